Source: an optimization exercise on an open RTL-to-GDS flow (aim: small area). Production flows keep margins and buffers that such runs may drop. At most, simulation tests tie the RTL to the original design; equivalence was not proved. Order is by start time. A run may have started before the one above it ended, and the first run may already hold edits. The series may have gaps, and a smaller design here may also do less where the tests do not look. For runs 1 and 13, only the layout was checked, not whether the RTL still works. Power and IR drop assume default switching activity.

==> flow/design.v <==
module ly_2257_7_1(clk_in,rst,clk_div);   
parameter NUM_DIV = 2;      
input       clk_in;         
input       rst;
output reg  clk_div;        
reg [19:0]  count;          
always@(posedge clk_in or negedge rst)
begin
	if(!rst)
		begin
			count   <= 0;
			clk_div <= 0;
		end
	else
		begin
			if(count == NUM_DIV)
			begin
				clk_div <= !clk_div;
				count   <= 0;
			end
			else
				count   <= count + 1;
		end
end
endmodule
module ly_2257_7_2(clk_in,Key,codeout);   
input clk_in;         
input [13:0] Key;     
output reg [7:0] codeout;
always@ (*)
	begin
		if(Key[0] == 1)
			codeout = 8'b0000_0110;     
		else if(Key[1] == 1)
			codeout = 8'b0101_1011;     
		else if(Key[2] == 1)
			codeout = 8'b0100_1111;     
		else if(Key[3] == 1)
			codeout = 8'b0110_0110;     
		else if(Key[4] == 1)
			codeout = 8'b0110_1101;     
		else if(Key[5] == 1)
			codeout = 8'b0111_1100;     
		else if(Key[6] == 1)
			codeout = 8'b0000_0111;     
		else if(Key[7] == 1)
			codeout = 8'b1000_0110;     
		else if(Key[8] == 1)
			codeout = 8'b1101_1011;     
		else if(Key[9] == 1)
			codeout = 8'b1100_1111;     
		else if(Key[10] == 1)
			codeout = 8'b1110_0110;     
		else if(Key[11] == 1)
			codeout = 8'b1110_1101;     
		else if(Key[12] == 1)
			codeout = 8'b1111_1100;     
		else if(Key[13] == 1) 
			codeout = 8'b1000_0111;     
		else    
			codeout = 8'b0011_1111;	    
	end
endmodule
module ly_2257_7_3(clk_in,rst,auto,Key,clk_out,clk_out2,codeout,low,middle);
input clk_in;    
input rst;       
input auto;      
input [13:0]  Key;      
output reg   clk_out;    
output reg   clk_out2;	 
output [7:0] codeout;    
output wire  [6:0] low;   	  
output wire  [6:0] middle;   
reg [13:0] tone;             
ly_2257_7_1 #(6*3882/2) l1(clk_in,rst,low[0]);
ly_2257_7_1 #(6*3405/2) l2(clk_in,rst,low[1]);
ly_2257_7_1 #(6*3033/2) l3(clk_in,rst,low[2]);
ly_2257_7_1 #(6*2863/2) l4(clk_in,rst,low[3]);
ly_2257_7_1 #(6*2551/2) l5(clk_in,rst,low[4]);
ly_2257_7_1 #(6*2272/2) l6(clk_in,rst,low[5]);
ly_2257_7_1 #(6*2025/2) l7(clk_in,rst,low[6]);
ly_2257_7_1 #(6*1991/2) m1(clk_in,rst,middle[0]);
ly_2257_7_1 #(6*1702/2) m2(clk_in,rst,middle[1]);
ly_2257_7_1 #(6*1516/2) m3(clk_in,rst,middle[2]);
ly_2257_7_1 #(6*1431/2) m4(clk_in,rst,middle[3]);
ly_2257_7_1 #(6*1275/2) m5(clk_in,rst,middle[4]);
ly_2257_7_1 #(6*1136/2) m6(clk_in,rst,middle[5]);
ly_2257_7_1 #(6*1012/2) m7(clk_in,rst,middle[6]);
parameter NUM_DIV_4HZ = 6*2500/2;
reg [19:0] count_4HZ;
reg        clk_4HZ;
wire       step_4HZ = (count_4HZ == NUM_DIV_4HZ) && !clk_4HZ;  
always @(posedge clk_in or negedge rst)
begin
	if(!rst)
	begin
		count_4HZ <= 0;
		clk_4HZ   <= 0;
	end
	else
	begin
		if(count_4HZ == NUM_DIV_4HZ)
		begin
			clk_4HZ   <= !clk_4HZ;
			count_4HZ <= 0;
		end
		else
			count_4HZ <= count_4HZ + 1;
	end
end
reg [7:0] count;
always @(posedge clk_in or negedge rst)   
begin
	if(!rst)
		count   <= 0;
	else
	begin
		if(auto && step_4HZ)
		begin
			if(count == 61)	
				count <= 0;
			else
				count <= count + 1'b1;
		end
	end
end
always @(posedge clk_in or negedge rst)
begin
	if(!rst)
		tone <= 0;
	else
	begin
		if(!auto)	tone <= Key;
		else
		begin
			case(count)              
					 1: tone <= 14'b000_0000_000_0000; 
					 2: tone <= 14'b000_0100_000_0000; 
					 3: tone <= 14'b001_0000_000_0000; 
					 4: tone <= 14'b000_0100_000_0000; 
					 5: tone <= 14'b000_0010_000_0000; 
					 6: tone <= 14'b000_0100_000_0000; 
					 7: tone <= 14'b001_0000_000_0000; 
					 8: tone <= 14'b000_0100_000_0000; 
					 9: tone <= 14'b000_0010_000_0000; 
					10: tone <= 14'b000_0010_000_0000; 
					11: tone <= 14'b001_0000_000_0000; 
					12: tone <= 14'b000_0100_000_0000; 
					13: tone <= 14'b000_0010_000_0000; 
					14: tone <= 14'b000_0100_000_0000; 
					15: tone <= 14'b001_0000_000_0000; 
					16: tone <= 14'b000_0010_000_0000; 
					17: tone <= 14'b000_0001_000_0000; 
					18: tone <= 14'b000_0001_000_0000; 
					19: tone <= 14'b000_0001_000_0000; 
					20: tone <= 14'b000_0010_000_0000; 
					21: tone <= 14'b000_0100_000_0000; 
					22: tone <= 14'b010_0000_000_0000; 
					23: tone <= 14'b010_0000_000_0000; 
					24: tone <= 14'b000_0100_000_0000; 
					25: tone <= 14'b000_0010_000_0000; 
					26: tone <= 14'b000_0010_000_0000; 
					27: tone <= 14'b000_0010_000_0000; 
					28: tone <= 14'b000_0001_000_0000; 
					29: tone <= 14'b000_0010_000_0000; 
					30: tone <= 14'b000_0100_000_0000; 
					31: tone <= 14'b000_0100_000_0000; 
					32: tone <= 14'b001_0000_000_0000; 
					33: tone <= 14'b000_0100_000_0000; 
					34: tone <= 14'b001_0000_000_0000; 
					35: tone <= 14'b001_0000_000_0000; 
					36: tone <= 14'b000_0100_000_0000; 
					37: tone <= 14'b000_0010_000_0000; 
					38: tone <= 14'b000_0100_000_0000; 
					39: tone <= 14'b001_0000_000_0000; 
					40: tone <= 14'b000_0100_000_0000; 
					41: tone <= 14'b000_0010_000_0000; 
					42: tone <= 14'b000_0100_000_0000; 
					43: tone <= 14'b001_0000_000_0000; 
					44: tone <= 14'b000_0100_000_0000; 
					45: tone <= 14'b000_0000_001_0000; 
					46: tone <= 14'b010_0000_000_0000; 
					47: tone <= 14'b010_0000_000_0000; 
					48: tone <= 14'b000_0100_000_0000; 
					49: tone <= 14'b000_0100_000_0000; 
					50: tone <= 14'b000_0100_000_0000; 
					51: tone <= 14'b000_0010_000_0000; 
					52: tone <= 14'b000_0001_000_0000; 
					53: tone <= 14'b000_0010_000_0000; 
					54: tone <= 14'b000_0100_000_0000; 
					55: tone <= 14'b000_0010_000_0000; 
					56: tone <= 14'b000_0001_000_0000; 
					57: tone <= 14'b000_0010_000_0000; 
					58: tone <= 14'b000_0100_000_0000; 
					59: tone <= 14'b000_0010_000_0000; 
					60: tone <= 14'b010_0000_000_0000; 
					61: tone <= 14'b010_0000_000_0000; 
			endcase	
	   end
	end
end
always@(*)       
begin
	case(tone)
		default: clk_out = 0;    
		14'b000_0000_000_0000: clk_out = 0;
		14'b000_0000_000_0001: clk_out = low[0];
		14'b000_0000_000_0010: clk_out = low[1];
		14'b000_0000_000_0100: clk_out = low[2];
		14'b000_0000_000_1000: clk_out = low[3];
		14'b000_0000_001_0000: clk_out = low[4];
		14'b000_0000_010_0000: clk_out = low[5];
		14'b000_0000_100_0000: clk_out = low[6];
		14'b000_0001_000_0000: clk_out = middle[0];
		14'b000_0010_000_0000: clk_out = middle[1];
		14'b000_0100_000_0000: clk_out = middle[2];
		14'b000_1000_000_0000: clk_out = middle[3];
		14'b001_0000_000_0000: clk_out = middle[4];
		14'b010_0000_000_0000: clk_out = middle[5];
		14'b100_0000_000_0000: clk_out = middle[6];
	endcase
end
always @(*)	clk_out2 = clk_out;
ly_2257_7_2 show(
	.clk_in(clk_in),
	.Key(tone),
	.codeout(codeout)
);
endmodule
module ly_2257_7(clk_in,rst,auto,Key,clk_out,clk_out2,codeout,low,middle);
input 		clk_in; 
input 		rst; 
input			auto; 
input [13:0]Key;
output wire [7:0]	codeout;  
output wire	clk_out;		 
output wire clk_out2;	 
output wire [6:0]low;
output wire [6:0]middle;
ly_2257_7_3 play(
	.clk_in(clk_in),
	.rst(rst),
	.auto(auto),
	.Key(Key) ,
	.clk_out(clk_out),
	.codeout(codeout),
	.low(low),
	.clk_out2(clk_out2),
	.middle(middle)
);
endmodule
==> flow/run.sh <==
#!/bin/bash
# synth_recipe.tcl (not shown) runs the flow's synth.tcl, then flattens the netlist and writes it again
# the make line also repeats each setting of config.mk as NAME=value (left out here)
make -C /OpenROAD-flow-scripts/flow DESIGN_CONFIG=/design/flow/config.mk WORK_HOME=/design/flow/orfs CLKGATE_MAP_FILE= SYNTH_SCRIPT=/design/flow/synth_recipe.tcl finish
==> flow/config.mk <==
export PLATFORM = sky130hd
export DESIGN_NAME = ly_2257_7
export DESIGN_NICKNAME = ly_2257_7
export VERILOG_FILES = /design/flow/design.v
export SDC_FILE = /design/flow/constraint.sdc
export NUM_CORES = 4
export LEC_CHECK = 0
export CAP_MARGIN = 20
export CORE_MARGIN = 2
export CORE_UTILIZATION = 40
export SLEW_MARGIN = 20
==> flow/constraint.sdc <==
create_clock -name core_clock -period 10.0 [get_ports {clk_in}]
set_input_delay 2.0000 -clock core_clock [delete_from_list [all_inputs] [get_ports {clk_in}]]
set_output_delay 2.0000 -clock core_clock [all_outputs]
set_load 0.01 [all_outputs]
==> results of run 1 <==
-- routing by layer --
metal | up-vias | GRT usage | wire length [um]
met5 | - | 0 | 23
met1 | 5362 | 0.210 | 14900
met4 | 4 | 0.0577 | 940
li1 | 5489 | - | -
met2 | 145 | 0.247 | 14400
met3 | 67 | 0.0318 | 1250
-- synth_stat cells, types with 3 or more instances --
cell type / instances / area (um^2)
dfrtp_1: 337 / 8430
nor2_1: 241 / 905
xnor2_1: 148 / 1300
nand3_1: 134 / 671
xor2_1: 127 / 1110
nand2_1: 117 / 439
nand4_1: 61 / 382
and3_1: 45 / 282
inv_1: 40 / 150
o21ai_0: 34 / 170
ha_1: 31 / 388
nor3_1: 30 / 150
nor4_1: 27 / 169
clkbuf_1: 21 / 78.8
buf_4: 20 / 150
a21oi_1: 19 / 95.1
nor4b_1: 16 / 140
nor2b_1: 14 / 87.6
and4_1: 13 / 114
and2_1: 12 / 75.1
a22o_1: 10 / 87.6
or3_1: 8 / 50.1
nand3b_1: 6 / 45.0
or2_2: 6 / 37.5
a31oi_1: 4 / 25.0
mux2_2: 4 / 45.0
a21bo_2: 3 / 30.0
a221o_1: 3 / 30.0
buf_2: 3 / 15.0
nand2b_1: 3 / 18.8
nand4bb_1: 3 / 33.8
nor3b_1: 3 / 22.5
or4_1: 3 / 22.5
-- through the flow --
stage	utilization	worst slack (ps)	instances	cell area (um^2)
5_1_grt	0.463	4940	2179	18400
3_3_place_gp	0.427	5690	2110	17000
2_1_floorplan	-	6310	1587	16100
3_5_place_dp	0.428	5640	2110	17000
6_report	0.463	5030	2179	18400
4_1_cts	0.463	5060	2178	18400
-- placed cells by master (no fill, tap or decap), types with 4 or more instances in the layout --
cell	count
clkbuf_1	6
nor2_1	241
ha_1	31
nor2b_1	14
nand2_1	117
nand3b_1	6
clkdlybuf4s50_1	39
nand4_1	61
and2_1	12
xor2_1	127
and3_1	45
clkbuf_8	9
a22o_1	10
or3_1	8
inv_1	40
and4_1	13
nor3_1	29
mux2_2	4
xnor2_1	148
dfrtp_1	337
a31oi_1	4
clkbuf_16	41
or2_2	6
a21oi_1	19
nor4_1	24
buf_4	5
nor4b_1	16
o21ai_0	34
bufinv_16	7
nand3_1	134
-- critical path, cell delays in order, from the launching register on --
cell and delay, ps:
dfrtp_1 490, nor4_1 510, nand2_1 140, o32ai_1 630, clkdlybuf4s50_1 670
-- final cells by class --
type | instances | area, um^2
multi-input combinational | 1163 | 7290
clock buffer | 56 | 1170
inverter | 40 | 150
tap | 525 | 657
clock inverter | 12 | 241
timing repair buffer | 46 | 463
sequential | 337 | 8430
fill | 3685 | 21300
-- cells by family after synthesis --
kind of cell,Yosys count
AOI/OAI and AO/OA,98
xor gates and xnor gates,275
adders and majority gates,31
buffers and inverters,87
DFF,337
muxes,5
and+or+nand+nor,754
-- sequential cells by signal (all words and copies together), names as in the netlist, 8 cells and up --
register,cells
play.l7.count,20
play.l2.count,20
play.m4.count,20
play.m2.count,20
play.m5.count,20
play.l4.count,20
play.l3.count,20
play.m1.count,20
play.count_4HZ,20
play.tone,14
play.m6.count,20
play.m7.count,20
play.m3.count,20
play.l6.count,20
play.l5.count,20
play.count,8
play.l1.count,20
-- worst max path at each step --
stage | end | from | cells after the start | slack (ps)
global placement | clk_out2 | play.tone[2] | 4 | 5690
finish | clk_out | play.tone[3] | 4 | 5030
CTS | clk_out | play.tone[2] | 4 | 5060
global route | clk_out | play.tone[3] | 6 | 4940
detailed placement | clk_out | play.tone[2] | 4 | 5640
floorplan | clk_out2 | play.tone[2] | 5 | 6310
-- report_power, final --
part | switching (mW) | leakage (nW) | total (mW) | internal [mW]
Combinational | 0.0466 | 2.91 | 0.0695 | 0.0229
Sequential | 0.0110 | 4.46 | 1.38 | 1.37
Clock | 0.557 | 0.692 | 1.55 | 0.993
==> notes.md, run 1 <==
status=complete, no violations; gr usage total=0.156; global route total overflow=0; Area Growth Syn to Fin=14.2%; post-CTS resize count=0; die width=205 um; crit share post-route=0.497; # diodes=0; leakage=8.07 nW; Ports=41; H-tree Lvls=2; Routed WL per cell=14.4 um; first-pass iteration count of the detailed router=7; Max-Cap Viols=0; worst hold start=play.l7.count[0]; synth warn=16; r2r setup slk=7370 ps; reg-to-reg endpoint=play.tone[8]; routability congestion estimate from global placement=0.830; row count=73; layout cell share with drive strength beyond 1=0.0544; DPL Wire Length=21.1 mm; Clk pin slew, worst setup/hold paths=60 ps; distinct cell type count after synthesis=64; Nets=1675; Worst Skew=13.6 ps; Seq/Total Area, Yosys=0.523; initial antenna violation count=2; CP Launch Type=flop; total chip power=3.00 mW; drt via density=5.08; syn_area_per_cell=10.2 um^2; crit path time final=4970 ps; Clk Latency, worst-skew pair=530 ps; first-pass GRT wire length=53.7 mm; drt drc=0; Compound-Gate Fraction of Synth Area=0.0398; Post-Synth XOR/XNOR Area=0.149; hold_buf cts=0; Synth Area in Adders=0.0241; post-route ant nets=0; Iteration-0 DRC Markers=748; Post CTS Setup Buffer Count=0; top_reg_cell synth=dfrtp_1; post-synthesis mux area share=0.00342; Die ar.=41900 um^2; number of flops mapped to enable cells by yosys=0; Buffers on Ports=40; final number of setup-violating endpoints=0; Synth Area in Simple Gates=0.233; synthesized area=16100 um^2; crit-path max FO=11; Worst Max-Slew Pin Slew=980 ps; Power Dens Cells=163 nW/um^2; largest family of logic cells by synthesized area=simple AND/OR/NAND/NOR gates; Fmax=0.201 GHz; Max Slew Vio Count=0; WHS Path Cells=1; Slew HR=0.346; clock root buffer master=clkbuf_16; CP required=8000 ps; async set or reset register ratio after synthesis=1.00; via count=11100; CTS Buf Count=39; Syn Nets=1635; Hold Violations, Final=0; Worst R2R Start=play.count[1]; Worst Hold End=play.l7.count[0]; largest net degree at the start of global routing=170; Starting Density=0.406; worst vdd ir=0.144 mV; Synth Register Bits=337; worst hold slack=463 ps; RSZ-0062 raised after global routing=no; Crit Path Category=reg2out; R2R depth=8; Sum Neg Setup Slack=0 ps; Clock Path Buffers=3; type of destination of the critical path=primary output; WL final=31.5 mm; cell count after synthesis=1587; critical path data arrival time=2970 ps; CTS Sinks=337; die span in y=205 um; CTS tree=done; number of global-route vias before repair=10900; HP Class=reg2reg; core area=39700 um^2
==> inputs of run 2 (changes only) <==
==> flow/design.v (replaced) <==
module ly_2257_7_lfsr(clk_in, rst, det);
parameter K    = 14;
parameter FT   = 0;
parameter NN   = 0;
parameter A    = 0;
parameter B    = 0;
parameter J    = 0;
parameter [K-1:0] X    = 0;
parameter [K-1:0] MASK = 0;
parameter [K-1:0] RSTV = 0;
parameter [K-1:0] INV  = 0;
input  clk_in;
input  rst;
output det;
reg  [K-1:0] t;                  
wire [K-1:0] s = t ^ INV;        
assign det = ((s ^ X) & MASK) == 0;
wire x = s[A];
wire y = s[B];
wire g = (FT == 0) ? x :
         (FT == 1) ? (x & y) :
         (FT == 2) ? (x | y) :
         (FT == 3) ? (x ^ y) : (x & ~y);
wire fb = s[K-1] ^ g ^ NN;
wire [K-1:0] flip = {{(K-1){1'b0}}, det} << J;
wire [K-1:0] n = {s[K-2:0], fb} ^ flip;
always @(posedge clk_in or negedge rst)
begin
	if(!rst)
		t <= RSTV ^ INV;
	else
		t <= n ^ INV;
end
endmodule
module ly_2257_7_1(clk_in,rst,clk_div);
parameter K    = 14;
parameter FT   = 0;
parameter NN   = 0;
parameter A    = 0;
parameter B    = 0;
parameter J    = 0;
parameter [K-1:0] X    = 0;
parameter [K-1:0] MASK = 0;
parameter [K-1:0] RSTV = 0;
parameter [K-1:0] INV  = 0;
input       clk_in;
input       rst;
output reg  clk_div;
wire det;
ly_2257_7_lfsr #(.K(K), .FT(FT), .NN(NN), .A(A), .B(B), .J(J),
                 .X(X), .MASK(MASK), .RSTV(RSTV), .INV(INV)) cnt(clk_in, rst, det);
always@(posedge clk_in or negedge rst)
begin
	if(!rst)
		clk_div <= 0;
	else if(det)
		clk_div <= !clk_div;
end
endmodule
module ly_2257_7_2(code,codeout);
input [3:0] code;
output reg [7:0] codeout;
always@ (*)
	begin
		case(code)
			4'd1:  codeout = 8'b0000_0110;     
			4'd2:  codeout = 8'b0101_1011;     
			4'd3:  codeout = 8'b0100_1111;     
			4'd4:  codeout = 8'b0110_0110;     
			4'd5:  codeout = 8'b0110_1101;     
			4'd6:  codeout = 8'b0111_1100;     
			4'd7:  codeout = 8'b0000_0111;     
			4'd8:  codeout = 8'b1000_0110;     
			4'd9:  codeout = 8'b1101_1011;     
			4'd10: codeout = 8'b1100_1111;     
			4'd11: codeout = 8'b1110_0110;     
			4'd12: codeout = 8'b1110_1101;     
			4'd13: codeout = 8'b1111_1100;     
			4'd14: codeout = 8'b1000_0111;     
			default: codeout = 8'b0011_1111;  
		endcase
	end
endmodule
module ly_2257_7_3(clk_in,rst,auto,Key,clk_out,clk_out2,codeout,low,middle);
input clk_in;
input rst;
input auto;
input [13:0]  Key;
output reg   clk_out;
output reg   clk_out2;
output [7:0] codeout;
output wire  [6:0] low;
output wire  [6:0] middle;
ly_2257_7_1 #(.K(14), .FT(2), .NN(0), .A(3), .B(4), .J(7), .X(14'd8095), .MASK(14'd16315), .RSTV(14'd16319), .INV(14'd16383)) l1(clk_in,rst,low[0]);
ly_2257_7_1 #(.K(14), .FT(0), .NN(0), .A(0), .B(0), .J(11), .X(14'd9865), .MASK(14'd11775), .RSTV(14'd1298), .INV(14'd0)) l2(clk_in,rst,low[1]);
ly_2257_7_1 #(.K(14), .FT(4), .NN(1), .A(8), .B(3), .J(0), .X(14'd1026), .MASK(14'd7159), .RSTV(14'd2052), .INV(14'd0)) l3(clk_in,rst,low[2]);
ly_2257_7_1 #(.K(14), .FT(2), .NN(0), .A(4), .B(7), .J(1), .X(14'd8158), .MASK(14'd7166), .RSTV(14'd16319), .INV(14'd16383)) l4(clk_in,rst,low[3]);
ly_2257_7_1 #(.K(13), .FT(0), .NN(0), .A(2), .B(0), .J(9), .X(13'd4359), .MASK(13'd7935), .RSTV(13'd14), .INV(13'd0)) l5(clk_in,rst,low[4]);
ly_2257_7_1 #(.K(13), .FT(0), .NN(0), .A(3), .B(0), .J(4), .X(13'd4085), .MASK(13'd8063), .RSTV(13'd8186), .INV(13'd8191)) l6(clk_in,rst,low[5]);
ly_2257_7_1 #(.K(13), .FT(0), .NN(0), .A(9), .B(0), .J(3), .X(13'd5924), .MASK(13'd2047), .RSTV(13'd3648), .INV(13'd0)) l7(clk_in,rst,low[6]);
ly_2257_7_1 #(.K(13), .FT(0), .NN(0), .A(11), .B(0), .J(5), .X(13'd3686), .MASK(13'd6655), .RSTV(13'd7405), .INV(13'd8191)) m1(clk_in,rst,middle[0]);
ly_2257_7_1 #(.K(13), .FT(0), .NN(0), .A(7), .B(0), .J(11), .X(13'd2559), .MASK(13'd3071), .RSTV(13'd7167), .INV(13'd8191)) m2(clk_in,rst,middle[1]);
ly_2257_7_1 #(.K(13), .FT(0), .NN(0), .A(3), .B(0), .J(8), .X(13'd3869), .MASK(13'd5119), .RSTV(13'd7995), .INV(13'd8191)) m3(clk_in,rst,middle[2]);
ly_2257_7_1 #(.K(13), .FT(2), .NN(0), .A(7), .B(10), .J(1), .X(13'd4094), .MASK(13'd6109), .RSTV(13'd8191), .INV(13'd8191)) m4(clk_in,rst,middle[3]);
ly_2257_7_1 #(.K(12), .FT(4), .NN(1), .A(2), .B(1), .J(9), .X(12'd3741), .MASK(12'd3839), .RSTV(12'd3899), .INV(12'd4095)) m5(clk_in,rst,middle[4]);
ly_2257_7_1 #(.K(12), .FT(2), .NN(0), .A(4), .B(7), .J(5), .X(12'd3090), .MASK(12'd4083), .RSTV(12'd2052), .INV(12'd0)) m6(clk_in,rst,middle[5]);
ly_2257_7_1 #(.K(12), .FT(2), .NN(0), .A(2), .B(10), .J(0), .X(12'd4087), .MASK(12'd2045), .RSTV(12'd4079), .INV(12'd4095)) m7(clk_in,rst,middle[6]);
wire step_4HZ;
ly_2257_7_lfsr #(.K(14), .FT(2), .NN(0), .A(5), .B(8), .J(7), .X(14'd9324), .MASK(14'd16255), .RSTV(14'd13437), .INV(14'd16383)) tempo(clk_in,rst,step_4HZ);
reg [5:0] count;
always @(posedge clk_in or negedge rst)
begin
	if(!rst)
		count   <= 0;
	else
	begin
		if(auto && step_4HZ)
		begin
			if(count == 61)
				count <= 0;
			else
				count <= count + 1'b1;
		end
	end
end
reg [3:0] tcode;
reg       tmulti;
reg [3:0] kcode;
integer   i;
always @(*)
begin
	kcode = 4'd0;
	for(i = 13; i >= 0; i = i - 1)
		if(Key[i]) kcode = i + 1;
end
wire kmulti = |(Key & (Key - 14'd1));
always @(posedge clk_in or negedge rst)
begin
	if(!rst)
	begin
		tcode  <= 4'd0;
		tmulti <= 1'b0;
	end
	else
	begin
		if(!auto)
		begin
			tcode  <= kcode;
			tmulti <= kmulti;
		end
		else
		begin
			case(count)
				 1: tcode <= 4'd0;
				 2: tcode <= 4'd10;
				 3: tcode <= 4'd12;
				 4: tcode <= 4'd10;
				 5: tcode <= 4'd9;
				 6: tcode <= 4'd10;
				 7: tcode <= 4'd12;
				 8: tcode <= 4'd10;
				 9: tcode <= 4'd9;
				10: tcode <= 4'd9;
				11: tcode <= 4'd12;
				12: tcode <= 4'd10;
				13: tcode <= 4'd9;
				14: tcode <= 4'd10;
				15: tcode <= 4'd12;
				16: tcode <= 4'd9;
				17: tcode <= 4'd8;
				18: tcode <= 4'd8;
				19: tcode <= 4'd8;
				20: tcode <= 4'd9;
				21: tcode <= 4'd10;
				22: tcode <= 4'd13;
				23: tcode <= 4'd13;
				24: tcode <= 4'd10;
				25: tcode <= 4'd9;
				26: tcode <= 4'd9;
				27: tcode <= 4'd9;
				28: tcode <= 4'd8;
				29: tcode <= 4'd9;
				30: tcode <= 4'd10;
				31: tcode <= 4'd10;
				32: tcode <= 4'd12;
				33: tcode <= 4'd10;
				34: tcode <= 4'd12;
				35: tcode <= 4'd12;
				36: tcode <= 4'd10;
				37: tcode <= 4'd9;
				38: tcode <= 4'd10;
				39: tcode <= 4'd12;
				40: tcode <= 4'd10;
				41: tcode <= 4'd9;
				42: tcode <= 4'd10;
				43: tcode <= 4'd12;
				44: tcode <= 4'd10;
				45: tcode <= 4'd5;
				46: tcode <= 4'd13;
				47: tcode <= 4'd13;
				48: tcode <= 4'd10;
				49: tcode <= 4'd10;
				50: tcode <= 4'd10;
				51: tcode <= 4'd9;
				52: tcode <= 4'd8;
				53: tcode <= 4'd9;
				54: tcode <= 4'd10;
				55: tcode <= 4'd9;
				56: tcode <= 4'd8;
				57: tcode <= 4'd9;
				58: tcode <= 4'd10;
				59: tcode <= 4'd9;
				60: tcode <= 4'd13;
				61: tcode <= 4'd13;
			endcase
			if(count != 0)
				tmulti <= 1'b0;
		end
	end
end
wire [15:0] wave = {1'b0, middle, low, 1'b0};
always@(*)
	clk_out = wave[tcode] & !tmulti;
always @(*)	clk_out2 = clk_out;
ly_2257_7_2 show(
	.code(tcode),
	.codeout(codeout)
);
endmodule
module ly_2257_7(clk_in,rst,auto,Key,clk_out,clk_out2,codeout,low,middle);
input 		clk_in; 
input 		rst; 
input			auto; 
input [13:0]Key;
output wire [7:0]	codeout;  
output wire	clk_out;		 
output wire clk_out2;	 
output wire [6:0]low;
output wire [6:0]middle;
ly_2257_7_3 play(
	.clk_in(clk_in),
	.rst(rst),
	.auto(auto),
	.Key(Key) ,
	.clk_out(clk_out),
	.codeout(codeout),
	.low(low),
	.clk_out2(clk_out2),
	.middle(middle)
);
endmodule
==> run 2 against run 1 <==
Effect of this change:
- largest cell class unchanged
- via count decreased by 62%
- power shrank 41%
- still clean on timing, DRC and antenna
- sequential share of layout area rose by 15 points
- area after synthesis fell by 51%
- die area down 50%
==> notes.md, run 2 <==
cell taking the most area after synthesis=dfrtp_1; largest family of logic cells by synthesized area=simple AND/OR/NAND/NOR gates; Clk Latency, worst-skew pair=500 ps (-30 ps); syn_area_per_cell=14.4 um^2 (+42%); critical path data arrival time=2790 ps (-180 ps); worst vdd ir=0.109 mV (-24%); H-tree Lvls=1 (-1); core area=19400 um^2 (-51%); Sum Neg Setup Slack=0 ps (unchanged); # diodes=0 (unchanged); crit path time final=4790 ps (-174 ps); drt drc=0 (unchanged); crit-path cells=mux4_2 > mux4_2 > nor2b_1 > clkdlybuf4s50_1; total chip power=1.77 mW (-41%); gr usage total=0.136 (-0.0192); fin util=0.474 (+0.0104); distinct cell type count after synthesis=63 (-1.6%); Placed Cells=822 (-61%); Fmax=0.209 GHz (+3.6%); post-route ant nets=0 (unchanged); cell count after synthesis=548 (-65%); leakage=3.92 nW (-51%); post-synthesis mux area share=0.0136 (+0.0102); Worst Skew=9.05 ps (-4.56 ps); HP Class=reg2reg; layout cell share with drive strength beyond 1=0.162 (+0.108); Syn Nets=576 (-65%); die span in y=145 um (-29%); first-pass GRT wire length=22.6 mm (-58%); Synth top cells by count=dfrtp_1 (186), dfstp_2 (36), xnor2_1 (27); largest net degree at the start of global routing=82 (-52%); Seq/Total Area, Yosys=0.709 (+0.185); CTS Buf Count=23 (-41%); Post CTS Setup Buffer Count=0 (unchanged); final number of setup-violating endpoints=0 (unchanged); count leader, synth=dfrtp_1; Die ar.=20900 um^2 (-50%); type of destination of the critical path=primary output; Worst Max-Slew Pin Slew=950 ps (-30.4 ps); Synth Area in Simple Gates=0.122 (-0.111); Clock Path Buffers=3 (unchanged); Max Slew Vio Count=0 (unchanged); clock root buffer master=clkbuf_16; Synth Area in Adders=0.0237 (-0.000323); critical path's most frequent cell=mux4_2; Crit Path Category=reg2out; worst hold slack=342 ps (-121 ps); initial antenna violation count=0 (-2); CP Launch Type=flop; first-pass iteration count of the detailed router=6 (-1); number of flops mapped to enable cells by yosys=0 (unchanged); via count=4201 (-62%); Ports=41 (unchanged); Layout Cells excl Fill=864 (-60%); CP required=8000 ps (about the same); CTS Sinks=222 (-34%); synthesized area=7900 um^2 (-51%); commonest non-fill, non-tap cell in the layout=dfrtp_1; WL final=13.7 mm (-57%); CTS tree=done; Post-Synth XOR/XNOR Area=0.0421 (-0.107); Clock Power Share=0.453 (-0.064); routability congestion estimate from global placement=0.838 (+0.90%); commonest non-fill, non-tap cells in the layout=dfrtp_1 (186), clkdlybuf4s50_1 (39), dfstp_2 (36); largest cells by area after synthesis=dfrtp_1 (59%), dfstp_2 (12%), xnor2_1 (3.0%), ha_1 (1.7%), buf_4 (1.4%); Clk pin slew, worst setup/hold paths=60 ps (about the same); Buffers on Ports=40 (unchanged); number of global-route vias before repair=4337 (-60%); Crit. Startpoint=play.tcode[0]; DPL Wire Length=8.85 mm (-58%); async set or reset register ratio after synthesis=1.00 (unchanged); status=complete, no violations; post-CTS resize count=0 (unchanged); Nets=610 (-64%); crit share post-route=0.479 (-0.0174); Iteration-0 DRC Markers=271 (-64%); Routed WL per cell=15.8 um (+9.7%); synth warn=31 (+15); Slowest-stage cell, CP=dfrtp_1; Power Dens Cells=193 nW/um^2 (+19%); Starting Density=0.407 (+0.00184); P_int=1.40 mW (-41%); sequential share of power=0.511 (+0.051); combinational group share of total power=0.036 (+0.013); switching share of power=0.211 (+0.00613); worst hold start=play.m4.cnt.t[5]; RSZ-0062 raised after global routing=no; Compound-Gate Fraction of Synth Area=0.0606 (+0.0208); Synth Register Bits=222 (-34%); net switching power=374 uW (-39%); drt via density=4.86 (-4.3%); global route total overflow=0 (unchanged); Max-Cap Viols=0 (unchanged); row count=51 (-30%); Synth top area share=0.589 (+0.0656); hold_buf cts=0 (unchanged); crit-path max FO=11 (unchanged); Slew HR=0.367 (+0.0203); Worst R2R Start=play.count[0]; Area Growth Syn to Fin=16.3%; CP max stage delay=590 ps (-80 ps); die width=145 um (-29%); top_reg_cell synth=dfrtp_1; Hold Violations, Final=0 (unchanged)
[run 2: path summary, 6_finish.rpt]
kind                       slack, ps  cells past startpoint          endpoint
hold reg to reg                  340                      0  play.m4.cnt.t[6]
min in group asynchronous       1500                      1  play.m5.cnt.t[4]
setup / recovery                5210                      4          clk_out2
hold / removal                   340                      0  play.m4.cnt.t[6]
max in group asynchronous       7120                      2  play.m7.cnt.t[3]
setup reg to reg                7820                      7     play.tcode[0]
[run 2: power groups by stage]
stage / Clock, mW / Combinational (mW) / Sequential (mW)
6_report: 0.803 / 0.0642 / 0.907
3_3_place_gp: 0 / 0.0644 / 0.922
2_1_floorplan: 0 / 0.0271 / 0.918
3_5_place_dp: 0 / 0.0658 / 0.922
4_1_cts: 0.832 / 0.0661 / 0.906
5_1_grt: 0.875 / 0.0719 / 0.907
[run 2: cell type report]
| class | instances | area (um^2) |
|---|---|---|
| clock buffers | 30 | 632 |
| fillers | 1691 | 10200 |
| multi-input cells | 282 | 2070 |
| repair buffers | 42 | 419 |
| clock inverters | 12 | 95.1 |
| well taps | 265 | 332 |
| flip-flops and latches | 222 | 5600 |
| inverters | 11 | 41.3 |
[run 2: critical path: cells and delay by family, from the launching register on]
family / cells / cell delay (ps)
muxes: 2 / 1060
buffers and inverters: 1 / 470
and+or+nand+nor: 1 / 170
DFF: 1 / 590
[run 2: routing by layer]
layer	share of wire	global-route usage	wire length [um]
met1	0.47	0.196	6470
met2	0.45	0.208	6210
met3	0.055	0.0325	755
met4	0.018	0.0404	246
met5	0	0	0
[run 2: cells by family after synthesis]
group | Yosys count
AO/OA/AOI/OAI | 66
flip-flops | 222
adder cells (fa/ha/maj) | 16
buffers and inverters | 44
AND/OR/NAND/NOR | 155
XOR/XNOR | 38
multiplexers | 7
[run 2: per-stage QoR]
stage / setup slack [ps] / instance area, um^2
floorplan: 6070 / 7900
global placement: 5760 / 8460
detailed placement: 5710 / 8460
CTS: 5170 / 9190
global route: 5070 / 9190
finish: 5210 / 9190
==> inputs of run 3 (changes only) <==
--- a/flow/config.mk
+++ b/flow/config.mk
@@ -9,3 +9,4 @@
 export CORE_MARGIN = 2
 export CORE_UTILIZATION = 40
+export CTS_BUF_LIST = sky130_fd_sc_hd__clkbuf_4
 export SLEW_MARGIN = 20
==> run 3 against run 2 <==
Effect of this change:
- first-iteration DRC count fell by 25%
- sequential power about the same
- power shrank 0.43%
- die area did not move
- wire length grew 3.1%
- largest cell class unchanged
- highest routed layer unchanged
==> notes.md, run 3 <==
critical path data arrival time=2940 ps (+150 ps); Slew HR=0.360 (-0.00649); status=complete, no violations; synth warn=31 (unchanged); Max-Cap Viols=0 (unchanged); CP max stage delay=600 ps (about the same); CTS Buf Count=56 (+140%); Slowest-stage cell, CP=dfrtp_1; clock root buffer master=clkbuf_4; async set or reset register ratio after synthesis=1.00 (unchanged); cell taking the most area after synthesis=dfrtp_1; top_reg_cell synth=dfrtp_1; HP Class=reg2reg; WL final=14.1 mm (+3.1%); Largest delay share family, worst path=multiplexers; sequential share of power=0.513 (+0.002); Clock Path Buffers=3 (unchanged); Clock Power Share=0.451 (-0.002); Routed WL per cell=15.2 um (-4.0%); die span in y=145 um (unchanged); CP Launch Type=flop; post-route ant nets=0 (unchanged); count leader, synth=dfrtp_1; core area=19400 um^2 (unchanged); Starting Density=0.407 (unchanged); global route total overflow=0 (unchanged); type of destination of the critical path=primary output; die width=145 um (unchanged); Fmax=0.202 GHz (-3.0%); cell count after synthesis=548 (unchanged); leakage=4.00 nW (+2.3%); distinct cell type count after synthesis=63 (unchanged); Die ar.=20900 um^2 (unchanged); post-CTS resize count=0 (unchanged); Worst Path Buf+Inv=1 (unchanged); fin util=0.476 (+0.00245); Worst Max-Slew Pin Slew=960 ps (+9.74 ps); Clk Latency, worst-skew pair=640 ps (+140 ps); Area Growth Syn to Fin=16.9%; commonest non-fill, non-tap cells in the layout=dfrtp_1 (186), clkbuf_4 (85), clkdlybuf4s50_1 (39); net switching power=399 uW (+6.5%); first-pass iteration count of the detailed router=4 (-2); Post CTS Setup Buffer Count=0 (unchanged); Sum Neg Setup Slack=0 ps (unchanged); crit path time final=4940 ps (+150 ps); initial antenna violation count=1 (+1); Power Dens Cells=191 nW/um^2 (-0.94%); Synth Register Bits=222 (unchanged); routability congestion estimate from global placement=0.838 (unchanged); layout cell share with drive strength beyond 1=0.227 (+0.0646); drt drc=0 (unchanged); Syn Nets=576 (unchanged); final number of setup-violating endpoints=0 (unchanged); Nets=643 (+5.4%); RSZ-0062 raised after global routing=no; CP required=8000 ps (about the same); DPL Wire Length=8.85 mm (unchanged); crit share post-route=0.494 (+0.0150); combinational group share of total power=0.036 (about the same); number of global-route vias before repair=4608 (+6.2%); Worst Skew=49.1 ps (+40.0 ps); row count=51 (unchanged); hold_buf cts=0 (unchanged); drt via density=4.75 (-2.4%); Ports=41 (unchanged); Synth top cells by count=dfrtp_1 (186), dfstp_2 (36), xnor2_1 (27); Hold Violations, Final=0 (unchanged); largest cells by area after synthesis=dfrtp_1 (59%), dfstp_2 (12%), xnor2_1 (3.0%), ha_1 (1.7%), buf_4 (1.4%); Iteration-0 DRC Markers=203 (-25%); gr usage total=0.143 (+0.00624); first-pass GRT wire length=23.4 mm (+3.6%); syn_area_per_cell=14.4 um^2 (unchanged); Clk pin slew, worst setup/hold paths=70 ps (about the same); number of flops mapped to enable cells by yosys=0 (unchanged); via count=4405 (+4.9%); critical path's most frequent cell=mux4_2; commonest non-fill, non-tap cell in the layout=dfrtp_1; Max Slew Vio Count=0 (unchanged); CTS Sinks=222 (unchanged); CTS tree=done; Buffers on Ports=40 (unchanged); synthesized area=7900 um^2 (unchanged); switching share of power=0.226 (+0.0147); Crit Path Category=reg2out; Seq/Total Area, Yosys=0.709 (unchanged); worst vdd ir=0.0831 mV (-24%); largest net degree at the start of global routing=82 (unchanged); H-tree Lvls=2 (+1); Synth top area share=0.589 (unchanged); crit-path cells=mux4_2 > mux4_2 > nor2b_1 > clkdlybuf4s50_1; P_int=1.37 mW (-2.3%); crit-path max FO=11 (unchanged)
run 3: cell types whose count changed in the layout (fill, tap and decap cells not counted), moves of 3 or more:
cell,previous run,this run
clkbuf_4,0,85
clkbuf_16,23,0
clkinv_1,0,14
clkinv_2,8,2
clkbuf_1,4,0
clkbuf_8,4,1
run 3: cell families (layout without fill, tap and decap cells):
kind of cell	after synthesis	count (layout)	share of synthesized area
xor gates and xnor gates	38	38	0.0421
adders and majority gates	16	16	0.0237
muxes	7	7	0.0136
DFF	222	222	0.709
AOI/OAI and AO/OA	66	66	0.0606
other	0	1	0
and+or+nand+nor	155	155	0.122
buffers and inverters	44	158	0.0296
run 3: path summary, 6_finish.rpt:
kind / start / to / slack, ps / depth (start not counted)
min in group asynchronous: rst / play.m5.cnt.t[3] / 1350 / 1
setup reg to reg: play.count[0] / play.tcode[0] / 7820 / 7
setup / recovery: play.tcode[0] / clk_out2 / 5060 / 4
hold reg to reg: play.m1.cnt.t[10] / play.m1.cnt.t[11] / 310 / 0
max in group asynchronous: rst / play.m6.cnt.t[9] / 7250 / 2
hold / removal: play.m1.cnt.t[10] / play.m1.cnt.t[11] / 310 / 0
run 3: stage by stage:
step | std cells | power, mW | cell area [um^2] | hold slack [ps] | setup WS (ps)
2_1_floorplan | 548 | 0.945 | 7900 | 331 | 6070
3_3_place_gp | 822 | 0.986 | 8460 | 336 | 5760
3_5_place_dp | 822 | 0.988 | 8460 | 336 | 5710
4_1_cts | 927 | 1.80 | 9230 | 303 | 4970
5_1_grt | 928 | 1.86 | 9240 | 329 | 4870
6_report | 928 | 1.77 | 9240 | 308 | 5060
run 3: final cells by class:
type,count,area [um^2]
sequential,222,5600
tap,265,332
multi-input combinational,282,2070
fill,1717,10200
timing repair buffer,42,419
inverter,11,41.3
clock buffer,85,638
clock inverter,20,134
antenna,1,2.50
run 3: layer usage:
| layer | global-route usage | part of all wire | vias up |
|---|---|---|---|
| li1 | - | - | 2088 |
| met1 | 0.198 | 0.47 | 2215 |
| met2 | 0.208 | 0.46 | 89 |
| met3 | 0.0493 | 0.055 | 13 |
| met4 | 0.0531 | 0.013 | 0 |
| met5 | 0 | 0 | - |
run 3: power by group through the flow:
stage          clock [mW]  combinational [mW]  sequential [mW]
6_report            0.796              0.0643            0.906
5_1_grt             0.886              0.0720            0.906
2_1_floorplan           0              0.0271            0.918
4_1_cts             0.830              0.0661            0.906
3_5_place_dp            0              0.0658            0.922
3_3_place_gp            0              0.0644            0.922
==> inputs of run 4 (changes only) <==
==> flow/flow/run.sh (new file) <==
#!/bin/bash
# Standard ORFS layout, with smaller port buffers and a clock tree without dummy loads.
set -euo pipefail
export CTS_ARGS="-sink_clustering_enable -repair_clock_nets -dont_use_dummy_load -buf_list sky130_fd_sc_hd__clkbuf_4"
export BUFFER_PORTS_ARGS="-buffer_cell sky130_fd_sc_hd__buf_1"
bash standard.sh > standard_flow.log 2>&1
==> flow/standard.sh (new file) <==
#!/bin/bash
# synth_recipe.tcl (not shown) runs the flow's synth.tcl, then flattens the netlist and writes it again
# the make line also repeats each setting of config.mk as NAME=value (left out here)
make -C /OpenROAD-flow-scripts/flow DESIGN_CONFIG=/design/flow/config.mk WORK_HOME=/design/flow/orfs CLKGATE_MAP_FILE= SYNTH_SCRIPT=/design/flow/synth_recipe.tcl "${@:-finish}"
--- a/flow/config.mk
+++ b/flow/config.mk
@@ -9,4 +9,3 @@
 export CORE_MARGIN = 2
 export CORE_UTILIZATION = 40
-export CTS_BUF_LIST = sky130_fd_sc_hd__clkbuf_4
 export SLEW_MARGIN = 20
removed: flow/run.sh
==> run 4 against run 3 <==
Effect of this change:
- still clean
- sequential power barely moved
- area after synthesis did not move
- die area did not move
- power is 15% lower
- worst hold slack improved by 21 ps
- maximum frequency grew 9.2%
- flip-flop and latch count did not move
- wire length fell by 1.7%
- clock skew increased by 5.0 ps
- critical path type unchanged
==> notes.md, run 4 <==
pre-CTS WS=6080 ps (+362 ps); Crit. Startpoint=play.tcode[0]; Worst Skew=54.1 ps (+5.03 ps); gr usage total=0.141 (-0.00117); Sum Neg Setup Slack=0 ps (unchanged); Clock Path Buffers=3 (unchanged); Buffers on Ports=40 (unchanged); Seq/Total Area, Yosys=0.709 (unchanged); largest family of logic cells by synthesized area=simple AND/OR/NAND/NOR gates; crit-path cells=mux4_2 > mux4_2 > nor2b_1 > buf_1; top_reg_cell synth=dfrtp_1; largest cells by area after synthesis=dfrtp_1 (59%), dfstp_2 (12%), xnor2_1 (3.0%), ha_1 (1.7%), buf_4 (1.4%); commonest non-fill, non-tap cells in the layout=dfrtp_1 (186), clkbuf_4 (55), buf_1 (39); critical path data arrival time=2530 ps (-410 ps); Clk Latency, worst-skew pair=640 ps (about the same); Synth Register Bits=222 (unchanged); routability congestion estimate from global placement=0.883 (+5.4%); CP max stage delay=590 ps (about the same); count leader, synth=dfrtp_1; cell taking the most area after synthesis=dfrtp_1; Area Growth Syn to Fin=9.45%; Slowest-stage cell, CP=dfrtp_1; die span in y=145 um (unchanged); critical path's most frequent cell=mux4_2; Compound-Gate Fraction of Synth Area=0.0606 (unchanged); CTS Sinks=222 (unchanged); crit path time final=4530 ps (-417 ps); die width=145 um (unchanged); largest net degree at the start of global routing=86 (+4.9%); synth warn=31 (unchanged); Routed WL per cell=15.8 um (+3.9%); Clk pin slew, worst setup/hold paths=60 ps (about the same); clock root buffer master=clkbuf_4; number of flops mapped to enable cells by yosys=0 (unchanged); drt drc=0 (unchanged); leakage=3.71 nW (-7.3%); WL final=13.9 mm (-1.7%); CTS Buf Count=54 (-3.6%); Worst Max-Slew Pin Slew=727 ps (-233 ps); DPL Wire Length=8.95 mm (+1.1%); hold_buf cts=0 (unchanged); Hold Violations, Final=0 (unchanged); Die ar.=20900 um^2 (unchanged); Post CTS Setup Buffer Count=0 (unchanged); CTS tree=done; Synth top area share=0.589 (unchanged); worst hold start=play.m3.cnt.t[10]; Ports=41 (unchanged); Starting Density=0.407 (unchanged); H-tree Lvls=2 (unchanged); RSZ-0062 raised after global routing=no; fin util=0.446 (-0.0302); Final WS setup=5470 ps (+417 ps); cell count after synthesis=548 (unchanged); post-synthesis mux area share=0.0136 (unchanged); Slew HR=0.515 (+0.155); Power Dens Cells=173 nW/um^2 (-9.4%); row count=51 (unchanged); crit share post-route=0.453 (-0.0417); Post-Synth XOR/XNOR Area=0.0421 (unchanged); Syn Nets=576 (unchanged); final number of setup-violating endpoints=0 (unchanged); first-pass iteration count of the detailed router=4 (unchanged); Synth Area in Simple Gates=0.122 (unchanged); HP Class=reg2reg; Synth Area in Adders=0.0237 (unchanged); core area=19400 um^2 (unchanged); Max Slew Vio Count=0 (unchanged); Iteration-0 DRC Markers=250 (+23%); drt via density=5.00 (+5.4%); via count=4392 (-0.30%); Fmax=0.221 GHz (+9.2%); Synth top cells by count=dfrtp_1 (186), dfstp_2 (36), xnor2_1 (27); type of destination of the critical path=primary output; layout cell share with drive strength beyond 1=0.186 (-0.0403); global route total overflow=0 (unchanged); crit-path max FO=11 (unchanged); number of global-route vias before repair=4585 (-0.50%); post-CTS resize count=0 (unchanged); Max-Cap Viols=0 (unchanged); Worst R2R Start=play.count[0]; async set or reset register ratio after synthesis=1.00 (unchanged); CP Launch Type=flop; Crit Path Category=reg2out; post-route ant nets=0 (unchanged); Nets=642 (-0.16%); distinct cell type count after synthesis=63 (unchanged); worst vdd ir=0.0770 mV (-7.3%); syn_area_per_cell=14.4 um^2 (unchanged); CP required=8000 ps (about the same); initial antenna violation count=1 (unchanged); synthesized area=7900 um^2 (unchanged); first-pass GRT wire length=23.1 mm (-1.4%); commonest non-fill, non-tap cell in the layout=dfrtp_1; status=complete, no violations
-- run 4: cell counts after synthesis --
Identical to the previous run, type by type.
-- run 4: cell families after synthesis --
| kind of cell | count (synthesis) |
|---|---|
| flip-flops | 222 |
| adder cells (fa/ha/maj) | 16 |
| AO/OA/AOI/OAI | 66 |
| multiplexers | 7 |
| XOR/XNOR | 38 |
| AND/OR/NAND/NOR | 155 |
| buffers and inverters | 44 |
-- run 4: per-layer routing --
| layer | GRT usage | routed length [um] | up-vias |
|---|---|---|---|
| met2 | 0.204 | 6230 | 103 |
| met4 | 0.0516 | 247 | 0 |
| met1 | 0.199 | 6450 | 2221 |
| met5 | 0 | 0 | - |
| li1 | - | - | 2045 |
| met3 | 0.0497 | 941 | 23 |
-- run 4: final cells by class --
type | count | area [um^2]
Antenna cell | 1 | 2.50
Tap cell | 265 | 332
Fill cell | 1791 | 10700
Inverter | 11 | 41.3
Multi-Input combinational cell | 282 | 2070
Sequential cell | 222 | 5600
Timing Repair Buffer | 43 | 200
Clock buffer | 54 | 405
-- run 4: worst max-delay path, delay by kind of cell, from the launching register on --
kind	cells	cell delay [ps]
multiplexers	2	1050
AND/OR/NAND/NOR	1	170
buffers and inverters	1	120
flip-flops	1	590
-- run 4: power breakdown --
part / internal [mW] / total [mW] / switching [mW]
logic: 0.0172 / 0.0553 / 0.0381
registers: 0.901 / 0.907 / 0.00584
clock network: 0.244 / 0.538 / 0.293
-- run 4: path summary, 6_finish.rpt --
| check | to | slack (ps) | cells after the start |
|---|---|---|---|
| worst max-delay path | clk_out | 5470 | 4 |
| worst min-delay path | play.m3.cnt.t[11] | 330 | 0 |
| worst max register to register | play.tcode[0] | 7800 | 7 |
| worst min register to register | play.m3.cnt.t[11] | 330 | 0 |
| max in group asynchronous | play.m1.cnt.t[6] | 7330 | 2 |
| min in group asynchronous | play.l6.cnt.t[8] | 1430 | 1 |
-- run 4: per-stage QoR --
| step | std cells | power [mW] | hold slack, ps | area (um^2) |
|---|---|---|---|---|
| 6_report | 878 | 1.50 | 329 | 8650 |
| 5_1_grt | 878 | 1.59 | 341 | 8650 |
| 4_1_cts | 876 | 1.53 | 329 | 8620 |
| 3_5_place_dp | 822 | 0.977 | 335 | 8210 |
| 3_3_place_gp | 822 | 0.976 | 332 | 8210 |
| 2_1_floorplan | 548 | 0.945 | 331 | 7900 |
==> inputs of run 5 (changes only) <==
--- a/flow/design.v
+++ b/flow/design.v
@@ -23,6 +23,17 @@
          (FT == 3) ? (x ^ y) : (x & ~y);
 wire fb = s[K-1] ^ g ^ NN;
-wire [K-1:0] flip = {{(K-1){1'b0}}, det} << J;
-wire [K-1:0] n = {s[K-2:0], fb} ^ flip;
+localparam XG  = (FT == 0) ? X[A] :
+                 (FT == 1) ? (X[A] & X[B]) :
+                 (FT == 2) ? (X[A] | X[B]) :
+                 (FT == 3) ? (X[A] ^ X[B]) : (X[A] & ~X[B]);
+localparam XJ  = (J == 0) ? !(X[K-1] ^ XG ^ NN) : !X[(J == 0) ? 0 : J-1];
+wire [K-1:0] nat = {s[K-2:0], fb};
+reg  [K-1:0] n;
+always @(*)
+begin
+	n = nat;
+	if(det)
+		n[J] = XJ;
+end
 always @(posedge clk_in or negedge rst)
 begin
@@ -58,25 +69,20 @@
 end
 endmodule
-module ly_2257_7_2(code,codeout);
-input [3:0] code;
+module ly_2257_7_2(oct,dig,codeout);
+input oct;
+input [2:0] dig;
 output reg [7:0] codeout;
 always@ (*)
 	begin
-		case(code)
-			4'd1:  codeout = 8'b0000_0110;     
-			4'd2:  codeout = 8'b0101_1011;     
-			4'd3:  codeout = 8'b0100_1111;     
-			4'd4:  codeout = 8'b0110_0110;     
-			4'd5:  codeout = 8'b0110_1101;     
-			4'd6:  codeout = 8'b0111_1100;     
-			4'd7:  codeout = 8'b0000_0111;     
-			4'd8:  codeout = 8'b1000_0110;     
-			4'd9:  codeout = 8'b1101_1011;     
-			4'd10: codeout = 8'b1100_1111;     
-			4'd11: codeout = 8'b1110_0110;     
-			4'd12: codeout = 8'b1110_1101;     
-			4'd13: codeout = 8'b1111_1100;     
-			4'd14: codeout = 8'b1000_0111;     
-			default: codeout = 8'b0011_1111;  
+		codeout[7] = oct;
+		case(dig)
+			3'd1:    codeout[6:0] = 7'b000_0110;     
+			3'd2:    codeout[6:0] = 7'b101_1011;     
+			3'd3:    codeout[6:0] = 7'b100_1111;     
+			3'd4:    codeout[6:0] = 7'b110_0110;     
+			3'd5:    codeout[6:0] = 7'b110_1101;     
+			3'd6:    codeout[6:0] = 7'b111_1100;     
+			3'd7:    codeout[6:0] = 7'b000_0111;     
+			default: codeout[6:0] = 7'b011_1111;     
 		endcase
 	end
@@ -124,20 +130,28 @@
 	end
 end
-reg [3:0] tcode;
+reg       toct;
+reg [2:0] tdig;
 reg       tmulti;
-reg [3:0] kcode;
+reg [2:0] ldig, mdig;
 integer   i;
 always @(*)
 begin
-	kcode = 4'd0;
-	for(i = 13; i >= 0; i = i - 1)
-		if(Key[i]) kcode = i + 1;
-end
-wire kmulti = |(Key & (Key - 14'd1));
+	ldig = 3'd0;
+	mdig = 3'd0;
+	for(i = 6; i >= 0; i = i - 1)
+	begin
+		if(Key[i])   ldig = i + 1;
+		if(Key[i+7]) mdig = i + 1;
+	end
+end
+wire       koct   = (ldig == 3'd0) && (mdig != 3'd0);
+wire [2:0] kdig   = koct ? mdig : ldig;
+wire       kmulti = |(Key & (Key - 14'd1));
 always @(posedge clk_in or negedge rst)
 begin
 	if(!rst)
 	begin
-		tcode  <= 4'd0;
+		toct   <= 1'b0;
+		tdig   <= 3'd0;
 		tmulti <= 1'b0;
 	end
@@ -146,5 +160,6 @@
 		if(!auto)
 		begin
-			tcode  <= kcode;
+			toct   <= koct;
+			tdig   <= kdig;
 			tmulti <= kmulti;
 		end
@@ -152,65 +167,65 @@
 		begin
 			case(count)
-				 1: tcode <= 4'd0;
-				 2: tcode <= 4'd10;
-				 3: tcode <= 4'd12;
-				 4: tcode <= 4'd10;
-				 5: tcode <= 4'd9;
-				 6: tcode <= 4'd10;
-				 7: tcode <= 4'd12;
-				 8: tcode <= 4'd10;
-				 9: tcode <= 4'd9;
-				10: tcode <= 4'd9;
-				11: tcode <= 4'd12;
-				12: tcode <= 4'd10;
-				13: tcode <= 4'd9;
-				14: tcode <= 4'd10;
-				15: tcode <= 4'd12;
-				16: tcode <= 4'd9;
-				17: tcode <= 4'd8;
-				18: tcode <= 4'd8;
-				19: tcode <= 4'd8;
-				20: tcode <= 4'd9;
-				21: tcode <= 4'd10;
-				22: tcode <= 4'd13;
-				23: tcode <= 4'd13;
-				24: tcode <= 4'd10;
-				25: tcode <= 4'd9;
-				26: tcode <= 4'd9;
-				27: tcode <= 4'd9;
-				28: tcode <= 4'd8;
-				29: tcode <= 4'd9;
-				30: tcode <= 4'd10;
-				31: tcode <= 4'd10;
-				32: tcode <= 4'd12;
-				33: tcode <= 4'd10;
-				34: tcode <= 4'd12;
-				35: tcode <= 4'd12;
-				36: tcode <= 4'd10;
-				37: tcode <= 4'd9;
-				38: tcode <= 4'd10;
-				39: tcode <= 4'd12;
-				40: tcode <= 4'd10;
-				41: tcode <= 4'd9;
-				42: tcode <= 4'd10;
-				43: tcode <= 4'd12;
-				44: tcode <= 4'd10;
-				45: tcode <= 4'd5;
-				46: tcode <= 4'd13;
-				47: tcode <= 4'd13;
-				48: tcode <= 4'd10;
-				49: tcode <= 4'd10;
-				50: tcode <= 4'd10;
-				51: tcode <= 4'd9;
-				52: tcode <= 4'd8;
-				53: tcode <= 4'd9;
-				54: tcode <= 4'd10;
-				55: tcode <= 4'd9;
-				56: tcode <= 4'd8;
-				57: tcode <= 4'd9;
-				58: tcode <= 4'd10;
-				59: tcode <= 4'd9;
-				60: tcode <= 4'd13;
-				61: tcode <= 4'd13;
+				 1: begin toct <= 1'b0; tdig <= 3'd0; end
+				 2: begin toct <= 1'b1; tdig <= 3'd3; end
+				 3: begin toct <= 1'b1; tdig <= 3'd5; end
+				 4: begin toct <= 1'b1; tdig <= 3'd3; end
+				 5: begin toct <= 1'b1; tdig <= 3'd2; end
+				 6: begin toct <= 1'b1; tdig <= 3'd3; end
+				 7: begin toct <= 1'b1; tdig <= 3'd5; end
+				 8: begin toct <= 1'b1; tdig <= 3'd3; end
+				 9: begin toct <= 1'b1; tdig <= 3'd2; end
+				10: begin toct <= 1'b1; tdig <= 3'd2; end
+				11: begin toct <= 1'b1; tdig <= 3'd5; end
+				12: begin toct <= 1'b1; tdig <= 3'd3; end
+				13: begin toct <= 1'b1; tdig <= 3'd2; end
+				14: begin toct <= 1'b1; tdig <= 3'd3; end
+				15: begin toct <= 1'b1; tdig <= 3'd5; end
+				16: begin toct <= 1'b1; tdig <= 3'd2; end
+				17: begin toct <= 1'b1; tdig <= 3'd1; end
+				18: begin toct <= 1'b1; tdig <= 3'd1; end
+				19: begin toct <= 1'b1; tdig <= 3'd1; end
+				20: begin toct <= 1'b1; tdig <= 3'd2; end
+				21: begin toct <= 1'b1; tdig <= 3'd3; end
+				22: begin toct <= 1'b1; tdig <= 3'd6; end
+				23: begin toct <= 1'b1; tdig <= 3'd6; end
+				24: begin toct <= 1'b1; tdig <= 3'd3; end
+				25: begin toct <= 1'b1; tdig <= 3'd2; end
+				26: begin toct <= 1'b1; tdig <= 3'd2; end
+				27: begin toct <= 1'b1; tdig <= 3'd2; end
+				28: begin toct <= 1'b1; tdig <= 3'd1; end
+				29: begin toct <= 1'b1; tdig <= 3'd2; end
+				30: begin toct <= 1'b1; tdig <= 3'd3; end
+				31: begin toct <= 1'b1; tdig <= 3'd3; end
+				32: begin toct <= 1'b1; tdig <= 3'd5; end
+				33: begin toct <= 1'b1; tdig <= 3'd3; end
+				34: begin toct <= 1'b1; tdig <= 3'd5; end
+				35: begin toct <= 1'b1; tdig <= 3'd5; end
+				36: begin toct <= 1'b1; tdig <= 3'd3; end
+				37: begin toct <= 1'b1; tdig <= 3'd2; end
+				38: begin toct <= 1'b1; tdig <= 3'd3; end
+				39: begin toct <= 1'b1; tdig <= 3'd5; end
+				40: begin toct <= 1'b1; tdig <= 3'd3; end
+				41: begin toct <= 1'b1; tdig <= 3'd2; end
+				42: begin toct <= 1'b1; tdig <= 3'd3; end
+				43: begin toct <= 1'b1; tdig <= 3'd5; end
+				44: begin toct <= 1'b1; tdig <= 3'd3; end
+				45: begin toct <= 1'b0; tdig <= 3'd5; end
+				46: begin toct <= 1'b1; tdig <= 3'd6; end
+				47: begin toct <= 1'b1; tdig <= 3'd6; end
+				48: begin toct <= 1'b1; tdig <= 3'd3; end
+				49: begin toct <= 1'b1; tdig <= 3'd3; end
+				50: begin toct <= 1'b1; tdig <= 3'd3; end
+				51: begin toct <= 1'b1; tdig <= 3'd2; end
+				52: begin toct <= 1'b1; tdig <= 3'd1; end
+				53: begin toct <= 1'b1; tdig <= 3'd2; end
+				54: begin toct <= 1'b1; tdig <= 3'd3; end
+				55: begin toct <= 1'b1; tdig <= 3'd2; end
+				56: begin toct <= 1'b1; tdig <= 3'd1; end
+				57: begin toct <= 1'b1; tdig <= 3'd2; end
+				58: begin toct <= 1'b1; tdig <= 3'd3; end
+				59: begin toct <= 1'b1; tdig <= 3'd2; end
+				60: begin toct <= 1'b1; tdig <= 3'd6; end
+				61: begin toct <= 1'b1; tdig <= 3'd6; end
 			endcase
 			if(count != 0)
@@ -219,10 +234,12 @@
 	end
 end
-wire [15:0] wave = {1'b0, middle, low, 1'b0};
+wire [7:0] lwave = {low, 1'b0};
+wire [7:0] mwave = {middle, 1'b0};
 always@(*)
-	clk_out = wave[tcode] & !tmulti;
+	clk_out = (toct ? mwave[tdig] : lwave[tdig]) & !tmulti;
 always @(*)	clk_out2 = clk_out;
 ly_2257_7_2 show(
-	.code(tcode),
+	.oct(toct),
+	.dig(tdig),
 	.codeout(codeout)
 );
==> flow/flow/run.sh (replaced) <==
#!/bin/bash
# The standard ORFS layout (standard.sh) with three changes:
#  - ABC maps the logic with an area-oriented script (flow/abc_area.script),
#    otherwise the synthesis is synth_recipe.tcl unchanged;
#  - the ports get buf_1 buffers;
#  - the clock tree uses clkbuf_8 over sink clusters of up to 20 flip-flops,
#    without dummy loads.
set -euo pipefail
here=$(pwd)
export BUFFER_PORTS_ARGS="-buffer_cell sky130_fd_sc_hd__buf_1"
export CTS_ARGS="-sink_clustering_enable -repair_clock_nets -dont_use_dummy_load -sink_clustering_size 20 -sink_clustering_max_diameter 50 -buf_list sky130_fd_sc_hd__clkbuf_8"
if [[ -f flow/abc_area.script ]]; then
  { head -n 1 synth_recipe.tcl
    echo "proc abc {args} { set i [lsearch -exact \$args -script]; if {\$i >= 0} { lset args [expr {\$i+1}] $here/flow/abc_area.script }; yosys abc {*}\$args }"
    tail -n +2 synth_recipe.tcl; } > own_synth.tcl
  sed "s#SYNTH_SCRIPT=[^ ]*#SYNTH_SCRIPT=$here/own_synth.tcl#" standard.sh > own_standard.sh
else
  cp standard.sh own_standard.sh
fi
bash own_standard.sh > standard_flow.log 2>&1
==> run 5 against run 4 <==
Effect of this change:
- via count fell by 5.1%
- synthesized cell count shrank 1.8%
- flip-flop and latch count did not move
- register-to-register slack lost 530 ps
- utilization fell by 0.64 points
- still clean
- wire length is 2.9% lower
- worst setup slack better by 160 ps
- power down 5.1%
- clock skew up 2.5 ps
- die area shrank 2.7%
==> notes.md, run 5 <==
status=complete, no violations; WHS Path Cells=0 (unchanged); clock root buffer master=clkbuf_8; Iteration-0 DRC Markers=252 (+0.80%); largest cells by area after synthesis=dfrtp_1 (61%), dfstp_2 (12%), xnor2_1 (2.2%), buf_4 (1.8%), nor2_1 (1.5%); row count=50 (-2.0%); crit-path cells=mux4_2 > mux2_2 > a21oi_1 > nor2_1 > buf_1; commonest non-fill, non-tap cell in the layout=dfrtp_1; initial antenna violation count=0 (-1); Synth Register Bits=222 (unchanged); Worst Skew=56.6 ps (+2.47 ps); number of global-route vias before repair=4308 (-6.0%); die width=143 um (-1.4%); Clk pin slew, worst setup/hold paths=100 ps (+40 ps); worst hold start=play.m4.cnt.t[1]; Fmax=0.229 GHz (+3.7%); via count=4167 (-5.1%); die span in y=143 um (-1.4%); Fill cells=1679 (-6.3%); worst hold slack=326 ps (-3.32 ps); Area Growth Syn to Fin=7.34%; Ports=41 (unchanged); hold_buf cts=0 (unchanged); Synth top area share=0.606 (+0.0168); H-tree Lvls=1 (-1); cell count after synthesis=538 (-1.8%); Clk Latency, worst-skew pair=520 ps (-120 ps); Power Dens Cells=172 nW/um^2 (-0.53%); # diodes=0 (-1); Routed WL per cell=16.7 um (+5.7%); core area=18800 um^2 (-3.3%); RSZ-0062 raised after global routing=no; number of flops mapped to enable cells by yosys=0 (unchanged); post-route cell area=8250 um^2 (-4.6%); drt drc=0 (unchanged); Buffers on Ports=40 (unchanged); Crit Path Category=reg2out; syn_area_per_cell=14.3 um^2 (-0.96%); HP Class=reg2reg; Max Slew Vio Count=0 (unchanged); Worst Path Buf+Inv=1 (unchanged); type of destination of the critical path=primary output; Post CTS Setup Buffer Count=0 (unchanged); global route total overflow=0 (unchanged); total chip power=1.42 mW (-5.1%); Hold Violations, Final=0 (unchanged); Worst Hold End=play.m4.cnt.t[2]; gr usage total=0.138 (-0.00336); r2r setup slk=7270 ps (-530 ps); Nets=597 (-7.0%); layout cell share with drive strength beyond 1=0.120 (-0.0659); critical path data arrival time=2360 ps (-170 ps); Syn Nets=560 (-2.8%); DPL Wire Length=9.13 mm (+2.0%); synth warn=31 (unchanged); commonest non-fill, non-tap cells in the layout=dfrtp_1 (186), buf_1 (39), dfstp_2 (36); Slew HR=0.381 (-0.134); routability congestion estimate from global placement=0.848 (-4.0%); post-CTS resize count=0 (unchanged); top_reg_cell synth=dfrtp_1; Placed Area=7960 um^2 (-3.1%); async set or reset register ratio after synthesis=1.00 (unchanged); crit-path max FO=9 (-2); Worst Max-Slew Pin Slew=929 ps (+201 ps); Starting Density=0.409 (+0.00202); first-pass iteration count of the detailed router=4 (unchanged); count leader, synth=dfrtp_1; fin util=0.440 (-0.00642); crit path time final=4360 ps (-161 ps); CTS Buf Count=21 (-61%); R2R depth=8 (+1); leakage=3.52 nW (-5.1%); Die ar.=20300 um^2 (-2.7%); CP max stage delay=550 ps (-40 ps); Worst R2R Start=play.count[1]; crit share post-route=0.436 (-0.0161); worst vdd ir=0.0688 mV (-11%); Sum Neg Setup Slack=0 ps (unchanged); reg-to-reg endpoint=play.tdig[2]; final number of setup-violating endpoints=0 (unchanged); Slowest-stage cell, CP=dfrtp_1; post-route ant nets=0 (unchanged); distinct cell type count after synthesis=59 (-6.3%); CP Launch Type=flop; CTS tree=done; synthesized area=7680 um^2 (-2.8%); Seq/Total Area, Yosys=0.729 (+0.0202); Largest delay share family, worst path=multiplexers; drt via density=5.16 (+3.2%); WL final=13.5 mm (-2.9%); Clock Path Buffers=3 (unchanged); first-pass GRT wire length=22.3 mm (-3.3%); Synth top cells by count=dfrtp_1 (186), dfstp_2 (36), nor2_1 (31); Max-Cap Viols=0 (unchanged); CP required=8000 ps (about the same); cell taking the most area after synthesis=dfrtp_1; CTS Sinks=222 (unchanged); largest net degree at the start of global routing=88 (+2.3%)
run 5: cell count changes after synthesis, moves of 4 or more:
| cell | change |
|---|---|
| nor2_1 | +12 |
| and2_1 | +4 |
| ha_1 | -6 |
| or3_1 | +5 |
| a21oi_1 | +8 |
| maj3_1 | -4 |
| buf_2 | -7 |
| xnor2_1 | -8 |
| a31oi_1 | +6 |
| nor2b_1 | -7 |
run 5: how the worst max path moves through the flow:
stage                            start           to  slack, ps  cells past startpoint
after floorplan           play.tdig[0]     clk_out2       6250                      6
after global placement    play.tdig[0]      clk_out       6160                      5
after detailed placement           rst  play.tmulti       6080                      2
after CTS                 play.tdig[0]      clk_out       5560                      5
after global routing      play.tdig[0]     clk_out2       5470                      5
final                     play.tdig[0]      clk_out       5640                      5
run 5: layout make-up:
class	instances	area [um^2]	share of cell area
sequential	222	5600	0.679
multi-input combinational	275	1850	0.224
tap	234	293	0.0355
clock buffer	21	289	0.0350
timing repair buffer	42	173	0.0209
inverter	13	48.8	0.00592
run 5: power breakdown:
group / internal (mW) / switching [mW] / leakage (nW)
logic: 0.0185 / 0.0455 / 0.722
registers: 0.901 / 0.00888 / 2.65
clock network: 0.188 / 0.261 / 0.151
run 5: cells by family (layout without fill, tap and decap cells):
family                   count (synthesis)  after routing  synth area share
flip-flops                             222            222             0.729
AND/OR/NAND/NOR                        154            154             0.115
AO/OA/AOI/OAI                           76             76            0.0664
buffers and inverters                   41             76            0.0311
XOR/XNOR                                32             32            0.0365
multiplexers                             7              7            0.0127
adder cells (fa/ha/maj)                  6              6           0.00944
run 5: layer usage:
| metal | track usage | routed length [um] | vias to the layer above |
|---|---|---|---|
| met1 | 0.204 | 6540 | 2123 |
| met4 | 0.0464 | 340 | 0 |
| met3 | 0.0286 | 549 | 23 |
| met2 | 0.205 | 6050 | 87 |
| met5 | 0 | 0 | - |
| li1 | - | - | 1934 |
run 5: through the flow:
stage	setup slack, ps	std cells
2_1_floorplan	6250	538
3_3_place_gp	6160	786
3_5_place_dp	6080	786
4_1_cts	5560	807
5_1_grt	5470	807
6_report	5640	807
==> inputs of run 6 (changes only) <==
==> flow/flow/abc_area.script (new file) <==
strash
&get -n
&dch -f
&nf -R 1000 -a
&put
topo
==> run 6 against run 5 <==
Effect of this change:
- cell count up 1.4%
- non-clock buffer count unchanged
- maximum frequency up 4.2%
- via count up 1.7%
- flip-flop and latch count unchanged
- first-iteration DRC count up 36%
- sequential share of layout area up 0.64 points
- die area down 1.1%
- worst hold slack better by 1.1 ps
- synthesized cell count up 0.56%
- critical endpoint unchanged
- largest cell class unchanged
==> notes.md, run 6 <==
CTS Sinks=222 (unchanged); Fill cells=1688 (+0.54%); crit share post-route=0.419 (-0.0174); commonest non-fill, non-tap cell in the layout=dfrtp_1; die width=142 um (-0.56%); Clk Latency, worst-skew pair=500 ps (-20 ps); Starting Density=0.407 (-0.00202); drt drc=0 (unchanged); Synth top cells by count=dfrtp_1 (186), nand2_1 (39), dfstp_2 (36); async set or reset register ratio after synthesis=1.00 (unchanged); Ports=41 (unchanged); Max-Cap Viols=0 (unchanged); cell taking the most area after synthesis=dfrtp_1; row count=50 (unchanged); critical path's most frequent cell=a21oi_1; number of flops mapped to enable cells by yosys=0 (unchanged); register area=5600 um^2 (unchanged); distinct cell type count after synthesis=50 (-15%); Synth top area share=0.613 (+0.00708); worst vdd ir=0.0602 mV (-13%); CTS tree=done; largest cells by area after synthesis=dfrtp_1 (61%), dfstp_2 (12%), xnor2_1 (2.4%), nand2_1 (1.9%), nor2_1 (1.7%); worst hold start=play.l4.cnt.t[10]; Synth Register Bits=222 (unchanged); CP max stage delay=570 ps (+20 ps); leakage=3.40 nW (-3.4%); top_reg_cell synth=dfrtp_1; Crit Path Category=reg2out; Fmax=0.239 GHz (+4.2%); Largest delay share family, worst path=simple AND/OR/NAND/NOR gates; CTS Buf Count=17 (-19%); pre-CTS WS=6180 ps (+97.7 ps); via count=4236 (+1.7%); Routed WL per cell=16.2 um (-3.2%); cell count after synthesis=541 (+0.56%); HP Class=reg2reg; Slowest-stage cell, CP=dfrtp_1; layout cell share with drive strength beyond 1=0.101 (-0.0194); Die ar.=20100 um^2 (-1.1%); Seq/Total Area, Yosys=0.737 (+0.00852); first-pass GRT wire length=22.4 mm (+0.43%); Final WS setup=5810 ps (+174 ps); hold_buf cts=0 (unchanged); WL final=13.2 mm (-1.9%); clock root buffer master=clkbuf_8; Worst Max-Slew Pin Slew=964 ps (+35.9 ps); Power Dens Cells=164 nW/um^2 (-5.0%); Crit. Startpoint=play.tdig[0]; CP required=8000 ps (about the same); crit-path max FO=11 (+2); Worst Skew=91.5 ps (+34.9 ps); first-pass iteration count of the detailed router=4 (unchanged); Nets=608 (+1.8%); syn_area_per_cell=14.0 um^2 (-1.7%); Hold Violations, Final=0 (unchanged); Iteration-0 DRC Markers=342 (+36%); die span in y=142 um (-0.56%); Sum Neg Setup Slack=0 ps (unchanged); post-CTS resize count=0 (unchanged); Syn Nets=563 (+0.54%); status=complete, no violations; number of global-route vias before repair=4421 (+2.6%); global route total overflow=0 (unchanged); count leader, synth=dfrtp_1; Buffers on Ports=40 (unchanged); crit-path cells=nor2b_1 > o21ai_0 > a21oi_1 > a21oi_1 > nor2_1 > a21oi_1 > nor2_1 > buf_1; crit path time final=4190 ps (-174 ps); commonest non-fill, non-tap cells in the layout=dfrtp_1 (186), nand2_1 (39), buf_1 (39); fin util=0.438 (-0.00121); Clock Path Buffers=3 (unchanged); H-tree Lvls=1 (unchanged); DPL Wire Length=9.10 mm (-0.26%); critical path data arrival time=2190 ps (-170 ps); synthesized area=7600 um^2 (-1.2%); Worst Path Buf+Inv=1 (unchanged); post-route ant nets=0 (unchanged); Max Slew Vio Count=0 (unchanged); Area Growth Syn to Fin=7.58%; Post CTS Setup Buffer Count=0 (unchanged); type of destination of the critical path=primary output; largest net degree at the start of global routing=80 (-9.1%); Worst R2R Start=play.count[0]; routability congestion estimate from global placement=0.923 (+8.7%); RSZ-0062 raised after global routing=no; # diodes=0 (unchanged); area occupied by multi-input gates=1850 um^2 (unchanged); drt via density=5.18 (+0.29%); core area=18600 um^2 (-0.67%); synth warn=31 (unchanged); initial antenna violation count=0 (unchanged); Clk pin slew, worst setup/hold paths=100 ps (about the same); gr usage total=0.138 (-0.000370); Slew HR=0.357 (-0.0239); CP Launch Type=flop; final number of setup-violating endpoints=0 (unchanged)
[run 6: final timing paths]
kind | to | slack [ps] | depth (start not counted)
worst max-delay path | clk_out | 5810 | 8
worst min-delay path | play.l4.cnt.t[11] | 330 | 0
worst max register to register | play.tdig[0] | 7520 | 9
worst min register to register | play.l4.cnt.t[11] | 330 | 0
max in group asynchronous | play.count[5] | 6750 | 2
min in group asynchronous | play.l5.cnt.t[11] | 1670 | 1
[run 6: where the power goes]
group / switching (mW) / internal, mW / total, mW
logic: 0.0295 / 0.00851 / 0.0380
registers: 0.00289 / 0.899 / 0.902
clock network: 0.246 / 0.153 / 0.399
total: 0.278 / 1.06 / 1.34
[run 6: final cells by class]
| cell class | instances | share of cell area |
|---|---|---|
| Sequential cell | 222 | 0.685 |
| Multi-Input combinational cell | 295 | 0.226 |
| Tap cell | 234 | 0.0358 |
| Clock buffer | 17 | 0.0286 |
| Timing Repair Buffer | 42 | 0.0207 |
| Inverter | 8 | 0.00367 |
[run 6: layer usage]
layer / global-route usage / wire (um) / vias to the layer above
met2: 0.206 / 5780 / 97
met4: 0.0447 / 289 / 0
met3: 0.0273 / 635 / 26
li1: - / - / 1958
met5: 0 / 0 / -
met1: 0.204 / 6520 / 2155
[run 6: metrics by stage]
step	instance area [um^2]	power (mW)	hold slack (ps)	instances
final	8170	1.34	327	818
after global routing	8170	1.40	336	818
after detailed placement	7940	0.958	336	801
after global placement	7940	0.956	332	801
after floorplan	7600	0.930	331	541
after CTS	8170	1.36	329	818
[run 6: worst register-to-register path, delay by kind of cell, from the launching register on]
family / cells / cell delay (ps)
buf+inv: 1 / 150
flops: 1 / 470
fa+ha+maj: 1 / 300
simple gates: 4 / 700
compound gates: 3 / 790
[run 6: kinds of logic after synthesis]
family,count (synthesis),synth area share
flops,222,0.737
simple gates,187,0.132
compound gates,66,0.0545
xor+xnor,32,0.0369
buf+inv,24,0.0198
fa+ha+maj,6,0.00955
mux,4,0.0102
==> inputs of run 7 (changes only) <==
--- a/flow/design.v
+++ b/flow/design.v
@@ -98,20 +98,20 @@
 output wire  [6:0] low;
 output wire  [6:0] middle;
-ly_2257_7_1 #(.K(14), .FT(2), .NN(0), .A(3), .B(4), .J(7), .X(14'd8095), .MASK(14'd16315), .RSTV(14'd16319), .INV(14'd16383)) l1(clk_in,rst,low[0]);
-ly_2257_7_1 #(.K(14), .FT(0), .NN(0), .A(0), .B(0), .J(11), .X(14'd9865), .MASK(14'd11775), .RSTV(14'd1298), .INV(14'd0)) l2(clk_in,rst,low[1]);
-ly_2257_7_1 #(.K(14), .FT(4), .NN(1), .A(8), .B(3), .J(0), .X(14'd1026), .MASK(14'd7159), .RSTV(14'd2052), .INV(14'd0)) l3(clk_in,rst,low[2]);
-ly_2257_7_1 #(.K(14), .FT(2), .NN(0), .A(4), .B(7), .J(1), .X(14'd8158), .MASK(14'd7166), .RSTV(14'd16319), .INV(14'd16383)) l4(clk_in,rst,low[3]);
-ly_2257_7_1 #(.K(13), .FT(0), .NN(0), .A(2), .B(0), .J(9), .X(13'd4359), .MASK(13'd7935), .RSTV(13'd14), .INV(13'd0)) l5(clk_in,rst,low[4]);
-ly_2257_7_1 #(.K(13), .FT(0), .NN(0), .A(3), .B(0), .J(4), .X(13'd4085), .MASK(13'd8063), .RSTV(13'd8186), .INV(13'd8191)) l6(clk_in,rst,low[5]);
-ly_2257_7_1 #(.K(13), .FT(0), .NN(0), .A(9), .B(0), .J(3), .X(13'd5924), .MASK(13'd2047), .RSTV(13'd3648), .INV(13'd0)) l7(clk_in,rst,low[6]);
-ly_2257_7_1 #(.K(13), .FT(0), .NN(0), .A(11), .B(0), .J(5), .X(13'd3686), .MASK(13'd6655), .RSTV(13'd7405), .INV(13'd8191)) m1(clk_in,rst,middle[0]);
-ly_2257_7_1 #(.K(13), .FT(0), .NN(0), .A(7), .B(0), .J(11), .X(13'd2559), .MASK(13'd3071), .RSTV(13'd7167), .INV(13'd8191)) m2(clk_in,rst,middle[1]);
-ly_2257_7_1 #(.K(13), .FT(0), .NN(0), .A(3), .B(0), .J(8), .X(13'd3869), .MASK(13'd5119), .RSTV(13'd7995), .INV(13'd8191)) m3(clk_in,rst,middle[2]);
-ly_2257_7_1 #(.K(13), .FT(2), .NN(0), .A(7), .B(10), .J(1), .X(13'd4094), .MASK(13'd6109), .RSTV(13'd8191), .INV(13'd8191)) m4(clk_in,rst,middle[3]);
-ly_2257_7_1 #(.K(12), .FT(4), .NN(1), .A(2), .B(1), .J(9), .X(12'd3741), .MASK(12'd3839), .RSTV(12'd3899), .INV(12'd4095)) m5(clk_in,rst,middle[4]);
-ly_2257_7_1 #(.K(12), .FT(2), .NN(0), .A(4), .B(7), .J(5), .X(12'd3090), .MASK(12'd4083), .RSTV(12'd2052), .INV(12'd0)) m6(clk_in,rst,middle[5]);
-ly_2257_7_1 #(.K(12), .FT(2), .NN(0), .A(2), .B(10), .J(0), .X(12'd4087), .MASK(12'd2045), .RSTV(12'd4079), .INV(12'd4095)) m7(clk_in,rst,middle[6]);
+ly_2257_7_1 #(.K(14), .FT(1), .NN(1), .A(2), .B(9), .J(3), .X(14'd68), .MASK(14'd16251), .RSTV(14'd129), .INV(14'd0)) l1(clk_in,rst,low[0]);
+ly_2257_7_1 #(.K(14), .FT(4), .NN(1), .A(4), .B(11), .J(8), .X(14'd8799), .MASK(14'd16376), .RSTV(14'd1471), .INV(14'd255)) l2(clk_in,rst,low[1]);
+ly_2257_7_1 #(.K(14), .FT(4), .NN(1), .A(3), .B(8), .J(11), .X(14'd1919), .MASK(14'd11262), .RSTV(14'd1791), .INV(14'd2047)) l3(clk_in,rst,low[2]);
+ly_2257_7_1 #(.K(14), .FT(2), .NN(0), .A(11), .B(12), .J(1), .X(14'd4389), .MASK(14'd11991), .RSTV(14'd8777), .INV(14'd1)) l4(clk_in,rst,low[3]);
+ly_2257_7_1 #(.K(13), .FT(0), .NN(0), .A(2), .B(0), .J(8), .X(13'd6275), .MASK(13'd8183), .RSTV(13'd4103), .INV(13'd0)) l5(clk_in,rst,low[4]);
+ly_2257_7_1 #(.K(13), .FT(0), .NN(0), .A(3), .B(0), .J(4), .X(13'd4085), .MASK(13'd8189), .RSTV(13'd8186), .INV(13'd8176)) l6(clk_in,rst,low[5]);
+ly_2257_7_1 #(.K(13), .FT(1), .NN(1), .A(10), .B(11), .J(7), .X(13'd4040), .MASK(13'd7162), .RSTV(13'd7952), .INV(13'd8064)) l7(clk_in,rst,low[6]);
+ly_2257_7_1 #(.K(13), .FT(0), .NN(0), .A(2), .B(0), .J(10), .X(13'd3688), .MASK(13'd6907), .RSTV(13'd6352), .INV(13'd7168)) m1(clk_in,rst,middle[0]);
+ly_2257_7_1 #(.K(13), .FT(0), .NN(0), .A(7), .B(0), .J(12), .X(13'd5119), .MASK(13'd6142), .RSTV(13'd6142), .INV(13'd8191)) m2(clk_in,rst,middle[1]);
+ly_2257_7_1 #(.K(13), .FT(0), .NN(0), .A(7), .B(0), .J(3), .X(13'd7352), .MASK(13'd7407), .RSTV(13'd6520), .INV(13'd8184)) m3(clk_in,rst,middle[2]);
+ly_2257_7_1 #(.K(13), .FT(1), .NN(1), .A(1), .B(4), .J(1), .X(13'd3), .MASK(13'd7930), .RSTV(13'd5), .INV(13'd1)) m4(clk_in,rst,middle[3]);
+ly_2257_7_1 #(.K(12), .FT(4), .NN(1), .A(1), .B(2), .J(9), .X(12'd354), .MASK(12'd4079), .RSTV(12'd196), .INV(12'd0)) m5(clk_in,rst,middle[4]);
+ly_2257_7_1 #(.K(12), .FT(1), .NN(1), .A(1), .B(2), .J(2), .X(12'd4031), .MASK(12'd4030), .RSTV(12'd3963), .INV(12'd4095)) m6(clk_in,rst,middle[5]);
+ly_2257_7_1 #(.K(12), .FT(0), .NN(0), .A(0), .B(0), .J(6), .X(12'd1224), .MASK(12'd4055), .RSTV(12'd2512), .INV(12'd4032)) m7(clk_in,rst,middle[6]);
 wire step_4HZ;
-ly_2257_7_lfsr #(.K(14), .FT(2), .NN(0), .A(5), .B(8), .J(7), .X(14'd9324), .MASK(14'd16255), .RSTV(14'd13437), .INV(14'd16383)) tempo(clk_in,rst,step_4HZ);
+ly_2257_7_lfsr #(.K(14), .FT(1), .NN(1), .A(4), .B(7), .J(1), .X(14'd3557), .MASK(14'd15343), .RSTV(14'd5763), .INV(14'd1)) tempo(clk_in,rst,step_4HZ);
 reg [5:0] count;
 always @(posedge clk_in or negedge rst)
==> run 7 against run 6 <==
Effect of this change:
- largest cell class unchanged
- synthesized cell count grew 1.3%
- worst setup slack worse by 46 ps
- largest power group unchanged
- maximum frequency shrank 1.1%
- final area is essentially flat
- still clean
- highest routed layer unchanged
- combinational power is 21% higher
==> notes.md, run 7 <==
status=complete, no violations; final number of setup-violating endpoints=0 (unchanged); CP Launch Type=flop; CP required=8000 ps (about the same); crit path time final=4240 ps (+45.6 ps); commonest non-fill, non-tap cells in the layout=dfrtp_1 (181), nand2_1 (51), nor2_1 (46); HP Class=reg2reg; Power Dens Cells=169 nW/um^2 (+3.1%); Synth Register Bits=222 (unchanged); first-pass GRT wire length=22.3 mm (-0.83%); initial antenna violation count=0 (unchanged); combinational group share of total power=0.033 (+0.005); Fill cells=1694 (+0.36%); Ports=41 (unchanged); crit-path max FO=7 (-4); gr usage total=0.136 (-0.00150); count leader, synth=dfrtp_1; largest cells by area after synthesis=dfrtp_1 (60%), dfstp_2 (14%), nand2_1 (2.5%), nor2_1 (2.3%), xnor2_1 (2.2%); # diodes=0 (unchanged); Clock Power Share=0.311 (+0.013); row count=50 (unchanged); hold_buf cts=0 (unchanged); clock root buffer master=clkbuf_8; Buffers on Ports=40 (unchanged); DPL Wire Length=8.78 mm (-3.6%); Clock Path Buffers=3 (unchanged); Post CTS Setup Buffer Count=0 (unchanged); async set or reset register ratio after synthesis=1.00 (unchanged); Seq/Total Area, Yosys=0.742 (+0.00424); Sum Neg Setup Slack=0 ps (unchanged); worst vdd ir=0.0605 mV (+0.53%); Starting Density=0.406 (-0.00188); largest net degree at the start of global routing=82 (+2.5%); Clk Latency, worst-skew pair=510 ps (about the same); die span in y=141 um (-0.23%); Worst Skew=58.6 ps (-32.9 ps); H-tree Lvls=1 (unchanged); net switching power=296 uW (+6.6%); Nets=616 (+1.3%); type of destination of the critical path=primary output; CTS Buf Count=19 (+2); top_reg_cell synth=dfrtp_1; Placed Area=7900 um^2 (-0.44%); fin util=0.438 (about the same); synth warn=31 (unchanged); routability congestion estimate from global placement=0.881 (-4.6%); Syn Nets=569 (+1.1%); commonest non-fill, non-tap cell in the layout=dfrtp_1; synthesized area=7560 um^2 (-0.46%); WL final=13.2 mm (-0.55%); leakage=3.32 nW (-2.4%); post-route ant nets=0 (unchanged); cell taking the most area after synthesis=dfrtp_1; Slew HR=0.316 (-0.0410); Synth top area share=0.599 (-0.0137); Iteration-0 DRC Markers=371 (+8.5%); layout cell share with drive strength beyond 1=0.111 (+0.0103); area occupied by multi-input gates=1810 um^2 (-1.8%); P_int=1.08 mW (+2.0%); register area=5610 um^2 (+0.11%); Max-Cap Viols=0 (unchanged); Worst Max-Slew Pin Slew=1020 ps (+52.2 ps); sequential share of power=0.656 (-0.018); Routed WL per cell=15.9 um (-1.6%); Die ar.=20000 um^2 (-0.45%); switching share of power=0.215 (+0.00737); via count=4294 (+1.4%); Area Growth Syn to Fin=7.98%; drt drc=0 (unchanged); Synth top cells by count=dfrtp_1 (181), nand2_1 (51), nor2_1 (46); distinct cell type count after synthesis=42 (-16%); CTS tree=done; post-CTS resize count=0 (unchanged); first-pass iteration count of the detailed router=5 (+1); crit share post-route=0.424 (+0.00456); Hold Violations, Final=0 (unchanged); number of global-route vias before repair=4388 (-0.75%); worst hold slack=340 ps (+13.4 ps); post-route cell area=8160 um^2 (about the same); drt via density=5.19 (+0.27%); syn_area_per_cell=13.8 um^2 (-1.7%); cell count after synthesis=548 (+1.3%); Crit Path Category=reg2out; Clk pin slew, worst setup/hold paths=110 ps (about the same); CTS Sinks=222 (unchanged); Fmax=0.236 GHz (-1.1%); critical path data arrival time=2240 ps (+50 ps); RSZ-0062 raised after global routing=no; global route total overflow=0 (unchanged); number of flops mapped to enable cells by yosys=0 (unchanged); Max Slew Vio Count=0 (unchanged); core area=18600 um^2 (unchanged); die width=141 um (-0.23%)
## run 7: cell types whose count changed after synthesis, sizes merged, moves of 4 or more
cell | before | now
and2 | 15 | 5
and3 | 4 | 0
dfrtp | 186 | 181
dfstp | 36 | 41
nand2 | 39 | 51
nand4 | 12 | 7
nor2 | 35 | 46
nor4 | 13 | 17
nor4b | 15 | 10
o21ai | 16 | 20
## run 7: per-stage QoR
stage | power (mW) | worst slack [ps] | cells
2_1_floorplan | 0.938 | 6460 | 548
3_5_place_dp | 0.968 | 6020 | 808
6_report | 1.38 | 5760 | 827
5_1_grt | 1.44 | 5620 | 827
3_3_place_gp | 0.966 | 6130 | 808
4_1_cts | 1.40 | 5700 | 827
## run 7: cell families (layout without fill, tap and decap cells)
kind of cell	Yosys count	after routing	synth area share
adder cells (fa/ha/maj)	4	4	0.00662
multiplexers	3	3	0.00894
XOR/XNOR	29	29	0.0336
buffers and inverters	22	67	0.0189
AO/OA/AOI/OAI	71	71	0.0569
flip-flops	222	222	0.742
AND/OR/NAND/NOR	197	197	0.134
## run 7: layout make-up
class / count / share of cell area
Clock buffer: 19 / 0.0320
Inverter: 6 / 0.00276
Multi-Input combinational cell: 304 / 0.222
Sequential cell: 222 / 0.687
Tap cell: 234 / 0.0359
Timing Repair Buffer: 42 / 0.0207
## run 7: path summary, 6_finish.rpt
check / slack, ps / to / cells after the start / startpoint
worst max register to register: 7080 / play.tdig[0] / 8 / play.count[0]
worst max-delay path: 5760 / clk_out2 / 6 / play.toct
max in group asynchronous: 6840 / play.tempo.t[8] / 2 / rst
min in group asynchronous: 1620 / play.m1.cnt.t[0] / 1 / rst
worst min register to register: 340 / play.m4.cnt.t[8] / 0 / play.m4.cnt.t[7]
worst min-delay path: 340 / play.m4.cnt.t[8] / 0 / play.m4.cnt.t[7]
## run 7: worst max-delay path, cell delays in order, from the launching register on
cell	delay, ps
dfrtp_1	530
mux4_2	550
nand2_1	80
a21oi_1	60
a21oi_1	220
nor2_1	130
buf_1	150
## run 7: power by group through the flow
stage	clock network (mW)	registers (mW)	logic (mW)
6_report	0.429	0.904	0.0460
3_3_place_gp	0	0.921	0.0455
3_5_place_dp	0	0.921	0.0471
5_1_grt	0.485	0.905	0.0534
4_1_cts	0.451	0.904	0.0472
2_1_floorplan	0	0.920	0.0180
## run 7: per-layer routing
layer | global-route usage | vias up | share of wire | wire length, um
met4 | 0.0532 | 0 | 0.030 | 393
met3 | 0.0226 | 38 | 0.047 | 617
met5 | 0 | - | 0 | 0
met1 | 0.209 | 2139 | 0.50 | 6550
met2 | 0.194 | 119 | 0.43 | 5590
li1 | - | 1998 | - | -
==> inputs of run 8 (changes only) <==
--- a/flow/flow/run.sh
+++ b/flow/flow/run.sh
@@ -4,10 +4,10 @@
 #    otherwise the synthesis is synth_recipe.tcl unchanged;
 #  - the ports get buf_1 buffers;
-#  - the clock tree uses clkbuf_8 over sink clusters of up to 20 flip-flops,
+#  - the clock tree uses clkbuf_8 over sink clusters of up to 20 flip-flops (80 um across),
 #    without dummy loads.
 set -euo pipefail
 here=$(pwd)
 export BUFFER_PORTS_ARGS="-buffer_cell sky130_fd_sc_hd__buf_1"
-export CTS_ARGS="-sink_clustering_enable -repair_clock_nets -dont_use_dummy_load -sink_clustering_size 20 -sink_clustering_max_diameter 50 -buf_list sky130_fd_sc_hd__clkbuf_8"
+export CTS_ARGS="-sink_clustering_enable -repair_clock_nets -dont_use_dummy_load -sink_clustering_size 20 -sink_clustering_max_diameter 80 -buf_list sky130_fd_sc_hd__clkbuf_8"
 if [[ -f flow/abc_area.script ]]; then
   { head -n 1 synth_recipe.tcl
--- a/flow/config.mk
+++ b/flow/config.mk
@@ -8,4 +8,5 @@
 export CAP_MARGIN = 20
 export CORE_MARGIN = 2
-export CORE_UTILIZATION = 40
+export CORE_UTILIZATION = 60
+export PLACE_DENSITY = 0.75
 export SLEW_MARGIN = 20
==> run 8 against run 7 <==
Effect of this change:
- first-iteration DRC count is 22% lower
- highest routed layer unchanged
- critical path type unchanged
- power is 3.7% lower
- still clean
- non-clock buffer count unchanged
- maximum frequency grew 1.8%
- sequential share of layout area up 1.1 points
- cell count fell by 8.0%
- wire length down 3.1%
==> notes.md, run 8 <==
worst hold start=play.l7.cnt.t[2]; Slew HR=0.285 (-0.0307); CTS Buf Count=15 (-4); Placed Cells=746 (-7.7%); Clock Path Buffers=3 (unchanged); HP Class=reg2reg; P_int=1.05 mW (-3.2%); Synth Area in Simple Gates=0.134 (unchanged); async set or reset register ratio after synthesis=1.00 (unchanged); Ports=41 (unchanged); switching share of power=0.211 (-0.00406); WL final=12.8 mm (-3.1%); core area=12500 um^2 (-33%); initial antenna violation count=0 (unchanged); Final WS setup=5840 ps (+75.5 ps); Post CTS Setup Buffer Count=0 (unchanged); drt via density=5.61 (+8.0%); CTS Sinks=222 (unchanged); distinct cell type count after synthesis=42 (unchanged); cell taking the most area after synthesis=dfrtp_1; status=complete, no violations; Power Dens Cells=165 nW/um^2 (-2.1%); type of destination of the critical path=primary output; commonest non-fill, non-tap cell in the layout=dfrtp_1; clock root buffer master=clkbuf_8; DPL Wire Length=8.69 mm (-1.0%); Worst Skew=55.9 ps (-2.71 ps); crit-path max FO=7 (unchanged); via count=4266 (-0.65%); Area Growth Syn to Fin=6.27%; worst hold slack=305 ps (-35.3 ps); Seq/Total Area, Yosys=0.742 (unchanged); R2R depth=7 (-1); layout cell share with drive strength beyond 1=0.105 (-0.00604); gr usage total=0.195 (+0.0588); post-route cell area=8040 um^2 (-1.6%); number of global-route vias before repair=4297 (-2.1%); Compound-Gate Fraction of Synth Area=0.0569 (unchanged); pre-CTS WS=6000 ps (-21.8 ps); die span in y=116 um (-18%); Worst R2R Start=play.count[0]; Iteration-0 DRC Markers=291 (-22%); Routed WL per cell=16.8 um (+5.4%); Synth top area share=0.599 (unchanged); CTS tree=done; top_reg_cell synth=dfrtp_1; synthesized area=7560 um^2 (unchanged); die width=116 um (-18%); drt drc=0 (unchanged); net switching power=280 uW (-5.5%); Clk Latency, worst-skew pair=490 ps (-20 ps); crit share post-route=0.416 (-0.00755); largest family of logic cells by synthesized area=simple AND/OR/NAND/NOR gates; Nets=612 (-0.65%); leakage=3.30 nW (-0.83%); Clock Power Share=0.285 (-0.026); Crit Path Category=reg2out; Syn Nets=569 (unchanged); Synth top cells by count=dfrtp_1 (181), nand2_1 (51), nor2_1 (46); Worst Max-Slew Pin Slew=1060 ps (+45.7 ps); worst vdd ir=0.128 mV (+110%); CP required=8000 ps (about the same); r2r setup slk=6980 ps (-100 ps); count leader, synth=dfrtp_1; syn_area_per_cell=13.8 um^2 (unchanged); cell count after synthesis=548 (unchanged); WHS Path Cells=0 (unchanged); Sum Neg Setup Slack=0 ps (unchanged); number of flops mapped to enable cells by yosys=0 (unchanged); Clk pin slew, worst setup/hold paths=110 ps (about the same); Synth Area in Adders=0.00662 (unchanged); Die ar.=13500 um^2 (-32%); CP Launch Type=flop; crit path time final=4160 ps (-75.5 ps); largest net degree at the start of global routing=89 (+8.5%); fin util=0.645 (+0.207); Post-Synth XOR/XNOR Area=0.0336 (unchanged); first-pass iteration count of the detailed router=4 (-1); reg-to-reg endpoint=play.tdig[0]; critical path data arrival time=2160 ps (-80 ps); post-synthesis mux area share=0.00894 (unchanged); row count=41 (-18%); routability congestion estimate from global placement=0.909 (+3.2%); Placed Area=7830 um^2 (-0.98%); total chip power=1.33 mW (-3.7%); Layout Cells excl Fill=761 (-8.0%); hold_buf cts=0 (unchanged); sequential share of power=0.681 (+0.025); RSZ-0062 raised after global routing=no; largest cells by area after synthesis=dfrtp_1 (60%), dfstp_2 (14%), nand2_1 (2.5%), nor2_1 (2.3%), xnor2_1 (2.2%); post-CTS resize count=0 (unchanged); Hold Violations, Final=0 (unchanged); synth warn=31 (unchanged); first-pass GRT wire length=21.0 mm (-5.9%); Max-Cap Viols=0 (unchanged); Buffers on Ports=40 (unchanged); Fmax=0.240 GHz (+1.8%); Synth Register Bits=222 (unchanged); H-tree Lvls=1 (unchanged); global route total overflow=0 (unchanged); combinational group share of total power=0.034 (about the same); # diodes=0 (unchanged); post-route ant nets=0 (unchanged); final number of setup-violating endpoints=0 (unchanged); Starting Density=0.607 (+0.201); Max Slew Vio Count=0 (unchanged); commonest non-fill, non-tap cells in the layout=dfrtp_1 (181), nand2_1 (51), nor2_1 (46); Worst Hold End=play.l7.cnt.t[3]
## run 8: cell counts after synthesis
Identical to the previous run, type by type.
## run 8: cell type report
class / count / area, um^2
Clock buffer: 15 / 206
Fill cell: 945 / 4430
Inverter: 6 / 22.5
Multi-Input combinational cell: 304 / 1810
Sequential cell: 222 / 5610
Tap cell: 172 / 215
Timing Repair Buffer: 42 / 173
## run 8: power groups by stage
stage / Combinational (mW) / Sequential (mW) / Clock (mW)
finish: 0.0456 / 0.905 / 0.378
global route: 0.0527 / 0.905 / 0.434
CTS: 0.0464 / 0.905 / 0.396
detailed placement: 0.0462 / 0.921 / 0
global placement: 0.0441 / 0.921 / 0
floorplan: 0.0180 / 0.920 / 0
## run 8: worst max path at each step
stage / startpoint / to / slack (ps) / cells past startpoint
5_1_grt: play.toct / clk_out2 / 5710 / 6
4_1_cts: play.toct / clk_out / 5780 / 6
3_3_place_gp: Key[0] / play.tmulti / 6190 / 9
2_1_floorplan: Key[0] / play.tmulti / 6460 / 8
3_5_place_dp: Key[0] / play.tmulti / 6000 / 9
6_report: play.toct / clk_out / 5840 / 6
## run 8: cell families after synthesis
kind of cell / Yosys count
and+or+nand+nor: 197
adders and majority gates: 4
AOI/OAI and AO/OA: 71
xor gates and xnor gates: 29
muxes: 3
buffers and inverters: 22
DFF: 222
## run 8: metal layers
| metal | global-route usage | part of all wire | up-vias |
|---|---|---|---|
| met1 | 0.295 | 0.48 | 2146 |
| met2 | 0.300 | 0.45 | 120 |
| met3 | 0.0332 | 0.053 | 25 |
| met5 | 0 | 0 | - |
| met4 | 0.0516 | 0.019 | 0 |
| li1 | - | - | 1975 |
## run 8: worst max-delay path, stage by stage (launching register included)
cell and delay (ps):
dfrtp_1 550, mux4_2 570, nand2_1 90, a21oi_1 60, a21oi_1 210, nor2_1 100
buf_1 140
==> inputs of run 9 (changes only) <==
--- a/flow/design.v
+++ b/flow/design.v
@@ -114,19 +114,21 @@
 wire step_4HZ;
 ly_2257_7_lfsr #(.K(14), .FT(1), .NN(1), .A(4), .B(7), .J(1), .X(14'd3557), .MASK(14'd15343), .RSTV(14'd5763), .INV(14'd1)) tempo(clk_in,rst,step_4HZ);
-reg [5:0] count;
+reg  [5:0] count_n;
+wire [5:0] count = ~count_n;
+wire       cdet  = ((count ^ 6'd62) & 6'd62) == 0;
+wire       cfb   = !(count[5] ^ (count[0] & count[1]));
+reg  [5:0] cnext;
+always @(*)
+begin
+	cnext = {count[4:0], cfb};
+	if(cdet)
+		cnext[2] = 1'b0;
+end
 always @(posedge clk_in or negedge rst)
 begin
 	if(!rst)
-		count   <= 0;
-	else
-	begin
-		if(auto && step_4HZ)
-		begin
-			if(count == 61)
-				count <= 0;
-			else
-				count <= count + 1'b1;
-		end
-	end
+		count_n <= ~6'd31;
+	else if(auto && step_4HZ)
+		count_n <= ~cnext;
 end
 reg       toct;
@@ -167,67 +169,67 @@
 		begin
 			case(count)
-				 1: begin toct <= 1'b0; tdig <= 3'd0; end
-				 2: begin toct <= 1'b1; tdig <= 3'd3; end
-				 3: begin toct <= 1'b1; tdig <= 3'd5; end
-				 4: begin toct <= 1'b1; tdig <= 3'd3; end
-				 5: begin toct <= 1'b1; tdig <= 3'd2; end
-				 6: begin toct <= 1'b1; tdig <= 3'd3; end
-				 7: begin toct <= 1'b1; tdig <= 3'd5; end
-				 8: begin toct <= 1'b1; tdig <= 3'd3; end
-				 9: begin toct <= 1'b1; tdig <= 3'd2; end
-				10: begin toct <= 1'b1; tdig <= 3'd2; end
-				11: begin toct <= 1'b1; tdig <= 3'd5; end
-				12: begin toct <= 1'b1; tdig <= 3'd3; end
-				13: begin toct <= 1'b1; tdig <= 3'd2; end
-				14: begin toct <= 1'b1; tdig <= 3'd3; end
-				15: begin toct <= 1'b1; tdig <= 3'd5; end
-				16: begin toct <= 1'b1; tdig <= 3'd2; end
-				17: begin toct <= 1'b1; tdig <= 3'd1; end
-				18: begin toct <= 1'b1; tdig <= 3'd1; end
-				19: begin toct <= 1'b1; tdig <= 3'd1; end
-				20: begin toct <= 1'b1; tdig <= 3'd2; end
-				21: begin toct <= 1'b1; tdig <= 3'd3; end
-				22: begin toct <= 1'b1; tdig <= 3'd6; end
-				23: begin toct <= 1'b1; tdig <= 3'd6; end
-				24: begin toct <= 1'b1; tdig <= 3'd3; end
-				25: begin toct <= 1'b1; tdig <= 3'd2; end
-				26: begin toct <= 1'b1; tdig <= 3'd2; end
-				27: begin toct <= 1'b1; tdig <= 3'd2; end
-				28: begin toct <= 1'b1; tdig <= 3'd1; end
-				29: begin toct <= 1'b1; tdig <= 3'd2; end
-				30: begin toct <= 1'b1; tdig <= 3'd3; end
-				31: begin toct <= 1'b1; tdig <= 3'd3; end
-				32: begin toct <= 1'b1; tdig <= 3'd5; end
-				33: begin toct <= 1'b1; tdig <= 3'd3; end
-				34: begin toct <= 1'b1; tdig <= 3'd5; end
-				35: begin toct <= 1'b1; tdig <= 3'd5; end
-				36: begin toct <= 1'b1; tdig <= 3'd3; end
-				37: begin toct <= 1'b1; tdig <= 3'd2; end
-				38: begin toct <= 1'b1; tdig <= 3'd3; end
-				39: begin toct <= 1'b1; tdig <= 3'd5; end
-				40: begin toct <= 1'b1; tdig <= 3'd3; end
-				41: begin toct <= 1'b1; tdig <= 3'd2; end
-				42: begin toct <= 1'b1; tdig <= 3'd3; end
-				43: begin toct <= 1'b1; tdig <= 3'd5; end
-				44: begin toct <= 1'b1; tdig <= 3'd3; end
-				45: begin toct <= 1'b0; tdig <= 3'd5; end
-				46: begin toct <= 1'b1; tdig <= 3'd6; end
-				47: begin toct <= 1'b1; tdig <= 3'd6; end
-				48: begin toct <= 1'b1; tdig <= 3'd3; end
-				49: begin toct <= 1'b1; tdig <= 3'd3; end
-				50: begin toct <= 1'b1; tdig <= 3'd3; end
-				51: begin toct <= 1'b1; tdig <= 3'd2; end
-				52: begin toct <= 1'b1; tdig <= 3'd1; end
-				53: begin toct <= 1'b1; tdig <= 3'd2; end
-				54: begin toct <= 1'b1; tdig <= 3'd3; end
-				55: begin toct <= 1'b1; tdig <= 3'd2; end
-				56: begin toct <= 1'b1; tdig <= 3'd1; end
-				57: begin toct <= 1'b1; tdig <= 3'd2; end
-				58: begin toct <= 1'b1; tdig <= 3'd3; end
-				59: begin toct <= 1'b1; tdig <= 3'd2; end
-				60: begin toct <= 1'b1; tdig <= 3'd6; end
-				61: begin toct <= 1'b1; tdig <= 3'd6; end
+				6'd62: begin toct <= 1'b0; tdig <= 3'd0; end
+				6'd56: begin toct <= 1'b1; tdig <= 3'd3; end
+				6'd48: begin toct <= 1'b1; tdig <= 3'd5; end
+				6'd32: begin toct <= 1'b1; tdig <= 3'd3; end
+				6'd0 : begin toct <= 1'b1; tdig <= 3'd2; end
+				6'd1 : begin toct <= 1'b1; tdig <= 3'd3; end
+				6'd3 : begin toct <= 1'b1; tdig <= 3'd5; end
+				6'd6 : begin toct <= 1'b1; tdig <= 3'd3; end
+				6'd13: begin toct <= 1'b1; tdig <= 3'd2; end
+				6'd27: begin toct <= 1'b1; tdig <= 3'd2; end
+				6'd54: begin toct <= 1'b1; tdig <= 3'd5; end
+				6'd44: begin toct <= 1'b1; tdig <= 3'd3; end
+				6'd24: begin toct <= 1'b1; tdig <= 3'd2; end
+				6'd49: begin toct <= 1'b1; tdig <= 3'd3; end
+				6'd34: begin toct <= 1'b1; tdig <= 3'd5; end
+				6'd4 : begin toct <= 1'b1; tdig <= 3'd2; end
+				6'd9 : begin toct <= 1'b1; tdig <= 3'd1; end
+				6'd19: begin toct <= 1'b1; tdig <= 3'd1; end
+				6'd38: begin toct <= 1'b1; tdig <= 3'd1; end
+				6'd12: begin toct <= 1'b1; tdig <= 3'd2; end
+				6'd25: begin toct <= 1'b1; tdig <= 3'd3; end
+				6'd51: begin toct <= 1'b1; tdig <= 3'd6; end
+				6'd39: begin toct <= 1'b1; tdig <= 3'd6; end
+				6'd15: begin toct <= 1'b1; tdig <= 3'd3; end
+				6'd30: begin toct <= 1'b1; tdig <= 3'd2; end
+				6'd61: begin toct <= 1'b1; tdig <= 3'd2; end
+				6'd58: begin toct <= 1'b1; tdig <= 3'd2; end
+				6'd52: begin toct <= 1'b1; tdig <= 3'd1; end
+				6'd40: begin toct <= 1'b1; tdig <= 3'd2; end
+				6'd16: begin toct <= 1'b1; tdig <= 3'd3; end
+				6'd33: begin toct <= 1'b1; tdig <= 3'd3; end
+				6'd2 : begin toct <= 1'b1; tdig <= 3'd5; end
+				6'd5 : begin toct <= 1'b1; tdig <= 3'd3; end
+				6'd11: begin toct <= 1'b1; tdig <= 3'd5; end
+				6'd22: begin toct <= 1'b1; tdig <= 3'd5; end
+				6'd45: begin toct <= 1'b1; tdig <= 3'd3; end
+				6'd26: begin toct <= 1'b1; tdig <= 3'd2; end
+				6'd53: begin toct <= 1'b1; tdig <= 3'd3; end
+				6'd42: begin toct <= 1'b1; tdig <= 3'd5; end
+				6'd20: begin toct <= 1'b1; tdig <= 3'd3; end
+				6'd41: begin toct <= 1'b1; tdig <= 3'd2; end
+				6'd18: begin toct <= 1'b1; tdig <= 3'd3; end
+				6'd37: begin toct <= 1'b1; tdig <= 3'd5; end
+				6'd10: begin toct <= 1'b1; tdig <= 3'd3; end
+				6'd21: begin toct <= 1'b0; tdig <= 3'd5; end
+				6'd43: begin toct <= 1'b1; tdig <= 3'd6; end
+				6'd23: begin toct <= 1'b1; tdig <= 3'd6; end
+				6'd46: begin toct <= 1'b1; tdig <= 3'd3; end
+				6'd28: begin toct <= 1'b1; tdig <= 3'd3; end
+				6'd57: begin toct <= 1'b1; tdig <= 3'd3; end
+				6'd50: begin toct <= 1'b1; tdig <= 3'd2; end
+				6'd36: begin toct <= 1'b1; tdig <= 3'd1; end
+				6'd8 : begin toct <= 1'b1; tdig <= 3'd2; end
+				6'd17: begin toct <= 1'b1; tdig <= 3'd3; end
+				6'd35: begin toct <= 1'b1; tdig <= 3'd2; end
+				6'd7 : begin toct <= 1'b1; tdig <= 3'd1; end
+				6'd14: begin toct <= 1'b1; tdig <= 3'd2; end
+				6'd29: begin toct <= 1'b1; tdig <= 3'd3; end
+				6'd59: begin toct <= 1'b1; tdig <= 3'd2; end
+				6'd55: begin toct <= 1'b1; tdig <= 3'd6; end
+				6'd47: begin toct <= 1'b1; tdig <= 3'd6; end
 			endcase
-			if(count != 0)
+			if(count != 6'd31 && count != 6'd60 && count != 6'd63)
 				tmulti <= 1'b0;
 		end
==> run 9 against run 8 <==
Effect of this change:
- still clean
- register-to-register slack gained 160 ps
- maximum frequency rose by 3.0%
- worst setup slack better by 120 ps
- utilization up 1.5 points
- non-clock buffer count unchanged
- synthesized cell count is 2.2% lower
- critical path depth unchanged
- area after synthesis is 0.46% lower
- wire length increased by 0.65%
- clock power decreased by 1%
- cell count decreased by 2.1%
- first-iteration DRC count rose by 37%
- highest routed layer unchanged
==> notes.md, run 9 <==
drt drc=0 (unchanged); Layout Cells excl Fill=745 (-2.1%); Max-Cap Viols=0 (unchanged); cell count after synthesis=536 (-2.2%); Seq/Total Area, Yosys=0.745 (+0.00362); hold_buf cts=0 (unchanged); distinct cell type count after synthesis=44 (+4.8%); type of destination of the critical path=primary output; Routed WL per cell=17.2 um (+2.8%); count leader, synth=dfrtp_1; crit share post-route=0.404 (-0.0122); Ports=41 (unchanged); die span in y=116 um (-0.22%); number of flops mapped to enable cells by yosys=0 (unchanged); crit-path max FO=7 (unchanged); reg-to-reg endpoint=play.toct; Max Slew Vio Count=0 (unchanged); Hold Violations, Final=0 (unchanged); final number of setup-violating endpoints=0 (unchanged); synth warn=31 (unchanged); drt via density=5.66 (+0.97%); Starting Density=0.621 (+0.0148); Clock Path Buffers=3 (unchanged); commonest non-fill, non-tap cell in the layout=dfrtp_1; Die ar.=13500 um^2 (-0.45%); Slew HR=0.371 (+0.0856); status=complete, no violations; synthesized area=7530 um^2 (-0.46%); cell taking the most area after synthesis=dfrtp_1; Synth top area share=0.599 (about the same); gr usage total=0.202 (+0.00676); largest net degree at the start of global routing=83 (-6.7%); WHS Path Cells=0 (unchanged); Clk Latency, worst-skew pair=470 ps (-20 ps); first-pass GRT wire length=21.4 mm (+2.1%); initial antenna violation count=0 (unchanged); Crit Path Category=reg2out; WL final=12.8 mm (+0.65%); CTS Sinks=222 (unchanged); Synth top cells by count=dfrtp_1 (180), nand2_1 (45), nor2_1 (43); CTS tree=done; Iteration-0 DRC Markers=398 (+37%); Placed Area=7780 um^2 (-0.51%); number of global-route vias before repair=4223 (-1.7%); Sum Neg Setup Slack=0 ps (unchanged); Fmax=0.248 GHz (+3.0%); Synth Register Bits=222 (unchanged); post-CTS resize count=0 (unchanged); worst hold start=play.m1.cnt.t[11]; Area Growth Syn to Fin=6.18% (about the same); top_reg_cell synth=dfrtp_1; CTS Buf Count=15 (unchanged); crit path time final=4040 ps (-122 ps); post-route ant nets=0 (unchanged); total chip power=1.32 mW (-0.55%); Placed Cells=730 (-2.1%); Post CTS Setup Buffer Count=0 (unchanged); Power Dens Cells=165 nW/um^2 (about the same); DPL Wire Length=8.83 mm (+1.7%); R2R depth=9 (+2); die width=116 um (-0.22%); worst vdd ir=0.121 mV (-5.0%); # diodes=0 (unchanged); layout cell share with drive strength beyond 1=0.109 (+0.00392); syn_area_per_cell=14.0 um^2 (+1.8%); Clk pin slew, worst setup/hold paths=110 ps (about the same); row count=40 (-2.4%); CP Launch Type=flop; core area=12100 um^2 (-2.8%); first-pass iteration count of the detailed router=5 (+1); H-tree Lvls=1 (unchanged); r2r setup slk=7140 ps (+160 ps); CP required=8000 ps (about the same); via count=4217 (-1.1%); Syn Nets=553 (-2.8%); HP Class=reg2reg; global route total overflow=0 (unchanged); critical path data arrival time=2040 ps (-120 ps); Worst R2R Start=play.count_n[5]; largest cells by area after synthesis=dfrtp_1 (60%), dfstp_2 (15%), xnor2_1 (2.3%), nand2_1 (2.2%), nor2_1 (2.1%); routability congestion estimate from global placement=0.885 (-2.6%); post-route cell area=7990 um^2 (-0.55%); Worst Skew=59.1 ps (+3.25 ps); async set or reset register ratio after synthesis=1.00 (unchanged); Nets=596 (-2.6%); Worst Hold End=play.m1.cnt.t[12]; Buffers on Ports=40 (unchanged); commonest non-fill, non-tap cells in the layout=dfrtp_1 (180), nand2_1 (45), nor2_1 (43); leakage=3.28 nW (-0.45%); Worst Max-Slew Pin Slew=944 ps (-119 ps); clock root buffer master=clkbuf_8; RSZ-0062 raised after global routing=no
## run 9: cell count changes in the layout (fill, tap and decap cells not counted), moves of 3 or more
cell | previous run | this run
a21oi_1 | 23 | 14
clkinv_1 | 6 | 3
ha_1 | 4 | 0
mux2_1 | 0 | 4
nand2_1 | 51 | 45
nand3_1 | 17 | 13
nor2_1 | 46 | 43
nor2b_1 | 5 | 9
nor4_1 | 17 | 14
o22ai_1 | 4 | 12
## run 9: report_power, final
| part | switching (mW) | leakage (nW) | internal, mW | total [mW] |
|---|---|---|---|---|
| Combinational | 0.0323 | 0.555 | 0.0111 | 0.0434 |
| Sequential | 0.00370 | 2.62 | 0.900 | 0.904 |
| Clock | 0.238 | 0.108 | 0.136 | 0.374 |
## run 9: how the worst max path moves through the flow
stage,depth (start not counted),endpoint,start,slack (ps)
after detailed placement,2,play.l3.cnt.t[1],rst,6340
final,6,clk_out2,play.toct,5960
after CTS,6,clk_out2,play.toct,5950
after global placement,2,play.l3.cnt.t[0],rst,6430
after floorplan,6,clk_out2,play.toct,6550
after global routing,6,clk_out,play.toct,5840
## run 9: per-layer routing
layer  part of all wire  GRT usage  vias up
met2               0.46      0.299       83
met5                  0          0        -
met4              0.015     0.0421        0
li1                   -          -     1948
met1               0.49      0.321     2172
met3              0.042     0.0366       14
## run 9: cell type report
class / count / area (um^2)
sequential: 222 / 5610
fill: 899 / 4120
multi-input combinational: 295 / 1790
tap: 168 / 210
clock buffer: 15 / 206
timing repair buffer: 42 / 169
inverter: 3 / 11.3
## run 9: cell families after synthesis
family / Yosys count / share of synthesized area
buf+inv: 19 / 0.0175
xor+xnor: 30 / 0.0349
flops: 222 / 0.745
mux: 7 / 0.0150
compound gates: 71 / 0.0585
simple gates: 187 / 0.129
## run 9: critical path, stage by stage, from the launching register on
cell,delay (ps)
dfrtp_1,530
mux4_2,540
nand2_1,80
nand2_1,50
a21oi_1,150
nor2_1,80
buf_1,130
## run 9: metrics by stage
stage | worst slack (ps) | utilization | hold slack (ps)
floorplan | 6550 | - | 331
global placement | 6430 | 0.643 | 332
detailed placement | 6340 | 0.643 | 336
CTS | 5950 | 0.660 | 310
global route | 5840 | 0.660 | 300
finish | 5960 | 0.660 | 307
==> inputs of run 10 (changes only) <==
--- a/flow/flow/run.sh
+++ b/flow/flow/run.sh
@@ -1,5 +1,5 @@
 #!/bin/bash
 # The standard ORFS layout (standard.sh) with three changes:
-#  - ABC maps the logic with an area-oriented script (flow/abc_area.script),
+#  - ABC restructures the logic (&deepsyn) and maps it for area (flow/abc_area.script),
 #    otherwise the synthesis is synth_recipe.tcl unchanged;
 #  - the ports get buf_1 buffers;
==> flow/flow/abc_area.script (replaced) <==
strash
&get -n
&deepsyn -T 60
&dch -f
&nf -a
&put
topo
==> run 10 against run 9 <==
Effect of this change:
- still clean
- final area is 4.2% lower
- clock skew is 14 ps higher
- die area is 4.1% lower
- clock power hardly changed
- register-to-register slack better by 470 ps
- wire length is 14% lower
- non-clock buffer count stayed put
- critical endpoint is now clk_out
==> notes.md, run 10 <==
status=complete, no violations; post-CTS resize count=0 (unchanged); Fill cells=851 (-5.3%); Ports=41 (unchanged); post-route cell area=7650 um^2 (-4.2%); number of flops mapped to enable cells by yosys=0 (unchanged); hold_buf cts=0 (unchanged); clock root buffer master=clkbuf_8; Iteration-0 DRC Markers=347 (-13%); Clk pin slew, worst setup/hold paths=110 ps (about the same); syn_area_per_cell=14.9 um^2 (+6.1%); global route total overflow=0 (unchanged); critical path data arrival time=2430 ps (+390 ps); crit-path cells=or2_0 > nor2_1 > or4_1 > a311oi_1 > buf_1; worst hold slack=360 ps (+53.4 ps); post-route ant nets=0 (unchanged); die span in y=114 um (-2.1%); largest cells by area after synthesis=dfrtp_1 (62%), dfstp_2 (15%), xnor2_1 (2.7%), nor2_1 (1.8%), buf_4 (1.7%); distinct cell type count after synthesis=43 (-2.3%); Clk Latency, worst-skew pair=480 ps (about the same); CP Launch Type=flop; crit share post-route=0.443 (+0.0390); crit-path max FO=9 (+2); Hold Violations, Final=0 (unchanged); Max Slew Vio Count=0 (unchanged); pre-CTS WS=6100 ps (-235 ps); async set or reset register ratio after synthesis=1.00 (unchanged); Largest delay share family, worst path=simple AND/OR/NAND/NOR gates; drt via density=5.63 (-0.60%); total chip power=1.32 mW (-0.16%); Worst Path Buf+Inv=1 (unchanged); CP max stage delay=510 ps (-30 ps); largest net degree at the start of global routing=89 (+7.2%); CP required=8000 ps (about the same); Fmax=0.226 GHz (-8.8%); first-pass GRT wire length=19.1 mm (-11%); Nets=544 (-8.7%); count leader, synth=dfrtp_1; CTS tree=done; core area=11900 um^2 (-2.1%); H-tree Lvls=1 (unchanged); via count=3781 (-10%); Synth top cells by count=dfrtp_1 (180), dfstp_2 (42), nor2_1 (34); Synth top area share=0.625 (+0.0263); initial antenna violation count=0 (unchanged); Area Growth Syn to Fin=6.14% (about the same); Die ar.=12900 um^2 (-4.1%); Routed WL per cell=16.5 um (-4.2%); RSZ-0062 raised after global routing=no; Worst Skew=73.0 ps (+13.8 ps); synth warn=31 (unchanged); Slowest-stage cell, CP=dfrtp_1; Crit Path Category=reg2out; Starting Density=0.608 (-0.0136); Slew HR=0.438 (+0.0667); Layout Cells excl Fill=672 (-9.8%); worst vdd ir=0.107 mV (-12%); Syn Nets=501 (-9.4%); drt drc=0 (unchanged); first-pass iteration count of the detailed router=4 (-1); type of destination of the critical path=primary output; Post CTS Setup Buffer Count=0 (unchanged); WL final=11.1 mm (-14%); Buffers on Ports=40 (unchanged); commonest non-fill, non-tap cells in the layout=dfrtp_1 (180), dfstp_2 (42), buf_1 (39); cell count after synthesis=484 (-9.7%); cell taking the most area after synthesis=dfrtp_1; gr usage total=0.185 (-0.0165); # diodes=0 (unchanged); Seq/Total Area, Yosys=0.778 (+0.0327); CTS Sinks=222 (unchanged); fin util=0.645 (-0.0147); number of global-route vias before repair=3795 (-10%); routability congestion estimate from global placement=0.820 (-7.4%); Max-Cap Viols=0 (unchanged); Worst Max-Slew Pin Slew=843 ps (-100 ps); Power Dens Cells=172 nW/um^2 (+4.3%); CTS Buf Count=15 (unchanged); Synth Register Bits=222 (unchanged); Placed Cells=657 (-10%); Final WS setup=5570 ps (-390 ps); die width=114 um (-2.1%); DPL Wire Length=7.39 mm (-16%); HP Class=reg2reg; top_reg_cell synth=dfrtp_1; final number of setup-violating endpoints=0 (unchanged); crit path time final=4430 ps (+390 ps); Clock Path Buffers=3 (unchanged); leakage=3.20 nW (-2.4%); synthesized area=7210 um^2 (-4.2%); row count=40 (unchanged); Placed Area=7440 um^2 (-4.4%); layout cell share with drive strength beyond 1=0.114 (+0.00510); Sum Neg Setup Slack=0 ps (unchanged); commonest non-fill, non-tap cell in the layout=dfrtp_1
[run 10: changes by cell type in the layout (fill, tap and decap cells not counted), moves of 4 or more]
| cell | before | now |
|---|---|---|
| o22ai_1 | 12 | 2 |
| a31oi_1 | 4 | 9 |
| o21ai_0 | 20 | 15 |
| nand2_1 | 45 | 30 |
| a211oi_1 | 4 | 0 |
| nor2_1 | 43 | 34 |
| xor2_1 | 10 | 6 |
| nand4_1 | 9 | 4 |
[run 10: logic make-up after synthesis]
kind of cell | count (synthesis) | synth area share
AO/OA/AOI/OAI | 56 | 0.0486
XOR/XNOR | 28 | 0.0340
buffers and inverters | 20 | 0.0187
flip-flops | 222 | 0.778
multiplexers | 4 | 0.00625
AND/OR/NAND/NOR | 154 | 0.115
[run 10: layout make-up]
| class | count | area [um^2] | share of cell area |
|---|---|---|---|
| clock buffer | 15 | 206 | 0.0270 |
| timing repair buffer | 42 | 173 | 0.0226 |
| multi-input combinational | 242 | 1470 | 0.192 |
| inverter | 4 | 15.0 | 0.00196 |
| tap | 147 | 184 | 0.0240 |
| sequential | 222 | 5610 | 0.733 |
[run 10: path summary, 6_finish.rpt]
path                                       start           endpoint  slack, ps  cells after the start
worst min register to register  play.m4.cnt.t[8]   play.m4.cnt.t[9]        360                      0
worst max-delay path                play.tdig[2]            clk_out       5570                      5
worst min-delay path            play.m4.cnt.t[8]   play.m4.cnt.t[9]        360                      0
min in group asynchronous                    rst   play.m3.cnt.t[5]       1620                      1
worst max register to register   play.count_n[1]       play.tdig[2]       7610                      5
max in group asynchronous                    rst  play.l7.cnt.t[10]       7050                      2
[run 10: where the power goes]
| part | total [mW] | internal [mW] | switching (mW) |
|---|---|---|---|
| Clock | 0.374 | 0.136 | 0.238 |
| Sequential | 0.903 | 0.900 | 0.00304 |
| Combinational | 0.0421 | 0.0101 | 0.0320 |
[run 10: per-layer routing]
layer | vias up | wire [um] | global-route usage
li1 | 1737 | - | -
met1 | 1923 | 5150 | 0.289
met2 | 101 | 5180 | 0.281
met3 | 20 | 513 | 0.0324
met4 | 0 | 248 | 0.0439
met5 | - | 0 | 0
==> inputs of run 11 (changes only) <==
--- a/flow/design.v
+++ b/flow/design.v
@@ -44,5 +44,5 @@
 end
 endmodule
-module ly_2257_7_1(clk_in,rst,clk_div);
+module ly_2257_7_1(clk_in,rst,en,clk_div);
 parameter K    = 14;
 parameter FT   = 0;
@@ -57,4 +57,5 @@
 input       clk_in;
 input       rst;
+input       en;
 output reg  clk_div;
 wire det;
@@ -65,5 +66,5 @@
 	if(!rst)
 		clk_div <= 0;
-	else if(det)
+	else if(en && det)
 		clk_div <= !clk_div;
 end
@@ -98,20 +99,36 @@
 output wire  [6:0] low;
 output wire  [6:0] middle;
-ly_2257_7_1 #(.K(14), .FT(1), .NN(1), .A(2), .B(9), .J(3), .X(14'd68), .MASK(14'd16251), .RSTV(14'd129), .INV(14'd0)) l1(clk_in,rst,low[0]);
-ly_2257_7_1 #(.K(14), .FT(4), .NN(1), .A(4), .B(11), .J(8), .X(14'd8799), .MASK(14'd16376), .RSTV(14'd1471), .INV(14'd255)) l2(clk_in,rst,low[1]);
-ly_2257_7_1 #(.K(14), .FT(4), .NN(1), .A(3), .B(8), .J(11), .X(14'd1919), .MASK(14'd11262), .RSTV(14'd1791), .INV(14'd2047)) l3(clk_in,rst,low[2]);
-ly_2257_7_1 #(.K(14), .FT(2), .NN(0), .A(11), .B(12), .J(1), .X(14'd4389), .MASK(14'd11991), .RSTV(14'd8777), .INV(14'd1)) l4(clk_in,rst,low[3]);
-ly_2257_7_1 #(.K(13), .FT(0), .NN(0), .A(2), .B(0), .J(8), .X(13'd6275), .MASK(13'd8183), .RSTV(13'd4103), .INV(13'd0)) l5(clk_in,rst,low[4]);
-ly_2257_7_1 #(.K(13), .FT(0), .NN(0), .A(3), .B(0), .J(4), .X(13'd4085), .MASK(13'd8189), .RSTV(13'd8186), .INV(13'd8176)) l6(clk_in,rst,low[5]);
-ly_2257_7_1 #(.K(13), .FT(1), .NN(1), .A(10), .B(11), .J(7), .X(13'd4040), .MASK(13'd7162), .RSTV(13'd7952), .INV(13'd8064)) l7(clk_in,rst,low[6]);
-ly_2257_7_1 #(.K(13), .FT(0), .NN(0), .A(2), .B(0), .J(10), .X(13'd3688), .MASK(13'd6907), .RSTV(13'd6352), .INV(13'd7168)) m1(clk_in,rst,middle[0]);
-ly_2257_7_1 #(.K(13), .FT(0), .NN(0), .A(7), .B(0), .J(12), .X(13'd5119), .MASK(13'd6142), .RSTV(13'd6142), .INV(13'd8191)) m2(clk_in,rst,middle[1]);
-ly_2257_7_1 #(.K(13), .FT(0), .NN(0), .A(7), .B(0), .J(3), .X(13'd7352), .MASK(13'd7407), .RSTV(13'd6520), .INV(13'd8184)) m3(clk_in,rst,middle[2]);
-ly_2257_7_1 #(.K(13), .FT(1), .NN(1), .A(1), .B(4), .J(1), .X(13'd3), .MASK(13'd7930), .RSTV(13'd5), .INV(13'd1)) m4(clk_in,rst,middle[3]);
-ly_2257_7_1 #(.K(12), .FT(4), .NN(1), .A(1), .B(2), .J(9), .X(12'd354), .MASK(12'd4079), .RSTV(12'd196), .INV(12'd0)) m5(clk_in,rst,middle[4]);
-ly_2257_7_1 #(.K(12), .FT(1), .NN(1), .A(1), .B(2), .J(2), .X(12'd4031), .MASK(12'd4030), .RSTV(12'd3963), .INV(12'd4095)) m6(clk_in,rst,middle[5]);
-ly_2257_7_1 #(.K(12), .FT(0), .NN(0), .A(0), .B(0), .J(6), .X(12'd1224), .MASK(12'd4055), .RSTV(12'd2512), .INV(12'd4032)) m7(clk_in,rst,middle[6]);
-wire step_4HZ;
-ly_2257_7_lfsr #(.K(14), .FT(1), .NN(1), .A(4), .B(7), .J(1), .X(14'd3557), .MASK(14'd15343), .RSTV(14'd5763), .INV(14'd1)) tempo(clk_in,rst,step_4HZ);
+reg  [2:0] c8;
+wire       d2 = c8[0];
+wire       d4 = c8[0] & c8[1];
+wire       d8 = &c8;
+wire       d7, d13, d19;
+always @(posedge clk_in or negedge rst)
+begin
+	if(!rst)
+		c8 <= 3'd0;
+	else
+		c8 <= c8 + 3'd1;
+end
+ly_2257_7_lfsr #(.K(3), .FT(4), .NN(1), .A(0), .B(1), .J(0), .X(3'd3), .MASK(3'd3), .RSTV(3'd6), .INV(3'd7)) s7(clk_in,rst,d7);
+ly_2257_7_lfsr #(.K(4), .FT(0), .NN(0), .A(0), .B(0), .J(0), .X(4'd13), .MASK(4'd7), .RSTV(4'd11), .INV(4'd15)) s13(clk_in,rst,d13);
+ly_2257_7_lfsr #(.K(5), .FT(0), .NN(0), .A(0), .B(0), .J(1), .X(5'd15), .MASK(5'd14), .RSTV(5'd29), .INV(5'd31)) s19(clk_in,rst,d19);
+ly_2257_7_1 #(.K(10), .FT(0), .NN(0), .A(6), .B(0), .J(8), .X(10'd222), .MASK(10'd999), .RSTV(10'd189), .INV(10'd255)) l1(clk_in,rst,d19,low[0]);
+ly_2257_7_1 #(.K(11), .FT(0), .NN(0), .A(2), .B(0), .J(1), .X(11'd938), .MASK(11'd765), .RSTV(11'd1878), .INV(11'd2046)) l2(clk_in,rst,d8,low[1]);
+ly_2257_7_1 #(.K(5), .FT(0), .NN(0), .A(2), .B(0), .J(3), .X(5'd2), .MASK(5'd29), .RSTV(5'd12), .INV(5'd0)) l3(clk_in,rst,d4 & d7 & d13,low[2]);
+ly_2257_7_1 #(.K(13), .FT(0), .NN(0), .A(9), .B(0), .J(3), .X(13'd4134), .MASK(13'd8094), .RSTV(13'd69), .INV(13'd7)) l4(clk_in,rst,d2,low[3]);
+ly_2257_7_1 #(.K(12), .FT(1), .NN(1), .A(3), .B(6), .J(0), .X(12'd1028), .MASK(12'd4094), .RSTV(12'd2056), .INV(12'd0)) l5(clk_in,rst,d2,low[4]);
+ly_2257_7_1 #(.K(13), .FT(0), .NN(0), .A(3), .B(0), .J(4), .X(13'd4085), .MASK(13'd8189), .RSTV(13'd8186), .INV(13'd8176)) l6(clk_in,rst,1'b1,low[5]);
+ly_2257_7_1 #(.K(11), .FT(0), .NN(0), .A(3), .B(0), .J(2), .X(11'd18), .MASK(11'd1789), .RSTV(11'd32), .INV(11'd0)) l7(clk_in,rst,d4,low[6]);
+ly_2257_7_1 #(.K(12), .FT(0), .NN(0), .A(0), .B(0), .J(3), .X(12'd1057), .MASK(12'd3063), .RSTV(12'd2123), .INV(12'd7)) m1(clk_in,rst,d2,middle[0]);
+ly_2257_7_1 #(.K(13), .FT(0), .NN(0), .A(6), .B(0), .J(11), .X(13'd2564), .MASK(13'd7934), .RSTV(13'd7176), .INV(13'd6144)) m2(clk_in,rst,1'b1,middle[1]);
+ly_2257_7_1 #(.K(13), .FT(0), .NN(0), .A(7), .B(0), .J(3), .X(13'd7352), .MASK(13'd7407), .RSTV(13'd6520), .INV(13'd8184)) m3(clk_in,rst,1'b1,middle[2]);
+ly_2257_7_1 #(.K(7), .FT(0), .NN(0), .A(5), .B(0), .J(3), .X(7'd1), .MASK(7'd124), .RSTV(7'd10), .INV(7'd0)) m4(clk_in,rst,d2 & d19,middle[3]);
+ly_2257_7_1 #(.K(11), .FT(0), .NN(0), .A(7), .B(0), .J(8), .X(11'd2047), .MASK(11'd2046), .RSTV(11'd1790), .INV(11'd2047)) m5(clk_in,rst,d2,middle[4]);
+ly_2257_7_1 #(.K(9), .FT(0), .NN(0), .A(4), .B(0), .J(3), .X(9'd347), .MASK(9'd507), .RSTV(9'd190), .INV(9'd511)) m6(clk_in,rst,d7,middle[5]);
+ly_2257_7_1 #(.K(12), .FT(1), .NN(1), .A(2), .B(10), .J(0), .X(12'd8), .MASK(12'd2045), .RSTV(12'd16), .INV(12'd0)) m7(clk_in,rst,1'b1,middle[6]);
+wire t577;
+ly_2257_7_lfsr #(.K(10), .FT(0), .NN(0), .A(2), .B(0), .J(2), .X(10'd905), .MASK(10'd491), .RSTV(10'd791), .INV(10'd3)) tempo(clk_in,rst,t577);
+wire step_4HZ = !c8[0] & d13 & t577;
 reg  [5:0] count_n;
 wire [5:0] count = ~count_n;
==> run 11 against run 10 <==
Effect of this change:
- final area shrank 6.6%
- still clean on timing, DRC and antenna
- largest cell class unchanged
- maximum frequency grew 3.8%
- flip-flop and latch count shrank 20
- area after synthesis shrank 6.8%
- highest routed layer unchanged
- worst hold slack lost 74 ps
- clock-buffer cell count shrank 1
- wire length shrank 1.9%
- sequential power shrank 9.1%
==> notes.md, run 11 <==
worst hold start=play.l5.cnt.t[0]; Synth top cells by count=dfrtp_1 (163), dfstp_2 (39), nor2_1 (32); gr usage total=0.192 (+0.00712); # diodes=0 (unchanged); global route total overflow=0 (unchanged); Area Growth Syn to Fin=6.37%; synthesized area=6720 um^2 (-6.8%); sequential share of power=0.679 (-0.006); post-route cell area=7150 um^2 (-6.6%); synth warn=34 (+9.7%); Post CTS Setup Buffer Count=0 (unchanged); first-pass GRT wire length=18.0 mm (-6.0%); Crit Path Category=reg2out; Routed WL per cell=17.1 um (+3.8%); CTS Buf Count=14 (-1); die width=110 um (-3.3%); critical path data arrival time=2270 ps (-160 ps); commonest non-fill, non-tap cell in the layout=dfrtp_1; Synth Register Bits=202 (-9.0%); async set or reset register ratio after synthesis=1.00 (unchanged); Buffers on Ports=40 (unchanged); distinct cell type count after synthesis=51 (+19%); crit share post-route=0.427 (-0.0162); P_int=955 uW (-8.7%); leakage=3.06 nW (-4.5%); number of global-route vias before repair=3641 (-4.1%); Starting Density=0.617 (+0.00941); cell count after synthesis=454 (-6.2%); Hold Violations, Final=0 (unchanged); grt met2 use=0.307 (+0.0257); CP Launch Type=flop; top_reg_cell synth=dfrtp_1; R2R depth=5 (unchanged); Iteration-0 DRC Markers=282 (-19%); core area=10900 um^2 (-8.2%); Placed Area=6950 um^2 (-6.6%); drt via density=5.57 (-1.0%); Clock Path Buffers=3 (unchanged); Max-Cap Viols=0 (unchanged); CTS Sinks=202 (-9.0%); syn_area_per_cell=14.8 um^2 (-0.63%); count leader, synth=dfrtp_1; type of destination of the critical path=primary output; Worst Max-Slew Pin Slew=767 ps (-76.6 ps); Slew HR=0.489 (+0.0511); post-route ant nets=0 (unchanged); hold_buf cts=0 (unchanged); Power Dens Cells=169 nW/um^2 (-1.9%); clock root buffer master=clkbuf_8; r2r setup slk=7950 ps (+340 ps); layout cell share with drive strength beyond 1=0.117 (+0.00289); Die ar.=12100 um^2 (-6.6%); switching share of power=0.210 (+0.00297); Fill cells=763 (-10%); WL final=10.9 mm (-1.9%); worst vdd ir=0.148 mV (+38%); Worst Skew=50.5 ps (-22.5 ps); Ports=41 (unchanged); combinational group share of total power=0.031 (about the same); Clk Latency, worst-skew pair=480 ps (about the same); via count=3537 (-6.5%); routability congestion estimate from global placement=0.850 (+3.7%); Max Slew Vio Count=0 (unchanged); GRT Max-Usage Layer=met2; post-CTS resize count=0 (unchanged); crit path time final=4270 ps (-162 ps); Crit. Startpoint=play.tdig[1]; met1 Use GR=0.281 (-0.00833); Sum Neg Setup Slack=0 ps (unchanged); RSZ-0062 raised after global routing=no; largest net degree at the start of global routing=84 (-5.6%); number of flops mapped to enable cells by yosys=0 (unchanged); WHS Path Cells=0 (unchanged); CP required=8000 ps (about the same); CTS tree=done; drt drc=0 (unchanged); die span in y=110 um (-3.3%); largest cells by area after synthesis=dfrtp_1 (61%), dfstp_2 (15%), xnor2_1 (2.9%), buf_4 (1.8%), nor2_1 (1.8%); Nets=516 (-5.1%); H-tree Lvls=1 (unchanged); commonest non-fill, non-tap cells in the layout=dfrtp_1 (163), buf_1 (39), dfstp_2 (39); crit-path max FO=9 (unchanged); Synth top area share=0.607 (-0.0178); status=complete, no violations; row count=38 (-5.0%); first-pass iteration count of the detailed router=4 (unchanged); Clock Power Share=0.290 (+0.006); initial antenna violation count=0 (unchanged); Fmax=0.234 GHz (+3.8%); Worst R2R Start=play.tempo.t[8]; HP Class=reg2reg; Clk pin slew, worst setup/hold paths=110 ps (about the same); net switching power=254 uW (-7.0%); final number of setup-violating endpoints=0 (unchanged); Syn Nets=473 (-5.6%); M3 GR Usage=0.0326 (+0.000190); DPL Wire Length=7.45 mm (+0.92%); Seq/Total Area, Yosys=0.759 (-0.0184); cell taking the most area after synthesis=dfrtp_1
[run 11: changes by cell type after synthesis, moves of 3 or more]
cell / delta
o31ai_1: +3
nor3_1: -7
o21ai_0: -9
dfrtp_1: -17
nor2b_1: -5
nand2_1: -3
clkinv_1: +3
a21oi_1: +3
dfstp_2: -3
a31oi_1: -4
xor2_1: +5
[run 11: cell families after synthesis]
logic type	count (synthesis)	synth area share
compound gates	54	0.0542
xor+xnor	33	0.0430
fa+ha+maj	2	0.00372
buf+inv	23	0.0218
flops	202	0.759
mux	4	0.00838
simple gates	136	0.109
[run 11: worst paths after layout]
| check | end |
|---|---|
| max | clk_out |
| min | play.l5.cnt.t[1] |
| max reg2reg | play.count_n[1] |
| min reg2reg | play.l5.cnt.t[1] |
| max in group asynchronous | play.m3.cnt.t[2] |
| min in group asynchronous | play.m2.cnt.t[0] |
[run 11: cell type report]
| cell class | instances | area, um^2 | share of cell area |
|---|---|---|---|
| multi-input cells | 229 | 1470 | 0.206 |
| flip-flops and latches | 202 | 5100 | 0.714 |
| repair buffers | 43 | 180 | 0.0252 |
| well taps | 140 | 175 | 0.0245 |
| clock buffers | 14 | 193 | 0.0270 |
| inverters | 7 | 26.3 | 0.00368 |
[run 11: metal layers]
layer  vias to the layer above  wire length [um]
met2                        52              5250
met4                         0               185
met1                      1817              5110
met5                         -                 0
li1                       1651                 -
met3                        17               344
[run 11: worst max-delay path, stage by stage, from the launching register on]
cell	delay [ps]
dfrtp_1	490
nor2b_1	370
a222oi_1	150
nand2_1	90
o21ai_0	80
a211oi_1	420
buf_1	210
[run 11: per-stage QoR]
step                hold WS [ps]  worst slack (ps)  total power, mW  cells   util
floorplan                    331              6400            0.848    454      -
global placement             334              6370            0.873    621  0.638
detailed placement           335              6240            0.874    621  0.638
CTS                          287              5730             1.22    635  0.656
global route                 299              5550             1.26    635  0.657
finish                       286              5730             1.21    635  0.657
[run 11: power groups by stage]
stage                     combinational (mW)  sequential [mW]  clock, mW
after floorplan                       0.0126            0.836          0
final                                 0.0372            0.821      0.351
after global placement                0.0369            0.836          0
after detailed placement              0.0381            0.836          0
after global routing                  0.0432            0.821      0.395
after CTS                             0.0382            0.821      0.362
==> inputs of run 12 (changes only) <==
==> flow/flow/abc_area.script (replaced) <==
strash
&get -n
&deepsyn -T 60
&nf -a -p -R 1000
&put
topo
==> run 12 against run 11 <==
Effect of this change:
- still clean
- clock skew is 15 ps higher
- combinational power is 6.7% lower
- global-route usage is 0.37 points higher
- clock-buffer cell count stayed put
- synthesized cell count is 4.6% higher
- die area is 0.50% higher
- first-iteration DRC count is 26% higher
- sequential power hardly changed
- flip-flop and latch count stayed put
- clock power is 1% lower
- utilization is 0.068 points lower
- via count is 5.1% higher
==> notes.md, run 12 <==
pre-CTS WS=5580 ps (-656 ps); leakage=3.06 nW (+0.19%); largest cells by area after synthesis=dfrtp_1 (60%), dfstp_2 (15%), xnor2_1 (2.6%), nor2_1 (2.4%), nand2_1 (1.8%); final number of setup-violating endpoints=0 (unchanged); # diodes=0 (unchanged); commonest non-fill, non-tap cell in the layout=dfrtp_1; Fill cells=807 (+5.8%); Worst Skew=65.4 ps (+14.9 ps); post-CTS resize count=0 (unchanged); Synth Register Bits=202 (unchanged); worst vdd ir=0.128 mV (-13%); Worst Path Buf+Inv=2 (+1); top_reg_cell synth=dfrtp_1; Max Slew Vio Count=0 (unchanged); CP required=8000 ps (about the same); CTS Sinks=202 (unchanged); cell count after synthesis=475 (+4.6%); global route total overflow=0 (unchanged); Starting Density=0.618 (about the same); commonest non-fill, non-tap cells in the layout=dfrtp_1 (163), nor2_1 (44), buf_1 (39), dfstp_2 (39), nand2_1 (33); HP Class=reg2reg; Post CTS Setup Buffer Count=0 (unchanged); Syn Nets=494 (+4.4%); number of flops mapped to enable cells by yosys=0 (unchanged); count leader, synth=dfrtp_1; routability congestion estimate from global placement=0.887 (+4.3%); syn_area_per_cell=14.2 um^2 (-3.9%); core area=10900 um^2 (+0.44%); distinct cell type count after synthesis=46 (-9.8%); r2r setup slk=7630 ps (-320 ps); hold_buf cts=0 (unchanged); first-pass iteration count of the detailed router=5 (+1); crit path time final=4270 ps (+5.27 ps); Placed Area=6980 um^2 (+0.40%); Die ar.=12100 um^2 (+0.50%); Clock Path Buffers=3 (unchanged); crit share post-route=0.427 (+0.000527); critical path depth=7 (+1); cell taking the most area after synthesis=dfrtp_1; Power Dens Cells=168 nW/um^2 (-0.85%); Clk Latency, worst-skew pair=470 ps (about the same); CTS tree=done; synth warn=34 (unchanged); initial antenna violation count=0 (unchanged); drt drc=0 (unchanged); Slowest-stage cell, CP=dfrtp_1; Compound-Gate Fraction of Synth Area=0.0519 (-0.00232); first-pass GRT wire length=18.6 mm (+3.3%); crit-path cells=clkinv_1 > nand2_1 > nor2_1 > nor4_1 > o21ai_0 > a21oi_1 > buf_1; Worst R2R Start=play.count_n[0]; Crit. Startpoint=play.tdig[1]; number of global-route vias before repair=3710 (+1.9%); Hold Violations, Final=0 (unchanged); Seq/Total Area, Yosys=0.756 (-0.00394); CP Launch Type=flop; Largest delay share family, worst path=flip-flops; worst hold start=play.l5.cnt.t[2]; Synth Area in Simple Gates=0.122 (+0.0130); Worst Max-Slew Pin Slew=896 ps (+129 ps); drt via density=5.68 (+1.9%); gr usage total=0.196 (+0.00373); layout cell share with drive strength beyond 1=0.109 (-0.00843); clock root buffer master=clkbuf_8; Clk pin slew, worst setup/hold paths=120 ps (about the same); WHS Path Cells=0 (unchanged); status=complete, no violations; Synth top cells by count=dfrtp_1 (163), nor2_1 (44), dfstp_2 (39); post-synthesis mux area share=0.00463 (-0.00375); fin util=0.656 (-0.000681); R2R depth=8 (+3); Crit Path Category=reg2out; row count=38 (unchanged); Nets=536 (+3.9%); synthesized area=6760 um^2 (+0.52%); largest net degree at the start of global routing=79 (-6.0%); RSZ-0062 raised after global routing=no; H-tree Lvls=1 (unchanged); Iteration-0 DRC Markers=355 (+26%); Fmax=0.234 GHz (-0.12%); Max-Cap Viols=0 (unchanged); Ports=41 (unchanged); Final WS setup=5730 ps (-5.27 ps); via count=3719 (+5.1%); CTS Buf Count=14 (unchanged); post-route ant nets=0 (unchanged); crit-path max FO=10 (+1); Slew HR=0.403 (-0.0862); Synth top area share=0.604 (-0.00315); largest family of logic cells by synthesized area=simple AND/OR/NAND/NOR gates; DPL Wire Length=7.75 mm (+3.9%); Area Growth Syn to Fin=6.17%; die width=110 um (+0.25%); post-route cell area=7170 um^2 (+0.33%); die span in y=110 um (+0.25%); Routed WL per cell=17.1 um (-0.15%); Buffers on Ports=40 (unchanged); WL final=11.2 mm (+3.0%); CP max stage delay=540 ps (+50 ps); type of destination of the critical path=primary output; Post-Synth XOR/XNOR Area=0.0402 (-0.00282); Synth Area in Adders=0.00370 (-0.0000193); async set or reset register ratio after synthesis=1.00 (unchanged); critical path data arrival time=2270 ps (about the same); Sum Neg Setup Slack=0 ps (unchanged)
-- run 12: final timing paths --
path | end
max | clk_out
min | play.l5.cnt.t[3]
max reg2reg | play.toct
min reg2reg | play.l5.cnt.t[3]
max in group asynchronous | play.m1.cnt.t[7]
min in group asynchronous | play.m7.cnt.t[9]
-- run 12: power by group --
part	internal, mW	switching, mW
clock network	0.127	0.220
logic	0.00785	0.0269
registers	0.818	0.00228
total	0.953	0.249
-- run 12: final cells by class --
class                      instances  area [um^2]  area share
tap                              140          175      0.0244
timing repair buffer              42          169      0.0236
clock buffer                      14          193      0.0269
inverter                           7         26.3     0.00366
sequential                       202         5100       0.712
multi-input combinational        250         1510       0.210
-- run 12: kinds of logic after synthesis --
logic type	count (synthesis)
XOR/XNOR	31
AND/OR/NAND/NOR	157
buffers and inverters	23
adder cells (fa/ha/maj)	2
multiplexers	3
flip-flops	202
AO/OA/AOI/OAI	57
-- run 12: layer usage --
metal  GRT usage  wire length (um)
met1       0.307              5350
met2       0.298              5190
met3      0.0306               494
met4      0.0429               175
met5           0                 0
-- run 12: stage by stage --
step	hold slack, ps	instances	total power [mW]
after floorplan	331	475	0.846
after global placement	334	641	0.870
after detailed placement	336	641	0.871
after CTS	290	655	1.22
after global routing	297	655	1.25
final	300	655	1.20
==> inputs of run 13 (changes only) <==
--- a/flow/design.v
+++ b/flow/design.v
@@ -131,21 +131,19 @@
 ly_2257_7_lfsr #(.K(10), .FT(0), .NN(0), .A(2), .B(0), .J(2), .X(10'd905), .MASK(10'd491), .RSTV(10'd791), .INV(10'd3)) tempo(clk_in,rst,t577);
 wire step_4HZ = !c8[0] & d13 & t577;
-reg  [5:0] count_n;
-wire [5:0] count = ~count_n;
-wire       cdet  = ((count ^ 6'd62) & 6'd62) == 0;
-wire       cfb   = !(count[5] ^ (count[0] & count[1]));
-reg  [5:0] cnext;
-always @(*)
-begin
-	cnext = {count[4:0], cfb};
-	if(cdet)
-		cnext[2] = 1'b0;
-end
-always @(posedge clk_in or negedge rst)
-begin
-	if(!rst)
-		count_n <= ~6'd31;
-	else if(auto && step_4HZ)
-		count_n <= ~cnext;
+reg [5:0] count;
+always @(posedge clk_in or negedge rst)
+begin
+	if(!rst)
+		count   <= 0;
+	else
+	begin
+		if(auto && step_4HZ)
+		begin
+			if(count == 61)
+				count <= 0;
+			else
+				count <= count + 1'b1;
+		end
+	end
 end
 reg       toct;
@@ -186,67 +184,67 @@
 		begin
 			case(count)
-				6'd62: begin toct <= 1'b0; tdig <= 3'd0; end
-				6'd56: begin toct <= 1'b1; tdig <= 3'd3; end
-				6'd48: begin toct <= 1'b1; tdig <= 3'd5; end
-				6'd32: begin toct <= 1'b1; tdig <= 3'd3; end
-				6'd0 : begin toct <= 1'b1; tdig <= 3'd2; end
-				6'd1 : begin toct <= 1'b1; tdig <= 3'd3; end
-				6'd3 : begin toct <= 1'b1; tdig <= 3'd5; end
-				6'd6 : begin toct <= 1'b1; tdig <= 3'd3; end
-				6'd13: begin toct <= 1'b1; tdig <= 3'd2; end
-				6'd27: begin toct <= 1'b1; tdig <= 3'd2; end
-				6'd54: begin toct <= 1'b1; tdig <= 3'd5; end
-				6'd44: begin toct <= 1'b1; tdig <= 3'd3; end
-				6'd24: begin toct <= 1'b1; tdig <= 3'd2; end
-				6'd49: begin toct <= 1'b1; tdig <= 3'd3; end
-				6'd34: begin toct <= 1'b1; tdig <= 3'd5; end
-				6'd4 : begin toct <= 1'b1; tdig <= 3'd2; end
-				6'd9 : begin toct <= 1'b1; tdig <= 3'd1; end
-				6'd19: begin toct <= 1'b1; tdig <= 3'd1; end
-				6'd38: begin toct <= 1'b1; tdig <= 3'd1; end
-				6'd12: begin toct <= 1'b1; tdig <= 3'd2; end
-				6'd25: begin toct <= 1'b1; tdig <= 3'd3; end
-				6'd51: begin toct <= 1'b1; tdig <= 3'd6; end
-				6'd39: begin toct <= 1'b1; tdig <= 3'd6; end
-				6'd15: begin toct <= 1'b1; tdig <= 3'd3; end
-				6'd30: begin toct <= 1'b1; tdig <= 3'd2; end
-				6'd61: begin toct <= 1'b1; tdig <= 3'd2; end
-				6'd58: begin toct <= 1'b1; tdig <= 3'd2; end
-				6'd52: begin toct <= 1'b1; tdig <= 3'd1; end
-				6'd40: begin toct <= 1'b1; tdig <= 3'd2; end
-				6'd16: begin toct <= 1'b1; tdig <= 3'd3; end
-				6'd33: begin toct <= 1'b1; tdig <= 3'd3; end
-				6'd2 : begin toct <= 1'b1; tdig <= 3'd5; end
-				6'd5 : begin toct <= 1'b1; tdig <= 3'd3; end
-				6'd11: begin toct <= 1'b1; tdig <= 3'd5; end
-				6'd22: begin toct <= 1'b1; tdig <= 3'd5; end
-				6'd45: begin toct <= 1'b1; tdig <= 3'd3; end
-				6'd26: begin toct <= 1'b1; tdig <= 3'd2; end
-				6'd53: begin toct <= 1'b1; tdig <= 3'd3; end
-				6'd42: begin toct <= 1'b1; tdig <= 3'd5; end
-				6'd20: begin toct <= 1'b1; tdig <= 3'd3; end
-				6'd41: begin toct <= 1'b1; tdig <= 3'd2; end
-				6'd18: begin toct <= 1'b1; tdig <= 3'd3; end
-				6'd37: begin toct <= 1'b1; tdig <= 3'd5; end
-				6'd10: begin toct <= 1'b1; tdig <= 3'd3; end
-				6'd21: begin toct <= 1'b0; tdig <= 3'd5; end
-				6'd43: begin toct <= 1'b1; tdig <= 3'd6; end
-				6'd23: begin toct <= 1'b1; tdig <= 3'd6; end
-				6'd46: begin toct <= 1'b1; tdig <= 3'd3; end
-				6'd28: begin toct <= 1'b1; tdig <= 3'd3; end
-				6'd57: begin toct <= 1'b1; tdig <= 3'd3; end
-				6'd50: begin toct <= 1'b1; tdig <= 3'd2; end
-				6'd36: begin toct <= 1'b1; tdig <= 3'd1; end
-				6'd8 : begin toct <= 1'b1; tdig <= 3'd2; end
-				6'd17: begin toct <= 1'b1; tdig <= 3'd3; end
-				6'd35: begin toct <= 1'b1; tdig <= 3'd2; end
-				6'd7 : begin toct <= 1'b1; tdig <= 3'd1; end
-				6'd14: begin toct <= 1'b1; tdig <= 3'd2; end
-				6'd29: begin toct <= 1'b1; tdig <= 3'd3; end
-				6'd59: begin toct <= 1'b1; tdig <= 3'd2; end
-				6'd55: begin toct <= 1'b1; tdig <= 3'd6; end
-				6'd47: begin toct <= 1'b1; tdig <= 3'd6; end
+				 1: begin toct <= 1'b0; tdig <= 3'd0; end
+				 2: begin toct <= 1'b1; tdig <= 3'd3; end
+				 3: begin toct <= 1'b1; tdig <= 3'd5; end
+				 4: begin toct <= 1'b1; tdig <= 3'd3; end
+				 5: begin toct <= 1'b1; tdig <= 3'd2; end
+				 6: begin toct <= 1'b1; tdig <= 3'd3; end
+				 7: begin toct <= 1'b1; tdig <= 3'd5; end
+				 8: begin toct <= 1'b1; tdig <= 3'd3; end
+				 9: begin toct <= 1'b1; tdig <= 3'd2; end
+				10: begin toct <= 1'b1; tdig <= 3'd2; end
+				11: begin toct <= 1'b1; tdig <= 3'd5; end
+				12: begin toct <= 1'b1; tdig <= 3'd3; end
+				13: begin toct <= 1'b1; tdig <= 3'd2; end
+				14: begin toct <= 1'b1; tdig <= 3'd3; end
+				15: begin toct <= 1'b1; tdig <= 3'd5; end
+				16: begin toct <= 1'b1; tdig <= 3'd2; end
+				17: begin toct <= 1'b1; tdig <= 3'd1; end
+				18: begin toct <= 1'b1; tdig <= 3'd1; end
+				19: begin toct <= 1'b1; tdig <= 3'd1; end
+				20: begin toct <= 1'b1; tdig <= 3'd2; end
+				21: begin toct <= 1'b1; tdig <= 3'd3; end
+				22: begin toct <= 1'b1; tdig <= 3'd6; end
+				23: begin toct <= 1'b1; tdig <= 3'd6; end
+				24: begin toct <= 1'b1; tdig <= 3'd3; end
+				25: begin toct <= 1'b1; tdig <= 3'd2; end
+				26: begin toct <= 1'b1; tdig <= 3'd2; end
+				27: begin toct <= 1'b1; tdig <= 3'd2; end
+				28: begin toct <= 1'b1; tdig <= 3'd1; end
+				29: begin toct <= 1'b1; tdig <= 3'd2; end
+				30: begin toct <= 1'b1; tdig <= 3'd3; end
+				31: begin toct <= 1'b1; tdig <= 3'd3; end
+				32: begin toct <= 1'b1; tdig <= 3'd5; end
+				33: begin toct <= 1'b1; tdig <= 3'd3; end
+				34: begin toct <= 1'b1; tdig <= 3'd5; end
+				35: begin toct <= 1'b1; tdig <= 3'd5; end
+				36: begin toct <= 1'b1; tdig <= 3'd3; end
+				37: begin toct <= 1'b1; tdig <= 3'd2; end
+				38: begin toct <= 1'b1; tdig <= 3'd3; end
+				39: begin toct <= 1'b1; tdig <= 3'd5; end
+				40: begin toct <= 1'b1; tdig <= 3'd3; end
+				41: begin toct <= 1'b1; tdig <= 3'd2; end
+				42: begin toct <= 1'b1; tdig <= 3'd3; end
+				43: begin toct <= 1'b1; tdig <= 3'd5; end
+				44: begin toct <= 1'b1; tdig <= 3'd3; end
+				45: begin toct <= 1'b0; tdig <= 3'd5; end
+				46: begin toct <= 1'b1; tdig <= 3'd6; end
+				47: begin toct <= 1'b1; tdig <= 3'd6; end
+				48: begin toct <= 1'b1; tdig <= 3'd3; end
+				49: begin toct <= 1'b1; tdig <= 3'd3; end
+				50: begin toct <= 1'b1; tdig <= 3'd3; end
+				51: begin toct <= 1'b1; tdig <= 3'd2; end
+				52: begin toct <= 1'b1; tdig <= 3'd1; end
+				53: begin toct <= 1'b1; tdig <= 3'd2; end
+				54: begin toct <= 1'b1; tdig <= 3'd3; end
+				55: begin toct <= 1'b1; tdig <= 3'd2; end
+				56: begin toct <= 1'b1; tdig <= 3'd1; end
+				57: begin toct <= 1'b1; tdig <= 3'd2; end
+				58: begin toct <= 1'b1; tdig <= 3'd3; end
+				59: begin toct <= 1'b1; tdig <= 3'd2; end
+				60: begin toct <= 1'b1; tdig <= 3'd6; end
+				61: begin toct <= 1'b1; tdig <= 3'd6; end
 			endcase
-			if(count != 6'd31 && count != 6'd60 && count != 6'd63)
+			if(count != 0 && count != 62 && count != 63)
 				tmulti <= 1'b0;
 		end
==> flow/flow/abc_area.script (replaced) <==
strash
&get -n
&deepsyn -T 60
&dch -f
&nf -a
&put
topo
==> run 13 against run 12 <==
Effect of this change:
- cell count increased by 1.8%
- area after synthesis increased by 1.6%
- non-clock buffer count unchanged
- clock skew decreased by 3.6 ps
- first-iteration DRC count decreased by 23%
- largest power group unchanged
==> notes.md, run 13 <==
commonest non-fill, non-tap cell in the layout=dfrtp_1; syn_area_per_cell=14.2 um^2 (-0.28%); worst hold slack=303 ps (+3.46 ps); crit share post-route=0.424 (-0.00355); status=complete, no violations; Ports=41 (unchanged); async set or reset register ratio after synthesis=1.00 (unchanged); Clock Path Buffers=3 (unchanged); Placed Area=7090 um^2 (+1.6%); Synth top cells by count=dfrtp_1 (164), dfstp_2 (38), nor2_1 (31); layout cell share with drive strength beyond 1=0.105 (-0.00378); top_reg_cell synth=dfrtp_1; CP required=8000 ps (about the same); number of flops mapped to enable cells by yosys=0 (unchanged); leakage=3.11 nW (+1.6%); HP Class=reg2reg; hold_buf cts=0 (unchanged); drt via density=5.57 (-1.9%); largest cells by area after synthesis=dfrtp_1 (60%), dfstp_2 (15%), xnor2_1 (2.8%), buf_4 (1.7%), nor2_1 (1.7%); Slew HR=0.500 (+0.0973); CP Launch Type=flop; clock root buffer master=clkbuf_8; Worst Max-Slew Pin Slew=750 ps (-146 ps); Die ar.=12300 um^2 (+1.6%); Hold Violations, Final=0 (unchanged); Syn Nets=507 (+2.6%); Crit Path Category=reg2out; Final WS setup=5760 ps (+35.4 ps); Placed Cells=653 (+1.9%); RSZ-0062 raised after global routing=no; first-pass iteration count of the detailed router=5 (unchanged); max layer used=met4; Area Growth Syn to Fin=6.23% (about the same); worst vdd ir=0.117 mV (-8.8%); final number of setup-violating endpoints=0 (unchanged); largest net degree at the start of global routing=92 (+16%); Worst Skew=61.9 ps (-3.56 ps); total chip power=1.21 mW (+0.21%); post-route cell area=7290 um^2 (+1.7%); Clk pin slew, worst setup/hold paths=110 ps (about the same); Max-Cap Viols=0 (unchanged); CP max stage delay=560 ps (+20 ps); met3 wire length=419 um (-15%); Synth Register Bits=202 (unchanged); Nets=549 (+2.4%); metal2 WL=4.93 mm (-5.0%); gr usage total=0.188 (-0.00778); synthesized area=6860 um^2 (+1.6%); Seq/Total Area, Yosys=0.743 (-0.0122); Power Dens Cells=165 nW/um^2 (-1.4%); Buffers on Ports=40 (unchanged); CTS Sinks=202 (unchanged); post-CTS resize count=0 (unchanged); fin util=0.647 (-0.00893); first-pass GRT wire length=18.9 mm (+1.9%); Post CTS Setup Buffer Count=0 (unchanged); Layout Cells excl Fill=667 (+1.8%); count leader, synth=dfrtp_1; Clk Latency, worst-skew pair=450 ps (-20 ps); via count=3714 (-0.13%); Slowest-stage cell, CP=dfrtp_1; drt drc=0 (unchanged); register area=5100 um^2 (about the same); synth warn=34 (unchanged); row count=39 (+2.6%); # diodes=0 (unchanged); global route total overflow=0 (unchanged); core area=11300 um^2 (+3.1%); Starting Density=0.609 (-0.00879); routability congestion estimate from global placement=0.890 (+0.39%); Fmax=0.236 GHz (+0.84%); crit-path cells=nor2b_1 > a22oi_1 > nand3_1 > a21oi_1 > nor3_1 > buf_1; post-route ant nets=0 (unchanged); type of destination of the critical path=primary output; area occupied by multi-input gates=1610 um^2 (+6.8%); critical path data arrival time=2240 ps (-30 ps); cell count after synthesis=484 (+1.9%); commonest non-fill, non-tap cells in the layout=dfrtp_1 (164), buf_1 (39), dfstp_2 (38); Sum Neg Setup Slack=0 ps (unchanged); Synth top area share=0.598 (-0.00593); DPL Wire Length=7.56 mm (-2.4%); cell taking the most area after synthesis=dfrtp_1; crit path time final=4240 ps (-35.4 ps); die span in y=111 um (+0.78%); pre-CTS WS=6300 ps (+720 ps); met1 WL=5.26 mm (-1.7%); distinct cell type count after synthesis=44 (-4.3%); die width=111 um (+0.78%); Max Slew Vio Count=0 (unchanged); Fill cells=814 (+0.87%); WL final=10.9 mm (-2.6%); number of global-route vias before repair=3795 (+2.3%); crit-path max FO=13 (+3); CTS tree=done; initial antenna violation count=0 (unchanged); Iteration-0 DRC Markers=272 (-23%); H-tree Lvls=1 (unchanged); CTS Buf Count=14 (unchanged); Routed WL per cell=16.4 um (-4.3%)
[run 13: final cells by class]
cell class | count | share of cell area
clock buffers | 14 | 0.0264
inverters | 9 | 0.00463
multi-input cells | 257 | 0.220
flip-flops and latches | 202 | 0.700
well taps | 143 | 0.0245
repair buffers | 42 | 0.0242
[run 13: worst max-delay path: cells and delay by family, from the launching register on]
family	cells	cell delay, ps
simple gates	3	780
compound gates	2	230
buf+inv	1	190
flops	1	560
[run 13: cells by family (layout without fill, tap and decap cells)]
family                   after synthesis  after routing  synth area share
adder cells (fa/ha/maj)                6              6            0.0109
AND/OR/NAND/NOR                      149            149             0.118
AO/OA/AOI/OAI                         69             69            0.0633
buffers and inverters                 25             65            0.0224
flip-flops                           202            202             0.743
XOR/XNOR                              33             33            0.0421
[run 13: where the power goes]
| group | total, mW | switching (mW) | internal, mW |
|---|---|---|---|
| sequential | 0.823 | 0.00383 | 0.819 |
| clock | 0.340 | 0.214 | 0.127 |
| combinational | 0.0421 | 0.0311 | 0.0111 |
[run 13: routing by layer]
metal | global-route usage | vias up
li1 | - | 1750
met1 | 0.292 | 1867
met2 | 0.279 | 75
met3 | 0.0328 | 22
met4 | 0.0583 | 0
met5 | 0 | -
[run 13: worst paths after layout]
kind | cells after the start | start | endpoint | slack (ps)
worst min register to register | 0 | play.m2.cnt.t[9] | play.m2.cnt.t[10] | 300
max in group asynchronous | 2 | rst | play.m2.cnt.t[9] | 7410
worst min-delay path | 0 | play.m2.cnt.t[9] | play.m2.cnt.t[10] | 300
worst max register to register | 7 | play.count[0] | play.tdig[1] | 7650
min in group asynchronous | 1 | rst | play.m5.cnt.t[10] | 1450
worst max-delay path | 6 | play.tdig[0] | clk_out2 | 5760
==> inputs of run 14 (changes only) <==
--- a/flow/design.v
+++ b/flow/design.v
@@ -131,19 +131,21 @@
 ly_2257_7_lfsr #(.K(10), .FT(0), .NN(0), .A(2), .B(0), .J(2), .X(10'd905), .MASK(10'd491), .RSTV(10'd791), .INV(10'd3)) tempo(clk_in,rst,t577);
 wire step_4HZ = !c8[0] & d13 & t577;
-reg [5:0] count;
-always @(posedge clk_in or negedge rst)
-begin
-	if(!rst)
-		count   <= 0;
-	else
-	begin
-		if(auto && step_4HZ)
-		begin
-			if(count == 61)
-				count <= 0;
-			else
-				count <= count + 1'b1;
-		end
-	end
+reg  [5:0] count_n;
+wire [5:0] count = ~count_n;
+wire       cdet  = ((count ^ 6'd3) & 6'd59) == 0;
+wire       cfb   = count[5] ^ (count[3] & count[4]) ^ 1'b1;
+reg  [5:0] cnext;
+always @(*)
+begin
+	cnext = {count[4:0], cfb};
+	if(cdet)
+		cnext[3] = 1'b1;
+end
+always @(posedge clk_in or negedge rst)
+begin
+	if(!rst)
+		count_n <= ~6'd4;
+	else if(auto && step_4HZ)
+		count_n <= ~cnext;
 end
 reg       toct;
@@ -184,67 +186,67 @@
 		begin
 			case(count)
-				 1: begin toct <= 1'b0; tdig <= 3'd0; end
-				 2: begin toct <= 1'b1; tdig <= 3'd3; end
-				 3: begin toct <= 1'b1; tdig <= 3'd5; end
-				 4: begin toct <= 1'b1; tdig <= 3'd3; end
-				 5: begin toct <= 1'b1; tdig <= 3'd2; end
-				 6: begin toct <= 1'b1; tdig <= 3'd3; end
-				 7: begin toct <= 1'b1; tdig <= 3'd5; end
-				 8: begin toct <= 1'b1; tdig <= 3'd3; end
-				 9: begin toct <= 1'b1; tdig <= 3'd2; end
-				10: begin toct <= 1'b1; tdig <= 3'd2; end
-				11: begin toct <= 1'b1; tdig <= 3'd5; end
-				12: begin toct <= 1'b1; tdig <= 3'd3; end
-				13: begin toct <= 1'b1; tdig <= 3'd2; end
-				14: begin toct <= 1'b1; tdig <= 3'd3; end
-				15: begin toct <= 1'b1; tdig <= 3'd5; end
-				16: begin toct <= 1'b1; tdig <= 3'd2; end
-				17: begin toct <= 1'b1; tdig <= 3'd1; end
-				18: begin toct <= 1'b1; tdig <= 3'd1; end
-				19: begin toct <= 1'b1; tdig <= 3'd1; end
-				20: begin toct <= 1'b1; tdig <= 3'd2; end
-				21: begin toct <= 1'b1; tdig <= 3'd3; end
-				22: begin toct <= 1'b1; tdig <= 3'd6; end
-				23: begin toct <= 1'b1; tdig <= 3'd6; end
-				24: begin toct <= 1'b1; tdig <= 3'd3; end
-				25: begin toct <= 1'b1; tdig <= 3'd2; end
-				26: begin toct <= 1'b1; tdig <= 3'd2; end
-				27: begin toct <= 1'b1; tdig <= 3'd2; end
-				28: begin toct <= 1'b1; tdig <= 3'd1; end
-				29: begin toct <= 1'b1; tdig <= 3'd2; end
-				30: begin toct <= 1'b1; tdig <= 3'd3; end
-				31: begin toct <= 1'b1; tdig <= 3'd3; end
-				32: begin toct <= 1'b1; tdig <= 3'd5; end
-				33: begin toct <= 1'b1; tdig <= 3'd3; end
-				34: begin toct <= 1'b1; tdig <= 3'd5; end
-				35: begin toct <= 1'b1; tdig <= 3'd5; end
-				36: begin toct <= 1'b1; tdig <= 3'd3; end
-				37: begin toct <= 1'b1; tdig <= 3'd2; end
-				38: begin toct <= 1'b1; tdig <= 3'd3; end
-				39: begin toct <= 1'b1; tdig <= 3'd5; end
-				40: begin toct <= 1'b1; tdig <= 3'd3; end
-				41: begin toct <= 1'b1; tdig <= 3'd2; end
-				42: begin toct <= 1'b1; tdig <= 3'd3; end
-				43: begin toct <= 1'b1; tdig <= 3'd5; end
-				44: begin toct <= 1'b1; tdig <= 3'd3; end
-				45: begin toct <= 1'b0; tdig <= 3'd5; end
-				46: begin toct <= 1'b1; tdig <= 3'd6; end
-				47: begin toct <= 1'b1; tdig <= 3'd6; end
-				48: begin toct <= 1'b1; tdig <= 3'd3; end
-				49: begin toct <= 1'b1; tdig <= 3'd3; end
-				50: begin toct <= 1'b1; tdig <= 3'd3; end
-				51: begin toct <= 1'b1; tdig <= 3'd2; end
-				52: begin toct <= 1'b1; tdig <= 3'd1; end
-				53: begin toct <= 1'b1; tdig <= 3'd2; end
-				54: begin toct <= 1'b1; tdig <= 3'd3; end
-				55: begin toct <= 1'b1; tdig <= 3'd2; end
-				56: begin toct <= 1'b1; tdig <= 3'd1; end
-				57: begin toct <= 1'b1; tdig <= 3'd2; end
-				58: begin toct <= 1'b1; tdig <= 3'd3; end
-				59: begin toct <= 1'b1; tdig <= 3'd2; end
-				60: begin toct <= 1'b1; tdig <= 3'd6; end
-				61: begin toct <= 1'b1; tdig <= 3'd6; end
+				6'd9 : begin toct <= 1'b0; tdig <= 3'd0; end
+				6'd19: begin toct <= 1'b1; tdig <= 3'd3; end
+				6'd39: begin toct <= 1'b1; tdig <= 3'd5; end
+				6'd14: begin toct <= 1'b1; tdig <= 3'd3; end
+				6'd29: begin toct <= 1'b1; tdig <= 3'd2; end
+				6'd58: begin toct <= 1'b1; tdig <= 3'd3; end
+				6'd53: begin toct <= 1'b1; tdig <= 3'd5; end
+				6'd42: begin toct <= 1'b1; tdig <= 3'd3; end
+				6'd20: begin toct <= 1'b1; tdig <= 3'd2; end
+				6'd41: begin toct <= 1'b1; tdig <= 3'd2; end
+				6'd18: begin toct <= 1'b1; tdig <= 3'd5; end
+				6'd37: begin toct <= 1'b1; tdig <= 3'd3; end
+				6'd10: begin toct <= 1'b1; tdig <= 3'd2; end
+				6'd21: begin toct <= 1'b1; tdig <= 3'd3; end
+				6'd43: begin toct <= 1'b1; tdig <= 3'd5; end
+				6'd22: begin toct <= 1'b1; tdig <= 3'd2; end
+				6'd45: begin toct <= 1'b1; tdig <= 3'd1; end
+				6'd26: begin toct <= 1'b1; tdig <= 3'd1; end
+				6'd52: begin toct <= 1'b1; tdig <= 3'd1; end
+				6'd40: begin toct <= 1'b1; tdig <= 3'd2; end
+				6'd16: begin toct <= 1'b1; tdig <= 3'd3; end
+				6'd33: begin toct <= 1'b1; tdig <= 3'd6; end
+				6'd2 : begin toct <= 1'b1; tdig <= 3'd6; end
+				6'd5 : begin toct <= 1'b1; tdig <= 3'd3; end
+				6'd11: begin toct <= 1'b1; tdig <= 3'd2; end
+				6'd23: begin toct <= 1'b1; tdig <= 3'd2; end
+				6'd47: begin toct <= 1'b1; tdig <= 3'd2; end
+				6'd30: begin toct <= 1'b1; tdig <= 3'd1; end
+				6'd60: begin toct <= 1'b1; tdig <= 3'd2; end
+				6'd57: begin toct <= 1'b1; tdig <= 3'd3; end
+				6'd51: begin toct <= 1'b1; tdig <= 3'd3; end
+				6'd38: begin toct <= 1'b1; tdig <= 3'd5; end
+				6'd12: begin toct <= 1'b1; tdig <= 3'd3; end
+				6'd25: begin toct <= 1'b1; tdig <= 3'd5; end
+				6'd50: begin toct <= 1'b1; tdig <= 3'd5; end
+				6'd36: begin toct <= 1'b1; tdig <= 3'd3; end
+				6'd8 : begin toct <= 1'b1; tdig <= 3'd2; end
+				6'd17: begin toct <= 1'b1; tdig <= 3'd3; end
+				6'd35: begin toct <= 1'b1; tdig <= 3'd5; end
+				6'd6 : begin toct <= 1'b1; tdig <= 3'd3; end
+				6'd13: begin toct <= 1'b1; tdig <= 3'd2; end
+				6'd27: begin toct <= 1'b1; tdig <= 3'd3; end
+				6'd54: begin toct <= 1'b1; tdig <= 3'd5; end
+				6'd44: begin toct <= 1'b1; tdig <= 3'd3; end
+				6'd24: begin toct <= 1'b0; tdig <= 3'd5; end
+				6'd48: begin toct <= 1'b1; tdig <= 3'd6; end
+				6'd32: begin toct <= 1'b1; tdig <= 3'd6; end
+				6'd0 : begin toct <= 1'b1; tdig <= 3'd3; end
+				6'd1 : begin toct <= 1'b1; tdig <= 3'd3; end
+				6'd3 : begin toct <= 1'b1; tdig <= 3'd3; end
+				6'd15: begin toct <= 1'b1; tdig <= 3'd2; end
+				6'd31: begin toct <= 1'b1; tdig <= 3'd1; end
+				6'd62: begin toct <= 1'b1; tdig <= 3'd2; end
+				6'd61: begin toct <= 1'b1; tdig <= 3'd3; end
+				6'd59: begin toct <= 1'b1; tdig <= 3'd2; end
+				6'd55: begin toct <= 1'b1; tdig <= 3'd1; end
+				6'd46: begin toct <= 1'b1; tdig <= 3'd2; end
+				6'd28: begin toct <= 1'b1; tdig <= 3'd3; end
+				6'd56: begin toct <= 1'b1; tdig <= 3'd2; end
+				6'd49: begin toct <= 1'b1; tdig <= 3'd6; end
+				6'd34: begin toct <= 1'b1; tdig <= 3'd6; end
 			endcase
-			if(count != 0 && count != 62 && count != 63)
+			if(count != 6'd4 && count != 6'd7 && count != 6'd63)
 				tmulti <= 1'b0;
 		end
==> run 14 against run 13 <==
Effect of this change:
- maximum frequency increased by 1.4%
- global-route usage decreased by 0.42 points
- die area decreased by 1.6%
- first-iteration DRC count decreased by 1.8%
- power decreased by 0.71%
- flip-flop and latch count unchanged
- utilization increased by 1.2 points
- critical path depth unchanged
- register-to-register slack got worse by 230 ps
- worst setup slack improved by 59 ps
- via count decreased by 2.7%
- critical path type unchanged
- critical endpoint unchanged
- largest cell class unchanged
==> notes.md, run 14 <==
Fill cells=774 (-4.9%); synth warn=34 (unchanged); Clk Latency, worst-skew pair=470 ps (+20 ps); critical path data arrival time=2180 ps (-60 ps); pre-CTS WS=6120 ps (-186 ps); largest net degree at the start of global routing=85 (-7.6%); first-pass GRT wire length=17.1 mm (-9.3%); commonest non-fill, non-tap cell in the layout=dfrtp_1; Slew HR=0.369 (-0.130); global route total overflow=0 (unchanged); DPL Wire Length=7.12 mm (-5.9%); Iteration-0 DRC Markers=267 (-1.8%); first-pass iteration count of the detailed router=4 (-1); leakage=3.02 nW (-2.9%); Synth Register Bits=202 (unchanged); WL final=10.5 mm (-3.6%); CTS tree=done; P_int=953 uW (-0.36%); HP Class=reg2reg; sequential share of power=0.686 (+0.003); fin util=0.659 (+0.0120); Clk pin slew, worst setup/hold paths=120 ps (about the same); worst hold slack=299 ps (-4.19 ps); reg-to-reg endpoint=play.toct; worst setup path endpoint=clk_out2; Nets=514 (-6.4%); CP Launch Type=flop; combinational group share of total power=0.028 (-0.007); Crit Path Category=reg2out; syn_area_per_cell=14.9 um^2 (+5.1%); hold_buf cts=0 (unchanged); count leader, synth=dfrtp_1; largest cells by area after synthesis=dfrtp_1 (59%), dfstp_2 (17%), xnor2_1 (2.6%), buf_4 (1.8%), xor2_1 (1.4%); synthesized area=6750 um^2 (-1.6%); status=complete, no violations; Synth top area share=0.589 (-0.00856); net switching power=243 uW (-2.1%); Syn Nets=472 (-6.9%); CTS Buf Count=14 (unchanged); distinct cell type count after synthesis=51 (+16%); H-tree Lvls=1 (unchanged); top_reg_cell synth=dfrtp_1; crit-path max FO=10 (-3); Hold Violations, Final=0 (unchanged); Ports=41 (unchanged); Power Dens Cells=167 nW/um^2 (+0.92%); Clock Path Buffers=3 (unchanged); drt drc=0 (unchanged); Max Slew Vio Count=0 (unchanged); die span in y=110 um (-0.80%); Synth top cells by count=dfrtp_1 (159), dfstp_2 (43), nand2_1 (24); drt via density=5.71 (+2.5%); Die ar.=12100 um^2 (-1.6%); initial antenna violation count=0 (unchanged); switching share of power=0.203 (-0.00278); CP required=8000 ps (about the same); Area Growth Syn to Fin=6.26% (about the same); number of flops mapped to enable cells by yosys=0 (unchanged); Fmax=0.239 GHz (+1.4%); post-route ant nets=0 (unchanged); Layout Cells excl Fill=633 (-5.1%); Max-Cap Viols=0 (unchanged); Sum Neg Setup Slack=0 ps (unchanged); Starting Density=0.620 (+0.0111); Seq/Total Area, Yosys=0.757 (+0.0133); row count=38 (-2.6%); crit share post-route=0.418 (-0.00591); Final WS setup=5820 ps (+59.1 ps); gr usage total=0.184 (-0.00416); number of global-route vias before repair=3517 (-7.3%); r2r setup slk=7420 ps (-230 ps); crit path time final=4180 ps (-59.1 ps); via count=3613 (-2.7%); routability congestion estimate from global placement=0.869 (-2.3%); Buffers on Ports=40 (unchanged); R2R depth=8 (+1); die width=110 um (-0.80%); Post CTS Setup Buffer Count=0 (unchanged); worst vdd ir=0.138 mV (+18%); core area=10900 um^2 (-3.4%); commonest non-fill, non-tap cells in the layout=dfrtp_1 (159), dfstp_2 (43), buf_1 (39); Worst R2R Start=play.count_n[4]; Placed Cells=619 (-5.2%); CTS Sinks=202 (unchanged); layout cell share with drive strength beyond 1=0.128 (+0.0228); worst hold start=play.l6.cnt.t[0]; Worst Skew=63.0 ps (+1.15 ps); type of destination of the critical path=primary output; Clock Power Share=0.287 (+0.005); Routed WL per cell=16.6 um (+1.6%); # diodes=0 (unchanged); async set or reset register ratio after synthesis=1.00 (unchanged); Crit. Startpoint=play.tdig[2]; Worst Max-Slew Pin Slew=946 ps (+196 ps); clock root buffer master=clkbuf_8; RSZ-0062 raised after global routing=no; cell count after synthesis=453 (-6.4%); final number of setup-violating endpoints=0 (unchanged); post-CTS resize count=0 (unchanged); cell taking the most area after synthesis=dfrtp_1
==> run 14: cell types whose count changed after synthesis, sizes merged, moves of 4 or more <==
cell   previous run  this run
a21oi            20        14
dfrtp           164       159
dfstp            38        43
ha                6         2
nand3            13         9
nor2             31        23
nor3             18        10
o21ai            14         9
==> run 14: how the worst min path moves through the flow <==
stage	to	slack (ps)	depth (start not counted)
floorplan	play.l1.cnt.t[4]	330	0
global placement	play.l1.cnt.t[4]	330	0
detailed placement	play.m2.cnt.t[1]	340	0
CTS	play.l6.cnt.t[1]	300	0
global route	play.l6.cnt.t[1]	300	0
finish	play.l6.cnt.t[1]	300	0
==> run 14: stage by stage <==
step,cell area [um^2],power [mW]
CTS,7170,1.21
global placement,6980,0.868
finish,7170,1.20
global route,7170,1.25
floorplan,6750,0.845
detailed placement,6980,0.869
==> run 14: final cells by class <==
cell class | count | area (um^2) | area share
clock buffer | 14 | 193 | 0.0269
inverter | 7 | 26.3 | 0.00366
multi-input combinational | 228 | 1500 | 0.209
sequential | 202 | 5110 | 0.712
tap | 140 | 175 | 0.0244
timing repair buffer | 42 | 169 | 0.0235
==> run 14: worst max-delay path, stage by stage, from the launching register on <==
cell,delay (ps)
dfrtp_1,530
nor2b_1,330
o21ai_0,140
a21oi_1,130
a211oi_1,60
a211oi_1,330
buf_1,190
==> run 14: power by group through the flow <==
stage / Sequential [mW] / Combinational, mW / Clock, mW
finish: 0.820 / 0.0330 / 0.343
global route: 0.821 / 0.0389 / 0.391
CTS: 0.820 / 0.0341 / 0.360
detailed placement: 0.835 / 0.0340 / 0
global placement: 0.835 / 0.0327 / 0
floorplan: 0.835 / 0.0103 / 0
==> run 14: cells by family (layout without fill, tap and decap cells) <==
group / after synthesis / in the layout / synth area share
AO/OA/AOI/OAI: 59 / 59 / 0.0584
adder cells (fa/ha/maj): 2 / 2 / 0.00371
flip-flops: 202 / 202 / 0.757
XOR/XNOR: 31 / 31 / 0.0402
multiplexers: 6 / 6 / 0.0132
AND/OR/NAND/NOR: 130 / 130 / 0.106
buffers and inverters: 23 / 63 / 0.0217
==> run 14: metal layers <==
metal / share of wire / global-route usage
met1: 0.49 / 0.286
met2: 0.44 / 0.276
met3: 0.055 / 0.0329
met4: 0.013 / 0.0470
met5: 0 / 0
==> inputs of run 15 (changes only) <==
==> flow/design.v: back to that of run 11 <==
==> flow/flow/abc_area.script (replaced) <==
strash
&get -n
&deepsyn -J 1000
&dch -f
&nf -a
&put
topo
==> run 15 against run 14 <==
Effect of this change:
- maximum frequency decreased by 2.1%
- critical endpoint is now clk_out
- cell count up 0.32%
- register-to-register slack better by 530 ps
- sequential power is essentially flat
- sequential share of layout area increased by 0.19 points
- utilization down 0.24 points
- synthesized cell count increased by 0.22%
- clock power increased by 2%
- flip-flop and latch count did not move
- largest power group unchanged
- clock skew fell by 13 ps
- highest routed layer unchanged
==> notes.md, run 15 <==
Fill cells=763 (-1.4%); cell taking the most area after synthesis=dfrtp_1; Sum Neg Setup Slack=0 ps (unchanged); die span in y=110 um (-0.22%); via count=3537 (-2.1%); Buffers on Ports=40 (unchanged); crit-path max FO=9 (-1); first-pass iteration count of the detailed router=4 (unchanged); post-route ant nets=0 (unchanged); Synth top area share=0.607 (+0.0176); Area Growth Syn to Fin=6.37% (about the same); critical path data arrival time=2270 ps (+90 ps); row count=38 (unchanged); Clk Latency, worst-skew pair=480 ps (about the same); synthesized area=6720 um^2 (-0.46%); syn_area_per_cell=14.8 um^2 (-0.68%); cell count after synthesis=454 (+0.22%); CTS tree=done; die width=110 um (-0.22%); Iteration-0 DRC Markers=282 (+5.6%); distinct cell type count after synthesis=51 (unchanged); pre-CTS WS=6240 ps (+121 ps); synth warn=34 (unchanged); CP required=8000 ps (about the same); H-tree Lvls=1 (unchanged); Worst Max-Slew Pin Slew=767 ps (-179 ps); worst vdd ir=0.148 mV (+7.6%); initial antenna violation count=0 (unchanged); r2r setup slk=7950 ps (+530 ps); Clock Path Buffers=3 (unchanged); clock root buffer master=clkbuf_8; leakage=3.06 nW (+1.2%); CTS Sinks=202 (unchanged); Syn Nets=473 (+0.21%); top_reg_cell synth=dfrtp_1; drt via density=5.57 (-2.4%); Worst Skew=50.5 ps (-12.5 ps); CTS Buf Count=14 (unchanged); Placed Area=6950 um^2 (-0.34%); Ports=41 (unchanged); Starting Density=0.617 (-0.00287); # diodes=0 (unchanged); global route total overflow=0 (unchanged); status=complete, no violations; largest net degree at the start of global routing=84 (-1.2%); commonest non-fill, non-tap cell in the layout=dfrtp_1; Crit Path Category=reg2out; final number of setup-violating endpoints=0 (unchanged); count leader, synth=dfrtp_1; first-pass GRT wire length=18.0 mm (+4.7%); number of global-route vias before repair=3641 (+3.5%); Synth top cells by count=dfrtp_1 (163), dfstp_2 (39), nor2_1 (32); crit path time final=4270 ps (+89.3 ps); WL final=10.9 mm (+3.4%); Slew HR=0.489 (+0.119); Die ar.=12100 um^2 (-0.44%); post-route cell area=7150 um^2 (-0.37%); HP Class=reg2reg; layout cell share with drive strength beyond 1=0.117 (-0.0106); Post CTS Setup Buffer Count=0 (unchanged); Final WS setup=5730 ps (-89.3 ps); Synth Register Bits=202 (unchanged); type of destination of the critical path=primary output; commonest non-fill, non-tap cells in the layout=dfrtp_1 (163), buf_1 (39), dfstp_2 (39); hold_buf cts=0 (unchanged); crit share post-route=0.427 (+0.00893); drt drc=0 (unchanged); Max Slew Vio Count=0 (unchanged); Fmax=0.234 GHz (-2.1%); post-CTS resize count=0 (unchanged); CP Launch Type=flop; async set or reset register ratio after synthesis=1.00 (unchanged); routability congestion estimate from global placement=0.850 (-2.2%); number of flops mapped to enable cells by yosys=0 (unchanged); RSZ-0062 raised after global routing=no; Seq/Total Area, Yosys=0.759 (+0.00278); Nets=516 (+0.39%); Clk pin slew, worst setup/hold paths=110 ps (about the same); DPL Wire Length=7.45 mm (+4.7%); Hold Violations, Final=0 (unchanged); core area=10900 um^2 (unchanged); Routed WL per cell=17.1 um (+3.0%); largest cells by area after synthesis=dfrtp_1 (61%), dfstp_2 (15%), xnor2_1 (2.9%), buf_4 (1.8%), nor2_1 (1.8%); Max-Cap Viols=0 (unchanged); Power Dens Cells=169 nW/um^2 (+1.4%); gr usage total=0.192 (+0.00821)
## run 15: critical path: stages, from the launching register on
cell and delay [ps]:
dfrtp_1 490, nor2b_1 370, a222oi_1 150, nand2_1 90, o21ai_0 80, a211oi_1 420
buf_1 210
## run 15: power by group
group	internal, mW	switching (mW)
Combinational	0.00909	0.0281
Sequential	0.819	0.00236
Clock	0.127	0.223
## run 15: worst paths after layout
| check | from | endpoint | cells after the start |
|---|---|---|---|
| max reg2reg | play.tempo.t[8] | play.count_n[1] | 5 |
| max in group asynchronous | rst | play.m3.cnt.t[2] | 2 |
| max | play.tdig[1] | clk_out | 6 |
| min | play.l5.cnt.t[0] | play.l5.cnt.t[1] | 0 |
| min reg2reg | play.l5.cnt.t[0] | play.l5.cnt.t[1] | 0 |
| min in group asynchronous | rst | play.m2.cnt.t[0] | 1 |
## run 15: metal layers
layer  share of wire  global-route usage
met3           0.032              0.0326
met1            0.47               0.281
met4           0.017              0.0488
met5               0                   0
met2            0.48               0.307
## run 15: cells by family (layout without fill, tap and decap cells)
logic type / count (synthesis) / after routing / synth area share
and+or+nand+nor: 136 / 136 / 0.109
muxes: 4 / 4 / 0.00838
DFF: 202 / 202 / 0.759
adders and majority gates: 2 / 2 / 0.00372
xor gates and xnor gates: 33 / 33 / 0.0430
AOI/OAI and AO/OA: 54 / 54 / 0.0542
buffers and inverters: 23 / 64 / 0.0218
## run 15: metrics by stage
stage               instances  hold slack, ps   util  power (mW)
floorplan                 454             331      -       0.848
global placement          621             334  0.638       0.873
detailed placement        621             335  0.638       0.874
CTS                       635             287  0.656        1.22
global route              635             299  0.657        1.26
finish                    635             286  0.657        1.21
## run 15: layout make-up
type / instances / area (um^2) / share of cell area
Clock buffer: 14 / 193 / 0.0270
Inverter: 7 / 26.3 / 0.00368
Multi-Input combinational cell: 229 / 1470 / 0.206
Sequential cell: 202 / 5100 / 0.714
Tap cell: 140 / 175 / 0.0245
Timing Repair Buffer: 43 / 180 / 0.0252
==> inputs of run 16 (changes only) <==
==> flow/design.v: back to that of run 14 <==
==> run 16 against run 15 <==
Effect of this change:
- largest power group unchanged
- sequential share of layout area rose by 0.21 points
- cell count fell by 0.31%
- clock power fell by 2%
- critical path depth rose by 1
- non-clock buffer count fell by 1
==> notes.md, run 16 <==
status=complete, no violations; Clock Path Buffers=3 (unchanged); post-CTS resize count=0 (unchanged); crit share post-route=0.419 (-0.00814); count leader, synth=dfrtp_1; H-tree Lvls=1 (unchanged); switching share of power=0.206 (-0.00380); worst hold start=play.l6.cnt.t[9]; Hold Violations, Final=0 (unchanged); Power Dens Cells=169 nW/um^2 (-0.29%); drt via density=5.57 (about the same); Routed WL per cell=16.7 um (-2.5%); Iteration-0 DRC Markers=210 (-26%); Clock Power Share=0.287 (-0.003); die width=110 um (about the same); cell count after synthesis=453 (-0.22%); r2r setup slk=7720 ps (-230 ps); initial antenna violation count=0 (unchanged); Worst Max-Slew Pin Slew=776 ps (+9.32 ps); Worst Skew=59.1 ps (+8.57 ps); Post CTS Setup Buffer Count=0 (unchanged); cell taking the most area after synthesis=dfrtp_1; Max-Cap Viols=0 (unchanged); commonest non-fill, non-tap cells in the layout=dfrtp_1 (159), dfstp_2 (43), buf_1 (39); grt met2 use=0.293 (-0.0135); Ports=41 (unchanged); Die ar.=12000 um^2 (-0.17%); Synth top cells by count=dfrtp_1 (159), dfstp_2 (43), nor2_1 (24); # diodes=0 (unchanged); sequential share of power=0.682 (+0.003); RSZ-0062 raised after global routing=no; Buffers on Ports=40 (unchanged); Fill cells=781 (+2.4%); critical path data arrival time=2190 ps (-80 ps); GRT Max-Usage Layer=met2; register area=5110 um^2 (about the same); distinct cell type count after synthesis=46 (-9.8%); Starting Density=0.616 (-0.00115); Clk Latency, worst-skew pair=470 ps (about the same); number of flops mapped to enable cells by yosys=0 (unchanged); R2R depth=4 (-1); CP required=8000 ps (about the same); DPL Wire Length=7.08 mm (-5.0%); die span in y=110 um (about the same); global route total overflow=0 (unchanged); leakage=3.04 nW (-0.64%); Synth Register Bits=202 (unchanged); first-pass GRT wire length=17.6 mm (-2.2%); Final WS setup=5810 ps (+81.4 ps); routability congestion estimate from global placement=0.777 (-8.6%); Synth top area share=0.593 (-0.0138); top_reg_cell synth=dfrtp_1; Seq/Total Area, Yosys=0.762 (+0.00216); Slew HR=0.475 (-0.0136); net switching power=248 uW (-2.3%); CTS Sinks=202 (unchanged); row count=38 (unchanged); worst hold slack=305 ps (+18.6 ps); Sum Neg Setup Slack=0 ps (unchanged); met1 Use GR=0.289 (+0.00832); P_int=955 uW (about the same); Worst Hold End=play.l6.cnt.t[10]; async set or reset register ratio after synthesis=1.00 (unchanged); gr usage total=0.189 (-0.00366); via count=3527 (-0.28%); Syn Nets=472 (-0.21%); Placed Area=6940 um^2 (-0.20%); crit path time final=4190 ps (-81.4 ps); number of global-route vias before repair=3542 (-2.7%); core area=10900 um^2 (unchanged); HP Class=reg2reg; CTS Buf Count=14 (unchanged); first-pass iteration count of the detailed router=4 (unchanged); post-route ant nets=0 (unchanged); syn_area_per_cell=14.8 um^2 (about the same); Layout Cells excl Fill=633 (-0.31%); Clk pin slew, worst setup/hold paths=110 ps (about the same); hold_buf cts=0 (unchanged); combinational group share of total power=0.031 (about the same); Placed Cells=619 (-0.32%); crit-path max FO=9 (unchanged); area occupied by multi-input gates=1460 um^2 (-0.77%); largest net degree at the start of global routing=88 (+4.8%); M3 GR Usage=0.0302 (-0.00237); Fmax=0.239 GHz (+1.9%); synth warn=34 (unchanged); clock root buffer master=clkbuf_8; pre-CTS WS=5570 ps (-667 ps); Crit Path Category=reg2out; Area Growth Syn to Fin=6.36% (about the same); drt drc=0 (unchanged); reg-to-reg endpoint=play.count_n[2]; CP Launch Type=flop; WHS Path Cells=0 (unchanged); CTS tree=done; layout cell share with drive strength beyond 1=0.126 (+0.00859); synthesized area=6710 um^2 (-0.19%); Worst R2R Start=play.tempo.t[8]; Nets=514 (-0.39%); largest cells by area after synthesis=dfrtp_1 (59%), dfstp_2 (17%), xnor2_1 (2.6%), buf_4 (1.8%), nor3_1 (1.6%); WL final=10.6 mm (-2.8%); worst vdd ir=0.122 mV (-18%); final number of setup-violating endpoints=0 (unchanged); Max Slew Vio Count=0 (unchanged); commonest non-fill, non-tap cell in the layout=dfrtp_1; type of destination of the critical path=primary output; post-route cell area=7130 um^2 (-0.19%)
run 16: changes by cell type in the layout (fill, tap and decap cells not counted), sizes merged, moves of 3 or more:
cell    delta
o22ai      +4
dfrtp      -4
nand2      -5
nor2       -8
o211ai     +3
dfstp      +4
nor3      +13
o21ai      +7
run 16: per-layer routing:
metal  up-vias  share of wire  wire length [um]
li1       1649              -                 -
met1      1801           0.48              5080
met2        60           0.47              4970
met3        17          0.032               339
met4         0          0.017               181
met5         -              0                 0
run 16: cells by family (layout without fill, tap and decap cells):
logic type,Yosys count,count (layout),share of synthesized area
AO/OA/AOI/OAI,59,59,0.0558
XOR/XNOR,32,32,0.0418
adder cells (fa/ha/maj),2,2,0.00373
buffers and inverters,23,63,0.0218
flip-flops,202,202,0.762
multiplexers,6,6,0.0114
AND/OR/NAND/NOR,129,129,0.104
run 16: worst max-delay path, stage by stage (launching register included):
cell	delay [ps]
dfrtp_1	510
clkinv_1	160
nand2_1	140
o22ai_1	100
nor4_1	200
nor3_1	110
nor3_1	320
buf_1	190
run 16: area by class of cell:
cell class / count / share of cell area
clock buffers: 14 / 0.0270
inverters: 7 / 0.00368
multi-input cells: 228 / 0.204
flip-flops and latches: 202 / 0.716
well taps: 140 / 0.0246
repair buffers: 42 / 0.0242
run 16: worst max-delay path by stage:
stage                       end  slack (ps)    startpoint  cells after the start
3_5_place_dp   play.l4.cnt.t[7]        5570           rst                      3
3_3_place_gp   play.l4.cnt.t[7]        5700           rst                      3
5_1_grt                 clk_out        5550  play.tdig[2]                      7
2_1_floorplan          clk_out2        6500  play.tdig[2]                      7
6_report               clk_out2        5810  play.tdig[2]                      7
4_1_cts                clk_out2        5780  play.tdig[2]                      7
run 16: power by group through the flow:
stage / Sequential, mW / Clock, mW / Combinational, mW
final: 0.821 / 0.345 / 0.0372
after global routing: 0.821 / 0.390 / 0.0431
after CTS: 0.821 / 0.359 / 0.0380
after detailed placement: 0.836 / 0 / 0.0379
after global placement: 0.836 / 0 / 0.0366
after floorplan: 0.835 / 0 / 0.0131
run 16: metrics by stage:
step,util,total power [mW]
6_report,0.655,1.20
5_1_grt,0.655,1.25
4_1_cts,0.655,1.22
3_5_place_dp,0.637,0.873
3_3_place_gp,0.637,0.872
2_1_floorplan,-,0.848

## port drivers added, routing unchanged
How much do the figures lean on ideal ports? The routed layouts below were timed once more, with nothing changed but the port constraints.
Step 1 assumes that a clkbuf_16 drives the clock port and a buf_2 every other input.
Step 2, shift: input delay + t, output delay - t, t = (earliest + latest rising clock arrival at the registers) / 2. This alone moves slack from input paths to output paths.
a / b / c = no drivers / after step 1 / after step 2; a / b = the first two.
| run | shift t [ns] | setup WS [ns] | worst data-port slew with drivers (ns) |
|---|---|---|---|
| run 1 | 0.575 | 5.035 / 4.985 / 5.560 | 0.09 |
| run 2 | 0.536 | 5.208 / 5.167 / 5.702 | 0.04 |
| run 3 | 0.660 | 5.058 / 5.022 / 5.682 | 0.04 |
| run 4 | 0.647 | 5.475 / 5.442 / 6.088 | 0.03 |
| run 5 | 0.526 | 5.636 / 5.599 / 6.125 | 0.05 |
| run 6 | 0.491 | 5.810 / 5.774 / 6.237 | 0.07 |
| run 7 | 0.524 | 5.764 / 5.726 / 5.937 | 0.03 |
| run 8 | 0.503 | 5.840 / 5.803 / 5.910 | 0.03 |
| run 9 | 0.484 | 5.962 / 5.925 / 6.348 | 0.04 |
| run 10 | 0.477 | 5.572 / 5.540 / 6.016 | 0.03 |
| run 11 | 0.488 | 5.733 / 5.697 / 6.185 | 0.04 |
| run 12 | 0.469 | 5.728 / 5.697 / 5.794 | 0.04 |
| run 13 | 0.469 | 5.764 / 5.730 / 6.198 | 0.04 |
| run 14 | 0.471 | 5.823 / 5.790 / 6.138 | 0.03 |
| run 15 | 0.488 | 5.733 / 5.697 / 6.185 | 0.04 |
| run 16 | 0.476 | 5.815 / 5.782 / 6.029 | 0.03 |
After both steps setup and hold are still met in every run listed. Setup slack includes reset recovery checks.
